Context: an optimization exercise on an open-source flow, tuned for small area, a short achievable clock period and few clock cycles per item. The choices shown serve that exercise and are no tape-out recipe.
At most, simulation tests tie the RTL to the original design; equivalence was not proved.
Runs are listed by start time; runs that overlapped did not see each other's results, and the first one shown may already differ from the original design.
Some runs may be left out. An edit can pass the tests and still lose a function that they never use.
Function not checked in runs 2 to 5, 14 to 18 and 25: the RTL went through the layout flow alone.
No activity file was given, so power comes from the tool's default toggle rates.

`flow/config.mk`:
```
export PLATFORM = sky130hd
export DESIGN_NAME = SPM
export DESIGN_NICKNAME = SPM
export VERILOG_FILES = /design/flow/design.v
export SDC_FILE = /design/flow/constraint.sdc
export NUM_CORES = 4
export LEC_CHECK = 0
export CAP_MARGIN = 20
export CORE_MARGIN = 2
export CORE_UTILIZATION = 40
export SLEW_MARGIN = 20
```
`flow/constraint.sdc`:
```
create_clock -name core_clock -period 5.0 [get_ports {clk}]
set_input_delay 1.0000 -clock core_clock [delete_from_list [all_inputs] [get_ports {clk}]]
set_output_delay 1.0000 -clock core_clock [all_outputs]
set_load 0.01 [all_outputs]
```
`flow/design.v`:
```
`timescale 1ns/1ps
module SPM (
    input wire clk,
    input wire rst,
    input wire start,
    input wire signed [7:0] a,
    input wire signed [7:0] b,
    output wire signed [15:0] prod,
    output reg done,
    output wire sign_flag
);
    reg signed [7:0] ra, rb;
    always @(posedge clk or posedge rst) begin
        if (rst) begin
            ra   <= 8'sd0;
            rb   <= 8'sd0;
            done <= 1'b0;
        end else begin
            done <= start;
            if (start) begin
                ra <= a;
                rb <= b;
            end
        end
    end
    assign prod      = ra * rb;
    assign sign_flag = ra[7] ^ rb[7];
endmodule
```
`flow/run.sh`:
```
#!/bin/bash
# synth_recipe.tcl (not shown) runs the flow's synth.tcl, then flattens the netlist and writes it again
# the make line also repeats each setting of config.mk as NAME=value (left out here)
make -C /OpenROAD-flow-scripts/flow DESIGN_CONFIG=/design/flow/config.mk WORK_HOME=/design/flow/orfs CLKGATE_MAP_FILE= SYNTH_SCRIPT=/design/flow/synth_recipe.tcl finish
```
==> impl_metrics.tcl, run 1 <==
set metrics [dict create \
    reg.largest.list "ra x8, rb x8, done x1" \
    timing.final.crit_share 1.10 \
    synth_ff_type "dfrtp_1" \
    place_hpwl_um 5460 \
    worstHoldPathType "register to register" \
    grt_pass1_wl_um 11900 \
    cts_made_buffers 3 \
    synth-edff-count 0 \
    viasPerCell 4.57 \
    wl_per_cell_um 12.1 \
    finalSetupViolations 7 \
    drt_iter0_drc 46 \
    synth_cell_type_count 32 \
    cts_sinks 17 \
    slew_violations 0 \
    grt_max_degree 19 \
    num_vias 2451 \
    final_nets 539 \
    final_cells 536 \
    worst_pin_slew_ps 742 \
    drcViolationCount 0 \
    grt_antenna_before_repair 0 \
    async_flop_share 1.00 \
    startpoint_type "register" \
    drive_above_1_share 0.392 \
    coreArea_um2 7690 \
    fin_worst_skew_ps 0 \
    dr.pass1.iters 3 \
    most-common-layout-cells "73 x inv_1, 56 x buf_4, 49 x fa_1, 35 x and2_1, 25 x clkdlybuf4s50_1" \
    so.violations "negative setup slack" \
    syn_inst 331 \
    grt_pass1_vias 2787 \
    die_width_um 93.0 \
    initial_utilization 0.413 \
    maxCapViolCount 0 \
    placed_cells 522 \
    path_max_fanout 6 \
    synth_warnings 1 \
    pin_count 37 \
    synth_seq_area_share 0.134 \
    track_usage 0.169 \
    numPortBuffers 36 \
    relSlewSlack 0.504 \
    insertedDiodeCount 0 \
    h-tree-depth 1 \
    final.setup.worst_slack_ps -513 \
    cp.arrival_ps 4510 \
    gr-total-overflow 0 \
    cts_root_buffer "clkbuf_8" \
    status "failed layout checks" \
    clkSlewWorstSetupHoldPaths_ps 70 \
    syn2layout_area_growth_pct 40.4 \
    finalCriticalPeriod_ps 5510 \
    clk-insertion-delay-late_ps 250 \
    crit_path_end_kind "primary output" \
    ant_nets 0 \
    routed_wirelength_um 6510 \
    critPathKind "register to primary output" \
    cts_buffer_depth 2 \
    die-area_um2 8660 \
    fp-row-count 32 \
    ys_ff_latch 17 \
    synth_nets 435 \
    required_ps 4000 \
    synth_area_per_cell_um2 9.58 \
    cts_tree "yes" \
    fmax_mhz 181 \
    gp_congestion 0.797 \
    hold_viol 0 \
    final_common_cell "inv_1" \
    synth_area_um2 3170 \
    die_h_um 93.0 \
    grt_setup_unrepaired "true" \
]
synthesized netlist by cell type (2+ instances only):
cell / instances / area share
xnor2_1: 12 / 0.033
nor4_1: 2 / 0.0039
xor2_1: 3 / 0.0083
dfrtp_1: 17 / 0.13
nand2_1: 15 / 0.018
ha_1: 30 / 0.12
mux2_2: 15 / 0.053
o21ai_0: 3 / 0.0047
o21ai_1: 3 / 0.0047
o21a_1: 2 / 0.0047
a21oi_1: 5 / 0.0079
nand4_1: 2 / 0.0039
nor2b_1: 7 / 0.014
and2_1: 43 / 0.085
a211oi_1: 2 / 0.0047
fa_1: 55 / 0.35
a21o_1: 2 / 0.0047
inv_1: 91 / 0.11
nand2b_1: 2 / 0.0039
o211ai_1: 2 / 0.0047
nor2_1: 7 / 0.0083
path summary, 6_finish.rpt:
kind / start / end / slack, ps / cells after the start
worst max-delay path: ra[4] / prod[14] / -510 / 14
worst min-delay path: ra[4] / ra[4] / 630 / 1
worst max register to register: ra[3] / ra[3] / 3930 / 3
worst min register to register: ra[4] / ra[4] / 630 / 1
max in group asynchronous: rst / rb[3] / 3420 / 2
min in group asynchronous: rst / done / 1120 / 2
metal layers:
layer / GRT usage / vias to the layer above / routed length [µm]
met2: 0.327 / 24 / 3490
met1: 0.210 / 1219 / 2860
met5: 0 / - / 0
met4: 0.0123 / 0 / 16
met3: 0.0193 / 3 / 144
li1: - / 1205 / -
per-stage QoR:
step	hold slack (ps)	utilization	area (µm²)	setup TNS (ps)	setup WS (ps)
finish	632	0.579	4450	-2010	-513
global route	645	0.579	4450	-3480	-660
CTS	634	0.563	4330	-2250	-506
detailed placement	618	0.542	4170	-4470	-779
global placement	624	0.542	4170	-4180	-713
floorplan	568	-	3280	-75.3	-75.3
worst max-delay path, cell delays in order, from the launching register on:
cell and delay (ps):
dfrtp_2 460, and2_4 160, fa_1 570, fa_1 440, fa_1 530, inv_2 40, fa_1 510, inv_2 50
ha_4 210, or4_4 480, o21ai_2 80, a21oi_2 60, or4_1 470, nand4_1 70, buf_2 130
repair_timing:
| action | CTS | global route |
|---|---|---|
| setup buffers | 6 | 4 |
| resized for setup | 76 | 24 |
| endpoints found under the hold margin | 0 | 0 |
| endpoints found under the setup margin | 11 | 9 |
| hold buffers | 0 | 0 |
| pin swaps | 29 | 32 |
cell families after synthesis:
group,after synthesis,synth area share
mux,15,0.0533
fa+ha+maj,85,0.465
simple gates,83,0.148
buf+inv,93,0.110
xor+xnor,15,0.0414
compound gates,23,0.0473
flops,17,0.134
final cells by class:
type	instances	area [µm²]
clock buffer	3	41.3
clock inverter	1	7.51
fill	723	3240
inverter	91	342
multi-input combinational	221	2650
sequential	17	440
tap	102	128
timing repair buffer	101	841
Testbench counts, summed over its fixed seeds: cycles 4,088, items 2,048.
Power of run 1 is not shown: the default activity estimate is doubtful for this run.
==> inputs of run 2 (changes only) <==
==> flow/design.v (replaced) <==
`timescale 1ns/1ps
module d_reg (
    input wire clk,
    input wire rst,
    input wire d,
    output reg q
);
    always @(posedge clk or posedge rst) begin
        if (rst) q <= 1'b0;
        else     q <= d;
    end
endmodule
module full_adder (
    input wire a,
    input wire b,
    input wire cin,
    output wire s,
    output wire cout
);
    assign s = a ^ b ^ cin;
    assign cout = (a & b) | (b & cin) | (a & cin);
endmodule
module pipe (
    input wire clk,
    input wire rst,
    input wire a,    
    input wire b,    
    output wire q    
);
    wire s_wire, cin_wire, cout_wire;
    wire current_cin; 
    full_adder fa_inst (
        .a(a), .b(b), .cin(current_cin), 
        .s(s_wire), .cout(cout_wire)
    );
    d_reg reg_carry (
        .clk(clk), .rst(rst), .d(cout_wire), .q(current_cin)
    );
    d_reg reg_sum (
        .clk(clk), .rst(rst), .d(s_wire), .q(q)
    );
endmodule
module serial_converter #(parameter WIDTH = 8) (
    input wire clk,
    input wire rst,
    input wire load,
    input wire [WIDTH-1:0] d,
    output wire dout
);
    reg [WIDTH-1:0] buffer_s;
    always @(negedge clk or posedge rst) begin
        if (rst) begin
            buffer_s <= 0;
        end else begin
            if (load)
                buffer_s <= d;
            else
                buffer_s <= {1'b0, buffer_s[WIDTH-1:1]};  
        end
    end
    assign dout = buffer_s[0];
endmodule
module shift_reg_out #(parameter WIDTH = 16) (
    input wire clk,
    input wire rst,
    input wire ena,
    input wire d,  
    output wire [WIDTH-1:0] q_reg
);
    reg [WIDTH-1:0] buffer_s;
    always @(posedge clk or posedge rst) begin
        if (rst) begin
            buffer_s <= 0;
        end else if (ena) begin
            buffer_s <= {d, buffer_s[WIDTH-1:1]};
        end
    end
    assign q_reg = buffer_s;
endmodule
module bit_counter #(parameter MAX_COUNT = 16) (
    input wire clk,
    input wire rst,
    input wire ena,
    output reg max_tick
);
    integer count;
    always @(posedge clk or posedge rst) begin
        if (rst) begin
            count <= 0;
            max_tick <= 0;
        end else if (ena) begin
            if (count == MAX_COUNT) begin
                count <= 0;
                max_tick <= 1;  
            end else begin
                count <= count + 1;
                max_tick <= 0;
            end
        end else begin
            max_tick <= 0;
            count <= 0;
        end
    end
endmodule
module sp_multiplier_8bit (
    input wire clk,
    input wire rst,
    input wire ena,
    input wire load,
    input wire [7:0] a,  
    input wire [7:0] b,  
    output wire data_ready,
    output wire [15:0] prod,  
    output wire prod_ser
);
    wire a_s;               
    wire [7:0] and_out;     
    wire [7:0] reg_out;     
    wire [15:0] prod_s;     
    wire ready_s;
    serial_converter #(.WIDTH(8)) U_SER_CONV (
        .clk(clk), .rst(rst), .load(load), .d(a), .dout(a_s)
    );
    genvar i;
    generate
        for (i=0; i<8; i=i+1) begin : AND_ARRAY
            assign and_out[i] = a_s & b[i];
        end
    endgenerate
    d_reg U_MSB_REG (
        .clk(clk), .rst(rst), .d(and_out[7]), .q(reg_out[7])
    );
    pipe U_PIPE_6 (.clk(clk), .rst(rst), .a(reg_out[7]), .b(and_out[6]), .q(reg_out[6]));
    pipe U_PIPE_5 (.clk(clk), .rst(rst), .a(reg_out[6]), .b(and_out[5]), .q(reg_out[5]));
    pipe U_PIPE_4 (.clk(clk), .rst(rst), .a(reg_out[5]), .b(and_out[4]), .q(reg_out[4]));
    pipe U_PIPE_3 (.clk(clk), .rst(rst), .a(reg_out[4]), .b(and_out[3]), .q(reg_out[3]));
    pipe U_PIPE_2 (.clk(clk), .rst(rst), .a(reg_out[3]), .b(and_out[2]), .q(reg_out[2]));
    pipe U_PIPE_1 (.clk(clk), .rst(rst), .a(reg_out[2]), .b(and_out[1]), .q(reg_out[1]));
    pipe U_PIPE_0 (.clk(clk), .rst(rst), .a(reg_out[1]), .b(and_out[0]), .q(reg_out[0]));
    assign prod_ser = reg_out[0];
    shift_reg_out #(.WIDTH(16)) U_SHIFT_OUT (
        .clk(clk), .rst(rst), .ena(ena), .d(reg_out[0]), .q_reg(prod_s)
    );
    bit_counter #(.MAX_COUNT(16)) U_COUNTER (
        .clk(clk), .rst(rst), .ena(ena), .max_tick(ready_s)
    );
    reg [15:0] final_prod_reg;
    always @(posedge clk or posedge rst) begin
        if (rst) final_prod_reg <= 0;
        else if (ready_s) final_prod_reg <= prod_s;
    end
    assign prod = final_prod_reg;
    d_reg U_READY_FLAG (.clk(clk), .rst(rst), .d(ready_s), .q(data_ready));
endmodule
module SPM (
    input wire clk,
    input wire rst,
    input wire start,          
    input wire signed [7:0] a,
    input wire signed [7:0] b,
    output reg signed [15:0] prod,
    output reg done,
    output reg sign_flag
);
    localparam S_IDLE = 2'b00;
    localparam S_WORK = 2'b01;
    localparam S_DONE = 2'b10;
    reg [1:0] state;
    reg core_load;
    reg core_ena;
    wire core_ready;
    wire [15:0] core_prod;
    reg [7:0] abs_a, abs_b;
    reg stored_sign;
    sp_multiplier_8bit U_CORE (
        .clk(clk),
        .rst(rst),
        .ena(core_ena),
        .load(core_load),
        .a(abs_a),
        .b(abs_b),
        .data_ready(core_ready),
        .prod(core_prod),
        .prod_ser()
    );
    always @(posedge clk or posedge rst) begin
        if (rst) begin
            state <= S_IDLE;
            core_load <= 0;
            core_ena <= 0;
            done <= 0;
            prod <= 0;
            sign_flag <= 0;
            abs_a <= 0;
            abs_b <= 0;
            stored_sign <= 0;
        end else begin
            case (state)
                S_IDLE: begin
                    done <= 0;
                    if (start) begin
                        stored_sign <= a[7] ^ b[7];
                        abs_a <= (a[7]) ? (~a + 1) : a;
                        abs_b <= (b[7]) ? (~b + 1) : b;
                        core_load <= 1; 
                        core_ena <= 1;   
                        state <= S_WORK;
                    end
                end
                S_WORK: begin
                    core_load <= 0;  
                    core_ena <= 1;   
                    if (core_ready) begin
                        core_ena <= 0;  
                        if (stored_sign)
                            prod <= (~core_prod + 1);  
                        else
                            prod <= core_prod;
                        sign_flag <= stored_sign;
                        done <= 1;
                        state <= S_DONE;
                    end
                end
                S_DONE: begin
                    state <= S_IDLE;
                    done <= 0; 
                end
            endcase
        end
    end
endmodule
==> run 2 against run 1 <==
The run now finishes clean. Critical path depth shrank 11. Wire length rose by 60%. Utilization fell by 9.2 points. Die area is 82% higher. Clock skew rose by 25 ps. Via count rose by 59%. First-iteration DRC count rose to 6.0 times the previous value. Setup slack improved by 1700 ps. Flip-flop and latch count rose by 111. Clock-buffer cell count is 18 higher. Critical endpoint is now U_CORE.U_PIPE_0.reg_sum.q. Largest cell class is now flip-flops and latches.
==> impl_metrics.tcl, run 2 <==
set metrics [dict create \
    rr_worst_depth 3 \
    drive_above_1_share 0.140 \
    p_leak_nw 3.20 \
    hold_slack_ps 418 \
    hold_viol 0 \
    hp-start "U_CORE.U_SER_CONV.buffer_s[4]" \
    drt_iter0_drc 276 \
    grt_use_met1 0.188 \
    cts_buffer_depth 2 \
    required_ps 5310 \
    synth_cell_type_count 36 \
    startpoint_type "register" \
    ant_nets 0 \
    grt_use_met3 0.0496 \
    power.density_nw_per_um2 531 \
    synth_area_um2 5910 \
    clk-insertion-delay-late_ps 420 \
    routed_wirelength_um 10400 \
    insertedDiodeCount 0 \
    cts_made_buffers 17 \
    cts_sinks 128 \
    worst_pin_slew_ps 944 \
    place_hpwl_um 6890 \
    grt_pass1_wl_um 18800 \
    clkSlewWorstSetupHoldPaths_ps 60 \
    fp-row-count 44 \
    final_common_cell "dfrtp_1" \
    ys_ff_latch 128 \
    die-area_um2 15800 \
    min_path_cells 1 \
    hold_path_end "U_CORE.U_SER_CONV.buffer_s[3]" \
    num_vias 3892 \
    die_width_um 126 \
    die_h_um 126 \
    wl_per_cell_um 13.3 \
    use_met2 0.235 \
    pwr-share-clk 0.338 \
    post_cts_buffers 0 \
    netlist_top_cells_count "120 x dfrtp_1, 64 x nand2_1, 46 x inv_1" \
    pin_count 37 \
    netlist.area_leader.share 0.508 \
    syn_inst 551 \
    cts_root_buffer "clkbuf_16" \
    maxCapViolCount 0 \
    cts_hold_buf 0 \
    coreArea_um2 14500 \
    setup_tns_ps 0 \
    seqPwrFrac 0.423 \
    worstHoldPathType "register to register" \
    synth_warnings 6 \
    critPathKind "register to register" \
    grt_antenna_before_repair 0 \
    relSlewSlack 0.369 \
    largest_reg_flops 32 \
    grt_setup_unrepaired "false" \
    reg2reg_to "U_CORE.U_PIPE_0.reg_sum.q" \
    most-common-layout-cells "120 x dfrtp_1, 64 x nand2_1, 45 x inv_1, 45 x o21ai_0, 38 x mux2_2" \
    track_usage 0.147 \
    path_max_fanout 8 \
    synth.most_common_cell "dfrtp_1" \
    finalSetupViolations 0 \
    switchingPower_w 0.00117 \
    synth-edff-count 0 \
    synth_nets 588 \
    gr-total-overflow 0 \
    gp_congestion 0.754 \
    dp_slack_ps 933 \
    grt_pass1_vias 4009 \
    cp.arrival_ps 4090 \
    h-tree-depth 4 \
    synth_ff_type "dfrtp_1" \
    synth_seq_area_share 0.542 \
    p_int_w 0.00257 \
    status "no timing/DRC/antenna violations" \
    async_flop_share 1.00 \
    drcViolationCount 0 \
    rr_startpoint "U_CORE.U_SER_CONV.buffer_s[0]" \
    viasPerCell 4.97 \
    reg2reg_slack_ps 1220 \
    swShare 0.312 \
    cts_tree "yes" \
    dr.pass1.iters 4 \
    syn2layout_area_growth_pct 19.3 \
    vdd_drop_max_mv 0.251 \
    numPortBuffers 36 \
    ys_top_cells_by_area "dfrtp_1 51%, mux2_2 7.2%, nand2_1 4.1%, xor2_1 4.0%, o21ai_0 3.8%" \
    yosysTopAreaCell "dfrtp_1" \
    final_nets 623 \
    crit_path_end_kind "register" \
    initial_utilization 0.408 \
    cts_resized 0 \
    max_flop_register "U_CORE.U_COUNTER.count" \
    slew_violations 0 \
    fin_worst_skew_ps 25.0 \
    grt_max_degree 74 \
    grt-busiest-layer "met2" \
    final.setup.worst_slack_ps 1220 \
    synth_area_per_cell_um2 10.7 \
    combPwrFrac 0.239 \
    nFillCells 1313 \
]
[run 2: cell count changes after synthesis, sizes merged, moves of 14 or more]
cell / change
dfrtp: +103
nand2: +49
fa: -48
inv: -45
and2: -41
o21ai: +40
nor2: +32
xor2: +24
mux2: +23
clkbuf: +19
ha: -19
nor3: +15
nand3: +14
[run 2: kinds of logic (layout without fill, tap and decap cells)]
family                     count (synthesis)  in the layout  synth area share
AOI/OAI and AO/OA                         64             64            0.0603
xor gates and xnor gates                  51             51            0.0756
adders and majority gates                 18             18            0.0470
buffers and inverters                     69            117            0.0453
DFF                                      128            128             0.542
muxes                                     41             41            0.0775
and+or+nand+nor                          180            180             0.152
[run 2: critical path, cell delays in order, from the launching register on]
cell and delay, ps:
dfrtn_1 550, nand2_1 110, fa_1 500, inv_1 40
[run 2: worst max path at each step]
stage	start	to	slack (ps)	cells past startpoint
after floorplan	rst	U_CORE.U_SER_CONV.buffer_s[0]	20	1
after CTS	U_CORE.U_SER_CONV.buffer_s[0]	U_CORE.U_PIPE_0.reg_sum.q	1210	3
after detailed placement	rst	U_CORE.U_SER_CONV.buffer_s[1]	930	2
final	U_CORE.U_SER_CONV.buffer_s[0]	U_CORE.U_PIPE_0.reg_sum.q	1220	3
after global placement	rst	U_CORE.U_SER_CONV.buffer_s[1]	950	2
after global routing	U_CORE.U_SER_CONV.buffer_s[0]	U_CORE.U_PIPE_0.reg_sum.q	1150	3
[run 2: power groups by stage]
| stage | Sequential [W] | Combinational [W] | Clock, W |
|---|---|---|---|
| after floorplan | 0.00150 | 0.000721 | 0 |
| after global placement | 0.00158 | 0.000856 | 0 |
| after detailed placement | 0.00160 | 0.000889 | 0 |
| after CTS | 0.00158 | 0.000903 | 0.00130 |
| after global routing | 0.00163 | 0.00104 | 0.00135 |
| final | 0.00158 | 0.000895 | 0.00127 |
[run 2: area by class of cell]
type                       count  area (µm²)  area share
clock buffer                  21         460      0.0653
clock inverter                11         155      0.0220
inverter                      46         176      0.0250
multi-input combinational    354        2440       0.346
sequential                   128        3200       0.454
tap                          184         230      0.0327
timing repair buffer          39         383      0.0543
[run 2: per-layer routing]
| layer | wire [µm] | share of wire |
|---|---|---|
| met3 | 365 | 0.035 |
| met2 | 4990 | 0.48 |
| met5 | 0 | 0 |
| met1 | 4950 | 0.48 |
| met4 | 106 | 0.010 |
[run 2: through the flow]
step	total power, W	utilization	cell area [µm²]	std cells
after floorplan	0.00222	-	5910	551
after global placement	0.00244	0.444	6430	751
after detailed placement	0.00249	0.444	6430	751
after CTS	0.00378	0.487	7050	783
after global routing	0.00401	0.487	7050	783
final	0.00374	0.487	7050	783
==> inputs of run 3 (changes only) <==
==> flow/design.v (replaced) <==
`timescale 1ns/1ps
module SPM (
    input wire clk,
    input wire rst,
    input wire start,
    input wire signed [7:0] a,
    input wire signed [7:0] b,
    output wire signed [15:0] prod,
    output reg done,
    output wire sign_flag
);
    reg [15:0] rp;
    reg rs;
    always @(posedge clk or posedge rst) begin
        if (rst) begin
            done <= 1'b0;
            rp   <= 16'd0;
            rs   <= 1'b0;
        end else begin
            done <= start;
            if (start) begin
                rp <= mprod;
                rs <= a[7] ^ b[7];
            end
        end
    end
    wire [7:0] ma = a;
    wire [7:0] mb = b;
    assign prod = rp;
    assign sign_flag = rs;
    wire pp1 = ma[0] & mb[0];
    wire pp2 = ma[0] & mb[1];
    wire pp3 = ma[0] & mb[2];
    wire pp4 = ma[0] & mb[3];
    wire pp5 = ma[0] & mb[4];
    wire pp6 = ma[0] & mb[5];
    wire pp7 = ma[0] & mb[6];
    wire pp8 = ~(ma[0] & mb[7]);
    wire pp9 = ma[1] & mb[0];
    wire pp10 = ma[1] & mb[1];
    wire pp11 = ma[1] & mb[2];
    wire pp12 = ma[1] & mb[3];
    wire pp13 = ma[1] & mb[4];
    wire pp14 = ma[1] & mb[5];
    wire pp15 = ma[1] & mb[6];
    wire pp16 = ~(ma[1] & mb[7]);
    wire pp17 = ma[2] & mb[0];
    wire pp18 = ma[2] & mb[1];
    wire pp19 = ma[2] & mb[2];
    wire pp20 = ma[2] & mb[3];
    wire pp21 = ma[2] & mb[4];
    wire pp22 = ma[2] & mb[5];
    wire pp23 = ma[2] & mb[6];
    wire pp24 = ~(ma[2] & mb[7]);
    wire pp25 = ma[3] & mb[0];
    wire pp26 = ma[3] & mb[1];
    wire pp27 = ma[3] & mb[2];
    wire pp28 = ma[3] & mb[3];
    wire pp29 = ma[3] & mb[4];
    wire pp30 = ma[3] & mb[5];
    wire pp31 = ma[3] & mb[6];
    wire pp32 = ~(ma[3] & mb[7]);
    wire pp33 = ma[4] & mb[0];
    wire pp34 = ma[4] & mb[1];
    wire pp35 = ma[4] & mb[2];
    wire pp36 = ma[4] & mb[3];
    wire pp37 = ma[4] & mb[4];
    wire pp38 = ma[4] & mb[5];
    wire pp39 = ma[4] & mb[6];
    wire pp40 = ~(ma[4] & mb[7]);
    wire pp41 = ma[5] & mb[0];
    wire pp42 = ma[5] & mb[1];
    wire pp43 = ma[5] & mb[2];
    wire pp44 = ma[5] & mb[3];
    wire pp45 = ma[5] & mb[4];
    wire pp46 = ma[5] & mb[5];
    wire pp47 = ma[5] & mb[6];
    wire pp48 = ~(ma[5] & mb[7]);
    wire pp49 = ma[6] & mb[0];
    wire pp50 = ma[6] & mb[1];
    wire pp51 = ma[6] & mb[2];
    wire pp52 = ma[6] & mb[3];
    wire pp53 = ma[6] & mb[4];
    wire pp54 = ma[6] & mb[5];
    wire pp55 = ma[6] & mb[6];
    wire pp56 = ~(ma[6] & mb[7]);
    wire pp57 = ~(ma[7] & mb[0]);
    wire pp58 = ~(ma[7] & mb[1]);
    wire pp59 = ~(ma[7] & mb[2]);
    wire pp60 = ~(ma[7] & mb[3]);
    wire pp61 = ~(ma[7] & mb[4]);
    wire pp62 = ~(ma[7] & mb[5]);
    wire pp63 = ~(ma[7] & mb[6]);
    wire pp64 = ma[7] & mb[7];
    wire s65 = pp7 ^ pp14;
    wire c66 = pp7 & pp14;
    wire s67 = pp8 ^ pp15 ^ pp22;
    wire c68 = (pp8 & pp15) | (pp8 & pp22) | (pp15 & pp22);
    wire s69 = pp29 ^ pp36;
    wire c70 = pp29 & pp36;
    wire s71 = pp16 ^ pp23 ^ pp30;
    wire c72 = (pp16 & pp23) | (pp16 & pp30) | (pp23 & pp30);
    wire s73 = pp37 ^ pp44 ^ pp51;
    wire c74 = (pp37 & pp44) | (pp37 & pp51) | (pp44 & pp51);
    wire s75 = pp24 ^ pp31 ^ pp38;
    wire c76 = (pp24 & pp31) | (pp24 & pp38) | (pp31 & pp38);
    wire s77 = pp5 ^ pp12;
    wire c78 = pp5 & pp12;
    wire s79 = pp6 ^ pp13 ^ pp20;
    wire c80 = (pp6 & pp13) | (pp6 & pp20) | (pp13 & pp20);
    wire s81 = pp27 ^ pp34;
    wire c82 = pp27 & pp34;
    wire s83 = pp21 ^ pp28 ^ pp35;
    wire c84 = (pp21 & pp28) | (pp21 & pp35) | (pp28 & pp35);
    wire s85 = pp42 ^ pp49 ^ s65;
    wire c86 = (pp42 & pp49) | (pp42 & s65) | (pp49 & s65);
    wire s87 = pp43 ^ pp50 ^ pp57;
    wire c88 = (pp43 & pp50) | (pp43 & pp57) | (pp50 & pp57);
    wire s89 = s67 ^ s69 ^ c66;
    wire c90 = (s67 & s69) | (s67 & c66) | (s69 & c66);
    wire s91 = pp58 ^ 1'b1 ^ s71;
    wire c92 = (pp58 & 1'b1) | (pp58 & s71) | (1'b1 & s71);
    wire s93 = s73 ^ c68 ^ c70;
    wire c94 = (s73 & c68) | (s73 & c70) | (c68 & c70);
    wire s95 = pp45 ^ pp52 ^ pp59;
    wire c96 = (pp45 & pp52) | (pp45 & pp59) | (pp52 & pp59);
    wire s97 = s75 ^ c72 ^ c74;
    wire c98 = (s75 & c72) | (s75 & c74) | (c72 & c74);
    wire s99 = pp32 ^ pp39 ^ pp46;
    wire c100 = (pp32 & pp39) | (pp32 & pp46) | (pp39 & pp46);
    wire s101 = pp53 ^ pp60 ^ c76;
    wire c102 = (pp53 & pp60) | (pp53 & c76) | (pp60 & c76);
    wire s103 = pp40 ^ pp47 ^ pp54;
    wire c104 = (pp40 & pp47) | (pp40 & pp54) | (pp47 & pp54);
    wire s105 = pp4 ^ pp11;
    wire c106 = pp4 & pp11;
    wire s107 = pp19 ^ pp26 ^ pp33;
    wire c108 = (pp19 & pp26) | (pp19 & pp33) | (pp26 & pp33);
    wire s109 = pp41 ^ s79 ^ s81;
    wire c110 = (pp41 & s79) | (pp41 & s81) | (s79 & s81);
    wire s111 = s83 ^ s85 ^ c80;
    wire c112 = (s83 & s85) | (s83 & c80) | (s85 & c80);
    wire s113 = s87 ^ s89 ^ c84;
    wire c114 = (s87 & s89) | (s87 & c84) | (s89 & c84);
    wire s115 = s91 ^ s93 ^ c88;
    wire c116 = (s91 & s93) | (s91 & c88) | (s93 & c88);
    wire s117 = s95 ^ s97 ^ c92;
    wire c118 = (s95 & s97) | (s95 & c92) | (s97 & c92);
    wire s119 = s99 ^ s101 ^ c96;
    wire c120 = (s99 & s101) | (s99 & c96) | (s101 & c96);
    wire s121 = pp61 ^ s103 ^ c100;
    wire c122 = (pp61 & s103) | (pp61 & c100) | (s103 & c100);
    wire s123 = pp48 ^ pp55 ^ pp62;
    wire c124 = (pp48 & pp55) | (pp48 & pp62) | (pp55 & pp62);
    wire s125 = pp3 ^ pp10;
    wire c126 = pp3 & pp10;
    wire s127 = pp18 ^ pp25 ^ s105;
    wire c128 = (pp18 & pp25) | (pp18 & s105) | (pp25 & s105);
    wire s129 = s77 ^ s107 ^ c106;
    wire c130 = (s77 & s107) | (s77 & c106) | (s107 & c106);
    wire s131 = c78 ^ s109 ^ c108;
    wire c132 = (c78 & s109) | (c78 & c108) | (s109 & c108);
    wire s133 = c82 ^ s111 ^ c110;
    wire c134 = (c82 & s111) | (c82 & c110) | (s111 & c110);
    wire s135 = c86 ^ s113 ^ c112;
    wire c136 = (c86 & s113) | (c86 & c112) | (s113 & c112);
    wire s137 = c90 ^ s115 ^ c114;
    wire c138 = (c90 & s115) | (c90 & c114) | (s115 & c114);
    wire s139 = c94 ^ s117 ^ c116;
    wire c140 = (c94 & s117) | (c94 & c116) | (s117 & c116);
    wire s141 = c98 ^ s119 ^ c118;
    wire c142 = (c98 & s119) | (c98 & c118) | (s119 & c118);
    wire s143 = c102 ^ s121 ^ c120;
    wire c144 = (c102 & s121) | (c102 & c120) | (s121 & c120);
    wire s145 = c104 ^ s123 ^ c122;
    wire c146 = (c104 & s123) | (c104 & c122) | (s123 & c122);
    wire s147 = pp56 ^ pp63 ^ c124;
    wire c148 = (pp56 & pp63) | (pp56 & c124) | (pp63 & c124);
    wire [15:0] row0 = {1'b0, pp64, s147, s145, s143, s141, s139, s137, s135, s133, s131, s129, s127, pp17, pp2, pp1};
    wire [15:0] row1 = {1'b0, c148, c146, c144, c142, c140, c138, c136, c134, c132, c130, c128, c126, s125, pp9, 1'b0};
    wire [15:0] sum = row0 + row1;
    wire [15:0] mprod = sum ^ 16'h8000;
endmodule
==> run 3 against run 2 <==
Still clean on timing, DRC and antenna. Sequential power shrank 85%. Clock power shrank 91%. Combinational power up 31%. Synthesized cell count is 46% lower. Final cell count decreased by 44%. Die area is 54% lower. Setup slack lost 1100 ps. Flip-flop and latch count down 110. Area after synthesis fell by 55%. Critical endpoint is now rp[14].
==> impl_metrics.tcl, run 3 <==
set metrics [dict create \
    synth_area_um2 2650 \
    post_cts_buffers 0 \
    synth_seq_area_share 0.170 \
    hold_slack_ps 481 \
    syn_inst 296 \
    drcViolationCount 0 \
    ant_nets 0 \
    fmax_mhz 205 \
    reg2reg_slack_ps 4050 \
    vdd_drop_max_mv 0.282 \
    synth_cell_type_count 42 \
    wl_per_cell_um 13.9 \
    place_hpwl_um 5120 \
    numPortBuffers 36 \
    synth.most_common_cell "inv_1" \
    p_leak_nw 1.68 \
    slew_violations 0 \
    cp.arrival_ps 5030 \
    startpoint_type "primary input" \
    ys_ff_latch 18 \
    maxCapViolCount 0 \
    die-area_um2 7280 \
    cts_tree "yes" \
    initial_utilization 0.414 \
    final_nets 440 \
    synth_nets 373 \
    fp-row-count 29 \
    path_max_fanout 4 \
    gr-total-overflow 0 \
    final_cells 439 \
    die_width_um 85.3 \
    placed_cells 435 \
    critPathKind "primary input to register" \
    cts_root_buffer "clkbuf_8" \
    routed_wirelength_um 6100 \
    cts_made_buffers 3 \
    grt_max_degree 25 \
    reg.largest.list "rp x16, done x1, rs x1" \
    yosysTopAreaCell "fa_1" \
    cts_sinks 18 \
    finalCriticalPeriod_ps 4870 \
    pin_count 37 \
    status "no timing/DRC/antenna violations" \
    final_common_cell "inv_1" \
    required_ps 5160 \
    startpoint "a[2]" \
    synth_ff_type "dfrtp_1" \
    fin_worst_skew_ps 0 \
    cts_buffer_depth 2 \
    die_h_um 85.3 \
    dr.pass1.iters 4 \
    most-common-layout-cells "56 x inv_1, 42 x nand2_1, 36 x fa_1, 35 x clkdlybuf4s50_1, 33 x and2_1" \
    drt_iter0_drc 72 \
    track_usage 0.185 \
    worst_pin_slew_ps 976 \
    timing.final.crit_share 0.974 \
    ys_top_cells_by_area "fa_1 27%, dfrtp_1 17%, ha_1 10%, inv_1 7.9%, and2_1 7.8%" \
    grt_pass1_wl_um 10800 \
    insertedDiodeCount 0 \
    hp-start "rp[4]" \
    power.total_w 0.00151 \
    worstHoldPathType "register to register" \
    grt_antenna_before_repair 0 \
    synth_area_per_cell_um2 8.94 \
    async_flop_share 1.00 \
    num_vias 2268 \
    netlist_top_cells_count "56 x inv_1, 42 x nand2_1, 36 x fa_1" \
    largest_reg_flops 16 \
    h-tree-depth 1 \
    max_flop_register "rp" \
    power.density_nw_per_um2 441 \
    coreArea_um2 6390 \
    syn2layout_area_growth_pct 29.7 \
    gp_congestion 0.900 \
    relSlewSlack 0.347 \
    drive_above_1_share 0.166 \
    viasPerCell 5.17 \
    hold_viol 0 \
    cts_hold_buf 0 \
    finalSetupViolations 0 \
    synth-edff-count 0 \
    crit_path_end_kind "register" \
    clkSlewWorstSetupHoldPaths_ps 70 \
    netlist.area_leader.share 0.272 \
    clk-insertion-delay-late_ps 250 \
    synth_warnings 1 \
    grt_pass1_vias 2382 \
    nFillCells 637 \
    rr_startpoint "rp[9]" \
]
[run 3: cell count changes after synthesis, sizes merged, moves of 12 or more]
cell    before  now
dfrtp      120   18
o21ai       47    9
nor3        16    4
mux2        38    7
nor2        39   10
fa           7   36
clkbuf      20    2
xor2        27    0
xnor2       24    5
and2         2   33
nor4        13    0
nand2       64   42
[run 3: worst paths after layout]
| path | endpoint | depth (start not counted) |
|---|---|---|
| max in group asynchronous | rp[10] | 2 |
| min in group asynchronous | rp[1] | 2 |
| min reg2reg | rp[4] | 1 |
| max | rp[14] | 15 |
| max reg2reg | rp[9] | 2 |
| min | rp[4] | 1 |
[run 3: what timing repair did]
item / 4_1_cts / 5_1_grt
resized for setup: 1 / 11
endpoints found under the setup margin: 1 / 6
cloned: 0 / 0
pin swaps: 0 / 9
[run 3: routing by layer]
layer | GRT usage | vias to the layer above | wire length (µm)
met4 | 0.0188 | 0 | 78
li1 | - | 1093 | -
met2 | 0.330 | 37 | 2970
met1 | 0.250 | 1129 | 2870
met3 | 0.0233 | 9 | 180
met5 | 0 | - | 0
[run 3: critical path, cell delays in order]
cell and delay, ps:
clkdlybuf4s50_1 430, and2_1 180, fa_1 530, inv_1 50
fa_1 500, fa_1 510, inv_1 50, fa_1 490
inv_1 60, ha_4 230, a21oi_2 230, o21ai_2 120
a221oi_2 310, a21oi_1 120, o31ai_2 210
[run 3: through the flow]
| stage | utilization | instance area, µm² | setup WS, ps | TNS, ps |
|---|---|---|---|---|
| global placement | 0.518 | 3310 | -195 | -803 |
| global route | 0.537 | 3430 | -46.1 | -46.1 |
| floorplan | - | 2650 | 370 | 0 |
| finish | 0.537 | 3430 | 132 | 0 |
| detailed placement | 0.518 | 3310 | -271 | -1120 |
| CTS | 0.527 | 3370 | 37.4 | 0 |
[run 3: logic make-up after synthesis]
group	Yosys count	share of synthesized area
buffers and inverters	59	0.0842
flip-flops	18	0.170
AND/OR/NAND/NOR	102	0.190
multiplexers	8	0.0350
adder cells (fa/ha/maj)	58	0.377
AO/OA/AOI/OAI	46	0.127
XOR/XNOR	5	0.0166
[run 3: area by class of cell]
| class | instances | area, µm² | area share |
|---|---|---|---|
| clock buffer | 4 | 55.1 | 0.0161 |
| inverter | 56 | 210 | 0.0613 |
| multi-input combinational | 219 | 2040 | 0.594 |
| sequential | 18 | 450 | 0.131 |
| tap | 77 | 96.3 | 0.0281 |
| timing repair buffer | 65 | 581 | 0.169 |
[run 3: power by group]
group	leakage, nW	internal, W	total (W)	switching (W)
Sequential	0.213	0.000202	0.000230	0.0000279
Clock	0.0288	0.0000699	0.000117	0.0000473
Combinational	1.44	0.000576	0.00117	0.000590
Total	1.68	0.000848	0.00151	0.000665
==> inputs of run 4 (changes only) <==
--- a/flow/design.v
+++ b/flow/design.v
@@ -11,4 +11,4 @@
 );
-    reg [15:0] rp;
-    reg rs;
+    reg [15:0] r0, r1;
+    reg rs, rc;
     always @(posedge clk or posedge rst) begin
@@ -16,4 +16,6 @@
             done <= 1'b0;
-            rp   <= 16'd0;
+            r0   <= 16'd0;
+            r1   <= 16'd0;
             rs   <= 1'b0;
+            rc   <= 1'b0;
         end else begin
@@ -21,3 +23,5 @@
             if (start) begin
-                rp <= mprod;
+                r0 <= nrow0;
+                r1 <= nrow1;
+                rc <= ncy;
                 rs <= a[7] ^ b[7];
@@ -28,3 +32,4 @@
     wire [7:0] mb = b;
-    assign prod = rp;
+    wire [11:0] hi = r0[15:4] + r1[15:4] + rc;
+    assign prod = {hi, r0[3:0]};
     assign sign_flag = rs;
@@ -180,4 +185,13 @@
     wire [15:0] row1 = {1'b0, c148, c146, c144, c142, c140, c138, c136, c134, c132, c130, c128, c126, s125, pp9, 1'b0};
-    wire [15:0] sum = row0 + row1;
-    wire [15:0] mprod = sum ^ 16'h8000;
+    wire s149 = row0[0] ^ row1[0];
+    wire c150 = row0[0] & row1[0];
+    wire s151 = row0[1] ^ row1[1] ^ c150;
+    wire c152 = (row0[1] & row1[1]) | (row0[1] & c150) | (row1[1] & c150);
+    wire s153 = row0[2] ^ row1[2] ^ c152;
+    wire c154 = (row0[2] & row1[2]) | (row0[2] & c152) | (row1[2] & c152);
+    wire s155 = row0[3] ^ row1[3] ^ c154;
+    wire c156 = (row0[3] & row1[3]) | (row0[3] & c154) | (row1[3] & c154);
+    wire [15:0] nrow0 = {row0[15:4] ^ 12'b100000000000, s155, s153, s151, s149};
+    wire [15:0] nrow1 = row1;
+    wire ncy = c156;
 endmodule
==> run 4 against run 3 <==
Sequential power grew 55%. Via count shrank 13%. Critical endpoint is now r0[9]. Combinational power shrank 18%. Still clean. Utilization down 5.4 points. Clock-buffer cell count up 3.
==> impl_metrics.tcl, run 4 <==
set metrics [dict create \
    track_usage 0.167 \
    synth-edff-count 0 \
    vdd_drop_max_mv 0.248 \
    critPathMaxStageDelay_ps 560 \
    fin_worst_skew_ps 0 \
    synth_seq_area_share 0.258 \
    synth_compound_area_frac 0.0692 \
    grt_pass1_wl_um 10000 \
    netlist_top_cells_count "40 x and2_1, 39 x fa_1, 37 x inv_1" \
    drive_above_1_share 0.116 \
    path_max_fanout 8 \
    async_flop_share 1.00 \
    fmax_mhz 253 \
    numPortBuffers 36 \
    cpMaxStageDelayCell "clkdlybuf4s50_1" \
    drcViolationCount 0 \
    synth_top_family_by_area "adder cells" \
    status "no timing/DRC/antenna violations" \
    reg.largest.list "r0 x16, r1 x11" \
    pwr-share-clk 0.132 \
    post_cts_buffers 0 \
    cts_tree "yes" \
    gp_congestion 0.791 \
    grt_antenna_before_repair 0 \
    combPwrFrac 0.634 \
    clk-insertion-delay-late_ps 280 \
    cts_made_buffers 5 \
    yosysTopAreaCell "fa_1" \
    syn_inst 273 \
    required_ps 5170 \
    nFillCells 710 \
    crit_path_frequent_cell "fa_1" \
    max_flop_register "r0" \
    fp-row-count 31 \
    crit_path_end_kind "register" \
    path_buf_inv 2 \
    p_int_w 0.000945 \
    largest_reg_flops 16 \
    cts_sinks 30 \
    critPathKind "primary input to register" \
    synth_area_per_cell_um2 10.7 \
    synth-xor-area-share 0.0271 \
    die-area_um2 7980 \
    finalSetupViolations 0 \
    startpoint_type "primary input" \
    ys_ff_latch 30 \
    cp_cell_sequence "clkdlybuf4s50_1 -> and2_1 -> fa_1 -> fa_1 -> fa_1 -> inv_1 -> fa_1 -> mux2_2" \
    cp.arrival_ps 4110 \
    syn2layout_area_growth_pct 18.4 \
    worstHoldPathType "register to register" \
    power.total_w 0.00152 \
    final_nets 386 \
    cts_resized 0 \
    grt_setup_unrepaired "false" \
    grt_max_degree 31 \
    synth_nets 350 \
    power.density_nw_per_um2 440 \
    synth_ff_type "dfrtp_1" \
    routed_wirelength_um 5650 \
    swShare 0.378 \
    p_leak_nw 1.59 \
    wl_per_cell_um 13.8 \
    synth_cell_type_count 30 \
    dr.pass1.iters 4 \
    final_common_cell "and2_1" \
    synth_area_um2 2910 \
    place_hpwl_um 4520 \
    die_h_um 89.3 \
    viasPerCell 4.82 \
    die_width_um 89.3 \
    gr-total-overflow 0 \
    most-common-layout-cells "40 x and2_1, 39 x fa_1, 37 x inv_1, 35 x clkdlybuf4s50_1, 30 x dfrtp_1" \
    netlist.area_leader.share 0.268 \
    clkSlewWorstSetupHoldPaths_ps 60 \
    seqPwrFrac 0.234 \
    synth.area.mux_share 0.0924 \
    timing.final.crit_share 0.789 \
    num_vias 1971 \
    finalCriticalPeriod_ps 3950 \
    cts_buffer_depth 2 \
    initial_utilization 0.408 \
    ant_nets 0 \
    cp_top_family "adder cells" \
    grt_pass1_vias 2191 \
    worst_pin_slew_ps 583 \
    synth.most_common_cell "and2_1" \
    pin_count 37 \
    coreArea_um2 7140 \
    hold_viol 0 \
    maxCapViolCount 0 \
    h-tree-depth 2 \
    slew_violations 0 \
    cts_hold_buf 0 \
    ys_top_cells_by_area "fa_1 27%, dfrtp_1 26%, mux2_2 8.9%, and2_1 8.6%, ha_1 8.2%" \
    synth_warnings 1 \
    cts_root_buffer "clkbuf_8" \
    setup_tns_ps 0 \
    synthSimpleGateAreaFrac 0.139 \
    switchingPower_w 0.000573 \
    drt_iter0_drc 53 \
    synthAdderAreaFrac 0.350 \
    insertedDiodeCount 0 \
    relSlewSlack 0.611 \
]
==> run 4: changes by cell type after synthesis, moves of 3 or more <==
cell,change
a21oi_1,-5
o211ai_1,-3
mux2_2,+17
dfrtp_1,+12
and2_1,+7
nand3_1,-4
nor2_1,-6
nand2_1,-13
fa_1,+3
xor2_1,+4
buf_4,+4
nor3_1,-4
ha_1,-3
inv_1,-19
==> run 4: kinds of logic after synthesis <==
family	after synthesis
XOR/XNOR	9
flip-flops	30
adder cells (fa/ha/maj)	58
buffers and inverters	46
AND/OR/NAND/NOR	78
multiplexers	24
AO/OA/AOI/OAI	28
==> run 4: path summary, 6_finish.rpt <==
| kind | to | slack, ps | from | depth (start not counted) |
|---|---|---|---|---|
| worst max-delay path | r0[9] | 1050 | a[2] | 8 |
| worst min-delay path | r0[15] | 510 | r0[15] | 1 |
| worst max register to register | r1[5] | 4200 | r1[5] | 1 |
| worst min register to register | r0[15] | 510 | r0[15] | 1 |
| max in group asynchronous | r1[12] | 3620 | rst | 3 |
| min in group asynchronous | r0[4] | 1100 | rst | 3 |
==> run 4: stage by stage <==
stage,hold slack (ps),util,worst slack [ps],instances,area [µm²]
6_report,505,0.483,1050,409,3450
5_1_grt,510,0.483,905,409,3450
4_1_cts,507,0.484,1040,409,3450
3_5_place_dp,486,0.471,740,401,3360
3_3_place_gp,495,0.471,779,401,3360
2_1_floorplan,458,-,1480,273,2910
==> run 4: power groups by stage <==
stage,clock (W),sequential [W],combinational (W)
6_report,0.000200,0.000356,0.000962
5_1_grt,0.000216,0.000365,0.00109
4_1_cts,0.000206,0.000358,0.000983
3_5_place_dp,0,0.000362,0.000980
3_3_place_gp,0,0.000362,0.000967
2_1_floorplan,0,0.000347,0.000619
==> run 4: metal layers <==
metal | wire [µm] | vias to the layer above | part of all wire | GRT usage
li1 | - | 932 | - | -
met1 | 2420 | 1013 | 0.43 | 0.202
met2 | 3040 | 21 | 0.54 | 0.308
met3 | 154 | 5 | 0.027 | 0.0388
met4 | 34 | 0 | 0.0060 | 0.0258
met5 | 0 | - | 0 | 0
==> run 4: final cells by class <==
cell class / instances / area, µm² / area share
clock buffer: 7 / 86.3 / 0.0250
clock inverter: 1 / 5.00 / 0.00145
inverter: 37 / 139 / 0.0403
multi-input combinational: 197 / 1970 / 0.572
sequential: 30 / 751 / 0.218
tap: 99 / 124 / 0.0359
timing repair buffer: 38 / 370 / 0.107
==> inputs of run 5 (changes only) <==
--- a/flow/design.v
+++ b/flow/design.v
@@ -32,4 +32,4 @@
     wire [7:0] mb = b;
-    wire [11:0] hi = r0[15:4] + r1[15:4] + rc;
-    assign prod = {hi, r0[3:0]};
+    wire [9:0] hi = r0[15:6] + r1[15:6] + rc;
+    assign prod = {hi, r0[5:0]};
     assign sign_flag = rs;
@@ -193,5 +193,9 @@
     wire c156 = (row0[3] & row1[3]) | (row0[3] & c154) | (row1[3] & c154);
-    wire [15:0] nrow0 = {row0[15:4] ^ 12'b100000000000, s155, s153, s151, s149};
+    wire s157 = row0[4] ^ row1[4] ^ c156;
+    wire c158 = (row0[4] & row1[4]) | (row0[4] & c156) | (row1[4] & c156);
+    wire s159 = row0[5] ^ row1[5] ^ c158;
+    wire c160 = (row0[5] & row1[5]) | (row0[5] & c158) | (row1[5] & c158);
+    wire [15:0] nrow0 = {row0[15:6] ^ 10'b1000000000, s159, s157, s155, s153, s151, s149};
     wire [15:0] nrow1 = row1;
-    wire ncy = c156;
+    wire ncy = c160;
 endmodule
==> run 5 against run 4 <==
Combinational power is 5.5% lower. Maximum frequency decreased by 2.3%. Sequential power is 5% lower. Sequential share of layout area fell by 0.64 points. Largest cell class unchanged. Global-route usage down 0.70 points.
==> impl_metrics.tcl, run 5 <==
set metrics [dict create \
    track_usage 0.160 \
    viasPerCell 4.77 \
    drive_above_1_share 0.0984 \
    seqPwrFrac 0.245 \
    die_width_um 88.2 \
    place_hpwl_um 4290 \
    final_cells 401 \
    die_h_um 88.2 \
    critPathMaxStageDelay_ps 650 \
    p_leak_nw 1.54 \
    synth_nets 351 \
    finalCriticalPeriod_ps 4040 \
    path_buf_inv 4 \
    fin_worst_skew_ps 0 \
    power.density_nw_per_um2 417 \
    synth_area_per_cell_um2 10.3 \
    switchingPower_w 0.000530 \
    crit_cells 10 \
    die-area_um2 7770 \
    worstHoldPathType "register to register" \
    gp_congestion 0.751 \
    required_ps 5160 \
    grt_pass1_wl_um 9670 \
    ys_top_cells_by_area "fa_1 29%, dfrtp_1 25%, and2_1 8.6%, mux2_2 7.9%, ha_1 7.5%" \
    gr-total-overflow 0 \
    worst_pin_slew_ps 563 \
    routed_wirelength_um 5310 \
    fp-row-count 30 \
    async_flop_share 1.00 \
    finalSetupViolations 0 \
    max_flop_register "r0" \
    synth.most_common_cell "inv_1" \
    drcViolationCount 0 \
    numPortBuffers 36 \
    startpoint "a[4]" \
    maxCapViolCount 0 \
    synth_warnings 1 \
    fmax_mhz 248 \
    crit_path_frequent_cell "fa_1" \
    insertedDiodeCount 0 \
    initial_utilization 0.415 \
    startpoint_type "primary input" \
    grt_pass1_vias 2106 \
    most-common-layout-cells "45 x inv_1, 41 x fa_1, 39 x and2_1, 36 x clkdlybuf4s50_1" \
    grt_antenna_before_repair 0 \
    path_max_fanout 8 \
    status "no timing/DRC/antenna violations" \
    relSlewSlack 0.624 \
    reg.largest.list "r0 x16, r1 x9" \
    slew_violations 0 \
    ys_ff_latch 28 \
    rr_startpoint "r0[7]" \
    reg2reg_to "r0[7]" \
    placed_cells 397 \
    cts_root_buffer "clkbuf_8" \
    hold_viol 0 \
    clkSlewWorstSetupHoldPaths_ps 90 \
    synth_cell_type_count 30 \
    cpMaxStageDelayCell "clkdlybuf4s50_1" \
    grt_setup_unrepaired "false" \
    largest_reg_flops 16 \
    cp.arrival_ps 4200 \
    syn2layout_area_growth_pct 17.0 \
    combPwrFrac 0.658 \
    cp_cell_sequence "clkdlybuf4s50_1 -> nand2_1 -> fa_1 -> inv_1 -> fa_1 -> inv_1 -> fa_1 -> inv_1 -> fa_1 -> mux2_2" \
    yosysTopAreaCell "fa_1" \
    grt_max_degree 34 \
    vdd_drop_max_mv 0.239 \
    dr.pass1.iters 4 \
    netlist.area_leader.share 0.290 \
    final_nets 383 \
    h-tree-depth 1 \
    coreArea_um2 6830 \
    cts_tree "yes" \
    synth-edff-count 0 \
    cp_top_family "adder cells" \
    drt_iter0_drc 78 \
    ant_nets 0 \
    final_common_cell "inv_1" \
    swShare 0.384 \
    clk-insertion-delay-late_ps 270 \
    endpoint "r0[8]" \
    syn_inst 274 \
    critPathKind "primary input to register" \
    crit_path_end_kind "register" \
    synth_seq_area_share 0.247 \
    cts_sinks 28 \
    num_vias 1913 \
    synth_ff_type "dfrtp_1" \
    fin_util 0.485 \
    cts_hold_buf 0 \
    cts_buffer_depth 2 \
    rr_worst_depth 1 \
    netlist_top_cells_count "46 x inv_1, 41 x fa_1, 39 x and2_1" \
    post_cts_buffers 0 \
    synth_area_um2 2830 \
    cts_made_buffers 3 \
    reg2reg_slack_ps 4180 \
    wl_per_cell_um 13.2 \
    timing.final.crit_share 0.807 \
    p_int_w 0.000851 \
    pwr-share-clk 0.098 \
    setup_tns_ps 0 \
    pin_count 37 \
    cts_resized 0 \
]
## run 5: cell types whose count changed in the layout (fill, tap and decap cells not counted), sizes merged, moves of 3 or more
| cell | change |
|---|---|
| clkbuf | -3 |
| nor2 | +3 |
| inv | +9 |
| a21o | -3 |
| nand3 | +3 |
## run 5: kinds of logic (layout without fill, tap and decap cells)
kind of cell,Yosys count,count (layout),share of synthesized area
AO/OA/AOI/OAI,20,20,0.0481
XOR/XNOR,7,7,0.0216
buffers and inverters,56,87,0.0830
adder cells (fa/ha/maj),58,58,0.365
multiplexers,21,21,0.0834
flip-flops,28,28,0.247
AND/OR/NAND/NOR,84,84,0.152
## run 5: area by class of cell
class | count | area (µm²)
fillers | 689 | 3520
flip-flops and latches | 28 | 701
repair buffers | 37 | 368
multi-input cells | 190 | 1900
inverters | 46 | 173
clock buffers | 4 | 55.1
well taps | 96 | 120
## run 5: through the flow
stage / cell area [µm²] / power [W] / worst slack [ps] / hold slack (ps)
after floorplan: 2830 / 0.000917 / 1360 / 459
after CTS: 3310 / 0.00141 / 952 / 506
after detailed placement: 3260 / 0.00127 / 656 / 473
after global placement: 3260 / 0.00126 / 694 / 472
final: 3310 / 0.00138 / 963 / 501
after global routing: 3310 / 0.00153 / 851 / 513
## run 5: power by group through the flow
stage	Combinational, W	Clock (W)	Sequential [W]
detailed placement	0.000925	0	0.000344
finish	0.000909	0.000135	0.000338
floorplan	0.000586	0	0.000331
global route	0.00103	0.000152	0.000348
CTS	0.000929	0.000143	0.000339
global placement	0.000914	0	0.000343
## run 5: metal layers
metal | routed length (µm) | vias up | global-route usage
met5 | 0 | - | 0
met4 | 32 | 0 | 0.0179
met3 | 139 | 2 | 0.0264
met2 | 2910 | 27 | 0.295
met1 | 2230 | 980 | 0.203
li1 | - | 904 | -
## run 5: worst min-delay path by stage
stage	endpoint	startpoint	depth (start not counted)
6_report	r1[10]	r1[10]	1
5_1_grt	r0[15]	r0[15]	1
4_1_cts	r1[10]	r1[10]	1
3_5_place_dp	r0[15]	r0[15]	1
3_3_place_gp	r0[15]	r0[15]	1
2_1_floorplan	r0[15]	r0[15]	1
==> inputs of run 6 (changes only) <==
==> flow/design.v (replaced) <==
`timescale 1ns/1ps
module SPM (
    input wire clk,
    input wire rst,
    input wire start,
    input wire signed [7:0] a,
    input wire signed [7:0] b,
    output wire signed [15:0] prod,
    output reg done,
    output wire sign_flag
);
    reg [15:0] r0, r1;
    reg rs, rc;
    always @(posedge clk or posedge rst) begin
        if (rst) begin
            done <= 1'b0;
            r0   <= 16'd0;
            r1   <= 16'd0;
            rs   <= 1'b0;
            rc   <= 1'b0;
        end else begin
            done <= start;
            if (start) begin
                r0 <= nrow0;
                r1 <= nrow1;
                rc <= ncy;
                rs <= a[7] ^ b[7];
            end
        end
    end
    wire [7:0] ma = a;
    wire [7:0] mb = b;
    wire [9:0] hi = r0[15:6] + r1[15:6] + rc;
    assign prod = {hi, r0[5:0]};
    assign sign_flag = rs;
    wire pp1 = ma[0] & mb[0];
    wire pp2 = ma[0] & mb[1];
    wire pp3 = ma[0] & mb[2];
    wire pp4 = ma[0] & mb[3];
    wire pp5 = ma[0] & mb[4];
    wire pp6 = ma[0] & mb[5];
    wire pp7 = ma[0] & mb[6];
    wire pp8 = ~(ma[0] & mb[7]);
    wire pp9 = ma[1] & mb[0];
    wire pp10 = ma[1] & mb[1];
    wire pp11 = ma[1] & mb[2];
    wire pp12 = ma[1] & mb[3];
    wire pp13 = ma[1] & mb[4];
    wire pp14 = ma[1] & mb[5];
    wire pp15 = ma[1] & mb[6];
    wire pp16 = ~(ma[1] & mb[7]);
    wire pp17 = ma[2] & mb[0];
    wire pp18 = ma[2] & mb[1];
    wire pp19 = ma[2] & mb[2];
    wire pp20 = ma[2] & mb[3];
    wire pp21 = ma[2] & mb[4];
    wire pp22 = ma[2] & mb[5];
    wire pp23 = ma[2] & mb[6];
    wire pp24 = ~(ma[2] & mb[7]);
    wire pp25 = ma[3] & mb[0];
    wire pp26 = ma[3] & mb[1];
    wire pp27 = ma[3] & mb[2];
    wire pp28 = ma[3] & mb[3];
    wire pp29 = ma[3] & mb[4];
    wire pp30 = ma[3] & mb[5];
    wire pp31 = ma[3] & mb[6];
    wire pp32 = ~(ma[3] & mb[7]);
    wire pp33 = ma[4] & mb[0];
    wire pp34 = ma[4] & mb[1];
    wire pp35 = ma[4] & mb[2];
    wire pp36 = ma[4] & mb[3];
    wire pp37 = ma[4] & mb[4];
    wire pp38 = ma[4] & mb[5];
    wire pp39 = ma[4] & mb[6];
    wire pp40 = ~(ma[4] & mb[7]);
    wire pp41 = ma[5] & mb[0];
    wire pp42 = ma[5] & mb[1];
    wire pp43 = ma[5] & mb[2];
    wire pp44 = ma[5] & mb[3];
    wire pp45 = ma[5] & mb[4];
    wire pp46 = ma[5] & mb[5];
    wire pp47 = ma[5] & mb[6];
    wire pp48 = ~(ma[5] & mb[7]);
    wire pp49 = ma[6] & mb[0];
    wire pp50 = ma[6] & mb[1];
    wire pp51 = ma[6] & mb[2];
    wire pp52 = ma[6] & mb[3];
    wire pp53 = ma[6] & mb[4];
    wire pp54 = ma[6] & mb[5];
    wire pp55 = ma[6] & mb[6];
    wire pp56 = ~(ma[6] & mb[7]);
    wire pp57 = ~(ma[7] & mb[0]);
    wire pp58 = ~(ma[7] & mb[1]);
    wire pp59 = ~(ma[7] & mb[2]);
    wire pp60 = ~(ma[7] & mb[3]);
    wire pp61 = ~(ma[7] & mb[4]);
    wire pp62 = ~(ma[7] & mb[5]);
    wire pp63 = ~(ma[7] & mb[6]);
    wire pp64 = ma[7] & mb[7];
    wire s65, c66;
    spm_ha u_s65 (.a(pp7), .b(pp14), .s(s65), .co(c66));
    wire s67, c68;
    spm_fa u_s67 (.a(pp8), .b(pp15), .ci(pp22), .s(s67), .co(c68));
    wire s69, c70;
    spm_ha u_s69 (.a(pp29), .b(pp36), .s(s69), .co(c70));
    wire s71, c72;
    spm_fa u_s71 (.a(pp16), .b(pp23), .ci(pp30), .s(s71), .co(c72));
    wire s73, c74;
    spm_fa u_s73 (.a(pp37), .b(pp44), .ci(pp51), .s(s73), .co(c74));
    wire s75, c76;
    spm_fa u_s75 (.a(pp24), .b(pp31), .ci(pp38), .s(s75), .co(c76));
    wire s77, c78;
    spm_ha u_s77 (.a(pp5), .b(pp12), .s(s77), .co(c78));
    wire s79, c80;
    spm_fa u_s79 (.a(pp6), .b(pp13), .ci(pp20), .s(s79), .co(c80));
    wire s81, c82;
    spm_ha u_s81 (.a(pp27), .b(pp34), .s(s81), .co(c82));
    wire s83, c84;
    spm_fa u_s83 (.a(pp21), .b(pp28), .ci(pp35), .s(s83), .co(c84));
    wire s85, c86;
    spm_fa u_s85 (.a(pp42), .b(pp49), .ci(s65), .s(s85), .co(c86));
    wire s87, c88;
    spm_fa u_s87 (.a(pp43), .b(pp50), .ci(pp57), .s(s87), .co(c88));
    wire s89, c90;
    spm_fa u_s89 (.a(s67), .b(s69), .ci(c66), .s(s89), .co(c90));
    wire s91 = ~(pp58 ^ s71);
    wire c92 = pp58 | s71;
    wire s93, c94;
    spm_fa u_s93 (.a(s73), .b(c68), .ci(c70), .s(s93), .co(c94));
    wire s95, c96;
    spm_fa u_s95 (.a(pp45), .b(pp52), .ci(pp59), .s(s95), .co(c96));
    wire s97, c98;
    spm_fa u_s97 (.a(s75), .b(c72), .ci(c74), .s(s97), .co(c98));
    wire s99, c100;
    spm_fa u_s99 (.a(pp32), .b(pp39), .ci(pp46), .s(s99), .co(c100));
    wire s101, c102;
    spm_fa u_s101 (.a(pp53), .b(pp60), .ci(c76), .s(s101), .co(c102));
    wire s103, c104;
    spm_fa u_s103 (.a(pp40), .b(pp47), .ci(pp54), .s(s103), .co(c104));
    wire s105, c106;
    spm_ha u_s105 (.a(pp4), .b(pp11), .s(s105), .co(c106));
    wire s107, c108;
    spm_fa u_s107 (.a(pp19), .b(pp26), .ci(pp33), .s(s107), .co(c108));
    wire s109, c110;
    spm_fa u_s109 (.a(pp41), .b(s79), .ci(s81), .s(s109), .co(c110));
    wire s111, c112;
    spm_fa u_s111 (.a(s83), .b(s85), .ci(c80), .s(s111), .co(c112));
    wire s113, c114;
    spm_fa u_s113 (.a(s87), .b(s89), .ci(c84), .s(s113), .co(c114));
    wire s115, c116;
    spm_fa u_s115 (.a(s91), .b(s93), .ci(c88), .s(s115), .co(c116));
    wire s117, c118;
    spm_fa u_s117 (.a(s95), .b(s97), .ci(c92), .s(s117), .co(c118));
    wire s119, c120;
    spm_fa u_s119 (.a(s99), .b(s101), .ci(c96), .s(s119), .co(c120));
    wire s121, c122;
    spm_fa u_s121 (.a(pp61), .b(s103), .ci(c100), .s(s121), .co(c122));
    wire s123, c124;
    spm_fa u_s123 (.a(pp48), .b(pp55), .ci(pp62), .s(s123), .co(c124));
    wire s125, c126;
    spm_ha u_s125 (.a(pp3), .b(pp10), .s(s125), .co(c126));
    wire s127, c128;
    spm_fa u_s127 (.a(pp18), .b(pp25), .ci(s105), .s(s127), .co(c128));
    wire s129, c130;
    spm_fa u_s129 (.a(s77), .b(s107), .ci(c106), .s(s129), .co(c130));
    wire s131, c132;
    spm_fa u_s131 (.a(c78), .b(s109), .ci(c108), .s(s131), .co(c132));
    wire s133, c134;
    spm_fa u_s133 (.a(c82), .b(s111), .ci(c110), .s(s133), .co(c134));
    wire s135, c136;
    spm_fa u_s135 (.a(c86), .b(s113), .ci(c112), .s(s135), .co(c136));
    wire s137, c138;
    spm_fa u_s137 (.a(c90), .b(s115), .ci(c114), .s(s137), .co(c138));
    wire s139, c140;
    spm_fa u_s139 (.a(c94), .b(s117), .ci(c116), .s(s139), .co(c140));
    wire s141, c142;
    spm_fa u_s141 (.a(c98), .b(s119), .ci(c118), .s(s141), .co(c142));
    wire s143, c144;
    spm_fa u_s143 (.a(c102), .b(s121), .ci(c120), .s(s143), .co(c144));
    wire s145, c146;
    spm_fa u_s145 (.a(c104), .b(s123), .ci(c122), .s(s145), .co(c146));
    wire s147, c148;
    spm_fa u_s147 (.a(pp56), .b(pp63), .ci(c124), .s(s147), .co(c148));
    wire [15:0] row0 = {1'b0, pp64, s147, s145, s143, s141, s139, s137, s135, s133, s131, s129, s127, pp17, pp2, pp1};
    wire [15:0] row1 = {1'b0, c148, c146, c144, c142, c140, c138, c136, c134, c132, c130, c128, c126, s125, pp9, 1'b0};
    wire s149, c150;
    spm_ha u_s149 (.a(row0[0]), .b(row1[0]), .s(s149), .co(c150));
    wire s151, c152;
    spm_fa u_s151 (.a(row0[1]), .b(row1[1]), .ci(c150), .s(s151), .co(c152));
    wire s153, c154;
    spm_fa u_s153 (.a(row0[2]), .b(row1[2]), .ci(c152), .s(s153), .co(c154));
    wire s155, c156;
    spm_fa u_s155 (.a(row0[3]), .b(row1[3]), .ci(c154), .s(s155), .co(c156));
    wire s157, c158;
    spm_fa u_s157 (.a(row0[4]), .b(row1[4]), .ci(c156), .s(s157), .co(c158));
    wire s159, c160;
    spm_fa u_s159 (.a(row0[5]), .b(row1[5]), .ci(c158), .s(s159), .co(c160));
    wire [15:0] nrow0 = {row0[15:6] ^ 10'b1000000000, s159, s157, s155, s153, s151, s149};
    wire [15:0] nrow1 = row1;
    wire ncy = c160;
endmodule
module spm_fa (input wire a, input wire b, input wire ci, output wire s, output wire co);
    assign s  = a ^ b ^ ci;
    assign co = (a & b) | (a & ci) | (b & ci);
endmodule
module spm_ha (input wire a, input wire b, output wire s, output wire co);
    assign s  = a ^ b;
    assign co = a & b;
endmodule
--- a/flow/config.mk
+++ b/flow/config.mk
@@ -10,2 +10,5 @@
 export CORE_UTILIZATION = 40
+export SETUP_SLACK_MARGIN = 1.5
 export SLEW_MARGIN = 20
+export SYNTH_HIERARCHICAL = 1
+export SYNTH_MINIMUM_KEEP_SIZE = 0
==> run 6 against run 5 <==
Largest power group unchanged. Critical path depth fell by 3. Final cell count shrank 12%. Clock skew is the same. Setup slack better by 600 ps. Sequential power barely moved. Clock power shrank 13%. Wire length up 0.94%. Register-to-register slack better by 40 ps. Critical path type unchanged. First-iteration DRC count fell by 49%. Critical endpoint unchanged.
==> impl_metrics.tcl, run 6 <==
set metrics [dict create \
    numPortBuffers 36 \
    synth_compound_area_frac 0.0417 \
    final_common_cell "and2_1" \
    combPwrFrac 0.662 \
    status "no timing/DRC/antenna violations" \
    worstHoldPathType "register to register" \
    switchingPower_w 0.000517 \
    finalSetupViolations 0 \
    synth.area.mux_share 0.0865 \
    crit_path_end_kind "register" \
    max_flop_register "r0" \
    num_vias 1768 \
    clkSlewWorstSetupHoldPaths_ps 90 \
    routed_wirelength_um 5360 \
    reg2reg_slack_ps 4220 \
    ys_ff_latch 28 \
    setup_tns_ps 0 \
    maxCapViolCount 0 \
    synth_area_per_cell_um2 11.4 \
    timing.final.crit_share 0.687 \
    die_h_um 86.7 \
    synthSimpleGateAreaFrac 0.165 \
    endpoint "r0[8]" \
    synthAdderAreaFrac 0.386 \
    synth_warnings 7 \
    synth_cell_type_count 26 \
    fin_util 0.475 \
    power.density_nw_per_um2 422 \
    dp_slack_ps 757 \
    initial_utilization 0.407 \
    synth_ff_type "dfrtp_1" \
    pin_count 37 \
    startpoint "b[6]" \
    p_leak_nw 1.43 \
    gr-total-overflow 0 \
    fmax_mhz 291 \
    worst_pin_slew_ps 540 \
    ys_top_cells_by_area "fa_1 31%, dfrtp_1 26%, and2_1 11%, mux2_2 8.7%, ha_1 7.8%" \
    rr_startpoint "r0[15]" \
    grt_pass1_vias 2038 \
    track_usage 0.162 \
    synth_area_um2 2730 \
    cts_root_buffer "clkbuf_8" \
    required_ps 5160 \
    dr.pass1.iters 4 \
    startpoint_type "primary input" \
    rr_worst_depth 1 \
    cpMaxStageDelayCell "fa_1" \
    synth-edff-count 0 \
    cts_hold_buf 0 \
    wl_per_cell_um 15.3 \
    path_buf_inv 1 \
    final.setup.worst_slack_ps 1560 \
    syn2layout_area_growth_pct 16.7 \
    synth.most_common_cell "and2_1" \
    yosysTopAreaCell "fa_1" \
    power.total_w 0.00135 \
    finalCriticalPeriod_ps 3440 \
    cts_made_buffers 3 \
    fin_worst_skew_ps 0 \
    cp_cell_sequence "clkdlybuf4s15_2 -> and2_1 -> fa_1 -> fa_1 -> fa_1 -> fa_1 -> mux2_2" \
    p_int_w 0.000829 \
    slew_violations 0 \
    clk-insertion-delay-late_ps 270 \
    vdd_drop_max_mv 0.202 \
    cts_sinks 28 \
    grt_max_degree 34 \
    largest_reg_flops 16 \
    async_flop_share 1.00 \
    coreArea_um2 6720 \
    nFillCells 649 \
    grt_setup_unrepaired "false" \
    critPathMaxStageDelay_ps 570 \
    grt_antenna_before_repair 0 \
    relSlewSlack 0.640 \
    grt_pass1_wl_um 9510 \
    syn_inst 239 \
    final_nets 351 \
    cts_tree "yes" \
    synth-xor-area-share 0.0256 \
    netlist_top_cells_count "50 x and2_1, 42 x fa_1, 28 x dfrtp_1" \
    h-tree-depth 1 \
    netlist.area_leader.share 0.308 \
    ant_nets 0 \
    die_width_um 86.7 \
    synth_seq_area_share 0.256 \
    cp.arrival_ps 3600 \
    drcViolationCount 0 \
    swShare 0.384 \
    reg.largest.list "r0 x16, r1 x9" \
    place_hpwl_um 4300 \
    drive_above_1_share 0.214 \
    drt_iter0_drc 40 \
    synth_top_family_by_area "adder cells" \
    viasPerCell 5.04 \
    die-area_um2 7510 \
    synth_nets 317 \
    crit_cells 7 \
    hold_viol 0 \
    pwr-share-clk 0.088 \
    crit_path_frequent_cell "fa_1" \
    cts_buffer_depth 2 \
    seqPwrFrac 0.250 \
    gp_congestion 0.811 \
    most-common-layout-cells "46 x and2_1, 37 x fa_1, 28 x dfrtp_1, 21 x mux2_2, 21 x nand2_1" \
    reg2reg_to "r0[15]" \
    insertedDiodeCount 0 \
    critPathKind "primary input to register" \
    cp_top_family "adder cells" \
    path_max_fanout 8 \
    fp-row-count 30 \
]
[run 6: changes by cell type after synthesis, moves of 3 or more]
cell,before,now
inv_1,46,12
and2_1,39,50
nand2_1,28,21
nor2_1,7,4
xnor2_1,4,7
[run 6: layout make-up]
class,instances,area (µm²),area share
repair buffers,38,319,0.100
inverters,12,45.0,0.0141
flip-flops and latches,28,701,0.220
clock buffers,3,41.3,0.0129
well taps,80,100,0.0314
multi-input cells,190,1980,0.622
[run 6: per-module statistics from Yosys, one instance, submodules excluded]
module | cell area, µm² | copies in the design
SPM | 1840 | 1
spm_fa | 20.0 | 40
spm_ha | 12.5 | 7
[run 6: worst min path at each step]
stage	start	endpoint	slack, ps	cells after the start
floorplan	r0[15]	r0[15]	460	1
global placement	r0[15]	r0[15]	470	1
detailed placement	r0[15]	r0[15]	480	1
CTS	r0[15]	r0[15]	500	1
global route	r0[15]	r0[15]	520	1
finish	r0[15]	r0[15]	500	1
[run 6: per-layer routing]
layer / wire length, µm / part of all wire / vias up / global-route usage
met5: 0 / 0 / - / 0
met3: 144 / 0.027 / 8 / 0.0276
met2: 2890 / 0.54 / 30 / 0.306
li1: - / - / 834 / -
met4: 57 / 0.011 / 0 / 0.0270
met1: 2260 / 0.42 / 896 / 0.196
[run 6: power by group through the flow]
stage          combinational, W  clock [W]  sequential [W]
2_1_floorplan          0.000571          0        0.000330
3_3_place_gp           0.000899          0        0.000341
3_5_place_dp           0.000912          0        0.000342
4_1_cts                0.000895   0.000124        0.000337
5_1_grt                 0.00101   0.000135        0.000346
6_report               0.000891   0.000118        0.000336
[run 6: cell families (layout without fill, tap and decap cells)]
kind of cell,Yosys count,in the layout
AOI/OAI and AO/OA,18,18
other,1,1
and+or+nand+nor,83,83
muxes,21,21
adders and majority gates,59,59
xor gates and xnor gates,8,8
DFF,28,28
buffers and inverters,21,53
[run 6: what timing repair did]
item                                   in CTS  in global routing
gates resized for setup                    58                 34
endpoints found under the hold margin       0                  0
setup buffers                               0                  0
setup endpoints to repair                  17                 12
pin swaps                                   5                 14
[run 6: per-stage QoR]
stage                     cell area, µm²  hold slack [ps]  cells
after floorplan                     2740              459    239
after global placement              3140              473    347
after detailed placement            3170              478    348
after CTS                           3230              503    351
after global routing                3190              524    351
final                               3190              504    351
Testbench counts for the RTL of run 6, summed over its fixed seeds: cycles 4,088, items 2,048.
==> inputs of run 7 (changes only) <==
--- a/flow/config.mk
+++ b/flow/config.mk
@@ -10,3 +10,3 @@
 export CORE_UTILIZATION = 40
-export SETUP_SLACK_MARGIN = 1.5
+export SETUP_SLACK_MARGIN = 0
 export SLEW_MARGIN = 20
==> run 7 against run 6 <==
Utilization is 0.093 points lower. Register-to-register slack about the same. Combinational power about the same. First-iteration DRC count rose by 50%. Setup slack worse by 490 ps. Critical path depth did not move. Via count fell by 1.6%. Maximum frequency fell by 12%. Critical endpoint is now r0[9]. Largest power group unchanged. Highest routed layer unchanged.
==> impl_metrics.tcl, run 7 <==
set metrics [dict create \
    clk-insertion-delay-late_ps 260 \
    ant_nets 0 \
    die_width_um 86.7 \
    startpoint "b[7]" \
    numPortBuffers 36 \
    cts_buffer_depth 2 \
    setup_tns_ps 0 \
    worstHoldPathType "register to register" \
    max_flop_register "r0" \
    crit_cells 7 \
    rr_startpoint "r0[15]" \
    finalSetupViolations 0 \
    cp_cell_sequence "clkdlybuf4s50_1 -> nand2_1 -> fa_1 -> fa_1 -> fa_1 -> fa_1 -> mux2_2" \
    viasPerCell 4.97 \
    track_usage 0.150 \
    grt_max_degree 34 \
    crit_path_end_kind "register" \
    syn2layout_area_growth_pct 16.5 \
    routed_wirelength_um 5020 \
    yosysTopAreaCell "fa_1" \
    wl_per_cell_um 14.3 \
    grt_antenna_before_repair 0 \
    grt_pass1_wl_um 8880 \
    slew_violations 0 \
    vdd_drop_max_mv 0.251 \
    required_ps 5150 \
    design_area_um2 3180 \
    finalCriticalPeriod_ps 3920 \
    critPathMaxStageDelay_ps 640 \
    gp_congestion 0.805 \
    synth.most_common_cell "and2_1" \
    synth_cell_type_count 26 \
    drive_above_1_share 0.104 \
    place_hpwl_um 4160 \
    power.density_nw_per_um2 422 \
    hold_viol 0 \
    die-area_um2 7510 \
    synth-edff-count 0 \
    cts_root_buffer "clkbuf_8" \
    path_buf_inv 1 \
    final.setup.worst_slack_ps 1080 \
    worst_pin_slew_ps 581 \
    cts_made_buffers 3 \
    syn_inst 239 \
    timing.final.crit_share 0.784 \
    maxCapViolCount 0 \
    drt_iter0_drc 60 \
    endpoint "r0[9]" \
    cp.arrival_ps 4070 \
    dp_slack_ps 783 \
    reg2reg_slack_ps 4230 \
    die_h_um 86.7 \
    relSlewSlack 0.612 \
    drcViolationCount 0 \
    placed_area_um2 3140 \
    netlist_top_cells_count "50 x and2_1, 42 x fa_1, 28 x dfrtp_1" \
    gr-total-overflow 0 \
    dr.pass1.iters 4 \
    fmax_mhz 255 \
    ys_ff_latch 28 \
    clkSlewWorstSetupHoldPaths_ps 80 \
    final_common_cell "and2_1" \
    insertedDiodeCount 0 \
    fin_worst_skew_ps 0 \
    cpMaxStageDelayCell "clkdlybuf4s50_1" \
    netlist.area_leader.share 0.308 \
    largest_reg_flops 16 \
    synth_seq_area_share 0.256 \
    grt_pass1_vias 1945 \
    num_vias 1739 \
    critPathKind "primary input to register" \
    cts_hold_buf 0 \
    initial_utilization 0.407 \
    coreArea_um2 6720 \
    ys_top_cells_by_area "fa_1 31%, dfrtp_1 26%, and2_1 11%, mux2_2 8.7%, ha_1 7.8%" \
    p_leak_nw 1.39 \
    status "no timing/DRC/antenna violations" \
    h-tree-depth 1 \
    final_nets 350 \
    cts_tree "yes" \
    synth_nets 317 \
    async_flop_share 1.00 \
    rr_worst_depth 1 \
    reg.largest.list "r0 x16, r1 x9" \
    cts_resized 0 \
    synth_ff_type "dfrtp_1" \
    reg2reg_to "r0[15]" \
    startpoint_type "primary input" \
    synth_area_um2 2730 \
    grt_setup_unrepaired "false" \
    cp_top_family "adder cells" \
    most-common-layout-cells "50 x and2_1, 42 x fa_1, 36 x clkdlybuf4s50_1, 28 x dfrtp_1" \
    path_max_fanout 8 \
    post_cts_buffers 0 \
    pin_count 37 \
    cts_sinks 28 \
    fp-row-count 30 \
    synth_area_per_cell_um2 11.4 \
    crit_path_frequent_cell "fa_1" \
    synth_warnings 7 \
]
[run 7: layer usage]
metal	wire length, µm	vias to the layer above	track usage
met4	8	0	0.0142
met1	2080	885	0.180
met5	0	-	0
met2	2790	23	0.290
met3	138	2	0.0267
li1	-	829	-
[run 7: power breakdown]
part           switching, W  internal (W)
Sequential        0.0000382      0.000299
Clock             0.0000614     0.0000539
Combinational      0.000398      0.000495
[run 7: per-module statistics from Yosys (local to each module, per instance)]
module | area (µm²) | times used
SPM | 1840 | 1
spm_fa | 20.0 | 40
spm_ha | 12.5 | 7
[run 7: kinds of logic after synthesis]
family                   Yosys count  synth area share
AND/OR/NAND/NOR                   83             0.165
flip-flops                        28             0.256
XOR/XNOR                           8            0.0256
buffers and inverters             21            0.0380
AO/OA/AOI/OAI                     18            0.0417
other                              1           0.00137
adder cells (fa/ha/maj)           59             0.386
multiplexers                      21            0.0865
[run 7: how the worst min path moves through the flow]
| stage | startpoint | to | slack [ps] | cells past startpoint |
|---|---|---|---|---|
| after floorplan | r0[15] | r0[15] | 460 | 1 |
| after global placement | r0[15] | r0[15] | 470 | 1 |
| after detailed placement | r0[15] | r0[15] | 470 | 1 |
| after CTS | r0[15] | r0[15] | 490 | 1 |
| after global routing | r0[15] | r0[15] | 510 | 1 |
| final | r0[15] | r0[15] | 490 | 1 |
[run 7: area by class of cell]
class / instances / area [µm²]
Clock buffer: 3 / 41.3
Sequential cell: 28 / 701
Fill cell: 656 / 3540
Timing Repair Buffer: 37 / 368
Tap cell: 80 / 100
Inverter: 12 / 45.0
Multi-Input combinational cell: 190 / 1930
[run 7: metrics by stage]
step	hold WS (ps)	cells	total power, W	util
5_1_grt	514	350	0.00148	0.474
3_3_place_gp	472	347	0.00124	0.468
6_report	490	350	0.00134	0.474
3_5_place_dp	472	347	0.00125	0.468
4_1_cts	492	350	0.00138	0.474
2_1_floorplan	459	239	0.000901	-
==> inputs of run 8 (changes only) <==
--- a/flow/config.mk
+++ b/flow/config.mk
@@ -10,3 +10,3 @@
 export CORE_UTILIZATION = 40
-export SETUP_SLACK_MARGIN = 0
+export SETUP_SLACK_MARGIN = 2
 export SLEW_MARGIN = 20
==> run 8 against run 7 <==
First-iteration DRC count unchanged. Hold slack better by 27 ps. Synthesized cell count stayed put. Flip-flop and latch count unchanged. Clock-buffer cell count is the same. Global-route usage grew 1.2 points. Combinational power rose by 13%. Via count increased by 6.6%. Wire length increased by 12%. Setup slack improved by 590 ps. Area after synthesis is the same. Sequential share of layout area down 2.5 points. Highest routed layer unchanged.
==> impl_metrics.tcl, run 8 <==
set metrics [dict create \
    clk-insertion-delay-late_ps 270 \
    crit_path_frequent_cell "fa_2" \
    finalSetupViolations 0 \
    synth_seq_area_share 0.256 \
    h-tree-depth 1 \
    p_leak_nw 1.60 \
    syn2layout_area_growth_pct 31.3 \
    cts_sinks 28 \
    drive_above_1_share 0.417 \
    synth_ff_type "dfrtp_1" \
    fp-row-count 30 \
    gr-total-overflow 0 \
    syn_inst 239 \
    drcViolationCount 0 \
    cts_tree "yes" \
    status "no timing/DRC/antenna violations" \
    cts_made_buffers 3 \
    yosysTopAreaCell "fa_1" \
    die-area_um2 7510 \
    maxCapViolCount 0 \
    crit_path_end_kind "register" \
    critPathKind "primary input to register" \
    wl_per_cell_um 15.2 \
    synth_area_um2 2730 \
    synth_cell_type_count 26 \
    grt_pass1_vias 2051 \
    cts_root_buffer "clkbuf_8" \
    worst_pin_slew_ps 596 \
    num_vias 1853 \
    swShare 0.381 \
    cp_cell_sequence "buf_8 -> and2_4 -> fa_2 -> fa_1 -> fa_2 -> fa_2 -> mux2_4" \
    startpoint_type "primary input" \
    design_area_um2 3590 \
    synth_nets 317 \
    place_hpwl_um 4310 \
    synth_warnings 7 \
    final_common_cell "and2_1" \
    setup_tns_ps 0 \
    pwr-share-clk 0.115 \
    ys_ff_latch 28 \
    slew_violations 0 \
    synth.most_common_cell "and2_1" \
    gp_congestion 0.809 \
    combPwrFrac 0.661 \
    hold_viol 0 \
    path_buf_inv 1 \
    coreArea_um2 6720 \
    synth-edff-count 0 \
    numPortBuffers 36 \
    die_width_um 86.7 \
    placed_area_um2 3230 \
    pin_count 37 \
    fin_worst_skew_ps 0 \
    seqPwrFrac 0.224 \
    viasPerCell 5.04 \
    power.density_nw_per_um2 427 \
    dr.pass1.iters 4 \
    netlist.area_leader.share 0.308 \
    clkSlewWorstSetupHoldPaths_ps 100 \
    async_flop_share 1.00 \
    vdd_drop_max_mv 0.324 \
    fmax_mhz 300 \
    synth_area_per_cell_um2 11.4 \
    drt_iter0_drc 60 \
    most-common-layout-cells "35 x and2_1, 28 x dfrtp_1, 22 x fa_1, 20 x fa_2, 18 x nand2_1" \
    routed_wirelength_um 5610 \
    cp_top_family "adder cells" \
    p_int_w 0.000948 \
    final_nets 367 \
    netlist_top_cells_count "50 x and2_1, 42 x fa_1, 28 x dfrtp_1" \
    finalCriticalPeriod_ps 3330 \
    grt_max_degree 29 \
    grt_antenna_before_repair 0 \
    die_h_um 86.7 \
    cts_buffer_depth 2 \
    largest_reg_flops 16 \
    grt_pass1_wl_um 9570 \
    required_ps 5170 \
    timing.final.crit_share 0.666 \
    worstHoldPathType "register to register" \
    max_flop_register "r0" \
    cp.arrival_ps 3500 \
    grt_setup_unrepaired "true" \
    relSlewSlack 0.603 \
    switchingPower_w 0.000583 \
    path_max_fanout 6 \
    ys_top_cells_by_area "fa_1 31%, dfrtp_1 26%, and2_1 11%, mux2_2 8.7%, ha_1 7.8%" \
    ant_nets 0 \
    cpMaxStageDelayCell "fa_2" \
    initial_utilization 0.407 \
    reg.largest.list "r0 x16, r1 x9" \
    track_usage 0.162 \
    critPathMaxStageDelay_ps 560 \
    insertedDiodeCount 0 \
]
-- run 8: cell counts after synthesis --
Identical to the previous run, type by type.
-- run 8: power groups by stage --
| stage | clock, W | combinational, W | sequential (W) |
|---|---|---|---|
| final | 0.000175 | 0.00101 | 0.000343 |
| after global routing | 0.000189 | 0.00112 | 0.000354 |
| after CTS | 0.000180 | 0.000947 | 0.000343 |
| after detailed placement | 0 | 0.000938 | 0.000342 |
| after global placement | 0 | 0.000925 | 0.000342 |
| after floorplan | 0 | 0.000597 | 0.000331 |
-- run 8: path summary, 6_finish.rpt --
path                         from  endpoint  slack, ps  cells past startpoint
setup / recovery             b[2]     r0[8]       1670                      7
hold / removal              r0[2]     r0[2]        520                      1
setup reg to reg           r0[11]    r0[11]       4190                      1
hold reg to reg             r0[2]     r0[2]        520                      1
max in group asynchronous     rst    r0[12]       3500                      2
min in group asynchronous     rst      done       1100                      2
-- run 8: timing repair --
item	4_1_cts	5_1_grt
gates resized for setup	140	27
setup buffers	7	10
pin swaps	26	42
hold buffers	0	0
setup endpoints to repair	28	19
gates cloned	0	0
-- run 8: per-module statistics from Yosys, one instance, submodules excluded --
module / cells / flip-flops and latches / copies in the design / cell area [µm²]
spm_ha: 1 / 0 / 7 / 12.5
spm_fa: 1 / 0 / 40 / 20.0
SPM: 192 / 28 / 1 / 1840
-- run 8: metrics by stage --
stage / hold slack (ps) / setup WS [ps] / util / std cells / total power (W)
6_report: 516 / 1670 / 0.534 / 368 / 0.00153
2_1_floorplan: 459 / 1580 / - / 239 / 0.000927
3_3_place_gp: 474 / 864 / 0.480 / 347 / 0.00127
5_1_grt: 527 / 1640 / 0.534 / 368 / 0.00167
3_5_place_dp: 476 / 832 / 0.480 / 347 / 0.00128
4_1_cts: 498 / 1660 / 0.511 / 358 / 0.00147
-- run 8: logic make-up after synthesis --
kind of cell	after synthesis	share of synthesized area
buffers and inverters	21	0.0380
adder cells (fa/ha/maj)	59	0.386
other	1	0.00137
flip-flops	28	0.256
AO/OA/AOI/OAI	18	0.0417
AND/OR/NAND/NOR	83	0.165
XOR/XNOR	8	0.0256
multiplexers	21	0.0865
-- run 8: layer usage --
layer  up-vias  GRT usage  part of all wire
met3         2     0.0257             0.022
li1        866          -                 -
met1       961      0.197              0.41
met4         0    0.00852            0.0016
met5         -          0                 0
met2        24      0.314              0.57
-- run 8: final cells by class --
cell class / count / area (µm²)
Sequential cell: 28 / 701
Tap cell: 80 / 100
Timing Repair Buffer: 54 / 504
Inverter: 12 / 45.0
Fill cell: 605 / 3130
Clock buffer: 3 / 41.3
Multi-Input combinational cell: 190 / 2170
Clock inverter: 1 / 30.0
==> inputs of run 9 (changes only) <==
--- a/flow/config.mk
+++ b/flow/config.mk
@@ -10,3 +10,3 @@
 export CORE_UTILIZATION = 40
-export SETUP_SLACK_MARGIN = 2
+export SETUP_SLACK_MARGIN = 2.5
 export SLEW_MARGIN = 20
==> run 9 against run 8 <==
Still clean on timing, DRC and antenna. Hold slack worse by 23 ps. Clock-buffer cell count increased by 1. Global-route usage rose by 0.30 points. Maximum frequency is 0.50% lower. Sequential share of layout area is 0.30 points lower. Register-to-register slack better by 20 ps. Critical endpoint is now prod[14]. Largest cell class unchanged. Largest power group unchanged.
==> impl_metrics.tcl, run 9 <==
set metrics [dict create \
    ys_top_cells_by_area "fa_1 31%, dfrtp_1 26%, and2_1 11%, mux2_2 8.7%, ha_1 7.8%" \
    synth.most_common_cell "and2_1" \
    die_h_um 86.7 \
    worst_pin_slew_ps 633 \
    worstHoldPathType "register to register" \
    synthSimpleGateAreaFrac 0.165 \
    most-common-layout-cells "30 x and2_1, 28 x dfrtp_1, 26 x fa_2, 20 x and2_4, 18 x nand2_1" \
    synth_ff_type "dfrtp_1" \
    synth_top_family_by_area "adder cells" \
    clkSlewWorstSetupHoldPaths_ps 90 \
    grt_use_met3 0.0276 \
    fp-row-count 30 \
    finalCriticalPeriod_ps 3350 \
    initial_utilization 0.407 \
    synth-edff-count 0 \
    largest_reg_flops 16 \
    rr_worst_depth 3 \
    wl_per_cell_um 15.1 \
    vdd_drop_max_mv 0.238 \
    cp.arrival_ps 2350 \
    cts_hold_buf 0 \
    cts_buffer_depth 2 \
    grt_pass1_wl_um 9650 \
    reg.largest.list "r0 x16, r1 x9" \
    placed_cells 347 \
    gr-total-overflow 0 \
    synth_seq_area_share 0.256 \
    h-tree-depth 1 \
    synth_area_um2 2730 \
    cpMaxStageDelayCell "fa_2" \
    synthAdderAreaFrac 0.386 \
    synth_area_per_cell_um2 11.4 \
    dp_slack_ps 835 \
    final_common_cell "and2_1" \
    netlist_top_cells_count "50 x and2_1, 42 x fa_1, 28 x dfrtp_1" \
    startpoint_type "register" \
    grt_antenna_before_repair 0 \
    track_usage 0.165 \
    status "no timing/DRC/antenna violations" \
    grt_setup_unrepaired "true" \
    path_buf_inv 3 \
    fin_util 0.542 \
    syn2layout_area_growth_pct 33.3 \
    synth_nets 317 \
    power.density_nw_per_um2 405 \
    path_max_fanout 2 \
    synth_warnings 7 \
    grt_use_met1 0.192 \
    critPathKind "register to primary output" \
    crit_path_end_kind "primary output" \
    timing.final.crit_share 0.669 \
    synth_cell_type_count 26 \
    critPathMaxStageDelay_ps 410 \
    maxCapViolCount 0 \
    coreArea_um2 6720 \
    syn_inst 239 \
    nFillCells 583 \
    cp_cell_sequence "inv_2 -> fa_2 -> fa_2 -> nand2b_4 -> buf_6 -> a21oi_4 -> a21o_1 -> a21oi_2 -> xnor2_2 -> buf_2" \
    final.setup.worst_slack_ps 1650 \
    yosysTopAreaCell "fa_1" \
    synth_compound_area_frac 0.0417 \
    reg2reg_slack_ps 4210 \
    place_hpwl_um 4330 \
    slew_violations 0 \
    drcViolationCount 0 \
    gp_congestion 0.777 \
    hold_path_end "r0[15]" \
    synth-xor-area-share 0.0256 \
    min_path_cells 1 \
    drive_above_1_share 0.474 \
    ant_nets 0 \
    async_flop_share 1.00 \
    grt_pass1_vias 2058 \
    relSlewSlack 0.578 \
    viasPerCell 5.01 \
    grt_max_degree 29 \
    die-area_um2 7510 \
    drt_iter0_drc 31 \
    ys_ff_latch 28 \
    grt-busiest-layer "met2" \
    pin_count 37 \
    hp-start "r0[15]" \
    fmax_mhz 299 \
    routed_wirelength_um 5570 \
    cp_top_family "adder cells" \
    finalSetupViolations 0 \
    insertedDiodeCount 0 \
    dr.pass1.iters 4 \
    netlist.area_leader.share 0.308 \
    num_vias 1849 \
    use_met2 0.324 \
    p_leak_nw 1.62 \
    cts_made_buffers 3 \
    hold_viol 0 \
    hold_slack_ps 493 \
    rr_startpoint "r0[7]" \
    max_flop_register "r0" \
    die_width_um 86.7 \
    cts_root_buffer "clkbuf_8" \
    final_cells 369 \
    final_nets 368 \
    cts_sinks 28 \
    numPortBuffers 36 \
    clk-insertion-delay-late_ps 270 \
    required_ps 4000 \
    setup_tns_ps 0 \
    reg2reg_to "r0[7]" \
    synth.area.mux_share 0.0865 \
    fin_worst_skew_ps 0 \
    crit_path_frequent_cell "fa_2" \
    cts_tree "yes" \
]
-- run 9: cell counts after synthesis --
No cell type changed its count.
-- run 9: worst reg2reg max path: stages, from the launching register on --
cell     delay, ps
dfrtp_1        390
buf_4          140
inv_1           90
o21ai_1         70
-- run 9: timing repair --
item / in CTS / in global routing
hold endpoints to repair: 0 / 0
pin swaps: 27 / 21
setup buffers: 12 / 6
setup endpoints to repair: 36 / 30
gates resized for setup: 160 / 26
-- run 9: how the worst max path moves through the flow --
| stage | startpoint | to | depth (start not counted) |
|---|---|---|---|
| floorplan | a[6] | r0[8] | 6 |
| global placement | b[7] | r0[9] | 7 |
| detailed placement | b[7] | r0[9] | 7 |
| CTS | b[3] | r0[8] | 7 |
| global route | rc | prod[14] | 10 |
| finish | rc | prod[14] | 10 |
-- run 9: layout make-up --
type | instances | area, µm² | area share
multi-input combinational | 190 | 2200 | 0.604
sequential | 28 | 701 | 0.192
timing repair buffer | 55 | 541 | 0.148
tap | 80 | 100 | 0.0275
clock buffer | 4 | 55.1 | 0.0151
inverter | 12 | 45.0 | 0.0124
-- run 9: kinds of logic after synthesis --
kind of cell,after synthesis
flops,28
mux,21
xor+xnor,8
simple gates,83
buf+inv,21
compound gates,18
other cells,1
fa+ha+maj,59
-- run 9: per-layer routing --
| layer | vias to the layer above | routed length [µm] |
|---|---|---|
| met5 | - | 0 |
| met4 | 0 | 14 |
| met3 | 2 | 116 |
| met2 | 20 | 3150 |
| met1 | 960 | 2300 |
| li1 | 867 | - |
-- run 9: stage by stage --
stage | cell area (µm²) | total power [W]
6_report | 3640 | 0.00148
5_1_grt | 3640 | 0.00162
4_1_cts | 3530 | 0.00147
3_5_place_dp | 3290 | 0.00133
3_3_place_gp | 3290 | 0.00131
2_1_floorplan | 2890 | 0.000972
-- run 9: Yosys stat by module (local to each module, per instance) --
module,copies in the design,cells,flip-flops and latches,area [µm²]
spm_ha,7,1,0,12.5
spm_fa,40,1,0,20.0
SPM,1,192,28,1840
-- run 9: report_power, final --
part / total [W] / internal, W / switching [W]
clock: 0.000138 / 0.0000704 / 0.0000672
combinational: 0.000999 / 0.000535 / 0.000465
sequential: 0.000339 / 0.000298 / 0.0000401
==> inputs of run 10 (changes only) <==
==> flow/flow/run.sh (new file) <==
#!/bin/bash
# The standard layout, with the port buffers made of sky130_fd_sc_hd__buf_2 cells
# instead of the delay-cell buffers buffer_ports picks by default.
set -euo pipefail
export BUFFER_PORTS_ARGS="-buffer_cell sky130_fd_sc_hd__buf_2"
bash standard.sh > standard.log 2>&1
==> flow/standard.sh (new file) <==
#!/bin/bash
# synth_recipe.tcl (not shown) runs the flow's synth.tcl, then flattens the netlist and writes it again
# the make line also repeats each setting of config.mk as NAME=value (left out here)
make -C /OpenROAD-flow-scripts/flow DESIGN_CONFIG=/design/flow/config.mk WORK_HOME=/design/flow/orfs CLKGATE_MAP_FILE= SYNTH_SCRIPT=/design/flow/synth_recipe.tcl "${@:-finish}"
--- a/flow/config.mk
+++ b/flow/config.mk
@@ -10,3 +10,3 @@
 export CORE_UTILIZATION = 40
-export SETUP_SLACK_MARGIN = 2.5
+export SETUP_SLACK_MARGIN = 1.5
 export SLEW_MARGIN = 20
removed: flow/run.sh
==> run 10 against run 9 <==
Maximum frequency is 1.8% lower. Sequential share of layout area is 4.1 points higher. Flip-flop and latch count is the same. Utilization shrank 9.4 points. Total power is 18% lower. Clock skew unchanged. Synthesized cell count did not move. Sequential power down 1%. Critical path type is now primary input to register. Critical endpoint is now r0[5]. Largest cell class unchanged.
==> impl_metrics.tcl, run 10 <==
set metrics [dict create \
    coreArea_um2 6720 \
    netlist_top_cells_count "50 x and2_1, 42 x fa_1, 28 x dfrtp_1" \
    largest_reg_flops 16 \
    seq_area_um2 701 \
    num_vias 1752 \
    relSlewSlack 0.591 \
    viasPerCell 5.02 \
    hold_viol 0 \
    synth_ff_type "dfrtp_1" \
    grt_pass1_wl_um 9010 \
    grt_max_degree 34 \
    power.total_w 0.00122 \
    gr-total-overflow 0 \
    synth-edff-count 0 \
    maxCapViolCount 0 \
    synth_area_per_cell_um2 11.4 \
    cp.arrival_ps 3570 \
    insertedDiodeCount 0 \
    post_cts_buffers 0 \
    clkSlewWorstSetupHoldPaths_ps 80 \
    rr_worst_depth 1 \
    dr.pass1.iters 4 \
    final.setup.worst_slack_ps 1590 \
    ys_ff_latch 28 \
    hp-start "r0[15]" \
    synth_seq_area_share 0.256 \
    hold_path_end "r0[15]" \
    setup_tns_ps 0 \
    drt_iter0_drc 50 \
    max_flop_register "r0" \
    final_common_cell "and2_1" \
    cts_buffer_depth 2 \
    ant_nets 0 \
    slew_violations 0 \
    h-tree-depth 1 \
    path_max_fanout 8 \
    yosysTopAreaCell "fa_1" \
    synth.most_common_cell "and2_1" \
    die-area_um2 7510 \
    status "no timing/DRC/antenna violations" \
    wl_per_cell_um 13.9 \
    drcViolationCount 0 \
    most-common-layout-cells "50 x and2_1, 38 x fa_1, 36 x buf_2, 28 x dfrtp_1" \
    reg2reg_slack_ps 4230 \
    die_width_um 86.7 \
    syn_inst 239 \
    routed_wirelength_um 4840 \
    cts_sinks 28 \
    reg.largest.list "r0 x16, r1 x9" \
    hold_slack_ps 496 \
    grt_setup_unrepaired "false" \
    min_path_cells 1 \
    cts_made_buffers 3 \
    async_flop_share 1.00 \
    p_leak_nw 1.38 \
    place_hpwl_um 4030 \
    power.density_nw_per_um2 404 \
    initial_utilization 0.407 \
    fin_worst_skew_ps 0 \
    vdd_drop_max_mv 0.281 \
    track_usage 0.151 \
    netlist.area_leader.share 0.308 \
    finalSetupViolations 0 \
    multi_input_area_um2 1940 \
    gp_congestion 0.786 \
    grt_pass1_vias 1976 \
    clk-insertion-delay-late_ps 260 \
    required_ps 5160 \
    finalCriticalPeriod_ps 3410 \
    startpoint_type "primary input" \
    synth_area_um2 2730 \
    crit_path_end_kind "register" \
    grt_antenna_before_repair 0 \
    critPathKind "primary input to register" \
    fp-row-count 30 \
    syn2layout_area_growth_pct 10.1 \
    rr_startpoint "r0[15]" \
    numPortBuffers 36 \
    cts_tree "yes" \
    synth_nets 317 \
    ys_top_cells_by_area "fa_1 31%, dfrtp_1 26%, and2_1 11%, mux2_2 8.7%, ha_1 7.8%" \
    nFillCells 647 \
    final_nets 349 \
    reg2reg_to "r0[15]" \
    die_h_um 86.7 \
    worst_pin_slew_ps 613 \
    cts_root_buffer "clkbuf_8" \
    synth_warnings 7 \
    synth_cell_type_count 26 \
    pin_count 37 \
    dp_slack_ps 1280 \
    worstHoldPathType "register to register" \
    fmax_mhz 293 \
    timing.final.crit_share 0.682 \
    drive_above_1_share 0.253 \
]
==> run 10: worst max path at each step <==
stage,end,start
2_1_floorplan,r0[5],b[5]
3_3_place_gp,r0[8],a[4]
3_5_place_dp,r0[8],b[4]
4_1_cts,prod[14],r0[6]
5_1_grt,r0[9],a[3]
6_report,r0[5],b[3]
==> run 10: kinds of logic after synthesis <==
logic type / synth area share
and+or+nand+nor: 0.165
adders and majority gates: 0.386
DFF: 0.256
muxes: 0.0865
buffers and inverters: 0.0380
AOI/OAI and AO/OA: 0.0417
xor gates and xnor gates: 0.0256
other: 0.00137
==> run 10: per-stage QoR <==
step	util	std cells	instance area (µm²)
after detailed placement	0.440	346	2960
after global placement	0.440	346	2960
after floorplan	-	239	2740
after CTS	0.446	349	3000
after global routing	0.448	349	3010
final	0.448	349	3010
==> run 10: power by group <==
| group | internal, W | switching (W) |
|---|---|---|
| sequential | 0.000298 | 0.0000369 |
| combinational | 0.000368 | 0.000397 |
| clock | 0.0000539 | 0.0000622 |
| total | 0.000721 | 0.000496 |
==> run 10: per-module statistics from Yosys (local to each module, per instance) <==
module / flip-flops and latches / times used
SPM: 28 / 1
spm_fa: 0 / 40
spm_ha: 0 / 7
==> run 10: critical path, cell delays in order <==
cell	delay [ps]
buf_2	150
and2_1	170
ha_1	310
fa_1	490
fa_2	400
fa_2	340
fa_1	430
mux2_2	270
==> run 10: layout make-up <==
class / count / area share
timing repair buffer: 36 / 0.0599
clock buffer: 3 / 0.0137
sequential: 28 / 0.233
multi-input combinational: 190 / 0.645
inverter: 12 / 0.0150
tap: 80 / 0.0333
==> run 10: repair_timing <==
| action | in CTS | in global routing |
|---|---|---|
| setup endpoints to repair | 0 | 4 |
| gates resized for setup | 0 | 4 |
| hold buffers | 0 | 0 |
==> run 10: routing by layer <==
| metal | wire length, µm | global-route usage | vias to the layer above |
|---|---|---|---|
| met5 | 0 | 0 | - |
| met4 | 14 | 0.0128 | 0 |
| met3 | 132 | 0.0267 | 4 |
| met2 | 2580 | 0.283 | 26 |
| met1 | 2110 | 0.190 | 892 |
| li1 | - | - | 830 |
==> inputs of run 11 (changes only) <==
==> flow/flow/run.sh (replaced) <==
#!/bin/bash
# The standard layout, with the port buffers made of sky130_fd_sc_hd__buf_1 cells
# instead of the delay-cell buffers buffer_ports picks by default.
set -euo pipefail
export BUFFER_PORTS_ARGS="-buffer_cell sky130_fd_sc_hd__buf_1"
bash standard.sh > standard.log 2>&1
==> run 11 against run 10 <==
Largest cell class unchanged. Sequential power is essentially flat. Still clean on timing, DRC and antenna. Largest power group unchanged. Area after synthesis is the same. Setup slack lost 16 ps. Hold slack gained 1.6 ps. Critical path type unchanged. First-iteration DRC count shrank 22%.
==> impl_metrics.tcl, run 11 <==
set metrics [dict create \
    hp-start "r0[15]" \
    rr_startpoint "r0[15]" \
    worst_pin_slew_ps 598 \
    coreArea_um2 6720 \
    maxCapViolCount 0 \
    initial_utilization 0.407 \
    most-common-layout-cells "49 x and2_1, 38 x fa_1, 28 x dfrtp_1, 21 x mux2_2, 21 x nand2_1" \
    required_ps 5160 \
    power.density_nw_per_um2 398 \
    final.setup.worst_slack_ps 1580 \
    relSlewSlack 0.601 \
    async_flop_share 1.00 \
    clk-insertion-delay-late_ps 260 \
    crit_path_end_kind "register" \
    dr.pass1.iters 4 \
    max_flop_register "r0" \
    design_area_um2 2990 \
    nFillCells 643 \
    grt_max_degree 34 \
    multi_input_area_um2 1940 \
    syn2layout_area_growth_pct 9.57 \
    ys_ff_latch 28 \
    startpoint_type "primary input" \
    worstHoldPathType "register to register" \
    cts_buffer_depth 2 \
    fin_worst_skew_ps 0 \
    seq_area_um2 701 \
    timing.final.crit_share 0.685 \
    h-tree-depth 1 \
    synth-edff-count 0 \
    startpoint "b[5]" \
    pin_count 37 \
    final_common_cell "and2_1" \
    path_max_fanout 8 \
    netlist.area_leader.share 0.308 \
    cts_sinks 28 \
    largest_reg_flops 16 \
    critPathMaxStageDelay_ps 560 \
    grt_pass1_vias 1992 \
    setup_tns_ps 0 \
    place_hpwl_um 4150 \
    synth_area_per_cell_um2 11.4 \
    syn_inst 239 \
    gr-total-overflow 0 \
    final_nets 350 \
    cpMaxStageDelayCell "fa_1" \
    power.total_w 0.00119 \
    insertedDiodeCount 0 \
    die-area_um2 7510 \
    cp.arrival_ps 3580 \
    numPortBuffers 36 \
    status "no timing/DRC/antenna violations" \
    critPathKind "primary input to register" \
    hold_viol 0 \
    cts_made_buffers 3 \
    drcViolationCount 0 \
    synth_cell_type_count 26 \
    routed_wirelength_um 5140 \
    rr_worst_depth 1 \
    grt_pass1_wl_um 9270 \
    crit_path_frequent_cell "fa_1" \
    synth_nets 317 \
    synth_area_um2 2730 \
    finalSetupViolations 0 \
    viasPerCell 5.07 \
    p_leak_nw 1.34 \
    ys_top_cells_by_area "fa_1 31%, dfrtp_1 26%, and2_1 11%, mux2_2 8.7%, ha_1 7.8%" \
    track_usage 0.157 \
    die_h_um 86.7 \
    reg.largest.list "r0 x16, r1 x9" \
    yosysTopAreaCell "fa_1" \
    cts_tree "yes" \
    slew_violations 0 \
    dp_slack_ps 1140 \
    synth_seq_area_share 0.256 \
    num_vias 1774 \
    clkSlewWorstSetupHoldPaths_ps 90 \
    drt_iter0_drc 39 \
    netlist_top_cells_count "50 x and2_1, 42 x fa_1, 28 x dfrtp_1" \
    cts_root_buffer "clkbuf_8" \
    fp-row-count 30 \
    ant_nets 0 \
    finalCriticalPeriod_ps 3420 \
    grt_antenna_before_repair 0 \
    fmax_mhz 292 \
    min_path_cells 1 \
    placed_area_um2 2920 \
    synth.most_common_cell "and2_1" \
    vdd_drop_max_mv 0.200 \
    grt_setup_unrepaired "true" \
    wl_per_cell_um 14.7 \
    die_width_um 86.7 \
    synth_ff_type "dfrtp_1" \
    synth_warnings 7 \
    cp_cell_sequence "clkbuf_2 -> and2_1 -> fa_1 -> fa_1 -> fa_1 -> fa_1 -> mux2_2" \
    drive_above_1_share 0.185 \
    gp_congestion 0.806 \
]
==> run 11: changes by cell type in the layout (fill, tap and decap cells not counted) <==
cell	before	now
buf_1	0	20
clkbuf_2	0	6
and2_4	0	1
and2_1	50	49
buf_2	36	10
buf_4	0	1
==> run 11: logic make-up (layout without fill, tap and decap cells) <==
family | after synthesis | after routing | share of synthesized area
and+or+nand+nor | 83 | 83 | 0.165
adders and majority gates | 59 | 59 | 0.386
DFF | 28 | 28 | 0.256
muxes | 21 | 21 | 0.0865
buffers and inverters | 21 | 52 | 0.0380
AOI/OAI and AO/OA | 18 | 18 | 0.0417
xor gates and xnor gates | 8 | 8 | 0.0256
other | 1 | 1 | 0.00137
==> run 11: per-module statistics from Yosys (local to each module, per instance) <==
| module | times used | cell area (µm²) | cells inside |
|---|---|---|---|
| SPM | 1 | 1840 | 192 |
| spm_ha | 7 | 12.5 | 1 |
| spm_fa | 40 | 20.0 | 1 |
==> run 11: area by class of cell <==
cell class,instances,area share
Clock buffer,3,0.0138
Inverter,12,0.0150
Timing Repair Buffer,37,0.0543
Sequential cell,28,0.234
Tap cell,80,0.0334
Multi-Input combinational cell,190,0.649
==> run 11: critical path, delay by kind of cell <==
family | cells | cell delay [ps]
muxes | 1 | 260
buffers and inverters | 1 | 140
and+or+nand+nor | 1 | 200
adders and majority gates | 4 | 1960
==> run 11: layer usage <==
metal  wire length, µm  share of wire  up-vias  GRT usage
met5                 0              0        -          0
met4                11         0.0021        0    0.00852
met2              2820           0.55       30      0.294
met1              2150           0.42      910      0.199
met3               161          0.031        2     0.0267
li1                  -              -      832          -
==> run 11: what timing repair did <==
item                       CTS  global route
setup endpoints to repair    5             7
pin swaps                    0             6
hold buffers                 0             0
cloned                       0             0
gates resized for setup     11            10
buffers inserted             0             0
==> run 11: stage by stage <==
stage          instances  utilization  hold slack, ps
6_report             350        0.446             497
5_1_grt              350        0.446             515
4_1_cts              350        0.443             500
3_5_place_dp         347        0.434             474
3_3_place_gp         347        0.434             475
2_1_floorplan        239            -             459
==> run 11: worst paths after layout <==
path / to / slack (ps)
worst max-delay path: r0[5] / 1580
worst min-delay path: r0[15] / 500
worst max register to register: r0[15] / 4230
worst min register to register: r0[15] / 500
max in group asynchronous: r0[7] / 3840
min in group asynchronous: done / 770
==> run 11: power breakdown <==
part           switching [W]  internal (W)  leakage, nW
Clock              0.0000649     0.0000540       0.0216
Sequential         0.0000369      0.000298        0.334
Combinational       0.000397      0.000339        0.979
Total               0.000499      0.000691         1.34
==> inputs of run 12 (changes only) <==
==> flow/flow/run.sh (replaced) <==
#!/bin/bash
# The standard layout (standard.sh), with the port buffers made of
# sky130_fd_sc_hd__buf_1 cells instead of the delay-cell buffers that
# buffer_ports picks by default. make's full output goes to standard.log.
set -euo pipefail
export BUFFER_PORTS_ARGS="-buffer_cell sky130_fd_sc_hd__buf_1"
bash standard.sh > standard.log 2>&1
--- a/flow/config.mk
+++ b/flow/config.mk
@@ -7,2 +7,3 @@
 export LEC_CHECK = 0
+export ABC_CLOCK_PERIOD_IN_PS = 2000
 export CAP_MARGIN = 20
==> run 12 against run 11 <==
Total power is the same. Clock power is essentially flat. First-iteration DRC count is the same. Utilization is the same. Cell area is the same. Clock-buffer cell count is the same. Area after synthesis is the same. Critical path depth is the same. Non-clock buffer count is the same. Die area is the same. Register-to-register slack is essentially flat. Critical path type unchanged.
==> impl_metrics.tcl, run 12 <==
set metrics [dict create \
    fp-row-count 30 \
    netlist_top_cells_count "50 x and2_1, 42 x fa_1, 28 x dfrtp_1" \
    path_max_fanout 8 \
    worstHoldPathType "register to register" \
    die-area_um2 7510 \
    design_area_um2 2990 \
    drt_iter0_drc 39 \
    post_cts_buffers 0 \
    grt_pass1_wl_um 9270 \
    fin_util 0.446 \
    clkSlewWorstSetupHoldPaths_ps 90 \
    synth_area_per_cell_um2 11.4 \
    syn2layout_area_growth_pct 9.57 \
    critPathKind "primary input to register" \
    grt_setup_unrepaired "true" \
    startpoint_type "primary input" \
    crit_cells 7 \
    p_leak_nw 1.34 \
    drive_above_1_share 0.185 \
    max_flop_register "r0" \
    final_nets 350 \
    synth_seq_area_share 0.256 \
    cts_sinks 28 \
    gr-total-overflow 0 \
    synth_ff_type "dfrtp_1" \
    finalCriticalPeriod_ps 3420 \
    viasPerCell 5.07 \
    path_buf_inv 1 \
    fin_worst_skew_ps 0 \
    crit_path_frequent_cell "fa_1" \
    yosysTopAreaCell "fa_1" \
    ys_top_cells_by_area "fa_1 31%, dfrtp_1 26%, and2_1 11%, mux2_2 8.7%, ha_1 7.8%" \
    place_hpwl_um 4150 \
    drcViolationCount 0 \
    cp_top_family "adder cells" \
    clk-insertion-delay-late_ps 260 \
    grt_max_degree 34 \
    critPathMaxStageDelay_ps 560 \
    ys_ff_latch 28 \
    min_path_cells 1 \
    cts_buffer_depth 2 \
    insertedDiodeCount 0 \
    placed_area_um2 2920 \
    cts_root_buffer "clkbuf_8" \
    pin_count 37 \
    synth.most_common_cell "and2_1" \
    num_vias 1774 \
    synth_warnings 7 \
    status "no timing/DRC/antenna violations" \
    grt_antenna_before_repair 0 \
    power.density_nw_per_um2 398 \
    async_flop_share 1.00 \
    cp_cell_sequence "clkbuf_2 -> and2_1 -> fa_1 -> fa_1 -> fa_1 -> fa_1 -> mux2_2" \
    worst_pin_slew_ps 598 \
    rr_worst_depth 1 \
    timing.final.crit_share 0.685 \
    hold_viol 0 \
    die_h_um 86.7 \
    nFillCells 643 \
    cts_made_buffers 3 \
    initial_utilization 0.407 \
    cp.arrival_ps 3580 \
    gp_congestion 0.806 \
    synth_cell_type_count 26 \
    routed_wirelength_um 5140 \
    most-common-layout-cells "49 x and2_1, 38 x fa_1, 28 x dfrtp_1, 21 x mux2_2, 21 x nand2_1" \
    numPortBuffers 36 \
    ant_nets 0 \
    synth_nets 317 \
    synth-edff-count 0 \
    track_usage 0.157 \
    cpMaxStageDelayCell "fa_1" \
    coreArea_um2 6720 \
    h-tree-depth 1 \
    finalSetupViolations 0 \
    reg.largest.list "r0 x16, r1 x9" \
    slew_violations 0 \
    largest_reg_flops 16 \
    dp_slack_ps 1140 \
    final.setup.worst_slack_ps 1580 \
    dr.pass1.iters 4 \
    grt_pass1_vias 1992 \
    cts_tree "yes" \
    die_width_um 86.7 \
    maxCapViolCount 0 \
    syn_inst 239 \
    fmax_mhz 292 \
    final_common_cell "and2_1" \
    synth_area_um2 2730 \
    required_ps 5160 \
    crit_path_end_kind "register" \
    setup_tns_ps 0 \
    relSlewSlack 0.601 \
    reg2reg_slack_ps 4230 \
    netlist.area_leader.share 0.308 \
    vdd_drop_max_mv 0.200 \
    wl_per_cell_um 14.7 \
]
run 12: cell counts in the layout (fill, tap and decap cells not counted):
Identical to the previous run, type by type.
run 12: Yosys stat by module, one instance, submodules excluded:
| module | area, µm² | flops+latches | cells inside |
|---|---|---|---|
| spm_fa | 20.0 | 0 | 1 |
| spm_ha | 12.5 | 0 | 1 |
| SPM | 1840 | 28 | 192 |
run 12: cell families (layout without fill, tap and decap cells):
logic type | Yosys count | after routing | synth area share
flip-flops | 28 | 28 | 0.256
adder cells (fa/ha/maj) | 59 | 59 | 0.386
other | 1 | 1 | 0.00137
buffers and inverters | 21 | 52 | 0.0380
multiplexers | 21 | 21 | 0.0865
AND/OR/NAND/NOR | 83 | 83 | 0.165
XOR/XNOR | 8 | 8 | 0.0256
AO/OA/AOI/OAI | 18 | 18 | 0.0417
run 12: through the flow:
stage | hold slack [ps] | instances | power [W]
after floorplan | 459 | 239 | 0.000901
after detailed placement | 474 | 347 | 0.00109
after global placement | 475 | 347 | 0.00108
final | 497 | 350 | 0.00119
after global routing | 515 | 350 | 0.00133
after CTS | 500 | 350 | 0.00121
run 12: timing repair:
| action | in CTS | in global routing |
|---|---|---|
| pin swaps | 0 | 6 |
| endpoints found under the hold margin | 0 | 0 |
| hold buffers | 0 | 0 |
| resized for setup | 11 | 10 |
| setup endpoints to repair | 5 | 7 |
run 12: worst paths after layout:
| kind | start | to |
|---|---|---|
| max reg2reg | r0[15] | r0[15] |
| min | r0[15] | r0[15] |
| max | b[5] | r0[5] |
| min reg2reg | r0[15] | r0[15] |
| min in group asynchronous | rst | done |
| max in group asynchronous | rst | r0[7] |
run 12: per-layer routing:
metal / track usage / wire length [µm]
met5: 0 / 0
met4: 0.00852 / 11
met3: 0.0267 / 161
met2: 0.294 / 2820
met1: 0.199 / 2150
run 12: layout make-up:
type	count	area (µm²)	area share
Multi-Input combinational cell	190	1940	0.649
Sequential cell	28	701	0.234
Timing Repair Buffer	37	163	0.0543
Tap cell	80	100	0.0334
Inverter	12	45.0	0.0150
Clock buffer	3	41.3	0.0138
run 12: power by group:
part	switching [W]	internal [W]	leakage, nW
combinational	0.000397	0.000339	0.979
clock	0.0000649	0.0000540	0.0216
sequential	0.0000369	0.000298	0.334
total	0.000499	0.000691	1.34
==> inputs of run 13 (changes only) <==
--- a/flow/config.mk
+++ b/flow/config.mk
@@ -7,6 +7,5 @@
 export LEC_CHECK = 0
-export ABC_CLOCK_PERIOD_IN_PS = 2000
 export CAP_MARGIN = 20
 export CORE_MARGIN = 2
-export CORE_UTILIZATION = 40
+export CORE_UTILIZATION = 60
 export SETUP_SLACK_MARGIN = 1.5
==> run 13 against run 12 <==
Cell area shrank 1.3%. Combinational power barely moved. Clock power about the same. Sequential share of layout area grew 0.30 points. First-iteration DRC count up 92%. Highest routed layer unchanged. Via count down 2.0%. Clock skew unchanged.
==> impl_metrics.tcl, run 13 <==
set metrics [dict create \
    cts_buffer_depth 2 \
    placed_cells 319 \
    power.total_w 0.00119 \
    path_max_fanout 8 \
    reg2reg_slack_ps 4230 \
    finalCriticalPeriod_ps 3440 \
    hp-start "r0[15]" \
    fp-row-count 24 \
    synthSimpleGateAreaFrac 0.165 \
    synth_ff_type "dfrtp_1" \
    grt_max_degree 34 \
    post_cts_buffers 0 \
    synth_warnings 7 \
    yosysTopAreaCell "fa_1" \
    viasPerCell 5.40 \
    max_flop_register "r0" \
    hold_viol 0 \
    vdd_drop_max_mv 0.313 \
    required_ps 5150 \
    routed_wirelength_um 4780 \
    rr_startpoint "r0[15]" \
    slew_violations 0 \
    coreArea_um2 4380 \
    grt_antenna_before_repair 0 \
    numPortBuffers 36 \
    gp_congestion 0.808 \
    fmax_mhz 291 \
    timing.final.crit_share 0.687 \
    synthAdderAreaFrac 0.386 \
    p_leak_nw 1.34 \
    drcViolationCount 0 \
    track_usage 0.219 \
    netlist.area_leader.share 0.308 \
    drive_above_1_share 0.181 \
    synth_area_per_cell_um2 11.4 \
    synth_top_family_by_area "adder cells" \
    place_hpwl_um 3910 \
    die_h_um 71.5 \
    fin_worst_skew_ps 0 \
    insertedDiodeCount 0 \
    critPathKind "primary input to register" \
    fin_util 0.674 \
    ys_top_cells_by_area "fa_1 31%, dfrtp_1 26%, and2_1 11%, mux2_2 8.7%, ha_1 7.8%" \
    most-common-layout-cells "49 x and2_1, 39 x fa_1, 28 x dfrtp_1, 21 x mux2_2, 21 x nand2_1" \
    wl_per_cell_um 14.9 \
    cts_made_buffers 3 \
    clk-insertion-delay-late_ps 260 \
    crit_path_end_kind "register" \
    pin_count 37 \
    num_vias 1739 \
    startpoint_type "primary input" \
    cts_tree "yes" \
    gr-total-overflow 0 \
    synth_area_um2 2730 \
    netlist_top_cells_count "50 x and2_1, 42 x fa_1, 28 x dfrtp_1" \
    finalSetupViolations 0 \
    syn_inst 239 \
    synth-edff-count 0 \
    rr_worst_depth 1 \
    grt_setup_unrepaired "true" \
    largest_reg_flops 16 \
    async_flop_share 1.00 \
    grt_pass1_vias 1879 \
    cts_sinks 28 \
    syn2layout_area_growth_pct 8.20 \
    final_cells 322 \
    reg2reg_to "r0[15]" \
    die-area_um2 5110 \
    worst_pin_slew_ps 563 \
    final_common_cell "and2_1" \
    synth_seq_area_share 0.256 \
    maxCapViolCount 0 \
    synth.area.mux_share 0.0865 \
    synth_compound_area_frac 0.0417 \
    relSlewSlack 0.624 \
    final_nets 350 \
    grt_pass1_wl_um 8630 \
    cp.arrival_ps 3590 \
    status "no timing/DRC/antenna violations" \
    synth_nets 317 \
    die_width_um 71.5 \
    synth.most_common_cell "and2_1" \
    dr.pass1.iters 4 \
    initial_utilization 0.623 \
    cts_hold_buf 0 \
    h-tree-depth 1 \
    reg.largest.list "r0 x16, r1 x9" \
    cts_root_buffer "clkbuf_8" \
    setup_tns_ps 0 \
    ys_ff_latch 28 \
    drt_iter0_drc 75 \
    synth_cell_type_count 26 \
    min_path_cells 1 \
    worstHoldPathType "register to register" \
    hold_path_end "r0[15]" \
    synth-xor-area-share 0.0256 \
    power.density_nw_per_um2 402 \
    clkSlewWorstSetupHoldPaths_ps 90 \
    ant_nets 0 \
]
[run 13: cell types whose count changed in the layout (fill, tap and decap cells not counted), sizes merged]
cell,before,now
buf,31,27
clkbuf,9,13
[run 13: worst max-delay path, stage by stage]
cell and delay (ps):
buf_2 150, and2_1 180, fa_1 500, fa_1 580, fa_1 450, fa_1 460, mux2_2 270
[run 13: per-stage QoR]
step	cell area [µm²]	hold WS, ps	setup WS [ps]
after floorplan	2740	459	1520
after global placement	2880	474	1170
after detailed placement	2880	475	1170
after CTS	2930	496	1500
after global routing	2960	530	1470
final	2960	491	1560
[run 13: logic make-up (layout without fill, tap and decap cells)]
group / Yosys count / in the layout
adder cells (fa/ha/maj): 59 / 59
XOR/XNOR: 8 / 8
buffers and inverters: 21 / 52
multiplexers: 21 / 21
AND/OR/NAND/NOR: 83 / 83
other: 1 / 1
AO/OA/AOI/OAI: 18 / 18
flip-flops: 28 / 28
[run 13: layer usage]
metal	routed length, µm	global-route usage	up-vias
met5	0	0	-
met4	41	0.0252	0
met3	154	0.0352	6
met2	2630	0.413	27
met1	1960	0.272	874
li1	-	-	832
[run 13: cell type report]
cell class                      instances  area, µm²
Tap cell                               52       65.1
Sequential cell                        28        701
Clock buffer                            3       41.3
Timing Repair Buffer                   37        163
Multi-Input combinational cell        190       1940
Inverter                               12       45.0
Fill cell                             375       1430
[run 13: per-module statistics from Yosys (local to each module, per instance)]
module  copies in the design  cell area [µm²]  flip-flops and latches
SPM                        1             1840                      28
spm_fa                    40             20.0                       0
spm_ha                     7             12.5                       0
[run 13: how the worst max path moves through the flow]
stage               from  endpoint  slack, ps  depth (start not counted)
detailed placement  a[5]     r0[8]       1170                          7
CTS                 a[6]     r0[8]       1500                          7
finish              a[4]     r0[8]       1560                          7
floorplan           b[5]     r0[5]       1520                          6
global route        a[4]     r0[8]       1470                          7
global placement    b[7]     r0[9]       1170                          7
[run 13: power by group]
group	leakage, nW	switching [W]	internal, W
sequential	0.334	0.0000361	0.000298
combinational	0.982	0.000396	0.000340
clock	0.0216	0.0000625	0.0000540
[run 13: repair_timing]
| item | CTS | global route |
|---|---|---|
| gates resized for setup | 6 | 14 |
| setup endpoints to repair | 4 | 9 |
| pin swaps | 0 | 1 |
==> inputs of run 14 (changes only) <==
==> flow/design.v (replaced) <==
`timescale 1ns/1ps
module SPM (
    input wire clk,
    input wire rst,
    input wire start,
    input wire signed [7:0] a,
    input wire signed [7:0] b,
    output wire signed [15:0] prod,
    output reg done,
    output wire sign_flag
);
    reg [4:0] rl;
    reg [10:0] r0, r1;
    reg rc, rs;
    wire pp1 = a[0] & b[0];
    wire pp2 = a[0] & b[1];
    wire pp3 = a[0] & b[2];
    wire pp4 = a[0] & b[3];
    wire pp5 = a[0] & b[4];
    wire pp6 = a[0] & b[5];
    wire pp7 = a[0] & b[6];
    wire pp8 = ~(a[0] & b[7]);
    wire pp9 = a[1] & b[0];
    wire pp10 = a[1] & b[1];
    wire pp11 = a[1] & b[2];
    wire pp12 = a[1] & b[3];
    wire pp13 = a[1] & b[4];
    wire pp14 = a[1] & b[5];
    wire pp15 = a[1] & b[6];
    wire pp16 = ~(a[1] & b[7]);
    wire pp17 = a[2] & b[0];
    wire pp18 = a[2] & b[1];
    wire pp19 = a[2] & b[2];
    wire pp20 = a[2] & b[3];
    wire pp21 = a[2] & b[4];
    wire pp22 = a[2] & b[5];
    wire pp23 = a[2] & b[6];
    wire pp24 = ~(a[2] & b[7]);
    wire pp25 = a[3] & b[0];
    wire pp26 = a[3] & b[1];
    wire pp27 = a[3] & b[2];
    wire pp28 = a[3] & b[3];
    wire pp29 = a[3] & b[4];
    wire pp30 = a[3] & b[5];
    wire pp31 = a[3] & b[6];
    wire pp32 = ~(a[3] & b[7]);
    wire pp33 = a[4] & b[0];
    wire pp34 = a[4] & b[1];
    wire pp35 = a[4] & b[2];
    wire pp36 = a[4] & b[3];
    wire pp37 = a[4] & b[4];
    wire pp38 = a[4] & b[5];
    wire pp39 = a[4] & b[6];
    wire pp40 = ~(a[4] & b[7]);
    wire pp41 = a[5] & b[0];
    wire pp42 = a[5] & b[1];
    wire pp43 = a[5] & b[2];
    wire pp44 = a[5] & b[3];
    wire pp45 = a[5] & b[4];
    wire pp46 = a[5] & b[5];
    wire pp47 = a[5] & b[6];
    wire pp48 = ~(a[5] & b[7]);
    wire pp49 = a[6] & b[0];
    wire pp50 = a[6] & b[1];
    wire pp51 = a[6] & b[2];
    wire pp52 = a[6] & b[3];
    wire pp53 = a[6] & b[4];
    wire pp54 = a[6] & b[5];
    wire pp55 = a[6] & b[6];
    wire pp56 = ~(a[6] & b[7]);
    wire pp57 = ~(a[7] & b[0]);
    wire pp58 = ~(a[7] & b[1]);
    wire pp59 = ~(a[7] & b[2]);
    wire pp60 = ~(a[7] & b[3]);
    wire pp61 = ~(a[7] & b[4]);
    wire pp62 = ~(a[7] & b[5]);
    wire pp63 = ~(a[7] & b[6]);
    wire pp64 = a[7] & b[7];
    wire s65, c66;
    spm_fa u_s65 (.a(pp3), .b(pp10), .ci(pp17), .s(s65), .co(c66));
    wire s67, c68;
    spm_fa u_s67 (.a(pp4), .b(pp11), .ci(pp18), .s(s67), .co(c68));
    wire s69, c70;
    spm_fa u_s69 (.a(pp25), .b(c66), .ci(s67), .s(s69), .co(c70));
    wire s71, c72;
    spm_fa u_s71 (.a(pp5), .b(pp12), .ci(pp19), .s(s71), .co(c72));
    wire s73, c74;
    spm_fa u_s73 (.a(pp26), .b(pp33), .ci(c68), .s(s73), .co(c74));
    wire s75, c76;
    spm_fa u_s75 (.a(s71), .b(s73), .ci(c70), .s(s75), .co(c76));
    wire s77, c78;
    spm_fa u_s77 (.a(pp6), .b(pp13), .ci(pp20), .s(s77), .co(c78));
    wire s79, c80;
    spm_fa u_s79 (.a(pp27), .b(pp34), .ci(pp41), .s(s79), .co(c80));
    wire s81, c82;
    spm_fa u_s81 (.a(c72), .b(s77), .ci(s79), .s(s81), .co(c82));
    wire s83, c84;
    spm_fa u_s83 (.a(c74), .b(s81), .ci(c76), .s(s83), .co(c84));
    wire s85, c86;
    spm_fa u_s85 (.a(pp7), .b(pp14), .ci(pp21), .s(s85), .co(c86));
    wire s87, c88;
    spm_fa u_s87 (.a(pp28), .b(pp35), .ci(pp42), .s(s87), .co(c88));
    wire s89, c90;
    spm_fa u_s89 (.a(pp49), .b(c78), .ci(c80), .s(s89), .co(c90));
    wire s91, c92;
    spm_fa u_s91 (.a(s85), .b(s87), .ci(c82), .s(s91), .co(c92));
    wire s93, c94;
    spm_ha u_s93 (.a(s89), .b(s91), .s(s93), .co(c94));
    wire s95, c96;
    spm_fa u_s95 (.a(pp8), .b(pp15), .ci(pp22), .s(s95), .co(c96));
    wire s97, c98;
    spm_fa u_s97 (.a(pp29), .b(pp36), .ci(pp43), .s(s97), .co(c98));
    wire s99, c100;
    spm_fa u_s99 (.a(pp50), .b(pp57), .ci(c86), .s(s99), .co(c100));
    wire s101, c102;
    spm_fa u_s101 (.a(c88), .b(s95), .ci(s97), .s(s101), .co(c102));
    wire s103, c104;
    spm_fa u_s103 (.a(c90), .b(s99), .ci(s101), .s(s103), .co(c104));
    wire s105, c106;
    spm_ha u_s105 (.a(c92), .b(s103), .s(s105), .co(c106));
    wire s107 = ~(pp16 ^ pp23);
    wire c108 = pp16 | pp23;
    wire s109, c110;
    spm_fa u_s109 (.a(pp30), .b(pp37), .ci(pp44), .s(s109), .co(c110));
    wire s111, c112;
    spm_fa u_s111 (.a(pp51), .b(pp58), .ci(s107), .s(s111), .co(c112));
    wire s113, c114;
    spm_fa u_s113 (.a(c96), .b(c98), .ci(s109), .s(s113), .co(c114));
    wire s115, c116;
    spm_fa u_s115 (.a(s111), .b(c100), .ci(c102), .s(s115), .co(c116));
    wire s117, c118;
    spm_fa u_s117 (.a(s113), .b(s115), .ci(c104), .s(s117), .co(c118));
    wire s119, c120;
    spm_fa u_s119 (.a(pp24), .b(pp31), .ci(pp38), .s(s119), .co(c120));
    wire s121, c122;
    spm_fa u_s121 (.a(pp45), .b(pp52), .ci(pp59), .s(s121), .co(c122));
    wire s123, c124;
    spm_fa u_s123 (.a(c108), .b(c110), .ci(s119), .s(s123), .co(c124));
    wire s125, c126;
    spm_fa u_s125 (.a(s121), .b(c112), .ci(c114), .s(s125), .co(c126));
    wire s127, c128;
    spm_fa u_s127 (.a(s123), .b(c116), .ci(s125), .s(s127), .co(c128));
    wire s129, c130;
    spm_fa u_s129 (.a(pp32), .b(pp39), .ci(pp46), .s(s129), .co(c130));
    wire s131, c132;
    spm_fa u_s131 (.a(pp53), .b(pp60), .ci(c120), .s(s131), .co(c132));
    wire s133, c134;
    spm_fa u_s133 (.a(c122), .b(s129), .ci(s131), .s(s133), .co(c134));
    wire s135, c136;
    spm_fa u_s135 (.a(c124), .b(c126), .ci(s133), .s(s135), .co(c136));
    wire s137, c138;
    spm_fa u_s137 (.a(pp40), .b(pp47), .ci(pp54), .s(s137), .co(c138));
    wire s139, c140;
    spm_fa u_s139 (.a(pp61), .b(c130), .ci(s137), .s(s139), .co(c140));
    wire s141, c142;
    spm_fa u_s141 (.a(c132), .b(s139), .ci(c134), .s(s141), .co(c142));
    wire s143, c144;
    spm_fa u_s143 (.a(pp48), .b(pp55), .ci(pp62), .s(s143), .co(c144));
    wire s145, c146;
    spm_fa u_s145 (.a(c138), .b(s143), .ci(c140), .s(s145), .co(c146));
    wire s147, c148;
    spm_fa u_s147 (.a(pp56), .b(pp63), .ci(c144), .s(s147), .co(c148));
    wire s149, c150;
    spm_ha u_s149 (.a(pp2), .b(pp9), .s(s149), .co(c150));
    wire s151, c152;
    spm_ha u_s151 (.a(c150), .b(s65), .s(s151), .co(c152));
    wire s153, c154;
    spm_ha u_s153 (.a(c152), .b(s69), .s(s153), .co(c154));
    wire s155, c156;
    spm_ha u_s155 (.a(c154), .b(s75), .s(s155), .co(c156));
    wire s157, c158;
    spm_ha u_s157 (.a(c156), .b(s83), .s(s157), .co(c158));
    always @(posedge clk or posedge rst) begin
        if (rst) begin
            done <= 1'b0;
            rl   <= 5'd0;
            r0   <= 11'd0;
            r1   <= 11'd0;
            rc   <= 1'b0;
            rs   <= 1'b0;
        end else begin
            done <= start;
            if (start) begin
                rl <= {s155, s153, s151, s149, pp1};
                r0 <= {1'b1, pp64, s147, s145, s141, c128, c118, c106, c94, c84, s83};
                r1 <= {1'b0, c148, c146, c142, c136, s135, s127, s117, s105, s93, 1'b0};
                rc <= c156;
                rs <= a[7] ^ b[7];
            end
        end
    end
    wire [10:0] hi = r0 + r1 + rc;
    assign prod = {hi, rl};
    assign sign_flag = rs;
endmodule
module spm_fa (input wire a, input wire b, input wire ci, output wire s, output wire co);
    assign s  = a ^ b ^ ci;
    assign co = (a & b) | (a & ci) | (b & ci);
endmodule
module spm_ha (input wire a, input wire b, output wire s, output wire co);
    assign s  = a ^ b;
    assign co = a & b;
endmodule
--- a/flow/config.mk
+++ b/flow/config.mk
@@ -9,4 +9,4 @@
 export CORE_MARGIN = 2
-export CORE_UTILIZATION = 60
-export SETUP_SLACK_MARGIN = 1.5
+export CORE_UTILIZATION = 40
+export SETUP_SLACK_MARGIN = 1.8
 export SLEW_MARGIN = 20
==> run 14 against run 13 <==
Still clean on timing, DRC and antenna. Critical path depth stayed put. Area after synthesis is 0.73% lower. Final cell count is 10% higher. Cell area is 7.2% higher. Flip-flop and latch count stayed put. First-iteration DRC count is 40% lower. Wire length is 10% higher. Global-route usage is 6.9 points lower. Critical path type unchanged. Critical endpoint is now r1[3]. Highest routed layer unchanged.
==> impl_metrics.tcl, run 14 <==
set metrics [dict create \
    status "no timing/DRC/antenna violations" \
    synth_compound_area_frac 0.0457 \
    cp_cell_sequence "buf_12 -> and2_4 -> fa_1 -> fa_2 -> fa_1 -> fa_1 -> mux2_4" \
    synthAdderAreaFrac 0.378 \
    ys_top_cells_by_area "fa_1 30%, dfrtp_1 26%, and2_1 11%, ha_1 8.3%, mux2_1 5.8%" \
    critPathKind "primary input to register" \
    most-common-layout-cells "43 x and2_1, 30 x fa_1, 28 x dfrtp_1, 22 x nand2_1, 21 x buf_1" \
    reg.largest.list "r0 x11, r1 x9, rl x5" \
    startpoint_type "primary input" \
    ys_ff_latch 28 \
    fin_util 0.474 \
    insertedDiodeCount 0 \
    synthSimpleGateAreaFrac 0.173 \
    synth_ff_type "dfrtp_1" \
    numPortBuffers 36 \
    drive_above_1_share 0.218 \
    ant_nets 0 \
    netlist_top_cells_count "48 x and2_1, 40 x fa_1, 28 x dfrtp_1" \
    hp-start "rl[1]" \
    track_usage 0.149 \
    place_hpwl_um 4250 \
    grt_max_degree 32 \
    final_common_cell "and2_1" \
    placed_area_um2 2960 \
    p_leak_nw 1.39 \
    synth.area.mux_share 0.0955 \
    gr-total-overflow 0 \
    fp-row-count 30 \
    nFillCells 642 \
    synth_nets 312 \
    dp_slack_ps 1280 \
    critPathMaxStageDelay_ps 550 \
    syn2layout_area_growth_pct 16.8 \
    async_flop_share 1.00 \
    largest_reg_flops 11 \
    crit_path_frequent_cell "fa_1" \
    cts_buffer_depth 2 \
    synth_area_um2 2710 \
    finalCriticalPeriod_ps 3210 \
    worstHoldPathType "register to register" \
    fin_worst_skew_ps 0 \
    yosysTopAreaCell "fa_1" \
    cts_made_buffers 3 \
    synth_cell_type_count 30 \
    viasPerCell 5.15 \
    hold_path_end "rl[1]" \
    grt_pass1_wl_um 8880 \
    syn_inst 235 \
    dr.pass1.iters 4 \
    min_path_cells 1 \
    final_nets 353 \
    clkSlewWorstSetupHoldPaths_ps 90 \
    h-tree-depth 1 \
    vdd_drop_max_mv 0.352 \
    num_vias 1827 \
    cp.arrival_ps 3370 \
    synth_top_family_by_area "adder cells" \
    reg2reg_slack_ps 4180 \
    rr_startpoint "r0[0]" \
    cts_tree "yes" \
    design_area_um2 3170 \
    slew_violations 0 \
    relSlewSlack 0.617 \
    path_max_fanout 7 \
    cts_sinks 28 \
    synth-xor-area-share 0.0291 \
    setup_tns_ps 0 \
    fmax_mhz 312 \
    final.setup.worst_slack_ps 1790 \
    grt_setup_unrepaired "true" \
    pin_count 37 \
    worst_pin_slew_ps 574 \
    max_flop_register "r0" \
    synth.most_common_cell "and2_1" \
    synth_seq_area_share 0.258 \
    rr_worst_depth 1 \
    cpMaxStageDelayCell "fa_1" \
    routed_wirelength_um 5280 \
    power.density_nw_per_um2 411 \
    die-area_um2 7460 \
    timing.final.crit_share 0.641 \
    finalSetupViolations 0 \
    synth_area_per_cell_um2 11.5 \
    wl_per_cell_um 14.9 \
    drcViolationCount 0 \
    cts_hold_buf 0 \
    crit_path_end_kind "register" \
    gp_congestion 0.738 \
    coreArea_um2 6680 \
    hold_slack_ps 491 \
    hold_viol 0 \
    maxCapViolCount 0 \
    die_width_um 86.4 \
    netlist.area_leader.share 0.295 \
    grt_antenna_before_repair 0 \
    grt_pass1_vias 1920 \
    initial_utilization 0.406 \
    die_h_um 86.4 \
    reg2reg_to "r0[0]" \
    cts_root_buffer "clkbuf_8" \
    synth-edff-count 0 \
    required_ps 5160 \
    synth_warnings 7 \
    clk-insertion-delay-late_ps 260 \
    drt_iter0_drc 45 \
]
## run 14: changes by cell type after synthesis, moves of 3 or more
cell / before / now
a21oi_2: 1 / 4
xor2_1: 1 / 4
mux2_2: 21 / 9
buf_4: 6 / 0
mux2_1: 0 / 14
## run 14: how the worst max path moves through the flow
| stage | slack (ps) | startpoint | depth (start not counted) | end |
|---|---|---|---|---|
| 6_report | 1790 | b[2] | 7 | r1[3] |
| 4_1_cts | 1790 | a[3] | 7 | r1[4] |
| 2_1_floorplan | 1710 | a[1] | 6 | r1[3] |
| 5_1_grt | 1760 | b[2] | 7 | r1[3] |
| 3_3_place_gp | 1300 | b[7] | 7 | r1[5] |
| 3_5_place_dp | 1280 | b[7] | 7 | r1[5] |
## run 14: layout make-up
cell class | instances | area (µm²) | share of cell area
well taps | 80 | 100 | 0.0316
clock buffers | 4 | 55.1 | 0.0174
multi-input cells | 193 | 2040 | 0.643
inverters | 11 | 41.3 | 0.0130
flip-flops and latches | 28 | 701 | 0.221
repair buffers | 39 | 235 | 0.0742
## run 14: modules after synthesis, one instance, submodules excluded
module | times used | cells | flip-flops and latches | cell area (µm²)
SPM | 1 | 190 | 28 | 1860
spm_fa | 39 | 1 | 0 | 20.0
spm_ha | 6 | 1 | 0 | 12.5
## run 14: kinds of logic after synthesis
group	after synthesis
simple gates	85
flops	28
buf+inv	14
compound gates	18
xor+xnor	9
fa+ha+maj	58
mux	23
## run 14: metrics by stage
stage	total power (W)	cells
floorplan	0.000913	235
global placement	0.00113	349
detailed placement	0.00114	349
CTS	0.00129	353
global route	0.00144	355
finish	0.00130	355
## run 14: worst max-delay path, delay by kind of cell
kind | cells | cell delay [ps]
adders and majority gates | 4 | 1840
buffers and inverters | 1 | 110
muxes | 1 | 260
and+or+nand+nor | 1 | 150
## run 14: what timing repair did
item | CTS | global route
pin swaps | 2 | 9
setup endpoints to repair | 14 | 9
setup buffers | 0 | 2
resized for setup | 18 | 42
## run 14: power by group
group	switching [W]	internal [W]	leakage (nW)
logic	0.000454	0.000374	1.02
registers	0.0000397	0.000297	0.335
clock network	0.0000656	0.0000703	0.0288
total	0.000559	0.000742	1.39
## run 14: metal layers
metal,vias up,routed length [µm],global-route usage
met2,33,2830,0.257
li1,846,-,-
met1,940,2250,0.200
met3,8,113,0.0276
met4,0,84,0.0256
met5,-,0,0
==> inputs of run 15 (changes only) <==
--- a/flow/config.mk
+++ b/flow/config.mk
@@ -10,3 +10,3 @@
 export CORE_UTILIZATION = 40
-export SETUP_SLACK_MARGIN = 1.8
+export SETUP_SLACK_MARGIN = 1.5
 export SLEW_MARGIN = 20
==> run 15 against run 14 <==
Still clean. Synthesized cell count stayed put. Setup slack lost 150 ps. Via count decreased by 1.2%. Area after synthesis is the same. Sequential share of layout area increased by 1.2 points. Critical endpoint unchanged. Largest power group unchanged.
==> impl_metrics.tcl, run 15 <==
set metrics [dict create \
    status "no timing/DRC/antenna violations" \
    gr-total-overflow 0 \
    netlist.area_leader.share 0.295 \
    reg.largest.list "r0 x11, r1 x9, rl x5" \
    fin_worst_skew_ps 0 \
    finalCriticalPeriod_ps 3360 \
    fp-row-count 30 \
    grt_antenna_before_repair 0 \
    path_max_fanout 8 \
    clk-insertion-delay-late_ps 270 \
    worst_pin_slew_ps 580 \
    syn2layout_area_growth_pct 10.6 \
    wl_per_cell_um 14.2 \
    hp-start "rl[1]" \
    synth_nets 312 \
    maxCapViolCount 0 \
    cts_made_buffers 3 \
    setup_tns_ps 0 \
    grt_pass1_vias 1895 \
    ys_top_cells_by_area "fa_1 30%, dfrtp_1 26%, and2_1 11%, ha_1 8.3%, mux2_1 5.8%" \
    syn_inst 235 \
    critPathKind "primary input to register" \
    cp.arrival_ps 3520 \
    synth_area_per_cell_um2 11.5 \
    die-area_um2 7460 \
    clkSlewWorstSetupHoldPaths_ps 90 \
    synth_ff_type "dfrtp_1" \
    p_leak_nw 1.31 \
    die_h_um 86.4 \
    fin_util 0.449 \
    grt_pass1_wl_um 8760 \
    grt_setup_unrepaired "false" \
    cts_buffer_depth 2 \
    hold_slack_ps 492 \
    cts_sinks 28 \
    slew_violations 0 \
    worstHoldPathType "register to register" \
    timing.final.crit_share 0.671 \
    place_hpwl_um 4110 \
    startpoint_type "primary input" \
    drt_iter0_drc 70 \
    numPortBuffers 36 \
    final_nets 351 \
    rr_startpoint "r0[3]" \
    reg2reg_to "r0[3]" \
    most-common-layout-cells "48 x and2_1, 40 x fa_1, 34 x buf_1, 28 x dfrtp_1, 22 x nand2_1" \
    coreArea_um2 6680 \
    hold_viol 0 \
    grt_max_degree 32 \
    dr.pass1.iters 4 \
    finalSetupViolations 0 \
    cts_root_buffer "clkbuf_8" \
    largest_reg_flops 11 \
    synth_area_um2 2710 \
    num_vias 1805 \
    synth-edff-count 0 \
    insertedDiodeCount 0 \
    drcViolationCount 0 \
    reg2reg_slack_ps 4210 \
    required_ps 5170 \
    ant_nets 0 \
    cts_tree "yes" \
    initial_utilization 0.406 \
    relSlewSlack 0.613 \
    fmax_mhz 298 \
    vdd_drop_max_mv 0.270 \
    final_common_cell "and2_1" \
    synth_seq_area_share 0.258 \
    rr_worst_depth 1 \
    min_path_cells 1 \
    pin_count 37 \
    die_width_um 86.4 \
    routed_wirelength_um 5010 \
    synth_cell_type_count 30 \
    ys_ff_latch 28 \
    viasPerCell 5.11 \
    synth_warnings 7 \
    async_flop_share 1.00 \
    drive_above_1_share 0.0952 \
    power.density_nw_per_um2 418 \
    h-tree-depth 1 \
    synth.most_common_cell "and2_1" \
    gp_congestion 0.762 \
    yosysTopAreaCell "fa_1" \
    max_flop_register "r0" \
    hold_path_end "rl[1]" \
    netlist_top_cells_count "48 x and2_1, 40 x fa_1, 28 x dfrtp_1" \
    track_usage 0.147 \
    crit_path_end_kind "register" \
]
-- run 15: per-layer routing --
layer  track usage  vias up  routed length, µm
li1              -      846                  -
met1         0.202      920               2250
met2         0.250       32               2580
met3        0.0238        7                135
met4        0.0227        0                 45
met5             0        -                  0
-- run 15: worst max-delay path: stages --
cell and delay [ps]:
buf_1 270, and2_1 200, fa_1 430, fa_1 430
fa_1 520, fa_1 410, mux2_2 260
-- run 15: what timing repair did --
item / CTS / global route
setup endpoints to repair: 0 / 2
buffers inserted: 0 / 0
gates resized for setup: 0 / 2
hold buffers: 0 / 0
-- run 15: cells by family (layout without fill, tap and decap cells) --
family	count (synthesis)	after routing	share of synthesized area
buf+inv	14	52	0.0203
xor+xnor	9	9	0.0291
fa+ha+maj	58	58	0.378
mux	23	23	0.0955
simple gates	85	85	0.173
compound gates	18	18	0.0457
flops	28	28	0.258
-- run 15: metrics by stage --
stage	std cells	power, W	setup WS, ps	area [µm²]
floorplan	235	0.000910	1670	2710
global placement	349	0.00112	1300	2940
detailed placement	349	0.00113	1280	2940
CTS	353	0.00128	1580	3000
global route	353	0.00138	1510	3000
finish	353	0.00125	1640	3000
-- run 15: area by class of cell --
| class | count | area, µm² |
|---|---|---|
| tap | 80 | 100 |
| timing repair buffer | 37 | 145 |
| multi-input combinational | 193 | 1960 |
| clock buffer | 4 | 55.1 |
| inverter | 11 | 41.3 |
| sequential | 28 | 701 |
| fill | 656 | 3680 |
-- run 15: worst max path at each step --
| stage | depth (start not counted) | slack (ps) | startpoint | to |
|---|---|---|---|---|
| 2_1_floorplan | 6 | 1670 | a[1] | r1[3] |
| 3_3_place_gp | 7 | 1300 | b[7] | r1[3] |
| 3_5_place_dp | 7 | 1280 | b[7] | r1[3] |
| 4_1_cts | 7 | 1580 | b[7] | r1[3] |
| 5_1_grt | 7 | 1510 | b[6] | r1[3] |
| 6_report | 7 | 1640 | a[2] | r1[3] |
-- run 15: where the power goes --
part	switching, W	internal [W]
Clock	0.0000694	0.0000705
Sequential	0.0000361	0.000297
Combinational	0.000438	0.000341
Total	0.000544	0.000708
-- run 15: modules after synthesis (local to each module, per instance) --
module  cells  area, µm²  times used
spm_ha      1       12.5           6
SPM       190       1860           1
spm_fa      1       20.0          39
==> inputs of run 16 (changes only) <==
--- a/flow/design.v
+++ b/flow/design.v
@@ -13,3 +13,3 @@
     reg [10:0] r0, r1;
-    reg rc, rs;
+    reg rs;
     wire pp1 = a[0] & b[0];
@@ -178,3 +178,2 @@
             r1   <= 11'd0;
-            rc   <= 1'b0;
             rs   <= 1'b0;
@@ -185,4 +184,3 @@
                 r0 <= {1'b1, pp64, s147, s145, s141, c128, c118, c106, c94, c84, s83};
-                r1 <= {1'b0, c148, c146, c142, c136, s135, s127, s117, s105, s93, 1'b0};
-                rc <= c156;
+                r1 <= {1'b0, c148, c146, c142, c136, s135, s127, s117, s105, s93, c156};
                 rs <= a[7] ^ b[7];
@@ -191,3 +189,3 @@
     end
-    wire [10:0] hi = r0 + r1 + rc;
+    wire [10:0] hi = r0 + r1;
     assign prod = {hi, rl};
--- a/flow/config.mk
+++ b/flow/config.mk
@@ -10,3 +10,3 @@
 export CORE_UTILIZATION = 40
-export SETUP_SLACK_MARGIN = 1.5
+export SETUP_SLACK_MARGIN = 1.65
 export SLEW_MARGIN = 20
==> run 16 against run 15 <==
Setup slack gained 98 ps. Non-clock buffer count increased by 1. Sequential share of layout area fell by 0.36 points. Maximum frequency is 3.0% higher. Global-route usage up 1.4 points. Hold slack gained 14 ps. Clock-buffer cell count is the same. Die area rose by 0.27%. Critical path depth unchanged. Final cell count fell by 0.85%. Cell area up 1.5%.
==> impl_metrics.tcl, run 16 <==
set metrics [dict create \
    syn_inst 231 \
    worst_pin_slew_ps 580 \
    nFillCells 637 \
    reg.largest.list "r0 x11, r1 x10, rl x5" \
    coreArea_um2 6680 \
    relSlewSlack 0.613 \
    final_common_cell "and2_1" \
    final_nets 348 \
    critPathKind "primary input to register" \
    drcViolationCount 0 \
    required_ps 5180 \
    gr-total-overflow 0 \
    grt_antenna_before_repair 0 \
    switchingPower_w 0.000535 \
    finalSetupViolations 0 \
    min_path_cells 1 \
    synth_warnings 7 \
    cpMaxStageDelayCell "fa_1" \
    grt_pass1_vias 2020 \
    grt_max_degree 32 \
    hp-start "r0[10]" \
    pwr-share-clk 0.110 \
    timing.final.crit_share 0.651 \
    cts_sinks 28 \
    die_width_um 86.5 \
    grt_pass1_wl_um 9410 \
    synth_ff_type "dfrtp_1" \
    crit_cells 7 \
    status "no timing/DRC/antenna violations" \
    cts_root_buffer "clkbuf_8" \
    p_int_w 0.000752 \
    reg2reg_to "r0[10]" \
    combPwrFrac 0.629 \
    ant_nets 0 \
    viasPerCell 5.12 \
    slew_violations 0 \
    initial_utilization 0.407 \
    track_usage 0.161 \
    clk-insertion-delay-late_ps 280 \
    synth_cell_type_count 28 \
    gp_congestion 0.786 \
    path_max_fanout 8 \
    path_buf_inv 1 \
    crit_path_frequent_cell "fa_1" \
    cp.arrival_ps 3430 \
    largest_reg_flops 11 \
    synth_area_per_cell_um2 11.8 \
    syn2layout_area_growth_pct 12.0 \
    swShare 0.416 \
    cts_hold_buf 0 \
    cts_buffer_depth 2 \
    clkSlewWorstSetupHoldPaths_ps 100 \
    synth_nets 308 \
    synth.most_common_cell "and2_1" \
    p_leak_nw 1.34 \
    h-tree-depth 1 \
    power.density_nw_per_um2 422 \
    rr_startpoint "r0[10]" \
    cts_tree "yes" \
    ys_ff_latch 28 \
    worstHoldPathType "register to register" \
    grt_setup_unrepaired "false" \
    maxCapViolCount 0 \
    cp_top_family "adder cells" \
    placed_cells 345 \
    most-common-layout-cells "49 x and2_1, 38 x fa_1, 28 x dfrtp_1, 24 x buf_1, 23 x mux2_2" \
    place_hpwl_um 4260 \
    pin_count 37 \
    critPathMaxStageDelay_ps 560 \
    final_cells 350 \
    num_vias 1793 \
    vdd_drop_max_mv 0.347 \
    dr.pass1.iters 4 \
    numPortBuffers 36 \
    insertedDiodeCount 0 \
    fin_worst_skew_ps 0 \
    seqPwrFrac 0.261 \
    fmax_mhz 307 \
    reg2reg_slack_ps 4220 \
    die-area_um2 7480 \
    fp-row-count 30 \
    wl_per_cell_um 14.6 \
    hold_slack_ps 506 \
    cp_cell_sequence "clkbuf_2 -> and2_1 -> fa_1 -> fa_2 -> fa_1 -> fa_1 -> mux2_2" \
    rr_worst_depth 1 \
    finalCriticalPeriod_ps 3260 \
    cts_made_buffers 3 \
    max_flop_register "r0" \
    drt_iter0_drc 61 \
    netlist.area_leader.share 0.294 \
    startpoint_type "primary input" \
    setup_tns_ps 0 \
    yosysTopAreaCell "fa_1" \
    hold_path_end "r0[10]" \
    crit_path_end_kind "register" \
    synth_area_um2 2720 \
    hold_viol 0 \
    async_flop_share 1.00 \
    routed_wirelength_um 5120 \
    netlist_top_cells_count "49 x and2_1, 40 x fa_1, 28 x dfrtp_1" \
    drive_above_1_share 0.204 \
    synth-edff-count 0 \
    synth_seq_area_share 0.258 \
    fin_util 0.456 \
    ys_top_cells_by_area "fa_1 29%, dfrtp_1 26%, and2_1 11%, mux2_2 9.5%, ha_1 8.3%" \
    die_h_um 86.5 \
]
[run 16: cells by family after synthesis]
kind of cell / Yosys count / synth area share
and+or+nand+nor: 84 / 0.172
DFF: 28 / 0.258
AOI/OAI and AO/OA: 18 / 0.0534
xor gates and xnor gates: 9 / 0.0290
adders and majority gates: 58 / 0.377
buffers and inverters: 11 / 0.0152
muxes: 23 / 0.0952
[run 16: layout make-up]
| class | instances | area [µm²] | area share |
|---|---|---|---|
| Clock buffer | 4 | 55.1 | 0.0181 |
| Inverter | 8 | 30.0 | 0.00986 |
| Multi-Input combinational cell | 192 | 1990 | 0.655 |
| Sequential cell | 28 | 701 | 0.230 |
| Tap cell | 80 | 100 | 0.0329 |
| Timing Repair Buffer | 38 | 165 | 0.0542 |
[run 16: power by group through the flow]
stage          combinational (W)  clock, W  sequential [W]
2_1_floorplan           0.000597         0        0.000336
3_3_place_gp            0.000795         0        0.000340
3_5_place_dp            0.000811         0        0.000342
4_1_cts                 0.000816  0.000149        0.000337
5_1_grt                 0.000936  0.000159        0.000344
6_report                0.000809  0.000141        0.000336
[run 16: stage by stage]
step                      setup WS [ps]  instance area, µm²  power, W
after floorplan                    1670                2720  0.000933
after global placement             1310                2950   0.00114
after detailed placement           1230                2950   0.00115
after CTS                          1660                3020   0.00130
after global routing               1670                3050   0.00144
final                              1740                3050   0.00129
[run 16: repair_timing]
| action | CTS | global route |
|---|---|---|
| endpoints found under the setup margin | 4 | 7 |
| cloned | 0 | 0 |
| pin swaps | 0 | 3 |
| resized for setup | 7 | 11 |
| setup buffers | 0 | 1 |
[run 16: modules after synthesis, one instance, submodules excluded]
module | times used | cells | cell area (µm²) | flops+latches
spm_fa | 39 | 1 | 20.0 | 0
SPM | 1 | 186 | 1860 | 28
spm_ha | 6 | 1 | 12.5 | 0
[run 16: worst max path at each step]
stage / startpoint / end / slack [ps]
after CTS: b[2] / r1[3] / 1660
after floorplan: a[1] / r1[3] / 1670
after global routing: a[4] / r1[3] / 1670
final: a[3] / r1[3] / 1740
after global placement: b[7] / r1[3] / 1310
after detailed placement: b[7] / r1[3] / 1230
[run 16: routing by layer]
metal | wire length, µm | global-route usage | vias up | share of wire
met1 | 2090 | 0.200 | 922 | 0.41
met4 | 44 | 0.0298 | 0 | 0.0086
met5 | 0 | 0 | - | 0
met3 | 145 | 0.0267 | 6 | 0.028
met2 | 2840 | 0.295 | 28 | 0.55
li1 | - | - | 837 | -
==> inputs of run 17 (changes only) <==
==> flow/design.v (replaced) <==
`timescale 1ns/1ps
module SPM (
    input wire clk,
    input wire rst,
    input wire start,
    input wire signed [7:0] a,
    input wire signed [7:0] b,
    output wire signed [15:0] prod,
    output reg done,
    output wire sign_flag
);
    reg [4:0] rl;
    reg [10:0] r0;
    reg [10:0] r1;
    reg rs;
    wire pp1 = ~(a[0] & b[0]);
    wire pp2 = ~(a[0] & b[1]);
    wire pp3 = ~(a[0] & b[2]);
    wire pp4 = ~(a[0] & b[3]);
    wire pp5 = ~(a[0] & b[4]);
    wire pp6 = ~(a[0] & b[5]);
    wire pp7 = ~(a[0] & b[6]);
    wire pp8 = a[0] & b[7];
    wire pp9 = ~(a[1] & b[0]);
    wire pp10 = ~(a[1] & b[1]);
    wire pp11 = ~(a[1] & b[2]);
    wire pp12 = ~(a[1] & b[3]);
    wire pp13 = ~(a[1] & b[4]);
    wire pp14 = ~(a[1] & b[5]);
    wire pp15 = ~(a[1] & b[6]);
    wire pp16 = a[1] & b[7];
    wire pp17 = ~(a[2] & b[0]);
    wire pp18 = ~(a[2] & b[1]);
    wire pp19 = ~(a[2] & b[2]);
    wire pp20 = ~(a[2] & b[3]);
    wire pp21 = ~(a[2] & b[4]);
    wire pp22 = ~(a[2] & b[5]);
    wire pp23 = ~(a[2] & b[6]);
    wire pp24 = a[2] & b[7];
    wire pp25 = ~(a[3] & b[0]);
    wire pp26 = ~(a[3] & b[1]);
    wire pp27 = ~(a[3] & b[2]);
    wire pp28 = ~(a[3] & b[3]);
    wire pp29 = ~(a[3] & b[4]);
    wire pp30 = ~(a[3] & b[5]);
    wire pp31 = ~(a[3] & b[6]);
    wire pp32 = a[3] & b[7];
    wire pp33 = ~(a[4] & b[0]);
    wire pp34 = ~(a[4] & b[1]);
    wire pp35 = ~(a[4] & b[2]);
    wire pp36 = ~(a[4] & b[3]);
    wire pp37 = ~(a[4] & b[4]);
    wire pp38 = ~(a[4] & b[5]);
    wire pp39 = ~(a[4] & b[6]);
    wire pp40 = a[4] & b[7];
    wire pp41 = ~(a[5] & b[0]);
    wire pp42 = ~(a[5] & b[1]);
    wire pp43 = ~(a[5] & b[2]);
    wire pp44 = ~(a[5] & b[3]);
    wire pp45 = ~(a[5] & b[4]);
    wire pp46 = ~(a[5] & b[5]);
    wire pp47 = ~(a[5] & b[6]);
    wire pp48 = a[5] & b[7];
    wire pp49 = ~(a[6] & b[0]);
    wire pp50 = ~(a[6] & b[1]);
    wire pp51 = ~(a[6] & b[2]);
    wire pp52 = ~(a[6] & b[3]);
    wire pp53 = ~(a[6] & b[4]);
    wire pp54 = ~(a[6] & b[5]);
    wire pp55 = ~(a[6] & b[6]);
    wire pp56 = a[6] & b[7];
    wire pp57 = a[7] & b[0];
    wire pp58 = a[7] & b[1];
    wire pp59 = a[7] & b[2];
    wire pp60 = a[7] & b[3];
    wire pp61 = a[7] & b[4];
    wire pp62 = a[7] & b[5];
    wire pp63 = a[7] & b[6];
    wire pp64 = ~(a[7] & b[7]);
    wire s65, c66;
    spm_fa u_s65 (.a(pp3), .b(pp10), .ci(pp17), .s(s65), .co(c66));
    wire s67, c68;
    spm_fa u_s67 (.a(pp4), .b(pp11), .ci(pp18), .s(s67), .co(c68));
    wire s69, c70;
    spm_fa u_s69 (.a(pp25), .b(c66), .ci(s67), .s(s69), .co(c70));
    wire s71, c72;
    spm_fa u_s71 (.a(pp5), .b(pp12), .ci(pp19), .s(s71), .co(c72));
    wire s73, c74;
    spm_fa u_s73 (.a(pp26), .b(pp33), .ci(c68), .s(s73), .co(c74));
    wire s75, c76;
    spm_fa u_s75 (.a(s71), .b(s73), .ci(c70), .s(s75), .co(c76));
    wire s77, c78;
    spm_fa u_s77 (.a(pp6), .b(pp13), .ci(pp20), .s(s77), .co(c78));
    wire s79, c80;
    spm_fa u_s79 (.a(pp27), .b(pp34), .ci(pp41), .s(s79), .co(c80));
    wire s81, c82;
    spm_fa u_s81 (.a(c72), .b(s77), .ci(s79), .s(s81), .co(c82));
    wire s83, c84;
    spm_fa u_s83 (.a(c74), .b(s81), .ci(c76), .s(s83), .co(c84));
    wire s85, c86;
    spm_fa u_s85 (.a(pp7), .b(pp14), .ci(pp21), .s(s85), .co(c86));
    wire s87, c88;
    spm_fa u_s87 (.a(pp28), .b(pp35), .ci(pp42), .s(s87), .co(c88));
    wire s89, c90;
    spm_fa u_s89 (.a(pp49), .b(c78), .ci(c80), .s(s89), .co(c90));
    wire s91, c92;
    spm_fa u_s91 (.a(s85), .b(s87), .ci(c82), .s(s91), .co(c92));
    wire s93, c94;
    spm_han u_s93 (.a(s89), .b(s91), .s(s93), .co(c94));
    wire s95, c96;
    spm_fa u_s95 (.a(pp15), .b(pp22), .ci(pp29), .s(s95), .co(c96));
    wire s97, c98;
    spm_fa u_s97 (.a(pp36), .b(pp43), .ci(pp50), .s(s97), .co(c98));
    wire s99, c100;
    spm_fa u_s99 (.a(pp8), .b(pp57), .ci(c86), .s(s99), .co(c100));
    wire s101, c102;
    spm_fa u_s101 (.a(c88), .b(s95), .ci(s97), .s(s101), .co(c102));
    wire s103, c104;
    spm_fa u_s103 (.a(c90), .b(s99), .ci(s101), .s(s103), .co(c104));
    wire s105, c106;
    spm_han u_s105 (.a(c92), .b(s103), .s(s105), .co(c106));
    wire s107, c108;
    spm_ha u_s107 (.a(pp23), .b(pp30), .s(s107), .co(c108));
    wire s109, c110;
    spm_fa u_s109 (.a(pp37), .b(pp44), .ci(pp51), .s(s109), .co(c110));
    wire s111, c112;
    spm_fa u_s111 (.a(pp16), .b(pp58), .ci(s107), .s(s111), .co(c112));
    wire s113, c114;
    spm_fa u_s113 (.a(c96), .b(c98), .ci(s109), .s(s113), .co(c114));
    wire s115, c116;
    spm_fa u_s115 (.a(s111), .b(c100), .ci(c102), .s(s115), .co(c116));
    wire s117, c118;
    spm_fa u_s117 (.a(s113), .b(s115), .ci(c104), .s(s117), .co(c118));
    wire s119, c120;
    spm_fa u_s119 (.a(pp31), .b(pp38), .ci(pp45), .s(s119), .co(c120));
    wire s121, c122;
    spm_fa u_s121 (.a(pp52), .b(pp24), .ci(pp59), .s(s121), .co(c122));
    wire s123, c124;
    spm_fa u_s123 (.a(c108), .b(c110), .ci(s119), .s(s123), .co(c124));
    wire s125, c126;
    spm_fa u_s125 (.a(s121), .b(c112), .ci(c114), .s(s125), .co(c126));
    wire s127, c128;
    spm_fa u_s127 (.a(s123), .b(s125), .ci(c116), .s(s127), .co(c128));
    wire s129, c130;
    spm_fa u_s129 (.a(pp39), .b(pp46), .ci(pp53), .s(s129), .co(c130));
    wire s131, c132;
    spm_fa u_s131 (.a(pp32), .b(pp60), .ci(c120), .s(s131), .co(c132));
    wire s133, c134;
    spm_fa u_s133 (.a(c122), .b(s129), .ci(s131), .s(s133), .co(c134));
    wire s135, c136;
    spm_fa u_s135 (.a(c124), .b(c126), .ci(s133), .s(s135), .co(c136));
    wire s137, c138;
    spm_fa u_s137 (.a(pp47), .b(pp54), .ci(pp40), .s(s137), .co(c138));
    wire s139, c140;
    spm_fa u_s139 (.a(pp61), .b(c130), .ci(s137), .s(s139), .co(c140));
    wire s141, c142;
    spm_fa u_s141 (.a(c132), .b(s139), .ci(c134), .s(s141), .co(c142));
    wire s143, c144;
    spm_fa u_s143 (.a(pp55), .b(pp48), .ci(pp62), .s(s143), .co(c144));
    wire s145, c146;
    spm_fa u_s145 (.a(c138), .b(s143), .ci(c140), .s(s145), .co(c146));
    wire s147, c148;
    spm_fa u_s147 (.a(pp56), .b(pp63), .ci(c144), .s(s147), .co(c148));
    wire s149, c150;
    spm_han u_s149 (.a(pp2), .b(pp9), .s(s149), .co(c150));
    wire s151, c152;
    spm_han u_s151 (.a(c150), .b(s65), .s(s151), .co(c152));
    wire s153, c154;
    spm_han u_s153 (.a(c152), .b(s69), .s(s153), .co(c154));
    wire s155, c156;
    spm_han u_s155 (.a(c154), .b(s75), .s(s155), .co(c156));
    always @(posedge clk or posedge rst) begin
        if (rst) begin
            done <= 1'b0;
            rl <= 5'b11111;
            r0 <= 11'b11111111111;
            r1 <= 11'b11111111111;
            rs   <= 1'b0;
        end else begin
            done <= start;
            if (start) begin
                rl <= {s155, s153, s151, s149, pp1};
                r0 <= {1'b0, pp64, s147, s145, s141, c128, c118, c106, c94, s93, s83};
                r1 <= {1'b1, c148, c146, c142, c136, s135, s127, s117, s105, c84, c156};
                rs <= a[7] ^ b[7];
            end
        end
    end
    wire [4:0] rlt = rl ^ 5'b11111;
    wire [10:0] hic = r0 + r1 + 1'b1;
    wire [10:0] hi = ~hic;
    assign prod = {hi, rlt};
    assign sign_flag = rs;
endmodule
module spm_fa (input wire a, input wire b, input wire ci, output wire s, output wire co);
    assign s  = a ^ b ^ ci;
    assign co = (a & b) | (a & ci) | (b & ci);
endmodule
module spm_ha (input wire a, input wire b, output wire s, output wire co);
    assign s  = a ^ b;
    assign co = a & b;
endmodule
module spm_han (input wire a, input wire b, output wire s, output wire co);
    assign s  = ~(a ^ b);
    assign co = a | b;
endmodule
--- a/flow/config.mk
+++ b/flow/config.mk
@@ -10,3 +10,3 @@
 export CORE_UTILIZATION = 40
-export SETUP_SLACK_MARGIN = 1.65
+export SETUP_SLACK_MARGIN = 1.6
 export SLEW_MARGIN = 20
==> run 17 against run 16 <==
Highest routed layer unchanged. Still clean on timing, DRC and antenna. Clock power barely moved. Setup slack lost 63 ps. Non-clock buffer count is the same. Die area rose by 2.1%. Total power is 16% higher. Critical path depth stayed put. Critical endpoint is now r1[4]. Critical path type unchanged. Maximum frequency shrank 1.9%. Wire length up 4.7%.
==> impl_metrics.tcl, run 17 <==
set metrics [dict create \
    synth-edff-count 0 \
    worstHoldPathType "register to register" \
    ant_nets 0 \
    cts_sinks 28 \
    worst_pin_slew_ps 382 \
    cts_tree "yes" \
    dr.pass1.iters 4 \
    required_ps 5200 \
    num_vias 1940 \
    initial_utilization 0.411 \
    maxCapViolCount 0 \
    combPwrFrac 0.651 \
    crit_path_end_kind "register" \
    slew_violations 0 \
    drcViolationCount 0 \
    relSlewSlack 0.745 \
    most-common-layout-cells "55 x nand2_1, 39 x fa_1, 33 x inv_1, 26 x dfstp_2, 25 x buf_1" \
    place_hpwl_um 4320 \
    insertedDiodeCount 0 \
    fin_util 0.457 \
    pwr-share-clk 0.093 \
    synth.most_common_cell "nand2_1" \
    hold_slack_ps 489 \
    path_max_fanout 8 \
    finalCriticalPeriod_ps 3320 \
    die_h_um 87.4 \
    syn_inst 273 \
    track_usage 0.162 \
    ys_top_cells_by_area "fa_1 29%, dfstp_2 25%, ha_1 8.1%, nand2_1 7.4%, mux2_2 7.3%" \
    post_cts_buffers 0 \
    critPathKind "primary input to register" \
    ys_ff_latch 28 \
    syn2layout_area_growth_pct 11.1 \
    gp_congestion 0.802 \
    synth_seq_area_share 0.264 \
    synth_cell_type_count 30 \
    switchingPower_w 0.000649 \
    grt_pass1_wl_um 9840 \
    die-area_um2 7630 \
    setup_tns_ps 0 \
    final_nets 381 \
    synth_warnings 7 \
    pin_count 37 \
    finalSetupViolations 0 \
    grt_antenna_before_repair 0 \
    swShare 0.434 \
    cts_root_buffer "clkbuf_8" \
    grt_pass1_vias 2268 \
    max_flop_register "r0" \
    drive_above_1_share 0.234 \
    yosysTopAreaCell "fa_1" \
    gr-total-overflow 0 \
    reg.largest.list "r0 x11, r1 x10, rl x5" \
    power.total_w 0.00149 \
    h-tree-depth 1 \
    die_width_um 87.4 \
    final_common_cell "nand2_1" \
    nFillCells 662 \
    power.density_nw_per_um2 484 \
    synth_nets 350 \
    drt_iter0_drc 52 \
    netlist_top_cells_count "55 x nand2_1, 40 x fa_1, 36 x inv_1" \
    cts_buffer_depth 2 \
    clkSlewWorstSetupHoldPaths_ps 90 \
    routed_wirelength_um 5360 \
    seqPwrFrac 0.256 \
    cp.arrival_ps 3530 \
    netlist.area_leader.share 0.288 \
    clk-insertion-delay-late_ps 270 \
    viasPerCell 5.07 \
    startpoint_type "primary input" \
    numPortBuffers 36 \
    fmax_mhz 301 \
    cts_hold_buf 0 \
    fin_worst_skew_ps 0 \
    cts_made_buffers 3 \
    largest_reg_flops 11 \
    synth_area_per_cell_um2 10.2 \
    grt_setup_unrepaired "true" \
    synth_area_um2 2780 \
    p_leak_nw 1.33 \
    status "no timing/DRC/antenna violations" \
    timing.final.crit_share 0.664 \
    synth_ff_type "dfstp_2" \
    hold_viol 0 \
    vdd_drop_max_mv 0.313 \
    p_int_w 0.000845 \
    dp_slack_ps 1260 \
    async_flop_share 1.00 \
    fp-row-count 30 \
    grt_max_degree 37 \
    coreArea_um2 6760 \
    final.setup.worst_slack_ps 1680 \
    wl_per_cell_um 14.0 \
]
==> run 17: cell count changes after synthesis, moves of 3 or more <==
cell	previous run	this run
a21oi_1	5	8
mux2_2	23	18
buf_2	0	3
inv_1	8	36
clkbuf_1	3	8
dfrtp_1	28	2
nor2_1	4	7
and2_1	49	14
o21ai_0	5	8
dfstp_2	0	26
nand2_1	19	55
==> run 17: power by group through the flow <==
stage	Sequential [W]	Clock [W]	Combinational [W]
finish	0.000383	0.000138	0.000972
global route	0.000395	0.000150	0.00112
CTS	0.000384	0.000146	0.000943
detailed placement	0.000388	0	0.000938
global placement	0.000386	0	0.000923
floorplan	0.000374	0	0.000697
==> run 17: final cells by class <==
cell class	instances	area [µm²]	area share
flip-flops and latches	28	733	0.238
clock buffers	4	55.1	0.0178
multi-input cells	197	1900	0.615
well taps	80	100	0.0324
inverters	36	135	0.0438
repair buffers	38	164	0.0531
==> run 17: final timing paths <==
kind / startpoint / end / slack, ps / cells past startpoint
max: a[6] / r1[4] / 1680 / 7
min: rl[1] / rl[1] / 490 / 2
max reg2reg: rl[3] / rl[3] / 4190 / 2
min reg2reg: rl[1] / rl[1] / 490 / 2
max in group asynchronous: rst / r1[6] / 3940 / 3
min in group asynchronous: rst / done / 750 / 3
==> run 17: logic make-up (layout without fill, tap and decap cells) <==
logic type | Yosys count | count (layout) | synth area share
muxes | 18 | 18 | 0.0729
and+or+nand+nor | 86 | 86 | 0.140
adders and majority gates | 58 | 58 | 0.369
AOI/OAI and AO/OA | 26 | 26 | 0.0599
buffers and inverters | 48 | 78 | 0.0662
xor gates and xnor gates | 9 | 9 | 0.0284
DFF | 28 | 28 | 0.264
==> run 17: worst max-delay path: stages <==
cell	delay, ps
buf_1	300
nand2_1	130
fa_1	470
fa_1	400
fa_1	520
fa_1	430
mux2_2	280
==> run 17: Yosys stat by module (local to each module, per instance) <==
module   cells inside  cell area, µm²
spm_han             5            27.5
spm_ha              1            12.5
SPM               203            1820
spm_fa              1            20.0
==> run 17: timing repair <==
item,in CTS,in global routing
endpoints found under the setup margin,2,9
pin swaps,0,7
gates resized for setup,2,19
==> run 17: per-layer routing <==
| metal | vias up | global-route usage | wire length, µm |
|---|---|---|---|
| li1 | 912 | - | - |
| met1 | 989 | 0.187 | 2200 |
| met2 | 35 | 0.315 | 2950 |
| met3 | 4 | 0.0275 | 164 |
| met4 | 0 | 0.0210 | 37 |
| met5 | - | 0 | 0 |
==> run 17: metrics by stage <==
stage | area, µm² | std cells
after floorplan | 2780 | 273
after global placement | 2980 | 379
after detailed placement | 2980 | 379
after CTS | 3040 | 383
after global routing | 3090 | 383
final | 3090 | 383
==> inputs of run 18 (changes only) <==
--- a/flow/design.v
+++ b/flow/design.v
@@ -11,5 +11,5 @@
 );
-    reg [4:0] rl;
-    reg [10:0] r0;
-    reg [10:0] r1;
+    reg [3:0] rl;
+    reg [11:0] r0;
+    reg [11:0] r1;
     reg rs;
@@ -169,4 +169,2 @@
     spm_han u_s153 (.a(c152), .b(s69), .s(s153), .co(c154));
-    wire s155, c156;
-    spm_han u_s155 (.a(c154), .b(s75), .s(s155), .co(c156));
     always @(posedge clk or posedge rst) begin
@@ -174,5 +172,5 @@
             done <= 1'b0;
-            rl <= 5'b11111;
-            r0 <= 11'b11111111111;
-            r1 <= 11'b11111111111;
+            rl <= 4'd0;
+            r0 <= 12'd0;
+            r1 <= 12'd0;
             rs   <= 1'b0;
@@ -181,5 +179,5 @@
             if (start) begin
-                rl <= {s155, s153, s151, s149, pp1};
-                r0 <= {1'b0, pp64, s147, s145, s141, c128, c118, c106, c94, s93, s83};
-                r1 <= {1'b1, c148, c146, c142, c136, s135, s127, s117, s105, c84, c156};
+                rl <= {~s153, ~s151, ~s149, ~pp1};
+                r0 <= {1'b1, ~pp64, ~s147, ~s145, ~s141, ~c128, ~c118, ~c106, ~c94, ~s93, ~s83, ~s75};
+                r1 <= {1'b0, ~c148, ~c146, ~c142, ~c136, ~s135, ~s127, ~s117, ~s105, ~c84, 1'b0, ~c154};
                 rs <= a[7] ^ b[7];
@@ -188,5 +186,6 @@
     end
-    wire [4:0] rlt = rl ^ 5'b11111;
-    wire [10:0] hic = r0 + r1 + 1'b1;
-    wire [10:0] hi = ~hic;
+    wire [3:0] rlt = rl;
+    wire [11:0] r0t = r0;
+    wire [11:0] r1t = r1;
+    wire [11:0] hi = r0t + r1t;
     assign prod = {hi, rlt};
==> run 18 against run 17 <==
Still clean on timing, DRC and antenna. Largest power group unchanged. First-iteration DRC count down 19%. Final cell count up 2.6%. Clock power about the same. Via count up 2.9%. Critical path type unchanged.
==> impl_metrics.tcl, run 18 <==
set metrics [dict create \
    grt_pass1_vias 2019 \
    design_area_um2 3070 \
    worst_pin_slew_ps 897 \
    setup_tns_ps 0 \
    clk-insertion-delay-late_ps 270 \
    synth_area_um2 2760 \
    status "no timing/DRC/antenna violations" \
    coreArea_um2 6720 \
    dr.pass1.iters 4 \
    num_vias 1996 \
    worstHoldPathType "register to register" \
    final_cells 393 \
    syn_inst 283 \
    gp_congestion 0.806 \
    drt_iter0_drc 42 \
    grt_max_degree 41 \
    final_common_cell "nand2_1" \
    crit_path_frequent_cell "fa_1" \
    final_nets 390 \
    syn2layout_area_growth_pct 11.1 \
    netlist.area_leader.share 0.283 \
    gr-total-overflow 0 \
    synth-edff-count 0 \
    wl_per_cell_um 13.8 \
    timing.final.crit_share 0.663 \
    numPortBuffers 36 \
    power.total_w 0.00135 \
    synth_cell_type_count 33 \
    fin_worst_skew_ps 0 \
    yosysTopAreaCell "fa_1" \
    cts_made_buffers 3 \
    clkSlewWorstSetupHoldPaths_ps 90 \
    cp.arrival_ps 3430 \
    netlist_top_cells_count "51 x nand2_1, 39 x fa_1, 37 x inv_1" \
    startpoint_type "primary input" \
    finalSetupViolations 0 \
    track_usage 0.150 \
    synth_warnings 7 \
    pin_count 37 \
    placed_cells 387 \
    place_hpwl_um 4270 \
    cts_buffer_depth 2 \
    cts_tree "yes" \
    cp_cell_sequence "buf_1 -> nand2_1 -> fa_1 -> fa_1 -> fa_1 -> fa_1 -> mux2i_1" \
    grt_antenna_before_repair 0 \
    die_width_um 87.1 \
    insertedDiodeCount 0 \
    grt_setup_unrepaired "false" \
    die_h_um 87.1 \
    drive_above_1_share 0.0767 \
    grt_pass1_wl_um 9090 \
    crit_path_end_kind "register" \
    relSlewSlack 0.402 \
    synth_nets 359 \
    viasPerCell 5.08 \
    synth_seq_area_share 0.254 \
    placed_area_um2 2950 \
    synth.most_common_cell "nand2_1" \
    die-area_um2 7580 \
    synth_ff_type "dfrtp_1" \
    ys_ff_latch 28 \
    reg.largest.list "r0 x12, r1 x10, rl x4" \
    synth_area_per_cell_um2 9.76 \
    power.density_nw_per_um2 440 \
    routed_wirelength_um 5440 \
    h-tree-depth 1 \
    drcViolationCount 0 \
    cts_root_buffer "clkbuf_8" \
    max_flop_register "r0" \
    most-common-layout-cells "51 x nand2_1, 39 x fa_1, 36 x inv_1, 30 x buf_1, 28 x dfrtp_1" \
    required_ps 5120 \
    initial_utilization 0.411 \
    largest_reg_flops 12 \
    vdd_drop_max_mv 0.205 \
    hold_viol 0 \
    fin_util 0.457 \
    fp-row-count 30 \
    maxCapViolCount 0 \
    path_max_fanout 8 \
    ant_nets 0 \
    slew_violations 0 \
    cts_hold_buf 0 \
    fmax_mhz 302 \
    ys_top_cells_by_area "fa_1 28%, dfrtp_1 25%, ha_1 8.2%, nand2_1 6.9%, inv_1 5.0%" \
    critPathMaxStageDelay_ps 520 \
    cpMaxStageDelayCell "fa_1" \
    critPathKind "primary input to register" \
    async_flop_share 1.00 \
    p_leak_nw 1.39 \
    finalCriticalPeriod_ps 3310 \
    cts_sinks 28 \
]
run 18: changes by cell type after synthesis, moves of 3 or more:
cell and delta:
buf_2 -3, mux2i_1 +13, dfrtp_1 +26, dfstp_2 -26
o21ai_0 -5, nand2_1 -4, nor2_1 +6, nor3b_1 +3
clkbuf_1 +3, a21oi_1 +9, mux2_2 -16
run 18: cells by family after synthesis:
family                   Yosys count  share of synthesized area
multiplexers                      15                     0.0553
flip-flops                        28                      0.254
AO/OA/AOI/OAI                     31                     0.0730
buffers and inverters             49                     0.0680
AND/OR/NAND/NOR                   95                      0.160
XOR/XNOR                           8                     0.0254
adder cells (fa/ha/maj)           57                      0.364
run 18: routing by layer:
metal | track usage | up-vias | wire, µm
li1 | - | 956 | -
met1 | 0.200 | 1007 | 2330
met2 | 0.264 | 31 | 2940
met3 | 0.0265 | 2 | 165
met4 | 0.0142 | 0 | 10
met5 | 0 | - | 0
run 18: per-stage QoR:
step	hold WS, ps	setup slack (ps)
2_1_floorplan	487	1620
3_3_place_gp	496	1390
3_5_place_dp	513	1380
4_1_cts	533	1640
5_1_grt	542	1580
6_report	528	1690
run 18: layout make-up:
cell class                      instances  area (µm²)
Fill cell                             664        3650
Sequential cell                        28         701
Timing Repair Buffer                   38         158
Inverter                               37         139
Tap cell                               80         100
Multi-Input combinational cell        206        1920
Clock buffer                            4        55.1
run 18: path summary, 6_finish.rpt:
check / startpoint / to / slack [ps] / cells after the start
worst max-delay path: b[6] / r1[5] / 1690 / 7
worst min-delay path: rl[0] / rl[0] / 530 / 2
worst max register to register: r0[11] / r0[11] / 4170 / 1
worst min register to register: rl[0] / rl[0] / 530 / 2
max in group asynchronous: rst / r0[6] / 3860 / 2
min in group asynchronous: rst / r1[0] / 760 / 2
run 18: worst max-delay path, delay by kind of cell:
| kind | cells | cell delay (ps) |
|---|---|---|
| fa+ha+maj | 4 | 1920 |
| buf+inv | 1 | 310 |
| mux | 1 | 70 |
| simple gates | 1 | 140 |
run 18: modules after synthesis (local to each module, per instance):
module | copies in the design | flops+latches | cells inside | cell area, µm²
SPM | 1 | 28 | 218 | 1830
spm_fa | 39 | 0 | 1 | 20.0
spm_han | 5 | 0 | 5 | 27.5
spm_ha | 1 | 0 | 1 | 12.5
run 18: power by group:
group	leakage [nW]	switching, W	total (W)	internal, W
Sequential	0.326	0.0000472	0.000340	0.000293
Clock	0.0288	0.0000655	0.000136	0.0000704
Combinational	1.03	0.000478	0.000873	0.000395
Total	1.39	0.000591	0.00135	0.000759
run 18: repair_timing:
item                                   in CTS  in global routing
buffers inserted                            0                  2
setup endpoints to repair                   0                  5
endpoints found under the hold margin       0                  0
gates resized for setup                     0                 17
==> inputs of run 19 (changes only) <==
--- a/flow/design.v
+++ b/flow/design.v
@@ -108,3 +108,3 @@
     wire s93, c94;
-    spm_han u_s93 (.a(s89), .b(s91), .s(s93), .co(c94));
+    spm_fa u_s93 (.a(s89), .b(s91), .ci(c84), .s(s93), .co(c94));
     wire s95, c96;
@@ -180,4 +180,4 @@
                 rl <= {~s153, ~s151, ~s149, ~pp1};
-                r0 <= {1'b1, ~pp64, ~s147, ~s145, ~s141, ~c128, ~c118, ~c106, ~c94, ~s93, ~s83, ~s75};
-                r1 <= {1'b0, ~c148, ~c146, ~c142, ~c136, ~s135, ~s127, ~s117, ~s105, ~c84, 1'b0, ~c154};
+                r0 <= {1'b1, ~pp64, ~s147, ~s145, ~s141, ~c128, ~c118, ~c106, ~s105, ~s93, ~s83, ~s75};
+                r1 <= {1'b0, ~c148, ~c146, ~c142, ~c136, ~s135, ~s127, ~s117, ~c94, 1'b0, 1'b0, ~c154};
                 rs <= a[7] ^ b[7];
--- a/flow/config.mk
+++ b/flow/config.mk
@@ -10,3 +10,3 @@
 export CORE_UTILIZATION = 40
-export SETUP_SLACK_MARGIN = 1.6
+export SETUP_SLACK_MARGIN = 1.8
 export SLEW_MARGIN = 20
==> run 19 against run 18 <==
Utilization rose by 2.3 points. Critical path type unchanged. Setup slack improved by 140 ps. Non-clock buffer count rose by 1. Flip-flop and latch count fell by 1. Combinational power fell by 15%.
==> impl_metrics.tcl, run 19 <==
set metrics [dict create \
    grt_antenna_before_repair 0 \
    die-area_um2 7170 \
    startpoint_type "primary input" \
    final_cells 368 \
    finalSetupViolations 0 \
    synth_ff_type "dfrtp_1" \
    vdd_drop_max_mv 0.227 \
    dr.pass1.iters 4 \
    clkSlewWorstSetupHoldPaths_ps 90 \
    fin_worst_skew_ps 0 \
    clk-insertion-delay-late_ps 270 \
    placed_cells 361 \
    die_h_um 84.7 \
    worstHoldPathType "register to register" \
    fp-row-count 29 \
    gp_congestion 0.802 \
    switchingPower_w 0.000520 \
    crit_path_end_kind "register" \
    syn2layout_area_growth_pct 16.3 \
    power.total_w 0.00119 \
    syn_inst 259 \
    max_flop_register "r0" \
    placed_area_um2 2820 \
    grt_pass1_wl_um 8910 \
    place_hpwl_um 3990 \
    timing.final.crit_share 0.634 \
    relSlewSlack 0.415 \
    path_max_fanout 7 \
    reg.largest.list "r0 x12, r1 x9, rl x4" \
    track_usage 0.153 \
    grt_max_degree 40 \
    status "no timing/DRC/antenna violations" \
    routed_wirelength_um 5060 \
    slew_violations 0 \
    design_area_um2 3030 \
    cts_root_buffer "clkbuf_8" \
    ant_nets 0 \
    maxCapViolCount 0 \
    grt_setup_unrepaired "true" \
    final_common_cell "nand2_1" \
    yosysTopAreaCell "fa_1" \
    initial_utilization 0.412 \
    cts_buffer_depth 2 \
    synth-edff-count 0 \
    synth_warnings 7 \
    wl_per_cell_um 13.8 \
    worst_pin_slew_ps 878 \
    fin_util 0.479 \
    viasPerCell 5.10 \
    insertedDiodeCount 0 \
    seqPwrFrac 0.273 \
    synth_nets 334 \
    ys_ff_latch 27 \
    synth_area_per_cell_um2 10.0 \
    drt_iter0_drc 78 \
    numPortBuffers 36 \
    reg2reg_slack_ps 4190 \
    power.density_nw_per_um2 394 \
    drcViolationCount 0 \
    drive_above_1_share 0.162 \
    setup_tns_ps 0 \
    hold_viol 0 \
    gr-total-overflow 0 \
    cpMaxStageDelayCell "fa_1" \
    synth_area_um2 2600 \
    coreArea_um2 6310 \
    pin_count 37 \
    required_ps 5130 \
    finalCriticalPeriod_ps 3170 \
    p_int_w 0.000672 \
    netlist_top_cells_count "49 x nand2_1, 40 x fa_1, 30 x inv_1" \
    largest_reg_flops 12 \
    p_leak_nw 1.35 \
    netlist.area_leader.share 0.308 \
    cp.arrival_ps 3300 \
    die_width_um 84.7 \
    fmax_mhz 315 \
    cp_top_family "adder cells" \
    critPathMaxStageDelay_ps 520 \
    most-common-layout-cells "45 x nand2_1, 32 x fa_1, 29 x inv_1, 27 x dfrtp_1, 19 x buf_1" \
    synth.most_common_cell "nand2_1" \
    cts_tree "yes" \
    cts_made_buffers 3 \
    final_nets 367 \
    swShare 0.436 \
    cts_sinks 27 \
    pwr-share-clk 0.102 \
    synth_cell_type_count 30 \
    h-tree-depth 1 \
    path_buf_inv 1 \
    async_flop_share 1.00 \
    crit_path_frequent_cell "fa_2" \
    num_vias 1877 \
    combPwrFrac 0.625 \
    critPathKind "primary input to register" \
    synth_seq_area_share 0.260 \
    cp_cell_sequence "buf_12 -> nand2_4 -> fa_2 -> fa_1 -> fa_2 -> fa_2 -> fa_1 -> a21oi_2" \
    cts_hold_buf 0 \
    grt_pass1_vias 1943 \
    ys_top_cells_by_area "fa_1 31%, dfrtp_1 26%, ha_1 7.7%, nand2_1 7.1%, inv_1 4.3%" \
]
==> run 19: cell families after synthesis <==
group,count (synthesis),share of synthesized area
adders and majority gates,56,0.385
and+or+nand+nor,85,0.145
AOI/OAI and AO/OA,27,0.0663
buffers and inverters,41,0.0601
muxes,13,0.0510
xor gates and xnor gates,10,0.0337
DFF,27,0.260
==> run 19: final timing paths <==
path,start,endpoint,cells past startpoint
min in group asynchronous,rst,done,2
max in group asynchronous,rst,r1[5],2
worst min-delay path,r0[11],r0[11],1
worst max-delay path,b[2],r0[2],8
worst max register to register,r0[2],r0[2],2
worst min register to register,r0[11],r0[11],1
==> run 19: Yosys stat by module (local to each module, per instance) <==
module,cells,cell area [µm²]
spm_ha,1,12.5
SPM,198,1680
spm_fa,1,20.0
spm_han,5,27.5
==> run 19: per-stage QoR <==
stage	hold slack [ps]	setup slack (ps)
after floorplan	459	1620
after detailed placement	487	1250
after global routing	532	1770
after CTS	512	1810
final	505	1830
after global placement	476	1310
==> run 19: layout make-up <==
type,count,area [µm²]
well taps,77,96.3
multi-input cells,191,1840
clock buffers,4,45.0
inverters,30,113
fillers,628,3290
flip-flops and latches,27,676
repair buffers,39,259
==> run 19: power by group through the flow <==
stage	Clock [W]	Sequential, W	Combinational (W)
after floorplan	0	0.000320	0.000543
after global placement	0	0.000329	0.000720
after detailed placement	0	0.000331	0.000727
after CTS	0.000126	0.000326	0.000733
after global routing	0.000139	0.000335	0.000841
final	0.000122	0.000326	0.000745
==> run 19: metal layers <==
| metal | vias to the layer above | share of wire | GRT usage |
|---|---|---|---|
| met4 | 0 | 0 | 0.00433 |
| met3 | 0 | 0.036 | 0.0275 |
| met2 | 36 | 0.55 | 0.276 |
| met1 | 963 | 0.42 | 0.204 |
| li1 | 878 | - | - |
| met5 | - | 0 | 0 |
==> run 19: timing repair <==
item,CTS,global route
gates resized for setup,19,31
gates cloned,0,0
setup endpoints to repair,11,9
pin swaps,0,9
buffers inserted,0,3
Testbench counts for the RTL of run 19, summed over its fixed seeds: cycles 4,088, items 2,048.
==> inputs of run 20 (changes only) <==
--- a/flow/config.mk
+++ b/flow/config.mk
@@ -10,3 +10,3 @@
 export CORE_UTILIZATION = 40
-export SETUP_SLACK_MARGIN = 1.8
+export SETUP_SLACK_MARGIN = 1.6
 export SLEW_MARGIN = 20
==> run 20 against run 19 <==
Hold slack worse by 5.5 ps. Clock power about the same. Global-route usage down 0.42 points. Synthesized cell count unchanged. Total power down 2.8%. Still clean. Critical endpoint is now r1[4].
==> impl_metrics.tcl, run 20 <==
set metrics [dict create \
    cts_made_buffers 3 \
    finalSetupViolations 0 \
    final_cells 365 \
    die_h_um 84.7 \
    drcViolationCount 0 \
    cts_sinks 27 \
    setup_tns_ps 0 \
    reg.largest.list "r0 x12, r1 x9, rl x4" \
    critPathMaxStageDelay_ps 530 \
    maxCapViolCount 0 \
    netlist_top_cells_count "49 x nand2_1, 40 x fa_1, 30 x inv_1" \
    fmax_mhz 304 \
    synth.most_common_cell "nand2_1" \
    startpoint_type "primary input" \
    grt_antenna_before_repair 0 \
    ys_top_cells_by_area "fa_1 31%, dfrtp_1 26%, ha_1 7.7%, nand2_1 7.1%, inv_1 4.3%" \
    pin_count 37 \
    cts_hold_buf 0 \
    hp-start "r0[11]" \
    reg2reg_to "r0[2]" \
    place_hpwl_um 4050 \
    synth_warnings 7 \
    numPortBuffers 36 \
    min_path_cells 1 \
    reg2reg_slack_ps 4190 \
    synth_seq_area_share 0.260 \
    grt-busiest-layer "met2" \
    insertedDiodeCount 0 \
    cpMaxStageDelayCell "fa_1" \
    critPathKind "primary input to register" \
    gp_congestion 0.813 \
    hold_viol 0 \
    num_vias 1846 \
    final_common_cell "nand2_1" \
    routed_wirelength_um 5020 \
    slew_violations 0 \
    clk-insertion-delay-late_ps 270 \
    placed_cells 361 \
    pwr-share-clk 0.106 \
    grt_use_met1 0.199 \
    rr_worst_depth 2 \
    die_width_um 84.7 \
    grt_max_degree 40 \
    timing.final.crit_share 0.659 \
    power.density_nw_per_um2 405 \
    rr_startpoint "r0[2]" \
    required_ps 5120 \
    grt_setup_unrepaired "false" \
    p_leak_nw 1.29 \
    synth_area_per_cell_um2 10.0 \
    grt_pass1_vias 1917 \
    fp-row-count 29 \
    synth_cell_type_count 30 \
    synth_ff_type "dfrtp_1" \
    status "no timing/DRC/antenna violations" \
    h-tree-depth 1 \
    viasPerCell 5.06 \
    path_max_fanout 8 \
    cp.arrival_ps 3410 \
    placed_area_um2 2800 \
    syn_inst 259 \
    grt_pass1_wl_um 8670 \
    finalCriticalPeriod_ps 3290 \
    p_int_w 0.000649 \
    grt_use_met3 0.0265 \
    ys_ff_latch 27 \
    drive_above_1_share 0.101 \
    async_flop_share 1.00 \
    cts_buffer_depth 2 \
    design_area_um2 2860 \
    combPwrFrac 0.614 \
    synth_nets 334 \
    hold_slack_ps 499 \
    gr-total-overflow 0 \
    cts_root_buffer "clkbuf_8" \
    coreArea_um2 6310 \
    initial_utilization 0.412 \
    relSlewSlack 0.425 \
    crit_path_end_kind "register" \
    track_usage 0.149 \
    worst_pin_slew_ps 862 \
    final_nets 364 \
    switchingPower_w 0.000510 \
    syn2layout_area_growth_pct 10.0 \
    yosysTopAreaCell "fa_1" \
    swShare 0.440 \
    worstHoldPathType "register to register" \
    die-area_um2 7170 \
    synth-edff-count 0 \
    cts_tree "yes" \
    wl_per_cell_um 13.7 \
    clkSlewWorstSetupHoldPaths_ps 90 \
    largest_reg_flops 12 \
    netlist.area_leader.share 0.308 \
    max_flop_register "r0" \
    most-common-layout-cells "49 x nand2_1, 36 x fa_1, 29 x inv_1, 27 x dfrtp_1, 22 x buf_1" \
    vdd_drop_max_mv 0.209 \
    hold_path_end "r0[11]" \
    drt_iter0_drc 40 \
    dr.pass1.iters 6 \
    use_met2 0.266 \
    cp_cell_sequence "buf_1 -> nand2_1 -> fa_1 -> fa_1 -> fa_1 -> fa_1 -> mux2i_1" \
    crit_path_frequent_cell "fa_1" \
    seqPwrFrac 0.281 \
    synth_area_um2 2600 \
    ant_nets 0 \
    fin_worst_skew_ps 0 \
]
-- run 20: cell counts after synthesis --
No cell type changed its count.
-- run 20: repair_timing --
action,in CTS,in global routing
pin swaps,0,0
setup endpoints to repair,1,3
buffers inserted,0,0
resized for setup,4,9
cloned,0,0
-- run 20: kinds of logic after synthesis --
kind of cell / Yosys count / share of synthesized area
fa+ha+maj: 56 / 0.385
mux: 13 / 0.0510
compound gates: 27 / 0.0663
buf+inv: 41 / 0.0601
simple gates: 85 / 0.145
flops: 27 / 0.260
xor+xnor: 10 / 0.0337
-- run 20: stage by stage --
| stage | setup slack, ps | total power, W | util |
|---|---|---|---|
| after global placement | 1300 | 0.00105 | 0.444 |
| after CTS | 1610 | 0.00119 | 0.452 |
| after floorplan | 1600 | 0.000858 | - |
| final | 1710 | 0.00116 | 0.453 |
| after global routing | 1630 | 0.00127 | 0.453 |
| after detailed placement | 1220 | 0.00105 | 0.444 |
-- run 20: layer usage --
metal	up-vias	routed length [µm]	part of all wire
li1	869	-	-
met1	950	2150	0.43
met2	27	2740	0.55
met3	0	134	0.027
met4	0	0	0
met5	-	0	0
-- run 20: worst max-delay path by stage --
stage               from  endpoint  slack, ps  cells after the start
global route        a[6]     r1[4]       1630                      7
finish              a[6]     r1[4]       1710                      7
detailed placement  b[3]     r0[2]       1220                      8
global placement    b[3]     r0[2]       1300                      8
CTS                 b[1]     r0[2]       1610                      8
floorplan           b[3]     r0[2]       1600                      8
-- run 20: worst max-delay path, delay by kind of cell --
family | cells | cell delay (ps)
adders and majority gates | 4 | 1880
buffers and inverters | 1 | 320
muxes | 1 | 80
and+or+nand+nor | 1 | 120
-- run 20: power by group through the flow --
stage,Combinational (W),Clock [W],Sequential (W)
final,0.000712,0.000123,0.000325
after global routing,0.000803,0.000134,0.000336
after CTS,0.000731,0.000127,0.000327
after detailed placement,0.000724,0,0.000331
after global placement,0.000717,0,0.000329
after floorplan,0.000537,0,0.000320
-- run 20: final cells by class --
type                       count  area (µm²)
clock buffer                   4        45.0
fill                         649        3450
inverter                      30         113
multi-input combinational    191        1780
sequential                    27         676
tap                           77        96.3
timing repair buffer          36         153
-- run 20: per-module statistics from Yosys (local to each module, per instance) --
module,area [µm²],flip-flops and latches
spm_fa,20.0,0
spm_han,27.5,0
spm_ha,12.5,0
SPM,1680,27
==> inputs of run 21 (changes only) <==
==> flow/flow/run.sh (replaced) <==
#!/bin/bash
# The standard layout (standard.sh), with the port buffers made of
# sky130_fd_sc_hd__buf_2 cells instead of the delay-cell buffers that
# buffer_ports picks by default. make's full output goes to standard.log.
set -euo pipefail
export BUFFER_PORTS_ARGS="-buffer_cell sky130_fd_sc_hd__buf_2"
bash standard.sh > standard.log 2>&1
==> run 21 against run 20 <==
Register-to-register slack better by 20 ps. Sequential share of layout area shrank 0.22 points. Hold slack gained 5.9 ps. Final cell count unchanged. Utilization rose by 0.44 points. Area after synthesis stayed put. Clock power is essentially flat.
==> impl_metrics.tcl, run 21 <==
set metrics [dict create \
    min_path_cells 1 \
    ys_ff_latch 27 \
    multi_input_area_um2 1780 \
    startpoint_type "primary input" \
    final.setup.worst_slack_ps 1710 \
    largest_reg_flops 12 \
    required_ps 5130 \
    initial_utilization 0.412 \
    placed_area_um2 2850 \
    pin_count 37 \
    routed_wirelength_um 5110 \
    gp_congestion 0.813 \
    netlist_top_cells_count "49 x nand2_1, 40 x fa_1, 30 x inv_1" \
    cpMaxStageDelayCell "fa_1" \
    place_hpwl_um 4090 \
    coreArea_um2 6310 \
    vdd_drop_max_mv 0.207 \
    cts_root_buffer "clkbuf_8" \
    h-tree-depth 1 \
    track_usage 0.153 \
    synth_ff_type "dfrtp_1" \
    synth_cell_type_count 30 \
    yosysTopAreaCell "fa_1" \
    slew_violations 0 \
    synth_area_per_cell_um2 10.0 \
    seq_area_um2 676 \
    critPathKind "primary input to register" \
    synth_nets 334 \
    clk-insertion-delay-late_ps 270 \
    synth_area_um2 2600 \
    synth.most_common_cell "nand2_1" \
    maxCapViolCount 0 \
    synth_warnings 7 \
    drive_above_1_share 0.177 \
    viasPerCell 5.06 \
    grt_pass1_wl_um 8850 \
    crit_path_end_kind "register" \
    finalCriticalPeriod_ps 3290 \
    clkSlewWorstSetupHoldPaths_ps 90 \
    num_vias 1847 \
    ys_top_cells_by_area "fa_1 31%, dfrtp_1 26%, ha_1 7.7%, nand2_1 7.1%, inv_1 4.3%" \
    max_flop_register "r0" \
    cts_hold_buf 0 \
    setup_tns_ps 0 \
    grt_pass1_vias 1979 \
    cp.arrival_ps 3410 \
    synth-edff-count 0 \
    fmax_mhz 304 \
    design_area_um2 2890 \
    hold_slack_ps 505 \
    synth_seq_area_share 0.260 \
    final_common_cell "nand2_1" \
    rr_worst_depth 2 \
    hold_viol 0 \
    cp_cell_sequence "buf_2 -> nand2_1 -> fa_2 -> fa_1 -> fa_2 -> fa_2 -> fa_1 -> a21oi_1" \
    dp_slack_ps 1420 \
    post_cts_buffers 0 \
    syn_inst 259 \
    syn2layout_area_growth_pct 11.1 \
    wl_per_cell_um 14.0 \
    async_flop_share 1.00 \
    grt_setup_unrepaired "false" \
    gr-total-overflow 0 \
    worst_pin_slew_ps 777 \
    grt_antenna_before_repair 0 \
    timing.final.crit_share 0.657 \
    numPortBuffers 36 \
    crit_path_frequent_cell "fa_2" \
    insertedDiodeCount 0 \
    cts_sinks 27 \
    dr.pass1.iters 4 \
    finalSetupViolations 0 \
    grt_max_degree 40 \
    cts_buffer_depth 2 \
    cts_resized 0 \
    fp-row-count 29 \
    nFillCells 631 \
    most-common-layout-cells "49 x nand2_1, 36 x fa_1, 36 x buf_2, 29 x inv_1, 27 x dfrtp_1" \
    die_h_um 84.7 \
    cts_tree "yes" \
    netlist.area_leader.share 0.308 \
    path_max_fanout 8 \
    drcViolationCount 0 \
    relSlewSlack 0.482 \
    worstHoldPathType "register to register" \
    power.density_nw_per_um2 410 \
    ant_nets 0 \
    critPathMaxStageDelay_ps 490 \
    die-area_um2 7170 \
    reg.largest.list "r0 x12, r1 x9, rl x4" \
    fin_worst_skew_ps 0 \
    drt_iter0_drc 40 \
    p_leak_nw 1.34 \
    status "no timing/DRC/antenna violations" \
    power.total_w 0.00119 \
    die_width_um 84.7 \
    final_nets 364 \
    cts_made_buffers 3 \
]
run 21: cell counts after synthesis:
No cell type changed its count.
run 21: per-layer routing:
metal  vias to the layer above  global-route usage  share of wire
li1                        876                   -              -
met5                         -                   0              0
met2                        36               0.288           0.54
met3                         5              0.0265          0.037
met1                       930               0.189           0.41
met4                         0              0.0173         0.0041
run 21: area by class of cell:
type	instances	area share
clock buffers	4	0.0156
inverters	30	0.0390
multi-input cells	191	0.616
flip-flops and latches	27	0.234
well taps	77	0.0333
repair buffers	36	0.0623
run 21: cells by family (layout without fill, tap and decap cells):
family,count (synthesis),after routing,synth area share
compound gates,27,27,0.0663
xor+xnor,10,10,0.0337
fa+ha+maj,56,56,0.385
buf+inv,41,70,0.0601
flops,27,27,0.260
mux,13,13,0.0510
simple gates,85,85,0.145
run 21: through the flow:
stage	std cells	util
5_1_grt	365	0.458
3_3_place_gp	361	0.451
4_1_cts	365	0.458
6_report	365	0.458
3_5_place_dp	361	0.451
2_1_floorplan	259	-
run 21: final timing paths:
path	startpoint	end	slack [ps]
worst max-delay path	a[0]	r0[2]	1710
max in group asynchronous	rst	r1[6]	3850
min in group asynchronous	rst	done	770
worst min-delay path	r0[11]	r0[11]	510
worst max register to register	r0[2]	r0[2]	4210
worst min register to register	r0[11]	r0[11]	510
run 21: modules after synthesis (local to each module, per instance):
module   cells inside  copies in the design
spm_fa              1                    40
spm_han             5                     4
SPM               198                     1
spm_ha              1                     1
run 21: critical path: cells and delay by family:
family	cells	cell delay, ps
AO/OA/AOI/OAI	1	60
buffers and inverters	1	180
adder cells (fa/ha/maj)	5	2060
AND/OR/NAND/NOR	1	110
run 21: power breakdown:
part	internal, W	switching (W)	leakage (nW)
Clock	0.0000572	0.0000671	0.0228
Sequential	0.000281	0.0000452	0.314
Combinational	0.000341	0.000394	1.01
==> inputs of run 22 (changes only) <==
==> flow/flow/run.sh (replaced) <==
#!/bin/bash
# The standard layout (standard.sh), with the port buffers made of
# sky130_fd_sc_hd__buf_1 cells instead of the delay-cell buffers that
# buffer_ports picks by default. make's full output goes to standard.log.
set -euo pipefail
export BUFFER_PORTS_ARGS="-buffer_cell sky130_fd_sc_hd__buf_1"
bash standard.sh > standard.log 2>&1
--- a/flow/config.mk
+++ b/flow/config.mk
@@ -10,3 +10,3 @@
 export CORE_UTILIZATION = 40
-export SETUP_SLACK_MARGIN = 1.6
+export SETUP_SLACK_MARGIN = 1.7
 export SLEW_MARGIN = 20
==> run 22 against run 21 <==
Final cell count is the same. First-iteration DRC count grew 130%. Combinational power shrank 3.9%. Via count grew 0.43%. Highest routed layer unchanged. Total power shrank 2.2%. Still clean. Cell area shrank 0.78%. Sequential power is essentially flat.
==> impl_metrics.tcl, run 22 <==
set metrics [dict create \
    multi_input_area_um2 1780 \
    hold_viol 0 \
    die-area_um2 7170 \
    endpoint "r0[2]" \
    cts_root_buffer "clkbuf_8" \
    clk-insertion-delay-late_ps 280 \
    syn2layout_area_growth_pct 10.2 \
    die_h_um 84.7 \
    grt_setup_unrepaired "true" \
    coreArea_um2 6310 \
    pwr-share-clk 0.111 \
    drcViolationCount 0 \
    grt_pass1_vias 1942 \
    cp.arrival_ps 3390 \
    final.setup.worst_slack_ps 1750 \
    rr_startpoint "r0[2]" \
    gp_congestion 0.846 \
    finalCriticalPeriod_ps 3250 \
    die_width_um 84.7 \
    initial_utilization 0.412 \
    track_usage 0.149 \
    finalSetupViolations 0 \
    nFillCells 635 \
    gr-total-overflow 0 \
    grt_antenna_before_repair 0 \
    ys_top_cells_by_area "fa_1 31%, dfrtp_1 26%, ha_1 7.7%, nand2_1 7.1%, inv_1 4.3%" \
    required_ps 5130 \
    seq_area_um2 676 \
    grt-busiest-layer "met2" \
    reg2reg_slack_ps 4200 \
    dr.pass1.iters 4 \
    reg2reg_to "r0[2]" \
    ys_ff_latch 27 \
    timing.final.crit_share 0.650 \
    syn_inst 259 \
    post_cts_buffers 0 \
    use_met2 0.263 \
    p_leak_nw 1.29 \
    clkSlewWorstSetupHoldPaths_ps 100 \
    p_int_w 0.000648 \
    synth_nets 334 \
    async_flop_share 1.00 \
    critPathKind "primary input to register" \
    max_flop_register "r0" \
    viasPerCell 5.08 \
    worst_pin_slew_ps 874 \
    fin_worst_skew_ps 0 \
    combPwrFrac 0.609 \
    worstHoldPathType "register to register" \
    yosysTopAreaCell "fa_1" \
    drt_iter0_drc 91 \
    fp-row-count 29 \
    grt_use_met3 0.0285 \
    rr_worst_depth 2 \
    relSlewSlack 0.417 \
    setup_tns_ps 0 \
    netlist.area_leader.share 0.308 \
    synth-edff-count 0 \
    routed_wirelength_um 4940 \
    place_hpwl_um 3940 \
    synth_area_per_cell_um2 10.0 \
    status "no timing/DRC/antenna violations" \
    path_max_fanout 8 \
    synth_seq_area_share 0.260 \
    numPortBuffers 36 \
    dp_slack_ps 1240 \
    insertedDiodeCount 0 \
    grt_pass1_wl_um 8710 \
    synth_warnings 7 \
    cts_made_buffers 3 \
    cts_hold_buf 0 \
    final_nets 364 \
    synth.most_common_cell "nand2_1" \
    reg.largest.list "r0 x12, r1 x9, rl x4" \
    startpoint_type "primary input" \
    synth_cell_type_count 30 \
    cts_sinks 27 \
    grt_use_met1 0.199 \
    fmax_mhz 308 \
    seqPwrFrac 0.280 \
    synth_area_um2 2600 \
    grt_max_degree 40 \
    vdd_drop_max_mv 0.226 \
    wl_per_cell_um 13.5 \
    ant_nets 0 \
    maxCapViolCount 0 \
    design_area_um2 2870 \
    drive_above_1_share 0.108 \
    pin_count 37 \
    cts_tree "yes" \
    crit_path_end_kind "register" \
    slew_violations 0 \
    netlist_top_cells_count "49 x nand2_1, 40 x fa_1, 30 x inv_1" \
    h-tree-depth 1 \
    most-common-layout-cells "49 x nand2_1, 36 x fa_1, 29 x inv_1, 27 x dfrtp_1, 21 x buf_1" \
    power.density_nw_per_um2 404 \
    final_common_cell "nand2_1" \
    largest_reg_flops 12 \
    cts_buffer_depth 2 \
    num_vias 1855 \
    startpoint "a[0]" \
    switchingPower_w 0.000510 \
    synth_ff_type "dfrtp_1" \
    placed_area_um2 2800 \
    swShare 0.440 \
]
==> run 22: power by group through the flow <==
| stage | Combinational [W] | Clock (W) | Sequential (W) |
|---|---|---|---|
| floorplan | 0.000538 | 0 | 0.000320 |
| global placement | 0.000717 | 0 | 0.000329 |
| global route | 0.000806 | 0.000139 | 0.000334 |
| detailed placement | 0.000722 | 0 | 0.000331 |
| finish | 0.000706 | 0.000128 | 0.000325 |
| CTS | 0.000727 | 0.000132 | 0.000326 |
==> run 22: metal layers <==
layer | vias up | routed length [µm]
met1 | 933 | 2030
li1 | 868 | -
met5 | - | 0
met2 | 50 | 2610
met4 | 0 | 35
met3 | 4 | 254
==> run 22: through the flow <==
stage          hold WS [ps]  utilization  power (W)  cells
2_1_floorplan           459            -   0.000858    259
3_3_place_gp            475        0.444    0.00105    361
3_5_place_dp            477        0.444    0.00105    361
6_report                508        0.454    0.00116    365
4_1_cts                 506        0.453    0.00118    365
5_1_grt                 532        0.454    0.00128    365
==> run 22: modules after synthesis, one instance, submodules excluded <==
module / copies in the design / flip-flops and latches
spm_ha: 1 / 0
SPM: 1 / 27
spm_fa: 40 / 0
spm_han: 4 / 0
==> run 22: critical path, stage by stage <==
cell,delay (ps)
buf_2,170
nand2_1,100
fa_2,400
fa_1,470
fa_2,350
fa_2,340
fa_1,480
a21oi_1,60
==> run 22: timing repair <==
item                                    4_1_cts  5_1_grt
cloned                                        0        0
resized for setup                             9        5
endpoints found under the setup margin        4        7
==> run 22: area by class of cell <==
cell class	instances	share of cell area
multi-input cells	191	0.621
flip-flops and latches	27	0.236
repair buffers	36	0.0537
inverters	30	0.0393
well taps	77	0.0336
clock buffers	3	0.0144
clock inverters	1	0.00262
==> run 22: logic make-up after synthesis <==
logic type,share of synthesized area
buffers and inverters,0.0601
DFF,0.260
muxes,0.0510
xor gates and xnor gates,0.0337
adders and majority gates,0.385
and+or+nand+nor,0.145
AOI/OAI and AO/OA,0.0663
==> run 22: worst min path at each step <==
stage	start	slack, ps	endpoint	cells after the start
final	r0[11]	510	r0[11]	1
after global routing	r0[10]	530	r0[10]	1
after CTS	r0[11]	510	r0[11]	1
after detailed placement	r0[11]	480	r0[11]	1
after global placement	r0[11]	480	r0[11]	1
after floorplan	r0[11]	460	r0[11]	1
==> inputs of run 23 (changes only) <==
--- a/flow/config.mk
+++ b/flow/config.mk
@@ -7,2 +7,3 @@
 export LEC_CHECK = 0
+export ABC_AREA = 1
 export CAP_MARGIN = 20
==> run 23 against run 22 <==
Critical path depth unchanged. Via count rose by 9.9%. Utilization decreased by 0.44 points. Non-clock buffer count grew 2. Critical path type unchanged. Critical endpoint unchanged. Hold slack worse by 17 ps. Synthesized cell count rose by 29%. Setup slack worse by 50 ps. Die area rose by 4.3%. Flip-flop and latch count unchanged. Combinational power shrank 13%. Total power is 8.7% lower. Area after synthesis increased by 4.6%.
==> impl_metrics.tcl, run 23 <==
set metrics [dict create \
    synth.most_common_cell "nand2_1" \
    finalSetupViolations 0 \
    seq_area_um2 676 \
    synth_area_per_cell_um2 8.12 \
    grt_antenna_before_repair 0 \
    largest_reg_flops 12 \
    hp-start "rl[2]" \
    viasPerCell 4.65 \
    die_width_um 86.5 \
    ys_ff_latch 27 \
    worstHoldPathType "register to register" \
    synth-edff-count 0 \
    gp_congestion 0.841 \
    rr_startpoint "r0[2]" \
    cts_tree "yes" \
    grt_pass1_vias 2097 \
    required_ps 5150 \
    crit_cells 8 \
    setup_tns_ps 0 \
    hold_slack_ps 490 \
    power.density_nw_per_um2 352 \
    cpMaxStageDelayCell "fa_1" \
    die-area_um2 7480 \
    multi_input_area_um2 1810 \
    reg2reg_slack_ps 4260 \
    p_leak_nw 1.53 \
    synth_cell_type_count 19 \
    fin_worst_skew_ps 0 \
    rr_worst_depth 2 \
    synth_seq_area_share 0.248 \
    h-tree-depth 1 \
    drive_above_1_share 0.0782 \
    timing.final.crit_share 0.660 \
    syn_inst 335 \
    relSlewSlack 0.719 \
    cts_sinks 27 \
    clkSlewWorstSetupHoldPaths_ps 90 \
    synth_warnings 7 \
    routed_wirelength_um 5450 \
    status "no timing/DRC/antenna violations" \
    critPathKind "primary input to register" \
    insertedDiodeCount 0 \
    num_vias 2038 \
    cp_cell_sequence "buf_2 -> nand2_1 -> fa_2 -> fa_1 -> fa_2 -> fa_2 -> fa_1 -> o21ai_1" \
    placed_cells 433 \
    syn2layout_area_growth_pct 10.4 \
    min_path_cells 2 \
    gr-total-overflow 0 \
    crit_path_frequent_cell "fa_2" \
    final_common_cell "nand2_1" \
    post_cts_buffers 0 \
    cts_made_buffers 3 \
    fin_util 0.450 \
    numPortBuffers 36 \
    worst_pin_slew_ps 422 \
    final_cells 438 \
    hold_path_end "rl[2]" \
    cp.arrival_ps 3460 \
    drcViolationCount 0 \
    netlist.area_leader.share 0.294 \
    clk-insertion-delay-late_ps 270 \
    crit_path_end_kind "register" \
    die_h_um 86.5 \
    ant_nets 0 \
    path_max_fanout 8 \
    place_hpwl_um 4480 \
    ys_top_cells_by_area "fa_1 29%, dfrtp_1 25%, nand2_1 18%, ha_1 7.4%, inv_1 6.6%" \
    pin_count 37 \
    grt_max_degree 49 \
    dr.pass1.iters 4 \
    grt_pass1_wl_um 9710 \
    cts_buffer_depth 2 \
    async_flop_share 1.00 \
    hold_viol 0 \
    most-common-layout-cells "129 x nand2_1, 47 x inv_1, 36 x fa_1, 27 x dfrtp_1, 22 x buf_1" \
    final_nets 434 \
    coreArea_um2 6680 \
    max_flop_register "r0" \
    vdd_drop_max_mv 0.129 \
    initial_utilization 0.407 \
    netlist_top_cells_count "130 x nand2_1, 48 x inv_1, 40 x fa_1" \
    track_usage 0.162 \
    maxCapViolCount 0 \
    slew_violations 0 \
    cp_top_family "adder cells" \
    synth_ff_type "dfrtp_1" \
    yosysTopAreaCell "fa_1" \
    synth_area_um2 2720 \
    reg.largest.list "r0 x12, r1 x9, rl x4" \
    fmax_mhz 303 \
    grt_setup_unrepaired "true" \
    path_buf_inv 1 \
    cts_root_buffer "clkbuf_8" \
    wl_per_cell_um 12.4 \
    reg2reg_to "r0[2]" \
    nFillCells 690 \
    finalCriticalPeriod_ps 3300 \
    drt_iter0_drc 71 \
    startpoint_type "primary input" \
    synth_nets 410 \
    critPathMaxStageDelay_ps 500 \
    fp-row-count 30 \
]
[run 23: changes by cell type after synthesis, moves of 7 or more]
cell      before  now
a21oi_1       15    3
and2_1        15    0
clkbuf_1       9   16
inv_1         30   48
mux2i_1       11    0
nand2_1       49  130
o21ai_0        1   22
[run 23: what timing repair did]
action / in CTS / in global routing
hold buffers: 0 / 0
resized for setup: 14 / 3
endpoints found under the hold margin: 0 / 0
pin swaps: 0 / 0
endpoints found under the setup margin: 4 / 5
[run 23: cell families after synthesis]
group | synth area share
AOI/OAI and AO/OA | 0.0547
adders and majority gates | 0.368
buffers and inverters | 0.0938
and+or+nand+nor | 0.216
xor gates and xnor gates | 0.0193
DFF | 0.248
[run 23: per-layer routing]
metal	vias up	routed length, µm	global-route usage
li1	1039	-	-
met1	959	2740	0.231
met2	34	2490	0.268
met3	6	138	0.0105
met4	0	78	0.0440
met5	-	0	0
[run 23: how the worst max path moves through the flow]
stage / to / startpoint
2_1_floorplan: r0[2] / b[2]
3_5_place_dp: r0[2] / b[1]
5_1_grt: r0[2] / a[0]
4_1_cts: r0[2] / b[2]
3_3_place_gp: r0[2] / b[1]
6_report: r0[2] / a[1]
[run 23: worst register-to-register path, cell delays in order, from the launching register on]
cell and delay, ps:
dfrtp_1 460, nand2_1 110, o21ai_1 60
[run 23: area by class of cell]
class	instances	area share
inverters	48	0.0600
multi-input cells	241	0.602
clock inverters	1	0.00250
flip-flops and latches	27	0.225
well taps	80	0.0333
repair buffers	38	0.0641
clock buffers	3	0.0137
[run 23: modules after synthesis (local to each module, per instance)]
module,cell area [µm²],flip-flops and latches,copies in the design
spm_han,27.5,0,4
SPM,1800,27,1
spm_ha,12.5,0,1
spm_fa,20.0,0,40
[run 23: where the power goes]
group	internal, W	total, W	switching (W)
clock network	0.0000565	0.000124	0.0000675
registers	0.000277	0.000319	0.0000424
logic	0.000250	0.000615	0.000365
total	0.000583	0.00106	0.000475
[run 23: per-stage QoR]
step / setup slack [ps] / cell area (µm²) / total power, W
3_3_place_gp: 1300 / 2910 / 0.000927
2_1_floorplan: 1600 / 2820 / 0.000776
3_5_place_dp: 1210 / 2910 / 0.000939
6_report: 1700 / 3010 / 0.00106
4_1_cts: 1700 / 2970 / 0.00107
5_1_grt: 1640 / 3010 / 0.00119
==> inputs of run 24 (changes only) <==
--- a/flow/config.mk
+++ b/flow/config.mk
@@ -7,3 +7,2 @@
 export LEC_CHECK = 0
-export ABC_AREA = 1
 export CAP_MARGIN = 20
@@ -11,3 +10,3 @@
 export CORE_UTILIZATION = 40
-export SETUP_SLACK_MARGIN = 1.7
+export SETUP_SLACK_MARGIN = 1.75
 export SLEW_MARGIN = 20
==> run 24 against run 23 <==
Synthesized cell count decreased by 23%. Sequential power increased by 1%. Cell area decreased by 2.7%. Utilization is 1.3 points higher. Maximum frequency is 4.2% higher. Global-route usage shrank 1.1 points. Register-to-register slack got worse by 50 ps. Sequential share of layout area is 0.64 points higher. Wire length decreased by 8.0%. Die area down 4.2%.
==> impl_metrics.tcl, run 24 <==
set metrics [dict create \
    coreArea_um2 6310 \
    finalCriticalPeriod_ps 3170 \
    ys_top_cells_by_area "fa_1 31%, dfrtp_1 26%, ha_1 7.7%, nand2_1 7.1%, inv_1 4.3%" \
    cp_cell_sequence "buf_6 -> nand2_2 -> fa_2 -> fa_1 -> fa_2 -> fa_2 -> fa_1 -> a21oi_1" \
    grt_max_degree 40 \
    netlist.area_leader.share 0.308 \
    h-tree-depth 1 \
    setup_tns_ps 0 \
    grt_antenna_before_repair 0 \
    crit_path_frequent_cell "fa_2" \
    ys_ff_latch 27 \
    fp-row-count 29 \
    required_ps 5120 \
    die-area_um2 7170 \
    synth_seq_area_share 0.260 \
    hold_viol 0 \
    startpoint_type "primary input" \
    drive_above_1_share 0.132 \
    netlist_top_cells_count "49 x nand2_1, 40 x fa_1, 30 x inv_1" \
    die_width_um 84.7 \
    grt_pass1_vias 1943 \
    track_usage 0.150 \
    path_buf_inv 1 \
    synth_top_family_by_area "adder cells" \
    synth-edff-count 0 \
    async_flop_share 1.00 \
    endpoint "r0[2]" \
    synth_warnings 7 \
    rr_worst_depth 2 \
    cp.arrival_ps 3290 \
    syn_inst 259 \
    synth_ff_type "dfrtp_1" \
    initial_utilization 0.412 \
    rr_startpoint "r0[2]" \
    place_hpwl_um 4060 \
    cp_top_family "adder cells" \
    worstHoldPathType "register to register" \
    clkSlewWorstSetupHoldPaths_ps 90 \
    critPathKind "primary input to register" \
    reg2reg_to "r0[2]" \
    reg2reg_slack_ps 4210 \
    synth.area.mux_share 0.0510 \
    path_max_fanout 8 \
    dr.pass1.iters 4 \
    final_nets 364 \
    crit_path_end_kind "register" \
    maxCapViolCount 0 \
    fmax_mhz 316 \
    most-common-layout-cells "46 x nand2_1, 32 x fa_1, 29 x inv_1, 27 x dfrtp_1, 21 x buf_1" \
    synth.most_common_cell "nand2_1" \
    post_cts_buffers 0 \
    drcViolationCount 0 \
    clk-insertion-delay-late_ps 270 \
    pin_count 37 \
    startpoint "b[1]" \
    final_common_cell "nand2_1" \
    critPathMaxStageDelay_ps 480 \
    cpMaxStageDelayCell "fa_1" \
    numPortBuffers 36 \
    synth_area_per_cell_um2 10.0 \
    p_leak_nw 1.30 \
    crit_cells 8 \
    fin_worst_skew_ps 0 \
    status "no timing/DRC/antenna violations" \
    viasPerCell 5.06 \
    cts_buffer_depth 2 \
    synth_cell_type_count 30 \
    yosysTopAreaCell "fa_1" \
    grt_pass1_wl_um 8830 \
    synth_compound_area_frac 0.0663 \
    finalSetupViolations 0 \
    routed_wirelength_um 5010 \
    cts_made_buffers 3 \
    grt_setup_unrepaired "false" \
    max_flop_register "r0" \
    vdd_drop_max_mv 0.239 \
    power.density_nw_per_um2 401 \
    slew_violations 0 \
    synthSimpleGateAreaFrac 0.145 \
    gp_congestion 0.801 \
    synth_area_um2 2600 \
    die_h_um 84.7 \
    wl_per_cell_um 13.7 \
    cts_root_buffer "clkbuf_8" \
    synth-xor-area-share 0.0337 \
    drt_iter0_drc 44 \
    synthAdderAreaFrac 0.385 \
    worst_pin_slew_ps 865 \
    largest_reg_flops 12 \
    timing.final.crit_share 0.634 \
    num_vias 1846 \
    synth_nets 334 \
    relSlewSlack 0.423 \
    cts_sinks 27 \
    syn2layout_area_growth_pct 12.3 \
    cts_tree "yes" \
    gr-total-overflow 0 \
    reg.largest.list "r0 x12, r1 x9, rl x4" \
    fin_util 0.463 \
    insertedDiodeCount 0 \
    ant_nets 0 \
]
## run 24: kinds of logic after synthesis
logic type	after synthesis
AND/OR/NAND/NOR	85
adder cells (fa/ha/maj)	56
buffers and inverters	41
AO/OA/AOI/OAI	27
flip-flops	27
multiplexers	13
XOR/XNOR	10
## run 24: per-layer routing
| metal | global-route usage | wire length, µm | up-vias |
|---|---|---|---|
| met4 | 0.0130 | 9 | 0 |
| met3 | 0.0265 | 129 | 3 |
| met5 | 0 | 0 | - |
| met1 | 0.195 | 2130 | 941 |
| met2 | 0.274 | 2740 | 26 |
| li1 | - | - | 876 |
## run 24: worst min path at each step
stage / from / to / slack, ps / cells after the start
final: r0[11] / r0[11] / 500 / 1
after global routing: r0[11] / r0[11] / 530 / 1
after CTS: r0[11] / r0[11] / 500 / 1
after detailed placement: r0[11] / r0[11] / 480 / 1
after global placement: r0[11] / r0[11] / 470 / 1
after floorplan: r0[11] / r0[11] / 460 / 1
## run 24: per-module statistics from Yosys (local to each module, per instance)
module | cell area (µm²) | flip-flops and latches | cells inside
SPM | 1680 | 27 | 198
spm_han | 27.5 | 0 | 5
spm_fa | 20.0 | 0 | 1
spm_ha | 12.5 | 0 | 1
## run 24: layout make-up
type / instances / area (µm²)
clock buffer: 4 / 45.0
fill: 617 / 3390
inverter: 30 / 113
multi-input combinational: 191 / 1810
sequential: 27 / 676
tap: 77 / 96.3
timing repair buffer: 36 / 184
## run 24: timing repair
item | CTS | global route
hold buffers | 0 | 0
setup endpoints to repair | 6 | 8
cloned | 0 | 0
pin swaps | 0 | 5
hold endpoints to repair | 0 | 0
gates resized for setup | 15 | 18
## run 24: per-stage QoR
| stage | hold slack (ps) | setup WS, ps | power (W) | area, µm² | instances |
|---|---|---|---|---|---|
| finish | 497 | 1830 | 0.00117 | 2920 | 365 |
| global route | 531 | 1760 | 0.00129 | 2920 | 365 |
| CTS | 501 | 1740 | 0.00119 | 2880 | 365 |
| detailed placement | 475 | 1240 | 0.00106 | 2810 | 361 |
| global placement | 473 | 1290 | 0.00105 | 2810 | 361 |
| floorplan | 459 | 1620 | 0.000861 | 2670 | 259 |
## run 24: power breakdown
group / internal [W] / switching, W / total (W)
sequential: 0.000281 / 0.0000423 / 0.000323
combinational: 0.000320 / 0.000406 / 0.000726
clock: 0.0000571 / 0.0000648 / 0.000122
total: 0.000658 / 0.000513 / 0.00117
==> inputs of run 25 (changes only) <==
--- a/flow/design.v
+++ b/flow/design.v
@@ -11,5 +11,5 @@
 );
-    reg [3:0] rl;
-    reg [11:0] r0;
-    reg [11:0] r1;
+    reg [5:0] rl;
+    reg [9:0] r0;
+    reg [9:0] r1;
     reg rs;
@@ -169,2 +169,6 @@
     spm_han u_s153 (.a(c152), .b(s69), .s(s153), .co(c154));
+    wire s155, c156;
+    spm_han u_s155 (.a(c154), .b(s75), .s(s155), .co(c156));
+    wire s157, c158;
+    spm_han u_s157 (.a(c156), .b(s83), .s(s157), .co(c158));
     always @(posedge clk or posedge rst) begin
@@ -172,5 +176,5 @@
             done <= 1'b0;
-            rl <= 4'd0;
-            r0 <= 12'd0;
-            r1 <= 12'd0;
+            rl <= 6'd0;
+            r0 <= 10'd0;
+            r1 <= 10'd0;
             rs   <= 1'b0;
@@ -179,5 +183,5 @@
             if (start) begin
-                rl <= {~s153, ~s151, ~s149, ~pp1};
-                r0 <= {1'b1, ~pp64, ~s147, ~s145, ~s141, ~c128, ~c118, ~c106, ~s105, ~s93, ~s83, ~s75};
-                r1 <= {1'b0, ~c148, ~c146, ~c142, ~c136, ~s135, ~s127, ~s117, ~c94, 1'b0, 1'b0, ~c154};
+                rl <= {~s157, ~s155, ~s153, ~s151, ~s149, ~pp1};
+                r0 <= {1'b1, ~pp64, ~s147, ~s145, ~s141, ~c128, ~c118, ~c106, ~s105, ~s93};
+                r1 <= {1'b0, ~c148, ~c146, ~c142, ~c136, ~s135, ~s127, ~s117, ~c94, ~c158};
                 rs <= a[7] ^ b[7];
@@ -186,6 +190,6 @@
     end
-    wire [3:0] rlt = rl;
-    wire [11:0] r0t = r0;
-    wire [11:0] r1t = r1;
-    wire [11:0] hi = r0t + r1t;
+    wire [5:0] rlt = rl;
+    wire [9:0] r0t = r0;
+    wire [9:0] r1t = r1;
+    wire [9:0] hi = r0t + r1t;
     assign prod = {hi, rlt};
==> run 25 against run 24 <==
Still clean. Register-to-register slack barely moved. Clock-buffer cell count did not move. Combinational power fell by 2%. Sequential share of layout area fell by 0.30 points. Clock power barely moved. Clock skew did not move. Cell area rose by 1.3%. Final cell count rose by 3.8%. First-iteration DRC count rose by 30%. Wire length fell by 2.3%. Non-clock buffer count did not move. Largest power group unchanged.
==> impl_metrics.tcl, run 25 <==
set metrics [dict create \
    status "no timing/DRC/antenna violations" \
    rr_startpoint "r0[9]" \
    synth-edff-count 0 \
    insertedDiodeCount 0 \
    dp_slack_ps 1270 \
    netlist_top_cells_count "50 x nand2_1, 42 x inv_1, 41 x fa_1" \
    most-common-layout-cells "47 x nand2_1, 41 x inv_1, 33 x fa_1, 27 x dfrtp_1, 21 x buf_1" \
    maxCapViolCount 0 \
    grt_setup_unrepaired "true" \
    worst_pin_slew_ps 864 \
    fmax_mhz 314 \
    crit_path_end_kind "register" \
    cts_sinks 27 \
    gp_congestion 0.799 \
    track_usage 0.145 \
    ys_top_cells_by_area "fa_1 31%, dfrtp_1 26%, ha_1 8.0%, nand2_1 7.1%, inv_1 6.0%" \
    largest_reg_flops 10 \
    coreArea_um2 6390 \
    relSlewSlack 0.424 \
    final_common_cell "nand2_1" \
    netlist.area_leader.share 0.311 \
    place_hpwl_um 3970 \
    drive_above_1_share 0.116 \
    grt_pass1_wl_um 8540 \
    synth_seq_area_share 0.256 \
    synth_area_um2 2640 \
    drt_iter0_drc 57 \
    cts_hold_buf 0 \
    synth_ff_type "dfrtp_1" \
    cp_cell_sequence "buf_6 -> nand2_4 -> fa_2 -> fa_1 -> fa_2 -> fa_2 -> inv_1 -> ha_1 -> inv_1 -> a21oi_1" \
    initial_utilization 0.414 \
    max_flop_register "r0" \
    routed_wirelength_um 4890 \
    cts_buffer_depth 2 \
    wl_per_cell_um 12.9 \
    cts_root_buffer "clkbuf_8" \
    clkSlewWorstSetupHoldPaths_ps 90 \
    path_max_fanout 8 \
    multi_input_area_um2 1800 \
    grt_max_degree 41 \
    critPathKind "primary input to register" \
    numPortBuffers 36 \
    drcViolationCount 0 \
    crit_path_frequent_cell "fa_2" \
    grt_pass1_vias 1886 \
    pin_count 37 \
    viasPerCell 4.89 \
    cp.arrival_ps 3300 \
    seq_area_um2 676 \
    slew_violations 0 \
    vdd_drop_max_mv 0.206 \
    nFillCells 624 \
    synth_warnings 7 \
    synth_area_per_cell_um2 9.68 \
    yosysTopAreaCell "fa_1" \
    finalSetupViolations 0 \
    num_vias 1855 \
    fin_worst_skew_ps 0 \
    hold_viol 0 \
    die-area_um2 7270 \
    ys_ff_latch 27 \
    async_flop_share 1.00 \
    die_h_um 85.3 \
    clk-insertion-delay-late_ps 270 \
    reg.largest.list "r0 x10, r1 x9, rl x6" \
    synth_nets 350 \
    synth.most_common_cell "nand2_1" \
    critPathMaxStageDelay_ps 520 \
    dr.pass1.iters 4 \
    ant_nets 0 \
    startpoint "b[1]" \
    endpoint "rl[5]" \
    final_nets 380 \
    h-tree-depth 1 \
    rr_worst_depth 1 \
    required_ps 5120 \
    cts_tree "yes" \
    finalCriticalPeriod_ps 3180 \
    reg2reg_slack_ps 4220 \
    setup_tns_ps 0 \
    syn_inst 273 \
    cpMaxStageDelayCell "fa_2" \
    gr-total-overflow 0 \
    reg2reg_to "r0[9]" \
    syn2layout_area_growth_pct 12.1 \
    timing.final.crit_share 0.637 \
    fp-row-count 29 \
    cts_made_buffers 3 \
    p_leak_nw 1.36 \
    startpoint_type "primary input" \
    synth_cell_type_count 23 \
    die_width_um 85.3 \
    grt_antenna_before_repair 0 \
    final.setup.worst_slack_ps 1820 \
    worstHoldPathType "register to register" \
    power.density_nw_per_um2 388 \
]
-- run 25: report_power, final --
group	total (W)	internal, W	switching, W
Combinational	0.000708	0.000310	0.000398
Clock	0.000122	0.0000571	0.0000645
Sequential	0.000318	0.000280	0.0000380
-- run 25: what timing repair did --
item	4_1_cts	5_1_grt
buffers inserted	0	0
endpoints found under the hold margin	0	0
pin swaps	0	4
resized for setup	15	16
endpoints found under the setup margin	8	4
cloned	0	0
-- run 25: per-layer routing --
layer	wire length, µm	vias to the layer above	track usage
li1	-	899	-
met1	2030	904	0.190
met2	2590	45	0.249
met3	234	7	0.0350
met4	42	0	0.0216
met5	0	-	0
-- run 25: worst min-delay path by stage --
| stage | start | end | depth (start not counted) |
|---|---|---|---|
| final | r0[9] | r0[9] | 1 |
| after detailed placement | r0[9] | r0[9] | 1 |
| after CTS | r0[9] | r0[9] | 1 |
| after global placement | r0[9] | r0[9] | 1 |
| after global routing | r0[9] | r0[9] | 1 |
| after floorplan | r0[9] | r0[9] | 1 |
-- run 25: modules after synthesis (local to each module, per instance) --
module | cells inside | flip-flops and latches | times used
spm_fa | 1 | 0 | 40
spm_han | 5 | 0 | 6
spm_ha | 1 | 0 | 1
SPM | 202 | 27 | 1
-- run 25: per-stage QoR --
stage | total power, W | std cells | cell area, µm² | hold WS (ps) | utilization
after floorplan | 0.000850 | 273 | 2740 | 459 | -
after global placement | 0.00103 | 375 | 2860 | 474 | 0.448
after detailed placement | 0.00104 | 375 | 2860 | 480 | 0.448
after CTS | 0.00117 | 379 | 2930 | 502 | 0.458
after global routing | 0.00127 | 379 | 2960 | 506 | 0.464
final | 0.00115 | 379 | 2960 | 501 | 0.464
-- run 25: cells by family after synthesis --
family,synth area share
AND/OR/NAND/NOR,0.145
buffers and inverters,0.0758
XOR/XNOR,0.0265
flip-flops,0.256
adder cells (fa/ha/maj),0.391
AO/OA/AOI/OAI,0.0592
multiplexers,0.0464
-- run 25: worst max-delay path: cells and delay by family --
family                     cells  cell delay [ps]
AOI/OAI and AO/OA              1               50
adders and majority gates      5             2010
buffers and inverters          3              200
and+or+nand+nor                1               50
-- run 25: layout make-up --
class | instances | area share
multi-input combinational | 193 | 0.609
clock buffer | 4 | 0.0152
sequential | 27 | 0.228
timing repair buffer | 36 | 0.0621
inverter | 42 | 0.0532
tap | 77 | 0.0325
==> inputs of run 26 (changes only) <==
--- a/flow/design.v
+++ b/flow/design.v
@@ -11,5 +11,5 @@
 );
-    reg [5:0] rl;
-    reg [9:0] r0;
-    reg [9:0] r1;
+    reg [3:0] rl;
+    reg [11:0] r0;
+    reg [11:0] r1;
     reg rs;
@@ -169,6 +169,2 @@
     spm_han u_s153 (.a(c152), .b(s69), .s(s153), .co(c154));
-    wire s155, c156;
-    spm_han u_s155 (.a(c154), .b(s75), .s(s155), .co(c156));
-    wire s157, c158;
-    spm_han u_s157 (.a(c156), .b(s83), .s(s157), .co(c158));
     always @(posedge clk or posedge rst) begin
@@ -176,5 +172,5 @@
             done <= 1'b0;
-            rl <= 6'd0;
-            r0 <= 10'd0;
-            r1 <= 10'd0;
+            rl <= 4'd0;
+            r0 <= 12'd0;
+            r1 <= 12'd0;
             rs   <= 1'b0;
@@ -183,5 +179,5 @@
             if (start) begin
-                rl <= {~s157, ~s155, ~s153, ~s151, ~s149, ~pp1};
-                r0 <= {1'b1, ~pp64, ~s147, ~s145, ~s141, ~c128, ~c118, ~c106, ~s105, ~s93};
-                r1 <= {1'b0, ~c148, ~c146, ~c142, ~c136, ~s135, ~s127, ~s117, ~c94, ~c158};
+                rl <= {~s153, ~s151, ~s149, ~pp1};
+                r0 <= {1'b1, ~pp64, ~s147, ~s145, ~s141, ~c128, ~c118, ~c106, ~s105, ~s93, ~s83, ~s75};
+                r1 <= {1'b0, ~c148, ~c146, ~c142, ~c136, ~s135, ~s127, ~s117, ~c94, 1'b0, 1'b0, ~c154};
                 rs <= a[7] ^ b[7];
@@ -190,6 +186,6 @@
     end
-    wire [5:0] rlt = rl;
-    wire [9:0] r0t = r0;
-    wire [9:0] r1t = r1;
-    wire [9:0] hi = r0t + r1t;
+    wire [3:0] rlt = rl;
+    wire [11:0] r0t = r0;
+    wire [11:0] r1t = r1;
+    wire [11:0] hi = r0t + r1t;
     assign prod = {hi, rlt};
--- a/flow/config.mk
+++ b/flow/config.mk
@@ -10,2 +10,3 @@
 export CORE_UTILIZATION = 40
+export GPL_TIMING_DRIVEN = 0
 export SETUP_SLACK_MARGIN = 1.75
==> run 26 against run 25 <==
Non-clock buffer count increased by 4. Global-route usage is 0.69 points higher. First-iteration DRC count rose by 33%. Via count is the same. Clock power about the same. Area after synthesis is 1.5% lower.
==> impl_metrics.tcl, run 26 <==
set metrics [dict create \
    relSlewSlack 0.626 \
    finalSetupViolations 0 \
    synth_area_um2 2600 \
    combPwrFrac 0.623 \
    seqPwrFrac 0.273 \
    ys_top_cells_by_area "fa_1 31%, dfrtp_1 26%, ha_1 7.7%, nand2_1 7.1%, inv_1 4.3%" \
    most-common-layout-cells "48 x nand2_1, 32 x fa_1, 29 x inv_1, 27 x dfrtp_1, 21 x buf_1" \
    dr.pass1.iters 6 \
    async_flop_share 1.00 \
    synth_area_per_cell_um2 10.0 \
    gr-total-overflow 0 \
    hold_slack_ps 489 \
    critPathKind "primary input to register" \
    rr_startpoint "r0[10]" \
    cts_buffer_depth 2 \
    synth_ff_type "dfrtp_1" \
    clkSlewWorstSetupHoldPaths_ps 90 \
    slew_violations 0 \
    yosysTopAreaCell "fa_1" \
    drive_above_1_share 0.137 \
    grt_antenna_before_repair 0 \
    synth_nets 334 \
    grt_setup_unrepaired "true" \
    hold_path_end "r0[11]" \
    num_vias 1855 \
    netlist.area_leader.share 0.308 \
    insertedDiodeCount 0 \
    max_flop_register "r0" \
    place_hpwl_um 4160 \
    largest_reg_flops 12 \
    hp-start "r0[11]" \
    timing.final.crit_share 0.640 \
    maxCapViolCount 0 \
    design_area_um2 2960 \
    switchingPower_w 0.000520 \
    h-tree-depth 1 \
    placed_area_um2 2870 \
    fp-row-count 29 \
    clk-insertion-delay-late_ps 270 \
    cts_hold_buf 0 \
    numPortBuffers 29 \
    grt_pass1_vias 1898 \
    cts_root_buffer "clkbuf_8" \
    final_nets 368 \
    required_ps 5140 \
    path_max_fanout 8 \
    die_width_um 84.7 \
    ant_nets 0 \
    die-area_um2 7170 \
    synth-edff-count 0 \
    power.density_nw_per_um2 401 \
    grt_max_degree 28 \
    swShare 0.438 \
    wl_per_cell_um 13.8 \
    cp.arrival_ps 3340 \
    drcViolationCount 0 \
    min_path_cells 1 \
    synth.most_common_cell "nand2_1" \
    syn_inst 259 \
    routed_wirelength_um 5090 \
    netlist_top_cells_count "49 x nand2_1, 40 x fa_1, 30 x inv_1" \
    setup_tns_ps 0 \
    cts_sinks 27 \
    rr_worst_depth 1 \
    synth_cell_type_count 30 \
    viasPerCell 5.03 \
    synth_seq_area_share 0.260 \
    finalCriticalPeriod_ps 3200 \
    gp_congestion 0.787 \
    fin_worst_skew_ps 0 \
    hold_viol 0 \
    final_common_cell "nand2_1" \
    initial_utilization 0.412 \
    synth_warnings 7 \
    die_h_um 84.7 \
    track_usage 0.151 \
    reg2reg_to "r0[10]" \
    cts_tree "yes" \
    reg.largest.list "r0 x12, r1 x9, rl x4" \
    pin_count 37 \
    status "no timing/DRC/antenna violations" \
    startpoint_type "primary input" \
    cts_made_buffers 3 \
    worstHoldPathType "register to register" \
    drt_iter0_drc 76 \
    grt_pass1_wl_um 8740 \
    ys_ff_latch 27 \
    p_int_w 0.000667 \
    fmax_mhz 312 \
    coreArea_um2 6310 \
    pwr-share-clk 0.104 \
    reg2reg_slack_ps 4230 \
    vdd_drop_max_mv 0.254 \
    crit_path_end_kind "register" \
    syn2layout_area_growth_pct 13.9 \
    p_leak_nw 1.31 \
    worst_pin_slew_ps 560 \
]
run 26: area by class of cell:
type                       instances  area (µm²)
tap                               77        96.3
buffer                            11        90.1
multi-input combinational        191        1820
sequential                        27         676
inverter                          30         113
timing repair buffer              29         126
clock buffer                       4        45.0
fill                             632        3350
run 26: timing repair:
item | CTS | global route
buffers inserted | 0 | 0
pin swaps | 0 | 5
setup endpoints to repair | 4 | 11
endpoints found under the hold margin | 0 | 0
resized for setup | 5 | 16
run 26: modules after synthesis (local to each module, per instance):
module | cells | copies in the design
SPM | 198 | 1
spm_han | 5 | 4
spm_ha | 1 | 1
spm_fa | 1 | 40
run 26: power groups by stage:
stage	Combinational, W	Sequential (W)	Clock (W)
after global routing	0.000837	0.000335	0.000141
after CTS	0.000733	0.000325	0.000127
after global placement	0.000717	0.000329	0
after floorplan	0.000541	0.000320	0
final	0.000739	0.000324	0.000124
after detailed placement	0.000729	0.000330	0
run 26: critical path, cell delays in order:
cell and delay [ps]:
clkbuf_4 160, nand2_1 100, fa_2 450, fa_2 360
fa_2 360, fa_2 340, fa_1 500, a21oi_1 70
run 26: kinds of logic after synthesis:
logic type	Yosys count	synth area share
XOR/XNOR	10	0.0337
flip-flops	27	0.260
AND/OR/NAND/NOR	85	0.145
adder cells (fa/ha/maj)	56	0.385
AO/OA/AOI/OAI	27	0.0663
buffers and inverters	41	0.0601
multiplexers	13	0.0510
run 26: how the worst max path moves through the flow:
stage / start / end / depth (start not counted)
final: a[2] / r0[2] / 8
after global routing: r0[0] / prod[14] / 8
after CTS: a[0] / r0[2] / 8
after detailed placement: a[0] / r0[2] / 8
after global placement: a[0] / r0[2] / 8
after floorplan: b[3] / r0[2] / 8
run 26: metal layers:
layer,global-route usage,routed length (µm)
met1,0.206,2190
met2,0.259,2670
met3,0.0295,213
met4,0.0216,17
met5,0,0
run 26: stage by stage:
stage	instances	util	power (W)	setup WS, ps
detailed placement	365	0.455	0.00106	1250
floorplan	259	-	0.000861	1620
global route	369	0.469	0.00131	1720
finish	369	0.469	0.00119	1800
global placement	365	0.455	0.00105	1280
CTS	369	0.463	0.00119	1720
Testbench counts for the RTL of run 26, summed over its fixed seeds: cycles 4,088, items 2,048.
==> inputs of run 27 (changes only) <==
--- a/flow/config.mk
+++ b/flow/config.mk
@@ -9,4 +9,3 @@
 export CORE_MARGIN = 2
-export CORE_UTILIZATION = 40
-export GPL_TIMING_DRIVEN = 0
+export CORE_UTILIZATION = 55
 export SETUP_SLACK_MARGIN = 1.75
==> run 27 against run 26 <==
Via count down 1.7%. Register-to-register slack got worse by 30 ps. Still clean. Combinational power up 1%. Largest power group unchanged. Clock-buffer cell count shrank 1. Cell area decreased by 0.17%.
==> impl_metrics.tcl, run 27 <==
set metrics [dict create \
    crit_path_end_kind "register" \
    synthSimpleGateAreaFrac 0.145 \
    cts_root_buffer "clkbuf_8" \
    power.density_nw_per_um2 404 \
    synth_ff_type "dfrtp_1" \
    fp-row-count 25 \
    synthAdderAreaFrac 0.385 \
    yosysTopAreaCell "fa_1" \
    place_hpwl_um 3990 \
    required_ps 5130 \
    p_leak_nw 1.33 \
    cts_hold_buf 0 \
    viasPerCell 5.28 \
    vdd_drop_max_mv 0.322 \
    wl_per_cell_um 14.2 \
    synth-xor-area-share 0.0337 \
    insertedDiodeCount 0 \
    routed_wirelength_um 4890 \
    final.setup.worst_slack_ps 1780 \
    drt_iter0_drc 85 \
    synth_top_family_by_area "adder cells" \
    synth_cell_type_count 30 \
    grt_use_met3 0.0331 \
    track_usage 0.206 \
    drive_above_1_share 0.151 \
    cts_buffer_depth 2 \
    clk-insertion-delay-late_ps 270 \
    relSlewSlack 0.423 \
    synth.most_common_cell "nand2_1" \
    grt_use_met1 0.267 \
    die-area_um2 5300 \
    fin_worst_skew_ps 0 \
    drcViolationCount 0 \
    worstHoldPathType "register to register" \
    syn_inst 259 \
    synth-edff-count 0 \
    grt_antenna_before_repair 0 \
    h-tree-depth 1 \
    synth_compound_area_frac 0.0663 \
    numPortBuffers 36 \
    pin_count 37 \
    status "no timing/DRC/antenna violations" \
    synth_area_per_cell_um2 10.0 \
    cp.arrival_ps 3350 \
    fin_util 0.639 \
    most-common-layout-cells "46 x nand2_1, 32 x fa_1, 29 x inv_1, 27 x dfrtp_1, 19 x buf_1" \
    coreArea_um2 4630 \
    reg.largest.list "r0 x12, r1 x9, rl x4" \
    initial_utilization 0.562 \
    largest_reg_flops 12 \
    final_nets 367 \
    startpoint_type "primary input" \
    power.total_w 0.00120 \
    gr-total-overflow 0 \
    ys_top_cells_by_area "fa_1 31%, dfrtp_1 26%, ha_1 7.7%, nand2_1 7.1%, inv_1 4.3%" \
    dp_slack_ps 1250 \
    cts_sinks 27 \
    fmax_mhz 311 \
    grt_max_degree 40 \
    grt_pass1_vias 1851 \
    num_vias 1823 \
    use_met2 0.372 \
    nFillCells 409 \
    synth_nets 334 \
    grt_setup_unrepaired "true" \
    grt_pass1_wl_um 8310 \
    syn2layout_area_growth_pct 13.7 \
    ant_nets 0 \
    cts_tree "yes" \
    cts_made_buffers 3 \
    final_common_cell "nand2_1" \
    worst_pin_slew_ps 865 \
    finalCriticalPeriod_ps 3220 \
    setup_tns_ps 0 \
    netlist.area_leader.share 0.308 \
    dr.pass1.iters 4 \
    maxCapViolCount 0 \
    synth.area.mux_share 0.0510 \
    synth_seq_area_share 0.260 \
    slew_violations 0 \
    synth_warnings 7 \
    critPathKind "primary input to register" \
    hold_viol 0 \
    ys_ff_latch 27 \
    clkSlewWorstSetupHoldPaths_ps 90 \
    max_flop_register "r0" \
    grt-busiest-layer "met2" \
    path_max_fanout 8 \
    die_width_um 72.8 \
    gp_congestion 0.840 \
    die_h_um 72.8 \
    synth_area_um2 2600 \
    timing.final.crit_share 0.644 \
    finalSetupViolations 0 \
    async_flop_share 1.00 \
    netlist_top_cells_count "49 x nand2_1, 40 x fa_1, 30 x inv_1" \
]
-- run 27: cell counts after synthesis --
No cell type changed its count.
-- run 27: area by class of cell --
class	instances	area, µm²	share of cell area
clock buffers	3	41.3	0.0140
clock inverters	1	5.00	0.00169
inverters	30	113	0.0381
multi-input cells	191	1810	0.613
flip-flops and latches	27	676	0.228
well taps	54	67.6	0.0228
repair buffers	39	244	0.0825
-- run 27: repair_timing --
action | 4_1_cts | 5_1_grt
endpoints found under the setup margin | 6 | 12
pin swaps | 0 | 8
buffers inserted | 0 | 2
gates resized for setup | 12 | 29
-- run 27: kinds of logic after synthesis --
logic type | Yosys count
muxes | 13
DFF | 27
xor gates and xnor gates | 10
and+or+nand+nor | 85
buffers and inverters | 41
AOI/OAI and AO/OA | 27
adders and majority gates | 56
-- run 27: metrics by stage --
| step | cell area [µm²] | cells | hold slack (ps) |
|---|---|---|---|
| finish | 2960 | 345 | 501 |
| global route | 2960 | 345 | 512 |
| CTS | 2850 | 342 | 504 |
| detailed placement | 2780 | 338 | 481 |
| global placement | 2780 | 338 | 473 |
| floorplan | 2670 | 259 | 459 |
-- run 27: per-module statistics from Yosys, one instance, submodules excluded --
module   flops+latches  times used  cell area, µm²  cells
spm_fa               0          40            20.0      1
spm_han              0           4            27.5      5
spm_ha               0           1            12.5      1
SPM                 27           1            1680    198
-- run 27: worst paths after layout --
check / startpoint / to / slack, ps / depth (start not counted)
hold / removal: r0[11] / r0[11] / 500 / 1
min in group asynchronous: rst / r0[0] / 600 / 2
hold reg to reg: r0[11] / r0[11] / 500 / 1
max in group asynchronous: rst / r1[6] / 4030 / 3
setup reg to reg: r0[2] / r0[2] / 4200 / 2
setup / recovery: b[1] / r0[2] / 1780 / 8
-- run 27: layer usage --
| metal | share of wire | vias up | routed length (µm) |
|---|---|---|---|
| met1 | 0.40 | 916 | 1950 |
| met3 | 0.023 | 7 | 113 |
| met4 | 0.011 | 0 | 53 |
| met2 | 0.57 | 22 | 2770 |
| li1 | - | 878 | - |
| met5 | 0 | - | 0 |
-- run 27: worst max-delay path: stages --
cell and delay [ps]:
buf_8 100, nand2_2 60, fa_2 380, fa_1 480, fa_2 390, fa_2 370, fa_1 500, a21oi_1 60
-- run 27: power by group --
part	internal, W	switching, W
clock	0.0000558	0.0000647
combinational	0.000344	0.000405
sequential	0.000281	0.0000456
==> inputs of run 28 (changes only) <==
--- a/flow/config.mk
+++ b/flow/config.mk
@@ -9,3 +9,5 @@
 export CORE_MARGIN = 2
-export CORE_UTILIZATION = 55
+export CORE_UTILIZATION = 40
+export CTS_CLUSTER_DIAMETER = 100
+export CTS_CLUSTER_SIZE = 30
 export SETUP_SLACK_MARGIN = 1.75
==> run 28 against run 27 <==
Register-to-register slack is essentially flat. Utilization down 18 points. Flip-flop and latch count is the same. Still clean on timing, DRC and antenna. Largest cell class unchanged. Cell area fell by 1.2%. Total power is 2.0% lower. Critical path type unchanged. Clock-buffer cell count is 1 higher. Hold slack worse by 3.6 ps. Via count grew 1.3%. Sequential share of layout area rose by 0.28 points.
==> impl_metrics.tcl, run 28 <==
set metrics [dict create \
    finalCriticalPeriod_ps 3170 \
    synth_area_per_cell_um2 10.0 \
    topRoutingLayerUsed "met4" \
    drive_above_1_share 0.132 \
    synth_ff_type "dfrtp_1" \
    critPathKind "primary input to register" \
    cts_root_buffer "clkbuf_8" \
    synth_area_um2 2600 \
    track_usage 0.150 \
    ys_ff_latch 27 \
    grt_pass1_wl_um 8830 \
    placed_area_um2 2810 \
    multi_input_area_um2 1810 \
    timing.final.crit_share 0.634 \
    post_cts_buffers 0 \
    fin_worst_skew_ps 0 \
    die-area_um2 7170 \
    setup_tns_ps 0 \
    netlist_top_cells_count "49 x nand2_1, 40 x fa_1, 30 x inv_1" \
    fmax_mhz 316 \
    insertedDiodeCount 0 \
    syn2layout_area_growth_pct 12.3 \
    seq_area_um2 676 \
    synth_warnings 7 \
    drcViolationCount 0 \
    most-common-layout-cells "46 x nand2_1, 32 x fa_1, 29 x inv_1, 27 x dfrtp_1, 21 x buf_1" \
    cts_tree "yes" \
    synth.area.mux_share 0.0510 \
    grt_max_degree 40 \
    final.setup.worst_slack_ps 1830 \
    relSlewSlack 0.423 \
    pin_count 37 \
    num_vias 1846 \
    h-tree-depth 1 \
    slew_violations 0 \
    status "no timing/DRC/antenna violations" \
    crit_path_end_kind "register" \
    numPortBuffers 36 \
    routed_wirelength_um 5010 \
    worstHoldPathType "register to register" \
    async_flop_share 1.00 \
    viasPerCell 5.06 \
    design_area_um2 2920 \
    ys_top_cells_by_area "fa_1 31%, dfrtp_1 26%, ha_1 7.7%, nand2_1 7.1%, inv_1 4.3%" \
    cts_sinks 27 \
    endpoint "r0[2]" \
    maxCapViolCount 0 \
    required_ps 5120 \
    syn_inst 259 \
    synth-edff-count 0 \
    power.density_nw_per_um2 401 \
    final_common_cell "nand2_1" \
    dp_slack_ps 1240 \
    netlist.area_leader.share 0.308 \
    max_flop_register "r0" \
    p_leak_nw 1.30 \
    grt_setup_unrepaired "false" \
    synth_compound_area_frac 0.0663 \
    vdd_drop_max_mv 0.239 \
    largest_reg_flops 12 \
    synth_seq_area_share 0.260 \
    rr_startpoint "r0[2]" \
    grt_antenna_before_repair 0 \
    synth-xor-area-share 0.0337 \
    path_max_fanout 8 \
    ant_nets 0 \
    rr_worst_depth 2 \
    synthAdderAreaFrac 0.385 \
    place_hpwl_um 4060 \
    reg2reg_to "r0[2]" \
    synth_cell_type_count 30 \
    gp_congestion 0.801 \
    synth.most_common_cell "nand2_1" \
    yosysTopAreaCell "fa_1" \
    gr-total-overflow 0 \
    cts_buffer_depth 2 \
    die_h_um 84.7 \
    startpoint_type "primary input" \
    fp-row-count 29 \
    synth_top_family_by_area "adder cells" \
    die_width_um 84.7 \
    worst_pin_slew_ps 865 \
    clk-insertion-delay-late_ps 270 \
    grt_pass1_vias 1943 \
    drt-met1-wl_um 2130 \
    clkSlewWorstSetupHoldPaths_ps 90 \
    cp.arrival_ps 3290 \
    cts_hold_buf 0 \
    dr_wl_met3_um 129 \
    initial_utilization 0.412 \
    synth_nets 334 \
    synthSimpleGateAreaFrac 0.145 \
    dr.pass1.iters 4 \
    wl_met2_um 2740 \
    coreArea_um2 6310 \
    finalSetupViolations 0 \
    final_nets 364 \
    wl_per_cell_um 13.7 \
    drt_iter0_drc 44 \
    cts_made_buffers 3 \
    startpoint "b[1]" \
    reg2reg_slack_ps 4210 \
    power.total_w 0.00117 \
    reg.largest.list "r0 x12, r1 x9, rl x4" \
    nFillCells 617 \
    hold_viol 0 \
]
-- run 28: cell types whose count changed in the layout (fill, tap and decap cells not counted), moves of 2 or more --
cell / delta
clkbuf_2: -4
buf_1: +2
buf_2: +2
buf_8: -2
-- run 28: metrics by stage --
step	instances	utilization	hold WS (ps)
after floorplan	259	-	459
after global placement	361	0.445	473
after detailed placement	361	0.445	475
after CTS	365	0.456	501
after global routing	365	0.463	531
final	365	0.463	497
-- run 28: layout make-up --
type,count,area share
clock buffers,4,0.0154
inverters,30,0.0385
flip-flops and latches,27,0.231
multi-input cells,191,0.619
well taps,77,0.0330
repair buffers,36,0.0629
-- run 28: logic make-up after synthesis --
kind of cell               count (synthesis)
xor gates and xnor gates                  10
buffers and inverters                     41
muxes                                     13
adders and majority gates                 56
and+or+nand+nor                           85
DFF                                       27
AOI/OAI and AO/OA                         27
-- run 28: metal layers --
| metal | up-vias | global-route usage |
|---|---|---|
| li1 | 876 | - |
| met1 | 941 | 0.195 |
| met2 | 26 | 0.274 |
| met3 | 3 | 0.0265 |
| met4 | 0 | 0.0130 |
| met5 | - | 0 |
-- run 28: worst min path at each step --
stage	start	endpoint	slack, ps	cells after the start
global placement	r0[11]	r0[11]	470	1
finish	r0[11]	r0[11]	500	1
global route	r0[11]	r0[11]	530	1
detailed placement	r0[11]	r0[11]	480	1
floorplan	r0[11]	r0[11]	460	1
CTS	r0[11]	r0[11]	500	1
-- run 28: power breakdown --
group | leakage [nW] | switching [W] | total (W) | internal (W)
sequential | 0.314 | 0.0000423 | 0.000323 | 0.000281
clock | 0.0228 | 0.0000648 | 0.000122 | 0.0000571
combinational | 0.962 | 0.000406 | 0.000726 | 0.000320
total | 1.30 | 0.000513 | 0.00117 | 0.000658
-- run 28: Yosys stat by module (local to each module, per instance) --
module	area (µm²)	times used	cells inside
SPM	1680	1	198
spm_ha	12.5	1	1
spm_fa	20.0	40	1
spm_han	27.5	4	5
-- run 28: critical path, cell delays in order --
cell     delay [ps]
buf_6           110
nand2_2          70
fa_2            380
fa_1            470
fa_2            380
fa_2            340
fa_1            480
a21oi_1          60
-- run 28: timing repair --
action                     4_1_cts  5_1_grt
setup endpoints to repair        6        8
gates cloned                     0        0
pin swaps                        0        5
gates resized for setup         15       18

[re-timing with driven ports]
How much do the figures lean on ideal ports? The routed layouts below were timed once more, with nothing changed but the port constraints. Step 1 assumes that a clkbuf_16 drives the clock port and a buf_2 every other input. Step 2 moves the port delays by t, midway between the first and last clock arrival at a register: inputs arrive t later, outputs are due t later. That takes back most of the time a late clock gives input paths. Slacks: no drivers / after step 1 / after step 2; pairs: no drivers / after step 1.
| run | shift t [ns] | slack for setup (ns) | worst setup path at the end |
|---|---|---|---|
| run 1 | 0.276 | -0.513 / -0.534 / -0.258 | register to output |
| run 3 | 0.272 | 0.132 / 0.134 / -0.138 | input to register |
| run 4 | 0.307 | 1.055 / 1.059 / 0.752 | input to register |
| run 5 | 0.290 | 0.963 / 0.964 / 0.674 | input to register |
| run 6 | 0.290 | 1.565 / 1.570 / 1.280 | input to register |
| run 7 | 0.287 | 1.079 / 1.082 / 0.795 | input to register |
| run 8 | 0.293 | 1.670 / 1.659 / 1.366 | input to register |
| run 9 | 0.294 | 1.653 / 1.626 / 1.334 | input to register |
| run 10 | 0.288 | 1.592 / 1.598 / 1.310 | input to register |
| run 11 | 0.290 | 1.576 / 1.580 / 1.290 | input to register |
| run 12 | 0.290 | 1.576 / 1.580 / 1.290 | input to register |
| run 13 | 0.293 | 1.563 / 1.571 / 1.278 | input to register |
| run 14 | 0.290 | 1.794 / 1.773 / 1.483 | input to register |
| run 15 | 0.297 | 1.644 / 1.648 / 1.351 | input to register |
| run 16 | 0.302 | 1.743 / 1.747 / 1.445 | input to register |
| run 17 | 0.292 | 1.679 / 1.682 / 1.390 | input to register |
| run 18 | 0.292 | 1.687 / 1.671 / 1.398 | input to register |
| run 19 | 0.287 | 1.830 / 1.790 / 1.503 | input to register |
| run 20 | 0.290 | 1.705 / 1.708 / 1.418 | input to register |
| run 21 | 0.296 | 1.715 / 1.719 / 1.423 | input to register |
| run 22 | 0.298 | 1.748 / 1.750 / 1.452 | input to register |
| run 23 | 0.291 | 1.698 / 1.699 / 1.407 | input to register |
| run 24 | 0.293 | 1.831 / 1.816 / 1.522 | input to register |
| run 25 | 0.293 | 1.816 / 1.801 / 1.507 | input to register |
| run 26 | 0.296 | 1.799 / 1.795 / 1.498 | input to register |
| run 27 | 0.291 | 1.781 / 1.738 / 1.447 | input to register |
| run 28 | 0.293 | 1.831 / 1.816 / 1.522 | input to register |
Met with ideal ports but missed after step 2: setup timing in run 3. For run 27, which loses most, drivers alone change the setup slack by -0.043 ns; drivers and shift together by -0.334 ns.
